Source: an optimization exercise on an open RTL-to-GDS flow (aim: small area, a short achievable clock period and few clock cycles per item). Production flows keep margins and buffers that such runs may drop.
At most, simulation tests tie the RTL to the original design; equivalence was not proved.
Runs are listed by start time; runs that overlapped did not see each other's results, and the first one shown may already differ from the original design.
Not every run is shown, and edits may drop behaviour that the tests do not exercise.
Only the layout flow was run in runs 2 to 13; the RTL was not checked for function there.
No activity file was given, so power comes from the tool's default toggle rates.

<file path="flow/config.mk">
export PLATFORM = sky130hd
export DESIGN_NAME = muldiv
export DESIGN_NICKNAME = muldiv
export VERILOG_FILES = /design/flow/design.v
export SDC_FILE = /design/flow/constraint.sdc
export NUM_CORES = 4
export LEC_CHECK = 0
export CAP_MARGIN = 20
export CORE_MARGIN = 2
export CORE_UTILIZATION = 40
export SLEW_MARGIN = 20
</file>
<file path="flow/constraint.sdc">
create_clock -name core_clock -period 8.0 [get_ports {clk}]
set_input_delay 1.6000 -clock core_clock [delete_from_list [all_inputs] [get_ports {clk}]]
set_output_delay 1.6000 -clock core_clock [all_outputs]
set_load 0.01 [all_outputs]
</file>
<file path="flow/design.v">
module multiplicacao(A, B, MtoC, CtoM, High, Low, Clock, Reset);
  input [31:0] A;
  input [31:0] B;
  input CtoM;
  input Clock;
  input Reset;
  output reg MtoC;
  output reg [31:0] High;
  output reg [31:0] Low;
  reg [4:0] Counter;
  reg running;
  reg negate;
  reg Result_comp2;
  reg [63:0] Result, A_aux;
  reg [31:0] B_aux;
  wire [63:0] aux = A_aux << Counter;
  wire [63:0] ResultNeg = (~Result) + 64'b1;
  always @(posedge Clock) begin
    MtoC <= 1'b0;
    if (Reset) begin
      running <= 1'b0;
      negate <= 1'b0;
    end
    else if (CtoM) begin
      Counter <= 5'd0;
      Result <= 64'd0;
      running <= 1'b1;
      negate <= 1'b0;
      if (A[31]) A_aux <= {32'b0, (~A) + 32'b1};
      else A_aux <= {32'b0, A};
      if (B[31]) B_aux <= (~B) + 32'b1;
      else B_aux <= B;
      Result_comp2 <= A[31] ^ B[31];
    end
    else if (running) begin
      if (B_aux[Counter]) Result <= Result + aux;
      Counter <= Counter + 5'd1;
      if (Counter == 5'd31) begin
        running <= 1'b0;
        negate <= 1'b1;
      end
    end
    else if (negate) begin
      negate <= 1'b0;
      MtoC <= 1'b1;
      if (Result_comp2) begin
        High <= ResultNeg[63:32];
        Low <= ResultNeg[31:0];
      end
      else begin
        High <= Result[63:32];
        Low <= Result[31:0];
      end
    end
  end
endmodule
module div(A, B, DtoC, CtoD, High, Low, Clock, Reset, DivZero);
  input [31:0] A;
  input [31:0] B;
  input CtoD;
  input Clock;
  input Reset;
  output reg DtoC;
  output reg [31:0] High;
  output reg [31:0] Low;
  output reg DivZero;
  reg [4:0] Counter;
  reg running;
  reg finish;
  reg sgA;
  reg sgB;
  reg [31:0] quo;
  reg [31:0] rem;
  reg [31:0] Bb, Aa;
  wire [32:0] remS = {rem, Aa[Counter]};
  always @(posedge Clock) begin
    DtoC <= 1'b0;
    if (Reset) begin
      running <= 1'b0;
      finish <= 1'b0;
      DivZero <= 1'b0;
    end
    else if (CtoD) begin
      finish <= 1'b0;
      if (B == 32'b0) begin
        DivZero <= 1'b1;
        DtoC <= 1'b1;
        running <= 1'b0;
      end
      else begin
        DivZero <= 1'b0;
        running <= 1'b1;
        rem <= 32'b0;
        quo <= 32'b0;
        Counter <= 5'd31;
        sgA <= A[31];
        sgB <= B[31];
        if (A[31]) Aa <= (~A) + 32'b1;
        else Aa <= A;
        if (B[31]) Bb <= (~B) + 32'b1;
        else Bb <= B;
      end
    end
    else if (running) begin
      if (remS >= {1'b0, Bb}) begin
        rem <= remS[31:0] - Bb;
        quo[Counter] <= 1'b1;
      end
      else begin
        rem <= remS[31:0];
      end
      Counter <= Counter - 5'd1;
      if (Counter == 5'd0) begin
        running <= 1'b0;
        finish <= 1'b1;
      end
    end
    else if (finish) begin
      finish <= 1'b0;
      DtoC <= 1'b1;
      High <= (sgA ^ sgB) ? (~quo) + 32'b1 : quo;
      Low <= sgA ? (~rem) + 32'b1 : rem;
    end
  end
endmodule
module muldiv(clk, reset, CtoM, CtoD, A, B, High, Low, MtoC, DtoC, DivZero);
  input clk;
  input reset;
  input CtoM;
  input CtoD;
  input [31:0] A;
  input [31:0] B;
  output [31:0] High;
  output [31:0] Low;
  output MtoC;
  output DtoC;
  output DivZero;
  wire [31:0] mHigh, mLow, dHigh, dLow;
  reg divOrMul;
  always @(posedge clk) begin
    if (reset) divOrMul <= 1'b0;
    else if (CtoD) divOrMul <= 1'b1;
    else if (CtoM) divOrMul <= 1'b0;
  end
  multiplicacao MMul(.A(A), .B(B), .MtoC(MtoC), .CtoM(CtoM), .High(mHigh), .Low(mLow),
                     .Clock(clk), .Reset(reset));
  div MDiv(.A(A), .B(B), .DtoC(DtoC), .CtoD(CtoD), .High(dHigh), .Low(dLow),
           .Clock(clk), .Reset(reset), .DivZero(DivZero));
  assign High = divOrMul ? dHigh : mHigh;
  assign Low = divOrMul ? dLow : mLow;
endmodule
</file>
<file path="flow/run.sh">
#!/bin/bash
# synth_recipe.tcl (not shown) runs the flow's synth.tcl, then flattens the netlist and writes it again
# the make line also repeats each setting of config.mk as NAME=value (left out here)
make -C /OpenROAD-flow-scripts/flow DESIGN_CONFIG=/design/flow/config.mk WORK_HOME=/design/flow/orfs CLKGATE_MAP_FILE= SYNTH_SCRIPT=/design/flow/synth_recipe.tcl finish
</file>
==> impl_metrics.env, run 1 <==
export IMPL_outcome="no timing/DRC/antenna violations"
export IMPL_period_minus_slack_ns=6.04
export IMPL_grt_usage_pct=22.8
export IMPL_path_clk_slew_ns=0.06
export IMPL_fp_coreArea_um2=65500
export IMPL_path_cells="buf_4 -> mux4_2 -> a21oi_1 -> mux2i_1 -> and2_1 -> ha_1 -> nand2_1 -> or3_1 -> o21bai_1 -> o211ai_1 -> a21boi_0 -> o21ai_0 -> a31oi_1 -> o21ai_0 -> mux2_2"
export IMPL_total_power_mw=6.60
export IMPL_dpl_cell_count=3481
export IMPL_grt_pass1_vias=19960
export IMPL_ir_drop_mv=0.144
export IMPL_synth_top_cell_area_share_pct=45.3
export IMPL_synth_seq_cells=405
export IMPL_synth_edff_count=397
export IMPL_grt_max_degree=79
export IMPL_r2r_end="MMul.Result[59]"
export IMPL_seq_area_frac_synth_pct=45.9
export IMPL_firstDrtPassIters=6
export IMPL_start_util_pct=40.2
export IMPL_drc=0
export IMPL_hpwlAfterDp_mm=60.6
export IMPL_worst_path_stages=15
export IMPL_fin_nets=2844
export IMPL_cts_resized=0
export IMPL_drv_slew=0
export IMPL_syn_instance_count=2572
export IMPL_yosys_warnings=3
export IMPL_r2r_start="MMul.Counter[0]"
export IMPL_place_gp_congestion=0.986
export IMPL_cp_arrival_ns=6.38
export IMPL_syn_cell_area_um2=26300
export IMPL_worstHoldStart="MDiv.DivZero"
export IMPL_async_reset_ff_share_pct=0
export IMPL_synth_area_leaders="edfxtp_1, xnor2_1, ha_1"
export IMPL_setup_viol=0
export IMPL_ios=135
export IMPL_finClkSkew_ns=0.0214
export IMPL_r2r_cells=15
export IMPL_min_path_cells=2
export IMPL_antenna_found_initial=0
export IMPL_routed_wl_mm=78.3
export IMPL_synth_most_common_cell="edfxtp_1"
export IMPL_vias_per_cell=5.77
export IMPL_finalHoldViolCount=0
export IMPL_worstSetupEndpointType="flop"
export IMPL_min_period_over_period_pct=75.5
export IMPL_overflow=0
export IMPL_die_width_um=261
export IMPL_clock_latency_ns=0.60
export IMPL_port_buffers=134
export IMPL_vias=20578
export IMPL_drv_cap=0
export IMPL_ant_nets=0
export IMPL_required_ns=8.34
export IMPL_worstMarginPinSlew_ns=1.07
export IMPL_cellPowerDensity_nw_per_um2=219
export IMPL_utilization_pct=46.1
export IMPL_critPathSlowestCell="edfxtp_1"
export IMPL_critPathKind="reg -> reg"
export IMPL_crit_path_max_fanout=21
export IMPL_fillers=6024
export IMPL_avgSynthCellArea_um2=10.2
export IMPL_worstHoldPathType="reg -> reg"
export IMPL_root_buffer="clkbuf_16"
export IMPL_path_common_cell="o21ai_0"
export IMPL_htree_levels=2
export IMPL_drt_iter0_drc=2087
export IMPL_cp_top_family="compound AO/OA/AOI/OAI gates"
export IMPL_ys_flop_type="edfxtp_1"
export IMPL_rsz0062_at_grt="false"
export IMPL_yosysTopAreaCell="edfxtp_1"
export IMPL_r2r_slack_ns=1.96
export IMPL_synth_common_cells="edfxtp_1, nand2_1, nor2_1, xnor2_1, a21oi_1"
export IMPL_fin_tns_setup_ns=0
export IMPL_crit_path_start_kind="flop"
export IMPL_cts_buffer_depth=3
export IMPL_drive_above_1_share_pct=9.29
export IMPL_path_buf_inv=1
export IMPL_ctsHoldBuffers=0
export IMPL_die_area_um2=67900
export IMPL_ys_types=74
export IMPL_syn_num_nets=2749
export IMPL_fmax_mhz=166
export IMPL_dieHeight_um=261
export IMPL_post_cts_buffers=0
export IMPL_hold_end="MDiv.DivZero"
export IMPL_relSlewSlack_pct=27.7
export IMPL_slowest_delay_ns=0.89
export IMPL_fin_cells=3568
export IMPL_leakage_nw=10.6
export IMPL_num_rows=94
export IMPL_cts_sinks=405
export IMPL_area_delta_synth_final_pct=14.6
export IMPL_cts_tree="built"
export IMPL_cts_buffers=47
export IMPL_wl_per_cell_um=21.9
export IMPL_grt_pass1_wl_mm=119
-- sequential cells by signal (all words and copies together) (netlist names), 5 cells and up --
register and flops:
MMul.A_aux 32, MMul.High 32, MDiv.quo 32, MMul.B_aux 32
MMul.Low 32, MMul.Counter 5, MDiv.rem 32, MDiv.Aa 32
MDiv.Low 32, MDiv.Counter 5, MMul.Result 64, MDiv.High 32
MDiv.Bb 32
-- tightest hold or removal path, delay by kind of cell, from the launching register on --
| kind | cells | cell delay [ns] |
|---|---|---|
| flip-flops | 1 | 0.31 |
| AND/OR/NAND/NOR | 1 | 0.06 |
| AO/OA/AOI/OAI | 1 | 0.06 |
-- layout by cell type, fill, tap and decap left out, types with 34 or more instances in the layout --
cell type	count
a21o_1	42
a21oi_1	200
a31oi_1	34
clkbuf_16	48
clkdlybuf4s50_1	132
edfxtp_1	397
ha_1	107
inv_1	84
mux2_2	85
mux2i_1	45
nand2_1	252
nand3_1	34
nor2_1	240
nor3_1	46
o21ai_0	134
o31ai_1	45
or3_1	34
xnor2_1	210
xor2_1	60
-- how the worst max path moves through the flow --
stage                      endpoint  slack [ns]             from
floorplan              MMul.High[0]        1.89             CtoM
global placement    MMul.Result[59]        2.28  MMul.Counter[0]
detailed placement  MMul.Result[59]        2.09  MMul.Counter[0]
CTS                 MMul.Result[59]        2.06  MMul.Counter[0]
global route        MMul.Result[59]        1.55  MMul.Counter[0]
finish              MMul.Result[59]        1.96  MMul.Counter[0]
-- layout make-up --
class | count | area (um2) | area share, %
Inverter | 87 | 327 | 1.08
Sequential cell | 405 | 12100 | 40.1
Clock inverter | 30 | 320 | 1.06
Timing Repair Buffer | 163 | 1560 | 5.18
Tap cell | 864 | 1080 | 3.58
Multi-Input combinational cell | 1963 | 13500 | 44.9
Antenna cell | 1 | 2.50 | 0.00829
Clock buffer | 55 | 1250 | 4.13
-- routing by layer --
metal  wire length [um]  global-route usage (%)  vias up
met5                  0                       0        -
met4               1810                    5.75        0
li1                   -                       -     9764
met2              35700                    36.8      731
met3               5930                    4.70      114
met1              34800                    31.4     9969
-- cells by family (layout without fill, tap and decap cells) --
group	Yosys count	in the layout	share of synthesized area, %
AO/OA/AOI/OAI	617	617	14.5
XOR/XNOR	270	270	8.98
buffers and inverters	204	335	2.91
AND/OR/NAND/NOR	806	806	14.5
flip-flops	405	405	45.9
adder cells (fa/ha/maj)	109	109	5.24
other	0	1	0
multiplexers	161	161	8.00
-- through the flow --
stage | setup slack (ns) | cell area, um2 | hold slack, ns
after detailed placement | 2.09 | 28600 | 0.464
after global placement | 2.28 | 28600 | 0.462
after CTS | 2.06 | 30200 | 0.473
after floorplan | 1.89 | 26300 | 0.453
after global routing | 1.55 | 30200 | 0.496
final | 1.96 | 30200 | 0.472
-- power by group --
| group | internal [mW] | leakage (nW) | switching, mW |
|---|---|---|---|
| clock | 1.26 | 0.746 | 0.927 |
| sequential | 2.54 | 3.77 | 0.147 |
| combinational | 0.683 | 6.11 | 1.04 |
| total | 4.48 | 10.6 | 2.12 |
Testbench counts, summed over its fixed seeds: cycles 108,800, ops 3,200.
==> inputs of run 2 (changes only) <==
==> flow/design.v (replaced) <==
module muldiv(clk, reset, CtoM, CtoD, A, B, High, Low, MtoC, DtoC, DivZero);
  input clk;
  input reset;
  input CtoM;
  input CtoD;
  input [31:0] A;
  input [31:0] B;
  output [31:0] High;
  output [31:0] Low;
  output MtoC;
  output DtoC;
  output DivZero;
  localparam IDLE = 3'd0, ABS = 3'd1, SETUP = 3'd2, ITER = 3'd3, FIX = 3'd4;
  reg [2:0] st;
  reg [31:0] H, L, M;
  reg [5:0] cnt;
  reg isdiv, sA, sB;
  reg mdone, ddone, dzero;
  assign High = H;
  assign Low = L;
  assign MtoC = mdone;
  assign DtoC = ddone;
  assign DivZero = dzero;
  function [5:0] blen;
    input [31:0] x;
    integer i;
    begin
      blen = 6'd0;
      for (i = 0; i < 32; i = i + 1)
        if (x[i]) blen = i + 1;
    end
  endfunction
  wire [5:0] la = blen(L);
  wire [5:0] lb = blen(H);
  wire a_short = (la <= lb);
  wire [5:0] n = a_short ? la : lb;
  wire [5:0] ldiff = la - lb;
  wire [31:0] sh_in = (!isdiv && a_short) ? L : H;
  wire [4:0] sh_amt = isdiv ? ldiff[4:0] : (6'd32 - n);
  wire [31:0] sh_out = sh_in << sh_amt;
  wire in_abs = (st == ABS);
  wire in_iter = (st == ITER);
  wire in_fix = (st == FIX);
  wire mstep = in_iter && !isdiv;
  wire dstep = in_iter && isdiv;
  wire [31:0] ax = mstep ? {L[30:0], 1'b0} :
                   (in_abs ? (L ^ {32{sA}}) : (dstep ? L : ~L));
  wire [31:0] ay = mstep ? (H[31] ? M : 32'd0) : (dstep ? ~M : 32'd0);
  wire acin = in_abs ? sA : !mstep;
  wire [32:0] asum = {1'b0, ax} + {1'b0, ay} + {32'd0, acin};
  wire ac = asum[32];
  wire [31:0] hx = mstep ? {H[30:0], L[31]} : (in_abs ? (H ^ {32{sB}}) : ~H);
  wire hci = in_abs ? sB : ((mstep || !isdiv) ? ac : 1'b1);
  wire [31:0] hsum = hx + {31'd0, hci};
  wire negH = sA ^ sB;
  wire negL = isdiv ? sA : (sA ^ sB);
  wire last = (cnt == 6'd1);
  always @(posedge clk) begin
    mdone <= 1'b0;
    ddone <= 1'b0;
    if (reset) begin
      st <= IDLE;
      dzero <= 1'b0;
    end
    else begin
      case (st)
        IDLE: begin
          if (CtoM || CtoD) begin
            H <= B;
            L <= A;
            sA <= A[31];
            sB <= B[31];
            isdiv <= CtoD;
            st <= ABS;
          end
        end
        ABS: begin
          L <= asum[31:0];
          H <= hsum;
          st <= SETUP;
        end
        SETUP: begin
          if (!isdiv) begin
            M <= a_short ? H : L;
            H <= sh_out;
            L <= 32'd0;
            cnt <= n;
            if (n == 6'd0) begin
              H <= 32'd0;
              st <= IDLE;
              mdone <= 1'b1;
            end
            else st <= ITER;
          end
          else begin
            M <= sh_out;
            H <= 32'd0;
            cnt <= ldiff + 6'd1;
            if (lb == 6'd0) begin
              st <= IDLE;
              ddone <= 1'b1;
              dzero <= 1'b1;
            end
            else if (la < lb) begin
              dzero <= 1'b0;
              if (sA) st <= FIX;
              else begin
                st <= IDLE;
                ddone <= 1'b1;
              end
            end
            else begin
              dzero <= 1'b0;
              st <= ITER;
            end
          end
        end
        ITER: begin
          cnt <= cnt - 6'd1;
          if (isdiv) begin
            if (ac) L <= asum[31:0];
            H <= {H[30:0], ac};
            M <= {1'b0, M[31:1]};
          end
          else begin
            L <= asum[31:0];
            H <= hsum;
          end
          if (last) begin
            if (isdiv ? (sA || sB) : (sA ^ sB)) st <= FIX;
            else begin
              st <= IDLE;
              mdone <= !isdiv;
              ddone <= isdiv;
            end
          end
        end
        FIX: begin
          if (negL) L <= asum[31:0];
          if (negH) H <= hsum;
          st <= IDLE;
          mdone <= !isdiv;
          ddone <= isdiv;
        end
        default: st <= IDLE;
      endcase
    end
  end
endmodule
==> impl_metrics.env, run 2 <==
export IMPL_port_buffers=134
export IMPL_fin_tns_setup_ns=0
export IMPL_seq_area_frac_synth_pct=23.0
export IMPL_yosysTopAreaCell="edfxtp_1"
export IMPL_num_rows=69
export IMPL_relSlewSlack_pct=22.3
export IMPL_finClkSkew_ns=0.0142
export IMPL_syn_cell_area_um2=14200
export IMPL_crit_path_max_fanout=5
export IMPL_synth_common_cells="nand2_1, o21ai_0, mux2i_1, a21oi_1, clkbuf_1"
export IMPL_place_area_um2=16100
export IMPL_antenna_found_initial=0
export IMPL_ys_flop_type="edfxtp_1"
export IMPL_synth_seq_cells=111
export IMPL_worstHoldStart="dzero"
export IMPL_drt_iter0_drc=1864
export IMPL_fmax_mhz=135
export IMPL_clock_latency_ns=0.39
export IMPL_final_setup_worst_slack_ns=0.566
export IMPL_fin_nets=2023
export IMPL_grt_pass1_vias=13832
export IMPL_cts_buffers=9
export IMPL_avgSynthCellArea_um2=7.61
export IMPL_slowest_delay_ns=0.48
export IMPL_path_buf_inv=0
export IMPL_drc=0
export IMPL_diodes=0
export IMPL_yosys_warnings=1
export IMPL_grt_max_degree=92
export IMPL_firstDrtPassIters=6
export IMPL_async_reset_ff_share_pct=0
export IMPL_top_regs="H: 32 flops, L: 32 flops, M: 32 flops"
export IMPL_grt_usage_pct=30.1
export IMPL_min_period_over_period_pct=92.9
export IMPL_routed_wl_mm=56.8
export IMPL_synth_most_common_cell="nand2_1"
export IMPL_area_delta_synth_final_pct=15.3
export IMPL_ant_nets=0
export IMPL_cts_sinks=111
export IMPL_synth_edff_count=105
export IMPL_finalHoldViolCount=0
export IMPL_worstHoldPathType="reg -> reg"
export IMPL_rsz0062_at_grt="false"
export IMPL_cp_arrival_ns=7.67
export IMPL_syn_num_nets=1984
export IMPL_drive_above_1_share_pct=7.73
export IMPL_fillers=3506
export IMPL_cts_buffer_depth=2
export IMPL_most_common_layout_cells="nand2_1, o21ai_0, mux2i_1"
export IMPL_grt_pass1_wl_mm=84.8
export IMPL_place_gp_congestion=0.927
export IMPL_die_area_um2=37100
export IMPL_fp_coreArea_um2=35300
export IMPL_required_ns=8.24
export IMPL_cts_tree="built"
export IMPL_critPathSlowestCell="fa_1"
export IMPL_drv_slew=0
export IMPL_wl_per_cell_um=23.9
export IMPL_cp_top_family="compound AO/OA/AOI/OAI gates"
export IMPL_hpwlAfterDp_mm=41.9
export IMPL_r2r_end="H[28]"
export IMPL_drv_cap=0
export IMPL_syn_instance_count=1870
export IMPL_r2r_cells=34
export IMPL_design_area_um2=16400
export IMPL_post_cts_buffers=0
export IMPL_vias_per_cell=6.36
export IMPL_r2r_start="isdiv"
export IMPL_dieHeight_um=193
export IMPL_min_path_cells=2
export IMPL_setup_viol=0
export IMPL_synth_top_cell_area_share_pct=22.1
export IMPL_ys_types=81
export IMPL_vias=15103
export IMPL_synth_area_leaders="edfxtp_1, mux2i_1, o21ai_0"
export IMPL_hold_end="dzero"
export IMPL_overflow=0
export IMPL_final_common_cell="nand2_1"
export IMPL_r2r_slack_ns=0.57
export IMPL_worstMarginPinSlew_ns=1.17
export IMPL_critPathKind="reg -> reg"
export IMPL_preCtsSetupSlack_ns=0.0160
export IMPL_ios=135
export IMPL_die_width_um=193
export IMPL_worstSetupEndpointType="flop"
export IMPL_path_clk_slew_ns=0.09
export IMPL_root_buffer="clkbuf_16"
export IMPL_start_util_pct=40.3
export IMPL_outcome="no timing/DRC/antenna violations"
export IMPL_htree_levels=3
export IMPL_crit_path_start_kind="flop"
export IMPL_utilization_pct=46.5
export IMPL_period_minus_slack_ns=7.43
==> run 2: worst max path at each step <==
stage          start    end  slack (ns)  depth (start not counted)
2_1_floorplan  isdiv  H[26]        0.05                         39
3_3_place_gp   st[1]  H[26]        0.23                         33
3_5_place_dp   st[1]  H[28]        0.02                         33
4_1_cts        st[1]  H[28]        0.06                         33
5_1_grt        isdiv  H[26]      0.0009                         34
6_report       isdiv  H[28]        0.57                         34
==> run 2: logic make-up (layout without fill, tap and decap cells) <==
family,count (synthesis),count (layout),synth area share (%)
and+or+nand+nor,532,532,16.8
adders and majority gates,46,46,4.20
buffers and inverters,232,276,6.71
AOI/OAI and AO/OA,660,660,29.8
DFF,111,111,23.0
xor gates and xnor gates,118,118,7.39
muxes,171,171,12.2
==> run 2: cell type report <==
type	instances	area (um2)	area share, %
repair buffers	218	2000	12.2
clock inverters	7	47.5	0.290
flip-flops and latches	111	3270	19.9
multi-input cells	1527	10100	61.7
well taps	461	577	3.51
inverters	42	158	0.960
clock buffers	9	225	1.37
==> run 2: what timing repair did <==
action,4_1_cts,5_1_grt
gates resized for setup,1,9
endpoints found under the setup margin,1,12
pin swaps,0,0
hold endpoints to repair,0,0
hold buffers,0,0
==> run 2: per-layer routing <==
layer  track usage (%)  vias up  part of all wire, %
met3              4.62       88                  9.4
met1              44.1     7187                   45
met5                 0        -                    0
li1                  -     7047                    -
met4              9.92        0                  3.0
met2              44.8      781                   42
==> run 2: stage by stage <==
| step | hold WS, ns | instances |
|---|---|---|
| 2_1_floorplan | 0.524 | 1870 |
| 3_3_place_gp | 0.464 | 2358 |
| 3_5_place_dp | 0.473 | 2358 |
| 4_1_cts | 0.494 | 2374 |
| 5_1_grt | 0.559 | 2375 |
| 6_report | 0.492 | 2375 |
==> run 2: worst min-delay path, cell delays in order, from the launching register on <==
cell     delay, ns
dfxtp_1       0.33
a21oi_1       0.06
nor2_1        0.07
Power of run 2 is not shown: the default activity estimate is doubtful for this run.
==> inputs of run 3 (changes only) <==
--- a/flow/config.mk
+++ b/flow/config.mk
@@ -5,7 +5,9 @@
 export SDC_FILE = /design/flow/constraint.sdc
 export NUM_CORES = 4
 export LEC_CHECK = 0
+export ABC_CLOCK_PERIOD_IN_PS = 3500
 export CAP_MARGIN = 20
 export CORE_MARGIN = 2
 export CORE_UTILIZATION = 40
+export SETUP_SLACK_MARGIN = 4.5
 export SLEW_MARGIN = 20
==> impl_metrics.env, run 3 <==
export IMPL_crit_path_start_kind="flop"
export IMPL_num_rows=69
export IMPL_cp_arrival_ns=6.91
export IMPL_critPathSlowestCell="edfxtp_1"
export IMPL_vias=17358
export IMPL_die_width_um=193
export IMPL_r2r_slack_ns=1.21
export IMPL_finClkSkew_ns=0.0101
export IMPL_preCtsSetupSlack_ns=0.397
export IMPL_outcome="no timing/DRC/antenna violations"
export IMPL_r2r_start="isdiv"
export IMPL_slowest_delay_ns=0.46
export IMPL_relSlewSlack_pct=31.6
export IMPL_syn_num_nets=1984
export IMPL_fin_tns_setup_ns=0
export IMPL_fin_nets=2354
export IMPL_top_regs="H: 32 flops, L: 32 flops, M: 32 flops"
export IMPL_period_minus_slack_ns=6.79
export IMPL_synth_top_family_by_area="compound AO/OA/AOI/OAI gates"
export IMPL_dieHeight_um=193
export IMPL_grt_max_degree=99
export IMPL_design_area_um2=21600
export IMPL_endpoint="H[20]"
export IMPL_drc=0
export IMPL_drv_slew=0
export IMPL_grt_usage_pct=34.0
export IMPL_synth_common_cells="nand2_1, o21ai_0, mux2i_1, a21oi_1, clkbuf_1"
export IMPL_final_setup_worst_slack_ns=1.21
export IMPL_yosys_warnings=1
export IMPL_muxShareOfSynthArea_pct=12.2
export IMPL_die_area_um2=37100
export IMPL_synth_compound_area_share_pct=29.8
export IMPL_start_util_pct=40.3
export IMPL_path_buf_inv=3
export IMPL_place_gp_congestion=0.919
export IMPL_grtUsageMet2_pct=51.8
export IMPL_area_delta_synth_final_pct=51.9
export IMPL_grtUsageMet1_pct=47.0
export IMPL_most_common_layout_cells="buf_4, nand2_1, o21ai_0"
export IMPL_synthXorXnorAreaFrac_pct=7.39
export IMPL_ant_nets=0
export IMPL_antenna_found_initial=2
export IMPL_port_buffers=134
export IMPL_routed_wl_mm=66.6
export IMPL_finalHoldViolCount=0
export IMPL_synth_top_cell_area_share_pct=22.1
export IMPL_cts_sinks=111
export IMPL_yosysTopAreaCell="edfxtp_1"
export IMPL_synth_seq_cells=111
export IMPL_critPathKind="reg -> reg"
export IMPL_drive_above_1_share_pct=32.9
export IMPL_ios=135
export IMPL_drv_cap=0
export IMPL_htree_levels=3
export IMPL_hpwlAfterDp_mm=42.1
export IMPL_worst_path_stages=32
export IMPL_async_reset_ff_share_pct=0
export IMPL_use_met3_pct=6.46
export IMPL_worstSetupEndpointType="flop"
export IMPL_clock_latency_ns=0.40
export IMPL_root_buffer="clkbuf_16"
export IMPL_synthSimpleGateAreaFrac_pct=16.8
export IMPL_diodes=0
export IMPL_cts_buffers=9
export IMPL_synth_edff_count=105
export IMPL_holdWs_ns=0.524
export IMPL_min_period_over_period_pct=84.9
export IMPL_cp_top_family="compound AO/OA/AOI/OAI gates"
export IMPL_wl_per_cell_um=24.6
export IMPL_drt_iter0_drc=2010
export IMPL_place_area_um2=16200
export IMPL_ys_flop_type="edfxtp_1"
export IMPL_grt_pass1_wl_mm=95.2
export IMPL_syn_instance_count=1870
export IMPL_final_common_cell="buf_4"
export IMPL_required_ns=8.12
export IMPL_path_clk_slew_ns=0.08
export IMPL_synth_area_leaders="edfxtp_1, mux2i_1, o21ai_0"
export IMPL_syn_cell_area_um2=14200
export IMPL_overflow=0
export IMPL_rsz0062_at_grt="true"
export IMPL_fmax_mhz=147
export IMPL_synth_fa_ha_area_share_pct=4.20
export IMPL_cts_buffer_depth=2
export IMPL_ys_types=81
export IMPL_avgSynthCellArea_um2=7.61
export IMPL_fp_coreArea_um2=35300
export IMPL_worstHoldPathType="reg -> reg"
export IMPL_firstDrtPassIters=7
export IMPL_grt_pass1_vias=15637
export IMPL_seq_area_frac_synth_pct=23.0
export IMPL_cts_tree="built"
export IMPL_r2r_cells=32
export IMPL_vias_per_cell=6.41
export IMPL_synth_most_common_cell="nand2_1"
export IMPL_worstMarginPinSlew_ns=1.02
export IMPL_grt_busiest_layer="met2"
export IMPL_crit_path_max_fanout=8
export IMPL_worstSetupStartpoint="isdiv"
export IMPL_r2r_end="H[20]"
export IMPL_path_common_cell="o21ai_2"
export IMPL_ctsHoldBuffers=0
export IMPL_setup_viol=0
-- run 3: cell counts after synthesis --
No cell type changed its count.
-- run 3: worst min path at each step --
stage	to	from	depth (start not counted)	slack, ns
after floorplan	dzero	dzero	2	0.52
after global placement	dzero	dzero	2	0.48
after CTS	dzero	dzero	2	0.52
final	dzero	dzero	2	0.52
after global routing	dzero	dzero	2	0.58
after detailed placement	dzero	dzero	2	0.50
-- run 3: cells by family after synthesis --
logic type               count (synthesis)
adder cells (fa/ha/maj)                 46
AO/OA/AOI/OAI                          660
XOR/XNOR                               118
flip-flops                             111
buffers and inverters                  232
AND/OR/NAND/NOR                        532
multiplexers                           171
-- run 3: repair_timing --
| action | CTS | global route |
|---|---|---|
| pin swaps | 116 | 93 |
| resized for setup | 296 | 187 |
| gates cloned | 7 | 3 |
| setup endpoints to repair | 162 | 160 |
| endpoints found under the hold margin | 0 | 0 |
| setup buffers | 238 | 115 |
-- run 3: final cells by class --
type	count	area, um2
multi-input combinational	1528	12100
tap	461	577
inverter	42	165
fill	2961	13700
clock buffer	10	229
timing repair buffer	548	5180
clock inverter	6	43.8
sequential	111	3280
-- run 3: tightest hold or removal path, delay by kind of cell, from the launching register on --
kind / cells / cell delay [ns]
simple gates: 1 / 0.07
compound gates: 1 / 0.07
flops: 1 / 0.36
-- run 3: routing by layer --
metal,vias to the layer above,wire (um)
li1,7726,-
met5,-,11
met4,2,2980
met1,8364,27400
met2,1095,29200
met3,171,6940
-- run 3: metrics by stage --
stage,instances,utilization [%]
finish,2706,61.3
detailed placement,2327,45.9
global placement,2326,45.8
CTS,2588,56.1
global route,2706,61.3
floorplan,1870,-
Power of run 3 is not shown: the default activity estimate is doubtful for this run.
==> inputs of run 4 (changes only) <==
==> flow/config.mk (replaced) <==
export PLATFORM = sky130hd
export DESIGN_NAME = muldiv
export DESIGN_NICKNAME = muldiv
export VERILOG_FILES = /design/flow/design.v
export SDC_FILE = /design/flow/constraint.sdc
export NUM_CORES = 4
export LEC_CHECK = 0
export ABC_CLOCK_PERIOD_IN_PS = 4500
export CAP_MARGIN = 20
export CORE_MARGIN = 2
export CORE_UTILIZATION = 40
export SETUP_SLACK_MARGIN = 3.5
export SLEW_MARGIN = 20
==> impl_metrics.env, run 4 <==
export IMPL_outcome="no timing/DRC/antenna violations"
export IMPL_area_delta_synth_final_pct=50.8
export IMPL_synth_top_cell_area_share_pct=22.1
export IMPL_syn_instance_count=1870
export IMPL_r2r_cells=35
export IMPL_cts_sinks=111
export IMPL_cts_tree="built"
export IMPL_routed_wl_mm=68.9
export IMPL_place_gp_congestion=0.972
export IMPL_setup_viol=0
export IMPL_drv_slew=0
export IMPL_worstHoldPathType="reg -> reg"
export IMPL_crit_path_max_fanout=3
export IMPL_critPathSlowestCell="edfxtp_1"
export IMPL_overflow=0
export IMPL_fin_tns_setup_ns=0
export IMPL_final_common_cell="buf_4"
export IMPL_cts_buffer_depth=2
export IMPL_worstSetupEndpointType="flop"
export IMPL_clock_latency_ns=0.40
export IMPL_async_reset_ff_share_pct=0
export IMPL_fmax_mhz=147
export IMPL_fin_nets=2322
export IMPL_synth_seq_cells=111
export IMPL_cp_arrival_ns=6.92
export IMPL_ant_nets=0
export IMPL_ios=135
export IMPL_ctsHoldBuffers=0
export IMPL_antenna_found_initial=0
export IMPL_slowest_delay_ns=0.44
export IMPL_drt_iter0_drc=2322
export IMPL_diodes=0
export IMPL_critPathKind="reg -> reg"
export IMPL_finClkSkew_ns=0.0191
export IMPL_drc=0
export IMPL_synth_common_cells="nand2_1, o21ai_0, mux2i_1, a21oi_1, clkbuf_1"
export IMPL_wl_per_cell_um=25.8
export IMPL_seq_area_frac_synth_pct=23.0
export IMPL_rsz0062_at_grt="true"
export IMPL_worstMarginPinSlew_ns=1.23
export IMPL_ys_types=81
export IMPL_period_minus_slack_ns=6.78
export IMPL_yosysTopAreaCell="edfxtp_1"
export IMPL_die_width_um=193
export IMPL_r2r_slack_ns=1.22
export IMPL_fp_coreArea_um2=35300
export IMPL_dieHeight_um=193
export IMPL_cts_buffers=9
export IMPL_path_clk_slew_ns=0.09
export IMPL_synth_most_common_cell="nand2_1"
export IMPL_finalHoldViolCount=0
export IMPL_vias=17374
export IMPL_drive_above_1_share_pct=30.3
export IMPL_grt_usage_pct=35.4
export IMPL_syn_num_nets=1984
export IMPL_grt_pass1_vias=15893
export IMPL_grt_pass1_wl_mm=98.6
export IMPL_required_ns=8.14
export IMPL_path_common_cell="o21ai_2"
export IMPL_hpwlAfterDp_mm=42.6
export IMPL_min_period_over_period_pct=84.8
export IMPL_fin_cells=2674
export IMPL_top_regs="H: 32 flops, L: 32 flops, M: 32 flops"
export IMPL_htree_levels=3
export IMPL_most_common_layout_cells="buf_4, nand2_1, o21ai_0"
export IMPL_crit_path_start_kind="flop"
export IMPL_grt_max_degree=58
export IMPL_port_buffers=134
export IMPL_relSlewSlack_pct=17.4
export IMPL_root_buffer="clkbuf_16"
export IMPL_die_area_um2=37100
export IMPL_num_rows=69
export IMPL_avgSynthCellArea_um2=7.61
export IMPL_yosys_warnings=1
export IMPL_syn_cell_area_um2=14200
export IMPL_vias_per_cell=6.50
export IMPL_firstDrtPassIters=6
export IMPL_ys_flop_type="edfxtp_1"
export IMPL_dpl_cell_count=2334
export IMPL_synth_area_leaders="edfxtp_1, mux2i_1, o21ai_0"
export IMPL_min_path_cells=2
export IMPL_drv_cap=0
export IMPL_synth_edff_count=105
export IMPL_start_util_pct=40.3
==> run 4: cell count changes in the layout (fill, tap and decap cells not counted), sizes merged, moves of 2 or more <==
cell,before,now
buf,410,375
bufbuf,1,3
clkinvlp,0,3
inv,44,42
==> run 4: kinds of logic after synthesis <==
family / count (synthesis) / share of synthesized area [%]
mux: 171 / 12.2
xor+xnor: 118 / 7.39
simple gates: 532 / 16.8
fa+ha+maj: 46 / 4.20
buf+inv: 232 / 6.71
flops: 111 / 23.0
compound gates: 660 / 29.8
==> run 4: final cells by class <==
type / count / area, um2
Timing Repair Buffer: 515 / 5310
Tap cell: 461 / 577
Clock inverter: 7 / 46.3
Inverter: 42 / 174
Fill cell: 2981 / 13800
Clock buffer: 9 / 225
Sequential cell: 111 / 3280
Multi-Input combinational cell: 1529 / 11900
==> run 4: metal layers <==
metal | track usage, % | wire length (um)
met2 | 55.1 | 30400
met3 | 5.55 | 7430
met5 | 0 | 0
met4 | 15.6 | 3620
met1 | 48.4 | 27500
==> run 4: path summary, 6_finish.rpt <==
kind         startpoint    end
max reg2reg       isdiv  H[30]
min               dzero  dzero
min reg2reg       dzero  dzero
max               isdiv  H[30]
==> run 4: what timing repair did <==
item,CTS,global route
pin swaps,81,91
buffers inserted,233,75
gates cloned,13,3
setup endpoints to repair,116,113
gates resized for setup,307,175
==> run 4: metrics by stage <==
stage	setup slack [ns]	utilization (%)	instance area, um2	hold slack [ns]
floorplan	1.11	-	14700	0.524
global placement	0.633	45.8	16200	0.475
detailed placement	0.505	45.8	16200	0.489
CTS	1.41	56.8	20100	0.510
global route	0.954	60.8	21500	0.566
finish	1.22	60.8	21500	0.514
==> run 4: critical path, delay by kind of cell (launching register included) <==
family,cells,cell delay [ns]
compound gates,15,2.57
xor+xnor,2,0.30
fa+ha+maj,4,1.14
buf+inv,2,0.26
flops,1,0.44
simple gates,12,1.79
Power of run 4 is not shown: the default activity estimate is doubtful for this run.
==> inputs of run 5 (changes only) <==
==> flow/design.v (replaced) <==
module muldiv(clk, reset, CtoM, CtoD, A, B, High, Low, MtoC, DtoC, DivZero);
  input clk;
  input reset;
  input CtoM;
  input CtoD;
  input [31:0] A;
  input [31:0] B;
  output [31:0] High;
  output [31:0] Low;
  output MtoC;
  output DtoC;
  output DivZero;
  reg s_abs, s_setup, s_iter, s_fix;
  reg [31:0] H, L, M;
  reg [5:0] cnt;
  reg [4:0] shamt;
  reg ashort, bzero;
  reg isdiv, sA, sB;
  reg mdone, ddone, dzero;
  assign High = H;
  assign Low = L;
  assign MtoC = mdone;
  assign DtoC = ddone;
  assign DivZero = dzero;
  function [5:0] blen;
    input [31:0] x;
    reg [15:0] h;
    reg [7:0] q;
    reg [3:0] o;
    reg [1:0] t;
    reg [4:0] z;
    begin
      z[4] = (x[31:16] == 16'd0);
      h = z[4] ? x[15:0] : x[31:16];
      z[3] = (h[15:8] == 8'd0);
      q = z[3] ? h[7:0] : h[15:8];
      z[2] = (q[7:4] == 4'd0);
      o = z[2] ? q[3:0] : q[7:4];
      z[1] = (o[3:2] == 2'd0);
      t = z[1] ? o[1:0] : o[3:2];
      z[0] = !t[1];
      blen = (x == 32'd0) ? 6'd0 : (6'd32 - {1'b0, z});
    end
  endfunction
  function [5:0] alen;
    input [31:0] x;
    reg [31:0] c;
    begin
      c = x ^ {32{x[31]}};
      alen = blen(c) + {5'd0, x[31] && ((c[31:1] & ~c[30:0]) == 31'd0)};
    end
  endfunction
  wire [5:0] la = alen(L);
  wire [5:0] lb = alen(H);
  wire a_sh = (la <= lb);
  wire [5:0] n = a_sh ? la : lb;
  wire [5:0] ldiff = la - lb;
  wire [5:0] nshift = 6'd32 - n;
  wire [31:0] sh_in = (!isdiv && ashort) ? L : H;
  wire [31:0] sh_out = sh_in << shamt;
  wire mstep = s_iter && !isdiv;
  wire dstep = s_iter && isdiv;
  wire [31:0] ax = mstep ? {L[30:0], 1'b0} :
                   (s_abs ? (L ^ {32{sA}}) : (dstep ? L : ~L));
  wire [31:0] ay = mstep ? (H[31] ? M : 32'd0) : (dstep ? ~M : 32'd0);
  wire acin = s_abs ? sA : !mstep;
  wire [32:0] asum = {1'b0, ax} + {1'b0, ay} + {32'd0, acin};
  wire ac = asum[32];
  wire [31:0] hx = mstep ? {H[30:0], L[31]} : (s_abs ? (H ^ {32{sB}}) : ~H);
  wire [31:0] hx1 = hx + 32'd1;
  wire lzero = (L == 32'd0);
  wire hci = s_abs ? sB : (mstep ? ac : (isdiv || lzero));
  wire [31:0] hsum = hci ? hx1 : hx;
  wire negH = sA ^ sB;
  wire negL = isdiv ? sA : (sA ^ sB);
  wire last = (cnt == 6'd1);
  wire czero = (cnt == 6'd0);
  always @(posedge clk) begin
    mdone <= 1'b0;
    ddone <= 1'b0;
    if (reset) begin
      s_abs <= 1'b0;
      s_setup <= 1'b0;
      s_iter <= 1'b0;
      s_fix <= 1'b0;
      dzero <= 1'b0;
    end
    else begin
      if (CtoM || CtoD) begin
        H <= B;
        L <= A;
        sA <= A[31];
        sB <= B[31];
        isdiv <= CtoD;
        s_abs <= 1'b1;
      end
      if (s_abs) begin
        L <= asum[31:0];
        H <= hsum;
        ashort <= a_sh;
        bzero <= (lb == 6'd0);
        if (isdiv) begin
          shamt <= ldiff[4:0];
          cnt <= (la < lb) ? 6'd0 : ldiff + 6'd1;
        end
        else begin
          shamt <= nshift[4:0];
          cnt <= n;
        end
        s_abs <= 1'b0;
        s_setup <= 1'b1;
      end
      if (s_setup) begin
        s_setup <= 1'b0;
        if (!isdiv) begin
          M <= ashort ? H : L;
          H <= czero ? 32'd0 : sh_out;
          L <= 32'd0;
          if (czero) mdone <= 1'b1;
          else s_iter <= 1'b1;
        end
        else begin
          M <= sh_out;
          H <= 32'd0;
          dzero <= bzero;
          if (bzero) ddone <= 1'b1;
          else if (czero) begin
            if (sA) s_fix <= 1'b1;
            else ddone <= 1'b1;
          end
          else s_iter <= 1'b1;
        end
      end
      if (s_iter) begin
        cnt <= cnt - 6'd1;
        if (isdiv) begin
          if (ac) L <= asum[31:0];
          H <= {H[30:0], ac};
          M <= {1'b0, M[31:1]};
        end
        else begin
          L <= asum[31:0];
          H <= hsum;
        end
        if (last) begin
          s_iter <= 1'b0;
          if (isdiv ? (sA || sB) : (sA ^ sB)) s_fix <= 1'b1;
          else begin
            mdone <= !isdiv;
            ddone <= isdiv;
          end
        end
      end
      if (s_fix) begin
        if (negL) L <= asum[31:0];
        if (negH) H <= hsum;
        s_fix <= 1'b0;
        mdone <= !isdiv;
        ddone <= isdiv;
      end
    end
  end
endmodule
==> flow/config.mk (replaced) <==
export PLATFORM = sky130hd
export DESIGN_NAME = muldiv
export DESIGN_NICKNAME = muldiv
export VERILOG_FILES = /design/flow/design.v
export SDC_FILE = /design/flow/constraint.sdc
export NUM_CORES = 4
export LEC_CHECK = 0
export ABC_CLOCK_PERIOD_IN_PS = 3000
export CAP_MARGIN = 20
export CORE_MARGIN = 2
export CORE_UTILIZATION = 40
export SETUP_SLACK_MARGIN = 5.0
export SLEW_MARGIN = 20
==> impl_metrics.env, run 5 <==
export IMPL_outcome="no timing/DRC/antenna violations"
export IMPL_most_common_layout_cells="nand2_1, buf_4, a21oi_1"
export IMPL_routed_wl_mm=86.8
export IMPL_required_ns=8.21
export IMPL_synth_seq_cells=119
export IMPL_relSlewSlack_pct=18.1
export IMPL_period_minus_slack_ns=5.61
export IMPL_htree_levels=4
export IMPL_path_clk_slew_ns=0.06
export IMPL_fillers=3696
export IMPL_cellPowerDensity_nw_per_um2=197
export IMPL_total_power_mw=4.72
export IMPL_r2r_slack_ns=2.39
export IMPL_worstMarginPinSlew_ns=1.23
export IMPL_synth_most_common_cell="nand2_1"
export IMPL_yosys_warnings=1
export IMPL_worstHoldPathType="reg -> reg"
export IMPL_antenna_found_initial=6
export IMPL_min_period_over_period_pct=70.1
export IMPL_avgSynthCellArea_um2=7.57
export IMPL_place_gp_congestion=0.974
export IMPL_wl_per_cell_um=28.3
export IMPL_dieHeight_um=209
export IMPL_drc=0
export IMPL_finalHoldViolCount=0
export IMPL_root_buffer="clkbuf_16"
export IMPL_yosysTopAreaCell="edfxtp_1"
export IMPL_num_rows=74
export IMPL_grt_pass1_vias=18800
export IMPL_synth_edff_count=112
export IMPL_cts_buffers=17
export IMPL_cp_arrival_ns=5.82
export IMPL_grt_max_degree=62
export IMPL_ys_types=102
export IMPL_setup_viol=0
export IMPL_rsz0062_at_grt="true"
export IMPL_grt_usage_pct=38.6
export IMPL_crit_path_start_kind="flop"
export IMPL_vias=20348
export IMPL_cts_sinks=119
export IMPL_clock_latency_ns=0.47
export IMPL_fp_coreArea_um2=41100
export IMPL_syn_instance_count=2211
export IMPL_finClkSkew_ns=0.0133
export IMPL_ios=135
export IMPL_area_delta_synth_final_pct=43.0
export IMPL_fin_tns_setup_ns=0
export IMPL_ctsHoldBuffers=0
export IMPL_drv_slew=0
export IMPL_synth_area_leaders="edfxtp_1, mux2i_1, nand2_1"
export IMPL_die_width_um=209
export IMPL_firstDrtPassIters=8
export IMPL_grt_pass1_wl_mm=125
export IMPL_synth_top_cell_area_share_pct=20.1
export IMPL_design_area_um2=23900
export IMPL_fmax_mhz=178
export IMPL_place_area_um2=18900
export IMPL_drt_iter0_drc=2701
export IMPL_ant_nets=0
export IMPL_final_setup_worst_slack_ns=2.39
export IMPL_cts_buffer_depth=2
export IMPL_worstSetupEndpointType="flop"
export IMPL_vias_per_cell=6.63
export IMPL_crit_path_max_fanout=21
export IMPL_fin_nets=2639
export IMPL_hpwlAfterDp_mm=56.2
export IMPL_top_regs="H: 32 flops, L: 32 flops, M: 32 flops"
export IMPL_synth_common_cells="nand2_1, a21oi_1, nor2_1, clkbuf_1, mux2i_1"
export IMPL_seq_area_frac_synth_pct=20.9
export IMPL_overflow=0
export IMPL_ir_drop_mv=0.206
export IMPL_start_util_pct=40.7
export IMPL_die_area_um2=43500
export IMPL_cts_tree="built"
export IMPL_final_common_cell="nand2_1"
export IMPL_ys_flop_type="edfxtp_1"
export IMPL_drive_above_1_share_pct=29.7
export IMPL_drv_cap=0
export IMPL_syn_num_nets=2329
export IMPL_port_buffers=134
export IMPL_leakage_nw=9.76
export IMPL_critPathKind="reg -> reg"
export IMPL_syn_cell_area_um2=16700
export IMPL_preCtsSetupSlack_ns=1.11
export IMPL_async_reset_ff_share_pct=0
[run 5: changes by cell type in the layout (fill, tap and decap cells not counted), moves of 30 or more]
cell / change
o21ai_0: -37
clkdlybuf4s50_1: -66
mux2i_4: -30
a21oi_1: +58
nand2_1: +77
nor2_1: +32
a21o_1: +38
a32oi_1: -48
[run 5: cell type report]
| type | instances | area (um2) | area share (%) |
|---|---|---|---|
| Tap cell | 532 | 666 | 2.78 |
| Antenna cell | 5 | 12.5 | 0.0523 |
| Multi-Input combinational cell | 1814 | 13800 | 57.8 |
| Timing Repair inverter | 1 | 7.51 | 0.0314 |
| Clock buffer | 19 | 433 | 1.81 |
| Clock inverter | 13 | 155 | 0.648 |
| Sequential cell | 119 | 3510 | 14.7 |
| Timing Repair Buffer | 497 | 5050 | 21.1 |
| Inverter | 71 | 282 | 1.18 |
[run 5: critical path, stage by stage, from the launching register on]
cell and delay (ns):
edfxtp_1 0.42, buf_4 0.17, buf_12 0.15, or4_4 0.45, a21oi_4 0.24, nand3b_1 0.11
a2111o_2 0.54, a21boi_4 0.18, o21ai_4 0.10, or2_1 0.25, a21oi_2 0.19, ha_4 0.16
and3_4 0.16, o211ai_2 0.08, mux2_4 0.34, ha_4 0.29, buf_4 0.11, nand4_1 0.17
o21a_4 0.31, buf_4 0.15, mux2i_4 0.21, and2_4 0.19, o2111ai_2 0.12, xor2_1 0.17
o21ai_1 0.06
[run 5: metrics by stage]
stage	utilization (%)	cells	hold slack [ns]
6_report	58.2	3071	0.465
5_1_grt	58.2	3068	0.518
4_1_cts	56.3	3015	0.472
3_5_place_dp	45.9	2734	0.463
3_3_place_gp	45.8	2734	0.467
2_1_floorplan	-	2211	0.472
[run 5: worst paths after layout]
kind,cells past startpoint,end,start
worst max-delay path,24,shamt[4],L[31]
worst min-delay path,2,dzero,dzero
worst max register to register,24,shamt[4],L[31]
worst min register to register,2,dzero,dzero
[run 5: cell families (layout without fill, tap and decap cells)]
logic type	after synthesis	in the layout	share of synthesized area [%]
buffers and inverters	287	601	6.74
DFF	119	119	20.9
xor gates and xnor gates	147	147	7.73
adders and majority gates	51	51	3.93
and+or+nand+nor	705	709	19.3
AOI/OAI and AO/OA	722	727	28.6
other	0	5	0
muxes	180	180	12.8
[run 5: what timing repair did]
item                       4_1_cts  5_1_grt
pin swaps                       77       38
setup endpoints to repair      270      218
gates cloned                    14        0
buffers inserted               235       49
gates resized for setup        608       84
[run 5: per-layer routing]
metal  global-route usage (%)  part of all wire, %  vias up
met2                     56.0                   42     1400
met3                     11.6                   13      321
li1                         -                    -     8859
met5                        0                0.032        -
met4                     19.6                  5.6        4
met1                     51.8                   40     9764
[run 5: where the power goes]
part	total [mW]	switching (mW)	leakage (nW)	internal (mW)
Sequential	0.887	0.0886	1.16	0.799
Combinational	3.00	1.69	8.33	1.31
Clock	0.833	0.347	0.273	0.487
==> inputs of run 6 (changes only) <==
==> flow/config.mk (replaced) <==
export PLATFORM = sky130hd
export DESIGN_NAME = muldiv
export DESIGN_NICKNAME = muldiv
export VERILOG_FILES = /design/flow/design.v
export SDC_FILE = /design/flow/constraint.sdc
export NUM_CORES = 4
export LEC_CHECK = 0
export ABC_CLOCK_PERIOD_IN_PS = 5000
export CAP_MARGIN = 20
export CORE_MARGIN = 2
export CORE_UTILIZATION = 40
export SETUP_SLACK_MARGIN = 3.0
export SLEW_MARGIN = 20
==> impl_metrics.env, run 6 <==
export IMPL_async_reset_ff_share_pct=0
export IMPL_seq_area_um2=3510
export IMPL_vias_per_cell=6.64
export IMPL_yosys_warnings=1
export IMPL_worstSetupEndpointType="flop"
export IMPL_multiInputGateArea_um2=12900
export IMPL_r2r_end="shamt[4]"
export IMPL_ys_flop_type="edfxtp_1"
export IMPL_syn_cell_area_um2=16700
export IMPL_rsz0062_at_grt="true"
export IMPL_worstMarginPinSlew_ns=1.07
export IMPL_ios=135
export IMPL_holdWs_ns=0.501
export IMPL_area_delta_synth_final_pct=26.3
export IMPL_cellPowerDensity_nw_per_um2=200
export IMPL_synth_area_leaders="edfxtp_1, mux2i_1, nand2_1"
export IMPL_hold_end="dzero"
export IMPL_place_area_um2=18600
export IMPL_crit_path_start_kind="flop"
export IMPL_grt_pass1_vias=18103
export IMPL_fin_nets=2491
export IMPL_relSlewSlack_pct=28.3
export IMPL_fin_cells=2918
export IMPL_num_rows=74
export IMPL_worstHoldStart="dzero"
export IMPL_critPathKind="reg -> reg"
export IMPL_setup_viol=0
export IMPL_root_buffer="clkbuf_16"
export IMPL_dpl_cell_count=2730
export IMPL_path_clk_slew_ns=0.07
export IMPL_fp_coreArea_um2=41100
export IMPL_overflow=0
export IMPL_cts_tree="built"
export IMPL_top_regs="H: 32 flops, L: 32 flops, M: 32 flops"
export IMPL_avgSynthCellArea_um2=7.57
export IMPL_firstDrtPassIters=6
export IMPL_syn_instance_count=2211
export IMPL_final_common_cell="nand2_1"
export IMPL_r2r_slack_ns=2.23
export IMPL_port_buffers=134
export IMPL_most_common_layout_cells="nand2_1, a21oi_1, buf_4"
export IMPL_cts_buffer_depth=2
export IMPL_grt_pass1_wl_mm=115
export IMPL_grt_max_degree=57
export IMPL_hpwlAfterDp_mm=54.0
export IMPL_preCtsSetupSlack_ns=1.17
export IMPL_r2r_start="H[28]"
export IMPL_cts_buffers=17
export IMPL_seq_area_frac_synth_pct=20.9
export IMPL_routed_wl_mm=78.3
export IMPL_start_util_pct=40.7
export IMPL_ys_types=102
export IMPL_synth_top_cell_area_share_pct=20.1
export IMPL_dieHeight_um=209
export IMPL_cts_sinks=119
export IMPL_required_ns=8.21
export IMPL_synth_seq_cells=119
export IMPL_grt_usage_pct=34.7
export IMPL_r2r_cells=26
export IMPL_ant_nets=0
export IMPL_drive_above_1_share_pct=18.3
export IMPL_die_width_um=209
export IMPL_drt_iter0_drc=2496
export IMPL_ir_drop_mv=0.149
export IMPL_syn_num_nets=2329
export IMPL_yosysTopAreaCell="edfxtp_1"
export IMPL_min_period_over_period_pct=72.1
export IMPL_leakage_nw=8.54
export IMPL_fillers=3950
export IMPL_place_gp_congestion=0.979
export IMPL_drv_cap=0
export IMPL_final_setup_worst_slack_ns=2.23
export IMPL_clock_latency_ns=0.46
export IMPL_wl_per_cell_um=26.8
export IMPL_synth_most_common_cell="nand2_1"
export IMPL_synth_edff_count=112
export IMPL_worstHoldPathType="reg -> reg"
export IMPL_drv_slew=0
export IMPL_htree_levels=4
export IMPL_finClkSkew_ns=0.0133
export IMPL_diodes=0
export IMPL_min_path_cells=2
export IMPL_synth_common_cells="nand2_1, a21oi_1, nor2_1, clkbuf_1, mux2i_1"
export IMPL_period_minus_slack_ns=5.77
export IMPL_antenna_found_initial=1
export IMPL_outcome="no timing/DRC/antenna violations"
export IMPL_crit_path_max_fanout=12
export IMPL_fin_tns_setup_ns=0
export IMPL_die_area_um2=43500
export IMPL_drc=0
export IMPL_vias=19390
export IMPL_fmax_mhz=173
export IMPL_design_area_um2=21200
export IMPL_utilization_pct=51.5
export IMPL_total_power_mw=4.23
export IMPL_finalHoldViolCount=0
export IMPL_cp_arrival_ns=5.98
[run 6: kinds of logic after synthesis]
logic type	count (synthesis)	synth area share [%]
fa+ha+maj	51	3.93
xor+xnor	147	7.73
flops	119	20.9
compound gates	722	28.6
mux	180	12.8
buf+inv	287	6.74
simple gates	705	19.3
[run 6: worst max-delay path by stage]
stage / start / to / slack (ns)
after floorplan: L[31] / shamt[4] / 2.45
after global placement: L[31] / shamt[4] / 1.20
after detailed placement: L[31] / shamt[4] / 1.17
after CTS: L[19] / shamt[3] / 2.47
after global routing: L[19] / shamt[2] / 1.99
final: H[28] / shamt[4] / 2.23
[run 6: layer usage]
| layer | global-route usage, % | vias up | wire length, um |
|---|---|---|---|
| li1 | - | 8533 | - |
| met1 | 47.9 | 9248 | 31500 |
| met2 | 50.7 | 1350 | 32800 |
| met3 | 8.78 | 259 | 10100 |
| met4 | 16.2 | 0 | 3870 |
| met5 | 0 | - | 0 |
[run 6: cell type report]
cell class                 instances  share of cell area (%)
clock buffer                      17                    2.01
clock inverter                    15                   0.846
inverter                          71                    1.34
multi-input combinational       1810                    60.8
sequential                       119                    16.6
tap                              532                    3.15
timing repair buffer             354                    15.3
[run 6: report_power, final]
group / internal (mW) / switching (mW) / total [mW]
registers: 0.799 / 0.142 / 0.941
clock network: 0.490 / 0.341 / 0.831
logic: 1.03 / 1.43 / 2.46
total: 2.32 / 1.91 / 4.23
[run 6: what timing repair did]
item                       in CTS  in global routing
setup buffers                 121                 26
gates resized for setup       111                 43
setup endpoints to repair      76                 47
hold buffers                    0                  0
cloned                          8                  1
pin swaps                      50                 37
[run 6: critical path, cell delays in order, from the launching register on]
cell	delay (ns)
edfxtp_1	0.58
or4_1	0.47
mux2i_1	0.21
nand4_1	0.19
buf_4	0.17
buf_4	0.12
buf_4	0.12
buf_6	0.14
o21ai_0	0.31
a32oi_2	0.15
o21ai_1	0.19
a31oi_1	0.12
ha_2	0.38
ha_2	0.18
inv_1	0.06
fa_2	0.36
a21o_1	0.17
a21oi_2	0.16
o21bai_1	0.09
a21o_1	0.19
buf_4	0.14
o21a_2	0.14
or3_4	0.34
o2111ai_4	0.10
o2111ai_2	0.15
xor2_1	0.18
o21ai_1	0.07
==> inputs of run 7 (changes only) <==
==> flow/design.v (replaced) <==
module muldiv(clk, reset, CtoM, CtoD, A, B, High, Low, MtoC, DtoC, DivZero);
  input clk;
  input reset;
  input CtoM;
  input CtoD;
  input [31:0] A;
  input [31:0] B;
  output [31:0] High;
  output [31:0] Low;
  output MtoC;
  output DtoC;
  output DivZero;
  reg s_abs, s_setup, s_iter, s_fix;
  reg [31:0] H, L;
  reg [32:0] M;
  reg [4:0] cnt, shamt;
  reg ashort, zflag, bzero;
  reg isdiv, sA, sB;
  reg mdone, ddone, dzero;
  assign High = H;
  assign Low = L;
  assign MtoC = mdone;
  assign DtoC = ddone;
  assign DivZero = dzero;
  function [5:0] lzc;
    input [31:0] x;
    reg [15:0] h;
    reg [7:0] q;
    reg [3:0] o;
    reg [1:0] t;
    reg [4:0] z;
    begin
      z[4] = (x[31:16] == 16'd0);
      h = z[4] ? x[15:0] : x[31:16];
      z[3] = (h[15:8] == 8'd0);
      q = z[3] ? h[7:0] : h[15:8];
      z[2] = (q[7:4] == 4'd0);
      o = z[2] ? q[3:0] : q[7:4];
      z[1] = (o[3:2] == 2'd0);
      t = z[1] ? o[1:0] : o[3:2];
      z[0] = !t[1];
      lzc = (x == 32'd0) ? 6'd32 : {1'b0, z};
    end
  endfunction
  wire [31:0] uA = sA ? {L[30:0], 1'b1} : L;
  wire [31:0] wB = (sB && !isdiv) ? {H[30:0], 1'b1} : {H[31:1], H[0] | sB};
  wire [5:0] zA = lzc(uA);
  wire [5:0] zB = lzc(wB);
  wire [6:0] zd = {1'b0, zB} - {1'b0, zA};
  wire zd_neg = zd[6];
  wire [31:0] sh_in = (!isdiv && ashort) ? L : H;
  wire [32:0] sh_out = {1'b0, sh_in} << shamt;
  wire mstep = s_iter && !isdiv;
  wire dstep = s_iter && isdiv;
  wire [31:0] ax = (mstep ? {L[30:0], 1'b0} : L) ^ {32{s_fix}};
  wire [31:0] ay = (M[31:0] & {32{(mstep && H[31]) || dstep}}) ^ {32{dstep}};
  wire acin = s_abs ? sA : (dstep || s_fix);
  wire [32:0] asum = {1'b0, ax} + {1'b0, ay} + {32'd0, acin};
  wire ac = asum[32];
  wire ge = ac && !M[32];
  wire [31:0] hx = (s_iter ? {H[30:0], L[31] && !isdiv} : H) ^ {32{s_fix}};
  wire [31:0] hx1 = hx + 32'd1;
  wire hci = s_abs ? sB : (mstep ? ac : (dstep ? ge : (isdiv || (L == 32'd0))));
  wire [31:0] hsum = hci ? hx1 : hx;
  wire negH = sA ^ sB;
  wire negL = isdiv ? sA : (sA ^ sB);
  wire last = (cnt == 5'd31);
  always @(posedge clk) begin
    mdone <= 1'b0;
    ddone <= 1'b0;
    if (reset) begin
      s_abs <= 1'b0;
      s_setup <= 1'b0;
      s_iter <= 1'b0;
      s_fix <= 1'b0;
      dzero <= 1'b0;
    end
    else begin
      if (CtoM || CtoD) begin
        L <= A ^ {32{A[31]}};
        H <= B ^ {32{B[31]}};
        sA <= A[31];
        sB <= B[31];
        isdiv <= CtoD;
        s_abs <= 1'b1;
      end
      if (s_abs) begin
        L <= asum[31:0];
        H <= hsum;
        ashort <= zd_neg;
        bzero <= zB[5];
        if (isdiv) begin
          shamt <= zd[4:0];
          cnt <= ~zd[4:0];
          zflag <= zd_neg;
        end
        else begin
          shamt <= zd_neg ? zA[4:0] : zB[4:0];
          cnt <= zd_neg ? zA[4:0] : zB[4:0];
          zflag <= zd_neg ? zA[5] : zB[5];
        end
        s_abs <= 1'b0;
        s_setup <= 1'b1;
      end
      if (s_setup) begin
        s_setup <= 1'b0;
        if (!isdiv) begin
          M <= {1'b0, ashort ? H : L};
          H <= zflag ? 32'd0 : sh_out[31:0];
          L <= 32'd0;
          if (zflag) mdone <= 1'b1;
          else s_iter <= 1'b1;
        end
        else begin
          M <= sh_out;
          H <= 32'd0;
          dzero <= bzero;
          if (bzero) ddone <= 1'b1;
          else if (zflag) begin
            if (sA) s_fix <= 1'b1;
            else ddone <= 1'b1;
          end
          else s_iter <= 1'b1;
        end
      end
      if (s_iter) begin
        cnt <= cnt + 5'd1;
        if (isdiv) begin
          if (ge) L <= asum[31:0];
          H <= hsum;
          M <= {1'b0, M[32:1]};
        end
        else begin
          L <= asum[31:0];
          H <= hsum;
        end
        if (last) begin
          s_iter <= 1'b0;
          if (isdiv ? (sA || sB) : (sA ^ sB)) s_fix <= 1'b1;
          else begin
            mdone <= !isdiv;
            ddone <= isdiv;
          end
        end
      end
      if (s_fix) begin
        if (negL) L <= asum[31:0];
        if (negH) H <= hsum;
        s_fix <= 1'b0;
        mdone <= !isdiv;
        ddone <= isdiv;
      end
    end
  end
endmodule
==> flow/config.mk (replaced) <==
export PLATFORM = sky130hd
export DESIGN_NAME = muldiv
export DESIGN_NICKNAME = muldiv
export VERILOG_FILES = /design/flow/design.v
export SDC_FILE = /design/flow/constraint.sdc
export NUM_CORES = 4
export LEC_CHECK = 0
export CAP_MARGIN = 20
export CORE_MARGIN = 2
export CORE_UTILIZATION = 40
export SLEW_MARGIN = 20
==> impl_metrics.env, run 7 <==
export IMPL_outcome="no timing/DRC/antenna violations"
export IMPL_setup_viol=0
export IMPL_root_buffer="clkbuf_16"
export IMPL_critPathKind="reg -> reg"
export IMPL_endpoint="cnt[0]"
export IMPL_overflow=0
export IMPL_cellPowerDensity_nw_per_um2=181
export IMPL_async_reset_ff_share_pct=0
export IMPL_cp_arrival_ns=6.13
export IMPL_largest_reg_flops=33
export IMPL_drv_slew=0
export IMPL_cts_tree="built"
export IMPL_top_register="M"
export IMPL_rsz0062_at_grt="false"
export IMPL_worstHoldPathType="reg -> reg"
export IMPL_final_common_cell="nor2_1"
export IMPL_fillers=3801
export IMPL_antenna_found_initial=0
export IMPL_cts_buffers=17
export IMPL_ys_flop_type="edfxtp_1"
export IMPL_cts_buffer_depth=2
export IMPL_worstMarginPinSlew_ns=1.11
export IMPL_r2r_end="cnt[0]"
export IMPL_r2r_cells=17
export IMPL_most_common_layout_cells="nor2_1, a21oi_1, mux2i_1, xnor2_1, nand2_1"
export IMPL_htree_levels=4
export IMPL_fmax_mhz=168
export IMPL_dieHeight_um=200
export IMPL_num_rows=71
export IMPL_drc=0
export IMPL_grt_max_degree=66
export IMPL_synth_common_cells="nor2_1, a21oi_1, mux2i_1, xnor2_1, nand2_1"
export IMPL_final_setup_worst_slack_ns=2.05
export IMPL_hpwlAfterDp_mm=44.3
export IMPL_synth_edff_count=113
export IMPL_ys_types=98
export IMPL_fp_coreArea_um2=37800
export IMPL_period_minus_slack_ns=5.95
export IMPL_post_cts_buffers=0
export IMPL_start_util_pct=40.8
export IMPL_grt_usage_pct=29.6
export IMPL_design_area_um2=17500
export IMPL_die_area_um2=40200
export IMPL_yosysTopAreaCell="edfxtp_1"
export IMPL_fin_nets=1946
export IMPL_drv_cap=0
export IMPL_relSlewSlack_pct=25.3
export IMPL_cts_resized=0
export IMPL_fin_tns_setup_ns=0
export IMPL_ios=135
export IMPL_drt_iter0_drc=1469
export IMPL_yosys_warnings=1
export IMPL_worstSetupEndpointType="flop"
export IMPL_grt_pass1_wl_mm=91.0
export IMPL_place_gp_congestion=1.00
export IMPL_die_width_um=200
export IMPL_clock_latency_ns=0.47
export IMPL_preCtsSetupSlack_ns=2.13
export IMPL_syn_cell_area_um2=15400
export IMPL_port_buffers=134
export IMPL_r2r_start="sA"
export IMPL_synth_area_leaders="edfxtp_1, mux2i_1, xnor2_1"
export IMPL_ctsHoldBuffers=0
export IMPL_routed_wl_mm=60.7
export IMPL_worstHoldStart="dzero"
export IMPL_synth_seq_cells=120
export IMPL_finClkSkew_ns=0.0201
export IMPL_path_clk_slew_ns=0.07
export IMPL_diodes=0
export IMPL_worstSetupStartpoint="sA"
export IMPL_min_period_over_period_pct=74.3
export IMPL_top_regs="M: 33 flops, H: 32 flops, L: 32 flops"
export IMPL_seq_area_frac_synth_pct=22.9
export IMPL_finalHoldViolCount=0
export IMPL_vias_per_cell=6.37
export IMPL_vias=15022
export IMPL_cts_sinks=120
export IMPL_ir_drop_mv=0.156
export IMPL_grt_pass1_vias=14193
export IMPL_area_delta_synth_final_pct=13.4
export IMPL_leakage_nw=6.49
export IMPL_avgSynthCellArea_um2=8.40
export IMPL_syn_instance_count=1838
export IMPL_crit_path_start_kind="flop"
export IMPL_ant_nets=0
export IMPL_place_area_um2=16900
export IMPL_synth_top_cell_area_share_pct=22.0
export IMPL_required_ns=8.18
export IMPL_firstDrtPassIters=7
export IMPL_r2r_slack_ns=2.05
export IMPL_wl_per_cell_um=25.8
export IMPL_synth_most_common_cell="nor2_1"
export IMPL_crit_path_max_fanout=30
export IMPL_drive_above_1_share_pct=8.99
export IMPL_syn_num_nets=1950
## run 7: cell count changes in the layout (fill, tap and decap cells not counted), moves of 20 or more
cell	delta
buf_4	-163
inv_1	-26
a21o_1	-24
o21ai_0	-43
a21oi_1	-37
mux4_2	+25
xor2_1	-20
nand2_1	-152
nand4_1	-20
xnor2_1	+56
## run 7: worst max-delay path, stage by stage, from the launching register on
cell and delay, ns:
edfxtp_1 1.02, inv_1 0.50, a211oi_1 0.45, and4_1 0.29
o21ai_1 0.24, o32ai_1 0.48, o32a_1 0.20, o22ai_1 0.14
ha_1 0.28, fa_1 0.47, nor2b_1 0.13, o21ai_0 0.14
a21oi_1 0.22, o21ai_0 0.10, nand2b_1 0.34, inv_1 0.22
a211oi_2 0.34, o31ai_1 0.12
## run 7: worst min-delay path by stage
stage | end | slack, ns | cells after the start
after floorplan | dzero | 0.48 | 2
after global placement | dzero | 0.45 | 2
after detailed placement | dzero | 0.45 | 2
after CTS | dzero | 0.45 | 2
after global routing | dzero | 0.51 | 2
final | dzero | 0.46 | 2
## run 7: cells by family after synthesis
family                     share of synthesized area (%)
AOI/OAI and AO/OA                                   24.2
and+or+nand+nor                                     15.6
buffers and inverters                               6.01
muxes                                               17.6
xor gates and xnor gates                            9.98
DFF                                                 22.9
adders and majority gates                           3.71
## run 7: routing by layer
metal | wire (um) | global-route usage [%] | part of all wire (%) | up-vias
met4 | 2960 | 14.5 | 4.9 | 0
li1 | - | - | - | 6851
met3 | 4820 | 4.16 | 7.9 | 151
met2 | 27200 | 46.3 | 45 | 764
met5 | 0 | 0 | 0 | -
met1 | 25700 | 40.3 | 42 | 7256
## run 7: per-stage QoR
step / hold WS, ns / instances / total power, mW / utilization [%]
final: 0.457 / 2358 / 3.17 / 46.3
after global routing: 0.506 / 2358 / 3.29 / 46.3
after CTS: 0.455 / 2358 / 3.14 / 46.3
after detailed placement: 0.446 / 2326 / 2.29 / 44.6
after global placement: 0.448 / 2326 / 2.29 / 44.6
after floorplan: 0.481 / 1838 / 1.81 / -
## run 7: area by class of cell
| type | count | area, um2 | area share [%] |
|---|---|---|---|
| Sequential cell | 120 | 3540 | 20.2 |
| Tap cell | 511 | 639 | 3.65 |
| Timing Repair Buffer | 162 | 1540 | 8.80 |
| Clock inverter | 14 | 174 | 0.993 |
| Clock buffer | 18 | 439 | 2.51 |
| Inverter | 41 | 156 | 0.893 |
| Multi-Input combinational cell | 1492 | 11000 | 62.9 |
## run 7: power breakdown
group	total, mW	internal (mW)	leakage (nW)	switching [mW]
logic	1.30	0.577	5.02	0.720
clock network	0.850	0.500	0.301	0.350
registers	1.02	0.794	1.17	0.228
==> inputs of run 8 (changes only) <==
--- a/flow/config.mk
+++ b/flow/config.mk
@@ -5,7 +5,9 @@
 export SDC_FILE = /design/flow/constraint.sdc
 export NUM_CORES = 4
 export LEC_CHECK = 0
+export ABC_CLOCK_PERIOD_IN_PS = 3000
 export CAP_MARGIN = 20
 export CORE_MARGIN = 2
 export CORE_UTILIZATION = 40
+export SETUP_SLACK_MARGIN = 4.5
 export SLEW_MARGIN = 20
==> impl_metrics.env, run 8 <==
export IMPL_outcome="no timing/DRC/antenna violations"
export IMPL_synth_seq_cells=120
export IMPL_fmax_mhz=221
export IMPL_vias=16659
export IMPL_fin_tns_setup_ns=0
export IMPL_vias_per_cell=6.48
export IMPL_synth_top_cell_area_share_pct=22.0
export IMPL_crit_path_max_fanout=7
export IMPL_synth_most_common_cell="nor2_1"
export IMPL_top_regs="M: 33 flops, H: 32 flops, L: 32 flops"
export IMPL_cp_top_family="compound AO/OA/AOI/OAI gates"
export IMPL_muxShareOfSynthArea_pct=17.6
export IMPL_fillers=3522
export IMPL_worstSetupEndpointType="flop"
export IMPL_grt_pass1_vias=15631
export IMPL_period_minus_slack_ns=4.52
export IMPL_die_area_um2=40200
export IMPL_drv_slew=0
export IMPL_hpwlAfterDp_mm=45.0
export IMPL_path_cells="or4_4 -> a211oi_4 -> buf_6 -> buf_8 -> a311oi_2 -> a22o_1 -> a22oi_2 -> a211o_1 -> o211ai_1 -> ha_2 -> fa_2 -> nor2b_2 -> o21ai_2 -> a21oi_2 -> o21ai_2 -> nand2b_4 -> mux2i_4 -> a21boi_1 -> nor2_1 -> a21oi_1"
export IMPL_dieHeight_um=200
export IMPL_holdWs_ns=0.453
export IMPL_synth_common_cells="nor2_1, a21oi_1, mux2i_1, xnor2_1, nand2_1"
export IMPL_most_common_layout_cells="buf_4, nor2_1, xnor2_1"
export IMPL_grt_usage_pct=33.4
export IMPL_ios=135
export IMPL_grt_max_degree=67
export IMPL_synthXorXnorAreaFrac_pct=9.98
export IMPL_r2r_slack_ns=3.48
export IMPL_fp_coreArea_um2=37800
export IMPL_synth_compound_area_share_pct=24.2
export IMPL_worstSetupStartpoint="H[21]"
export IMPL_syn_cell_area_um2=15400
export IMPL_place_gp_congestion=0.956
export IMPL_yosysTopAreaCell="edfxtp_1"
export IMPL_cts_sinks=120
export IMPL_port_buffers=134
export IMPL_synth_top_family_by_area="compound AO/OA/AOI/OAI gates"
export IMPL_endpoint="cnt[3]"
export IMPL_slowest_delay_ns=0.55
export IMPL_worstMarginPinSlew_ns=1.09
export IMPL_drv_cap=0
export IMPL_firstDrtPassIters=6
export IMPL_routed_wl_mm=69.8
export IMPL_root_buffer="clkbuf_16"
export IMPL_ant_nets=0
export IMPL_wl_per_cell_um=27.1
export IMPL_leakage_nw=7.67
export IMPL_path_buf_inv=2
export IMPL_num_rows=71
export IMPL_ir_drop_mv=0.171
export IMPL_drc=0
export IMPL_path_clk_slew_ns=0.06
export IMPL_required_ns=8.20
export IMPL_syn_instance_count=1838
export IMPL_syn_num_nets=1950
export IMPL_area_delta_synth_final_pct=31.0
export IMPL_antenna_found_initial=0
export IMPL_drive_above_1_share_pct=23.8
export IMPL_clock_latency_ns=0.47
export IMPL_cts_buffer_depth=2
export IMPL_htree_levels=4
export IMPL_synth_fa_ha_area_share_pct=3.71
export IMPL_synth_edff_count=113
export IMPL_diodes=0
export IMPL_critPathSlowestCell="or4_4"
export IMPL_critPathKind="reg -> reg"
export IMPL_synthSimpleGateAreaFrac_pct=15.6
export IMPL_min_period_over_period_pct=56.5
export IMPL_cts_buffers=17
export IMPL_r2r_end="cnt[3]"
export IMPL_finalHoldViolCount=0
export IMPL_finClkSkew_ns=0.00868
export IMPL_worst_path_stages=20
export IMPL_final_common_cell="buf_4"
export IMPL_largest_reg_flops=33
export IMPL_start_util_pct=40.8
export IMPL_die_width_um=200
export IMPL_rsz0062_at_grt="true"
export IMPL_ys_flop_type="edfxtp_1"
export IMPL_cellPowerDensity_nw_per_um2=174
export IMPL_cp_arrival_ns=4.72
export IMPL_ys_types=98
export IMPL_avgSynthCellArea_um2=8.40
export IMPL_relSlewSlack_pct=27.1
export IMPL_r2r_cells=20
export IMPL_top_register="M"
export IMPL_r2r_start="H[21]"
export IMPL_grt_pass1_wl_mm=102
export IMPL_fin_nets=2158
export IMPL_worstHoldPathType="reg -> reg"
export IMPL_async_reset_ff_share_pct=0
export IMPL_crit_path_start_kind="flop"
export IMPL_overflow=0
export IMPL_yosys_warnings=1
export IMPL_setup_viol=0
export IMPL_path_common_cell="o21ai_2"
export IMPL_cts_tree="built"
export IMPL_seq_area_frac_synth_pct=22.9
export IMPL_drt_iter0_drc=1741
export IMPL_synth_area_leaders="edfxtp_1, mux2i_1, xnor2_1"
-- run 8: changes by cell type in the layout (fill, tap and decap cells not counted), moves of 12 or more --
cell,before,now
buf_4,28,189
o21ai_0,88,62
buf_6,0,20
o21ai_1,5,20
a21oi_1,160,146
mux2i_1,149,137
-- run 8: worst min path at each step --
stage               endpoint  slack (ns)  depth (start not counted)   from
detailed placement     dzero        0.45                          2  dzero
CTS                    dzero        0.46                          2  dzero
finish                 dzero        0.45                          2  dzero
global route           dzero        0.47                          2  dzero
global placement       dzero        0.45                          2  dzero
floorplan              dzero        0.48                          2  dzero
-- run 8: tightest hold or removal path, delay by kind of cell (launching register included) --
family / cells / cell delay, ns
flops: 1 / 0.31
simple gates: 1 / 0.05
compound gates: 1 / 0.05
-- run 8: logic make-up after synthesis --
logic type               Yosys count
flip-flops                       120
multiplexers                     208
buffers and inverters            226
adder cells (fa/ha/maj)           44
AO/OA/AOI/OAI                    564
AND/OR/NAND/NOR                  500
XOR/XNOR                         176
-- run 8: layer usage --
metal	global-route usage [%]	share of wire, %
met5	0	0
met4	17.2	6.0
met3	5.24	8.8
met2	53.9	46
met1	43.4	40
-- run 8: final cells by class --
class                      count  area [um2]  share of cell area (%)
multi-input combinational   1503       11900                    58.9
sequential                   120        3540                    17.5
tap                          511         639                    3.16
inverter                      41         205                    1.01
clock inverter                14         149                   0.736
clock buffer                  18         439                    2.17
timing repair inverter         3        21.3                   0.105
timing repair buffer         360        3320                    16.4
-- run 8: where the power goes --
group	internal, mW	switching [mW]
clock	0.467	0.352
sequential	0.793	0.124
combinational	0.801	0.981
total	2.06	1.46
-- run 8: timing repair --
item / CTS / global route
endpoints found under the setup margin: 170 / 110
pin swaps: 39 / 22
resized for setup: 113 / 71
gates cloned: 14 / 3
hold buffers: 0 / 0
buffers inserted: 121 / 69
-- run 8: through the flow --
step / cells / setup slack (ns) / total power [mW] / utilization, % / cell area (um2)
2_1_floorplan: 1838 / 3.60 / 1.84 / - / 15800
3_3_place_gp: 2329 / 2.58 / 2.31 / 45.2 / 17100
3_5_place_dp: 2329 / 2.51 / 2.32 / 45.2 / 17100
4_1_cts: 2496 / 3.70 / 3.32 / 51.1 / 19300
5_1_grt: 2570 / 3.35 / 3.64 / 53.5 / 20200
6_report: 2570 / 3.48 / 3.52 / 53.5 / 20200
==> inputs of run 9 (changes only) <==
--- a/flow/design.v
+++ b/flow/design.v
@@ -14,7 +14,7 @@
   reg [31:0] H, L;
   reg [32:0] M;
   reg [4:0] cnt, shamt;
-  reg ashort, zflag, bzero;
+  reg za5, zb5;
   reg isdiv, sA, sB;
   reg mdone, ddone, dzero;
   assign High = H;
@@ -24,42 +24,82 @@
   assign DivZero = dzero;
   function [5:0] lzc;
     input [31:0] x;
-    reg [15:0] h;
-    reg [7:0] q;
-    reg [3:0] o;
-    reg [1:0] t;
-    reg [4:0] z;
+    reg [7:0] nz;
+    reg [1:0] c [0:7];
+    reg [3:0] v;
+    integer i;
     begin
-      z[4] = (x[31:16] == 16'd0);
-      h = z[4] ? x[15:0] : x[31:16];
-      z[3] = (h[15:8] == 8'd0);
-      q = z[3] ? h[7:0] : h[15:8];
-      z[2] = (q[7:4] == 4'd0);
-      o = z[2] ? q[3:0] : q[7:4];
-      z[1] = (o[3:2] == 2'd0);
-      t = z[1] ? o[1:0] : o[3:2];
-      z[0] = !t[1];
-      lzc = (x == 32'd0) ? 6'd32 : {1'b0, z};
+      for (i = 0; i < 8; i = i + 1) begin
+        v = x[4*i +: 4];
+        nz[i] = |v;
+        c[i] = v[3] ? 2'd0 : v[2] ? 2'd1 : v[1] ? 2'd2 : 2'd3;
+      end
+      lzc = nz[7] ? {3'd0, c[7]} :
+            nz[6] ? {3'd1, c[6]} :
+            nz[5] ? {3'd2, c[5]} :
+            nz[4] ? {3'd3, c[4]} :
+            nz[3] ? {3'd4, c[3]} :
+            nz[2] ? {3'd5, c[2]} :
+            nz[1] ? {3'd6, c[1]} :
+            nz[0] ? {3'd7, c[0]} : 6'd32;
+    end
+  endfunction
+  function [32:0] add32;
+    input [31:0] a;
+    input [31:0] b;
+    input ci;
+    reg [31:0] g, p, gg, pp;
+    integer i, l;
+    begin
+      g = a & b;
+      p = a ^ b;
+      gg = g;
+      pp = p;
+      gg[0] = g[0] | (p[0] & ci);
+      for (l = 0; l < 5; l = l + 1)
+        for (i = 0; i < 32; i = i + 1)
+          if ((i >> l) & 1) begin
+            gg[i] = gg[i] | (pp[i] & gg[((i >> l) << l) - 1]);
+            pp[i] = pp[i] & pp[((i >> l) << l) - 1];
+          end
+      add32 = {gg[31], p ^ {gg[30:0], ci}};
+    end
+  endfunction
+  function [31:0] inc32;
+    input [31:0] x;
+    reg [31:0] pp;
+    integer i, l;
+    begin
+      pp = x;
+      for (l = 0; l < 5; l = l + 1)
+        for (i = 0; i < 32; i = i + 1)
+          if ((i >> l) & 1)
+            pp[i] = pp[i] & pp[((i >> l) << l) - 1];
+      inc32 = x ^ {pp[30:0], 1'b1};
     end
   endfunction
   wire [31:0] uA = sA ? {L[30:0], 1'b1} : L;
   wire [31:0] wB = (sB && !isdiv) ? {H[30:0], 1'b1} : {H[31:1], H[0] | sB};
-  wire [5:0] zA = lzc(uA);
-  wire [5:0] zB = lzc(wB);
+  wire [5:0] zA_n = lzc(uA);
+  wire [5:0] zB_n = lzc(wB);
+  wire [5:0] zA = {za5, shamt};
+  wire [5:0] zB = {zb5, cnt};
   wire [6:0] zd = {1'b0, zB} - {1'b0, zA};
-  wire zd_neg = zd[6];
-  wire [31:0] sh_in = (!isdiv && ashort) ? L : H;
-  wire [32:0] sh_out = {1'b0, sh_in} << shamt;
+  wire ash = zd[6];
+  wire [4:0] amt = isdiv ? zd[4:0] : (ash ? zA[4:0] : zB[4:0]);
+  wire zflag = isdiv ? ash : (ash ? za5 : zb5);
+  wire [31:0] sh_in = (!isdiv && ash) ? L : H;
+  wire [32:0] sh_out = {1'b0, sh_in} << amt;
   wire mstep = s_iter && !isdiv;
   wire dstep = s_iter && isdiv;
   wire [31:0] ax = (mstep ? {L[30:0], 1'b0} : L) ^ {32{s_fix}};
   wire [31:0] ay = (M[31:0] & {32{(mstep && H[31]) || dstep}}) ^ {32{dstep}};
   wire acin = s_abs ? sA : (dstep || s_fix);
-  wire [32:0] asum = {1'b0, ax} + {1'b0, ay} + {32'd0, acin};
+  wire [32:0] asum = add32(ax, ay, acin);
   wire ac = asum[32];
   wire ge = ac && !M[32];
   wire [31:0] hx = (s_iter ? {H[30:0], L[31] && !isdiv} : H) ^ {32{s_fix}};
-  wire [31:0] hx1 = hx + 32'd1;
+  wire [31:0] hx1 = inc32(hx);
   wire hci = s_abs ? sB : (mstep ? ac : (dstep ? ge : (isdiv || (L == 32'd0))));
   wire [31:0] hsum = hci ? hx1 : hx;
   wire negH = sA ^ sB;
@@ -87,25 +127,16 @@
       if (s_abs) begin
         L <= asum[31:0];
         H <= hsum;
-        ashort <= zd_neg;
-        bzero <= zB[5];
-        if (isdiv) begin
-          shamt <= zd[4:0];
-          cnt <= ~zd[4:0];
-          zflag <= zd_neg;
-        end
-        else begin
-          shamt <= zd_neg ? zA[4:0] : zB[4:0];
-          cnt <= zd_neg ? zA[4:0] : zB[4:0];
-          zflag <= zd_neg ? zA[5] : zB[5];
-        end
+        {za5, shamt} <= zA_n;
+        {zb5, cnt} <= zB_n;
         s_abs <= 1'b0;
         s_setup <= 1'b1;
       end
       if (s_setup) begin
         s_setup <= 1'b0;
+        cnt <= isdiv ? ~amt : amt;
         if (!isdiv) begin
-          M <= {1'b0, ashort ? H : L};
+          M <= {1'b0, ash ? H : L};
           H <= zflag ? 32'd0 : sh_out[31:0];
           L <= 32'd0;
           if (zflag) mdone <= 1'b1;
@@ -114,8 +145,8 @@
         else begin
           M <= sh_out;
           H <= 32'd0;
-          dzero <= bzero;
-          if (bzero) ddone <= 1'b1;
+          dzero <= zb5;
+          if (zb5) ddone <= 1'b1;
           else if (zflag) begin
             if (sA) s_fix <= 1'b1;
             else ddone <= 1'b1;
==> impl_metrics.env, run 9 <==
export IMPL_cts_tree="built"
export IMPL_routed_wl_mm=85.4
export IMPL_synth_most_common_cell="nand2_1"
export IMPL_path_cells="clkinvlp_4 -> nor2_4 -> buf_8 -> buf_16 -> nor2_1 -> a21oi_2 -> xnor2_2 -> ha_1 -> a21o_1 -> a21oi_2 -> a21boi_2 -> o31a_1 -> buf_4 -> o2111ai_4 -> a21oi_2 -> a21o_1 -> a2111o_1 -> o21ai_1 -> nor3_1"
export IMPL_antenna_found_initial=0
export IMPL_cp_top_family="compound AO/OA/AOI/OAI gates"
export IMPL_fin_cells=2918
export IMPL_ir_drop_mv=0.192
export IMPL_hold_end="dzero"
export IMPL_min_path_cells=2
export IMPL_worstSetupEndpointType="flop"
export IMPL_cts_buffer_depth=2
export IMPL_synth_area_leaders="edfxtp_1, mux2i_1, xnor2_1"
export IMPL_setup_viol=0
export IMPL_async_reset_ff_share_pct=0
export IMPL_synth_top_cell_area_share_pct=21.4
export IMPL_syn_instance_count=2064
export IMPL_diodes=0
export IMPL_place_gp_congestion=0.961
export IMPL_root_buffer="clkbuf_16"
export IMPL_yosys_warnings=3
export IMPL_wl_per_cell_um=29.3
export IMPL_cellPowerDensity_nw_per_um2=193
export IMPL_finalHoldViolCount=0
export IMPL_port_buffers=134
export IMPL_grt_pass1_wl_mm=120
export IMPL_synth_seq_cells=119
export IMPL_num_rows=72
export IMPL_slowest_delay_ns=0.41
export IMPL_grt_pass1_vias=17524
export IMPL_r2r_start="s_iter"
export IMPL_rsz0062_at_grt="true"
export IMPL_cts_sinks=119
export IMPL_hpwlAfterDp_mm=53.4
export IMPL_crit_path_start_kind="flop"
export IMPL_grt_usage_pct=40.0
export IMPL_relSlewSlack_pct=22.5
export IMPL_critPathSlowestCell="a2111o_1"
export IMPL_drv_cap=0
export IMPL_drv_slew=0
export IMPL_multiInputGateArea_um2=13400
export IMPL_period_minus_slack_ns=4.15
export IMPL_htree_levels=4
export IMPL_worstMarginPinSlew_ns=1.15
export IMPL_vias_per_cell=6.53
export IMPL_seq_area_frac_synth_pct=22.3
export IMPL_avgSynthCellArea_um2=7.61
export IMPL_seq_area_um2=3510
export IMPL_yosysTopAreaCell="edfxtp_1"
export IMPL_finClkSkew_ns=0.0197
export IMPL_vias=19060
export IMPL_overflow=0
export IMPL_fin_tns_setup_ns=0
export IMPL_r2r_slack_ns=3.85
export IMPL_grt_max_degree=65
export IMPL_r2r_cells=19
export IMPL_die_width_um=202
export IMPL_syn_num_nets=2183
export IMPL_required_ns=8.21
export IMPL_outcome="no timing/DRC/antenna violations"
export IMPL_ios=135
export IMPL_utilization_pct=61.1
export IMPL_syn_cell_area_um2=15700
export IMPL_total_power_mw=4.56
export IMPL_drt_iter0_drc=2396
export IMPL_die_area_um2=40900
export IMPL_dpl_cell_count=2574
export IMPL_drive_above_1_share_pct=31.3
export IMPL_fillers=3391
export IMPL_fp_coreArea_um2=38700
export IMPL_worstHoldPathType="reg -> reg"
export IMPL_min_period_over_period_pct=51.8
export IMPL_ant_nets=0
export IMPL_worstHoldStart="dzero"
export IMPL_most_common_layout_cells="buf_4, nand2_1, a21oi_1"
export IMPL_clock_latency_ns=0.48
export IMPL_synth_edff_count=112
export IMPL_start_util_pct=40.5
export IMPL_path_clk_slew_ns=0.07
export IMPL_area_delta_synth_final_pct=50.7
export IMPL_fin_nets=2506
export IMPL_fmax_mhz=241
export IMPL_leakage_nw=9.08
export IMPL_top_register="M"
export IMPL_top_regs="M: 33 flops, H: 32 flops, L: 32 flops"
export IMPL_cp_arrival_ns=4.36
export IMPL_r2r_end="L[31]"
export IMPL_ys_types=84
export IMPL_ctsHoldBuffers=0
export IMPL_cts_buffers=17
export IMPL_path_common_cell="a21oi_2"
export IMPL_ys_flop_type="edfxtp_1"
export IMPL_dieHeight_um=202
export IMPL_drc=0
export IMPL_largest_reg_flops=33
export IMPL_crit_path_max_fanout=6
export IMPL_synth_common_cells="nand2_1, a21oi_1, nor2_1, xnor2_1, clkbuf_1"
export IMPL_path_buf_inv=4
export IMPL_critPathKind="reg -> reg"
export IMPL_final_common_cell="buf_4"
export IMPL_firstDrtPassIters=6
[run 9: cell types whose count changed in the layout (fill, tap and decap cells not counted), moves of 19 or more]
cell      previous run  this run
mux4_2              50         1
nand2_1            134       180
buf_6               20        65
buf_4              189       228
mux2i_1            137       101
inv_1               32        66
o22ai_1             46        18
buf_12              10        37
mux2i_4              3        30
o211ai_1            14        39
o21ai_0             62        87
nor3_1              23        45
a21oi_2             13        34
a21oi_1            146       165
[run 9: area by class of cell]
| class | count | share of cell area (%) |
|---|---|---|
| well taps | 518 | 2.74 |
| clock inverters | 15 | 0.957 |
| flip-flops and latches | 119 | 14.8 |
| repair buffers | 493 | 21.9 |
| clock buffers | 17 | 1.80 |
| inverters | 74 | 1.21 |
| multi-input cells | 1682 | 56.6 |
[run 9: per-layer routing]
| layer | wire length, um | vias to the layer above | global-route usage (%) |
|---|---|---|---|
| li1 | - | 8217 | - |
| met1 | 34400 | 9329 | 54.1 |
| met2 | 37200 | 1221 | 59.8 |
| met3 | 8840 | 291 | 9.05 |
| met4 | 4930 | 2 | 20.3 |
| met5 | 62 | - | 0 |
[run 9: tightest hold or removal path: stages (launching register included)]
cell	delay, ns
dfxtp_1	0.31
nand2_1	0.05
a21oi_1	0.05
[run 9: logic make-up (layout without fill, tap and decap cells)]
| logic type | after synthesis | after routing | share of synthesized area [%] |
|---|---|---|---|
| adder cells (fa/ha/maj) | 51 | 51 | 4.40 |
| AO/OA/AOI/OAI | 657 | 657 | 27.5 |
| flip-flops | 119 | 119 | 22.3 |
| XOR/XNOR | 188 | 188 | 10.5 |
| multiplexers | 159 | 159 | 10.4 |
| buffers and inverters | 267 | 599 | 6.84 |
| AND/OR/NAND/NOR | 623 | 627 | 18.1 |
[run 9: per-stage QoR]
step / area, um2 / hold slack, ns / worst slack [ns]
after detailed placement: 17600 / 0.446 / 2.32
after global placement: 17600 / 0.447 / 2.37
after global routing: 23700 / 0.506 / 3.75
after floorplan: 16200 / 0.477 / 3.92
final: 23700 / 0.455 / 3.85
after CTS: 22100 / 0.455 / 4.01
[run 9: how the worst max path moves through the flow]
stage / cells after the start / slack [ns] / end / from
6_report: 19 / 3.85 / L[31] / s_iter
5_1_grt: 16 / 3.75 / H[26] / isdiv
4_1_cts: 19 / 4.01 / H[26] / isdiv
3_5_place_dp: 15 / 2.32 / H[26] / shamt[0]
3_3_place_gp: 15 / 2.37 / H[26] / shamt[0]
2_1_floorplan: 21 / 3.92 / L[17] / isdiv
[run 9: report_power, final]
group | internal [mW] | leakage, nW | switching [mW] | total [mW]
combinational | 1.25 | 7.61 | 1.47 | 2.71
sequential | 0.781 | 1.16 | 0.151 | 0.932
clock | 0.553 | 0.309 | 0.363 | 0.916
[run 9: repair_timing]
action / CTS / global route
cloned: 19 / 2
pin swaps: 122 / 112
endpoints found under the hold margin: 0 / 0
endpoints found under the setup margin: 179 / 105
resized for setup: 378 / 189
buffers inserted: 206 / 85
==> inputs of run 10 (changes only) <==
==> flow/config.mk (replaced) <==
export PLATFORM = sky130hd
export DESIGN_NAME = muldiv
export DESIGN_NICKNAME = muldiv
export VERILOG_FILES = /design/flow/design.v
export SDC_FILE = /design/flow/constraint.sdc
export NUM_CORES = 4
export LEC_CHECK = 0
export ABC_AREA = 1
export CAP_MARGIN = 20
export CORE_MARGIN = 2
export CORE_UTILIZATION = 40
export SETUP_SLACK_MARGIN = 4.0
export SLEW_MARGIN = 20
==> impl_metrics.env, run 10 <==
export IMPL_outcome="no timing/DRC/antenna violations"
export IMPL_grt_usage_pct=35.0
export IMPL_drv_slew=0
export IMPL_wl_per_cell_um=23.6
export IMPL_crit_path_start_kind="flop"
export IMPL_grt_pass1_vias=17731
export IMPL_ir_drop_mv=0.166
export IMPL_cts_buffer_depth=2
export IMPL_r2r_cells=27
export IMPL_overflow=0
export IMPL_ctsHoldBuffers=0
export IMPL_ys_flop_type="edfxtp_1"
export IMPL_cts_sinks=119
export IMPL_syn_num_nets=2762
export IMPL_avgSynthCellArea_um2=6.10
export IMPL_required_ns=8.21
export IMPL_fp_coreArea_um2=39700
export IMPL_die_area_um2=41900
export IMPL_drc=0
export IMPL_antenna_found_initial=2
export IMPL_drive_above_1_share_pct=10.2
export IMPL_port_buffers=134
export IMPL_ant_nets=0
export IMPL_setup_viol=0
export IMPL_yosysTopAreaCell="edfxtp_1"
export IMPL_seq_area_frac_synth_pct=21.7
export IMPL_worstMarginPinSlew_ns=1.13
export IMPL_dieHeight_um=205
export IMPL_vias_per_cell=6.02
export IMPL_worstHoldPathType="reg -> reg"
export IMPL_grt_max_degree=83
export IMPL_period_minus_slack_ns=4.00
export IMPL_top_regs="M: 33 flops, H: 32 flops, L: 32 flops"
export IMPL_leakage_nw=8.95
export IMPL_path_clk_slew_ns=0.07
export IMPL_fin_nets=2859
export IMPL_start_util_pct=40.6
export IMPL_place_gp_congestion=0.942
export IMPL_utilization_pct=50.4
export IMPL_routed_wl_mm=77.3
export IMPL_largest_reg_flops=33
export IMPL_synth_most_common_cell="nand2_1"
export IMPL_min_path_cells=2
export IMPL_ys_types=51
export IMPL_synth_seq_cells=119
export IMPL_worstSetupEndpointType="flop"
export IMPL_die_width_um=205
export IMPL_hpwlAfterDp_mm=52.1
export IMPL_root_buffer="clkbuf_16"
export IMPL_clock_latency_ns=0.48
export IMPL_cellPowerDensity_nw_per_um2=179
export IMPL_synth_area_leaders="edfxtp_1, nand2_1, nand3_1"
export IMPL_rsz0062_at_grt="true"
export IMPL_crit_path_max_fanout=6
export IMPL_yosys_warnings=3
export IMPL_fin_tns_setup_ns=0
export IMPL_grt_pass1_wl_mm=110
export IMPL_cts_buffers=17
export IMPL_ios=135
export IMPL_syn_cell_area_um2=16100
export IMPL_final_common_cell="nand2_1"
export IMPL_firstDrtPassIters=6
export IMPL_synth_common_cells="nand2_1, nand3_1, o21ai_0, inv_1, a21oi_1"
export IMPL_finalHoldViolCount=0
export IMPL_drt_iter0_drc=2389
export IMPL_synth_edff_count=112
export IMPL_most_common_layout_cells="nand2_1, nand3_1, o21ai_0"
export IMPL_fmax_mhz=250
export IMPL_cp_arrival_ns=4.21
export IMPL_drv_cap=0
export IMPL_relSlewSlack_pct=24.9
export IMPL_syn_instance_count=2643
export IMPL_top_register="M"
export IMPL_synth_top_cell_area_share_pct=20.9
export IMPL_finClkSkew_ns=0.0177
export IMPL_min_period_over_period_pct=50.0
export IMPL_cts_tree="built"
export IMPL_vias=19743
export IMPL_critPathKind="reg -> reg"
export IMPL_async_reset_ff_share_pct=0
export IMPL_htree_levels=4
export IMPL_area_delta_synth_final_pct=24.2
export IMPL_num_rows=73
==> run 10: timing repair <==
action | in CTS | in global routing
resized for setup | 81 | 101
endpoints found under the setup margin | 97 | 160
gates cloned | 13 | 11
setup buffers | 29 | 35
pin swaps | 11 | 29
==> run 10: kinds of logic after synthesis <==
group                      count (synthesis)  synth area share [%]
and+or+nand+nor                         1317                  35.3
DFF                                      119                  21.7
xor gates and xnor gates                 152                  8.30
adders and majority gates                 51                  4.28
buffers and inverters                    418                  10.4
AOI/OAI and AO/OA                        586                  19.9
==> run 10: final cells by class <==
cell class              instances  area, um2
repair buffers                243       2700
flip-flops and latches        119       3510
repair inverters                5       35.0
clock buffers                  18        439
multi-input cells            2113      11600
clock inverters                14        164
fillers                      4078      19700
diodes                          1       2.50
well taps                     525        657
inverters                     241        945
==> run 10: power by group <==
group	internal [mW]	switching (mW)
Sequential	0.784	0.125
Combinational	0.650	1.18
Clock	0.475	0.381
Total	1.91	1.68
==> run 10: per-stage QoR <==
stage	area (um2)	hold slack (ns)	cells	setup WS (ns)	power (mW)
global route	20000	0.612	3278	3.83	3.77
detailed placement	17700	0.573	3158	2.15	2.48
floorplan	16200	0.513	2643	3.94	1.92
CTS	19200	0.589	3232	3.97	3.44
global placement	17700	0.545	3158	1.97	2.47
finish	20000	0.595	3279	4.00	3.59
==> run 10: worst paths after layout <==
kind / from / slack (ns) / endpoint
worst max-delay path: isdiv / 4.00 / L[3]
worst min register to register: M[8] / 0.59 / M[7]
worst min-delay path: M[8] / 0.59 / M[7]
worst max register to register: isdiv / 4.00 / L[3]
==> run 10: metal layers <==
metal  GRT usage, %  share of wire (%)
met3           6.49                 10
met5              0              0.012
met2           53.0                 43
met4           14.6                4.0
met1           48.5                 42
==> run 10: critical path: stages, from the launching register on <==
cell        delay (ns)
edfxtp_1          0.42
buf_12            0.17
nor2_4            0.16
buf_6             0.14
buf_12            0.13
nor2_4            0.04
xor2_1            0.17
fa_2              0.36
fa_2              0.41
inv_2             0.07
nand3_2           0.06
nand3_2           0.09
nand3_2           0.07
nand2_2           0.09
nand2_2           0.07
nand2_4           0.08
nand3_4           0.07
nand2_4           0.11
nand2_4           0.05
nand2_2           0.06
nand2_2           0.06
nand2_2           0.08
nand2_4           0.08
nand2_4           0.08
buf_12            0.14
clkinvlp_4        0.24
nand3_2           0.15
o21ai_1           0.07
==> inputs of run 11 (changes only) <==
==> flow/design.v (replaced) <==
module muldiv(clk, reset, CtoM, CtoD, A, B, High, Low, MtoC, DtoC, DivZero);
  input clk;
  input reset;
  input CtoM;
  input CtoD;
  input [31:0] A;
  input [31:0] B;
  output [31:0] High;
  output [31:0] Low;
  output MtoC;
  output DtoC;
  output DivZero;
  reg s_abs, s_setup, s_mit, s_dit, s_fix;
  reg [31:0] H, L, M;
  reg [5:0] cnt;
  reg [4:0] shamt;
  reg ashort, zflag, bzero;
  reg isdiv, sA, sB;
  reg mdone, ddone, dzero;
  assign High = H;
  assign Low = L;
  assign MtoC = mdone;
  assign DtoC = ddone;
  assign DivZero = dzero;
  function [5:0] lzc;
    input [31:0] x;
    reg [7:0] nz;
    reg [1:0] c [0:7];
    reg [3:0] v;
    integer i;
    begin
      for (i = 0; i < 8; i = i + 1) begin
        v = x[4*i +: 4];
        nz[i] = |v;
        c[i] = v[3] ? 2'd0 : v[2] ? 2'd1 : v[1] ? 2'd2 : 2'd3;
      end
      lzc = nz[7] ? {3'd0, c[7]} :
            nz[6] ? {3'd1, c[6]} :
            nz[5] ? {3'd2, c[5]} :
            nz[4] ? {3'd3, c[4]} :
            nz[3] ? {3'd4, c[3]} :
            nz[2] ? {3'd5, c[2]} :
            nz[1] ? {3'd6, c[1]} :
            nz[0] ? {3'd7, c[0]} : 6'd32;
    end
  endfunction
  function [32:0] add32;
    input [31:0] a;
    input [31:0] b;
    input ci;
    reg [31:0] g, p, gg, pp;
    integer i, l;
    begin
      g = a & b;
      p = a ^ b;
      gg = g;
      pp = p;
      gg[0] = g[0] | (p[0] & ci);
      for (l = 0; l < 5; l = l + 1)
        for (i = 0; i < 32; i = i + 1)
          if ((i >> l) & 1) begin
            gg[i] = gg[i] | (pp[i] & gg[((i >> l) << l) - 1]);
            pp[i] = pp[i] & pp[((i >> l) << l) - 1];
          end
      add32 = {gg[31], p ^ {gg[30:0], ci}};
    end
  endfunction
  function [31:0] inc32;
    input [31:0] x;
    reg [31:0] pp;
    integer i, l;
    begin
      pp = x;
      for (l = 0; l < 5; l = l + 1)
        for (i = 0; i < 32; i = i + 1)
          if ((i >> l) & 1)
            pp[i] = pp[i] & pp[((i >> l) << l) - 1];
      inc32 = x ^ {pp[30:0], 1'b1};
    end
  endfunction
  function [6:0] add7;
    input [6:0] a;
    input [6:0] b;
    input ci;
    reg [6:0] g, p, gg, pp;
    integer i, l;
    begin
      g = a & b;
      p = a ^ b;
      gg = g;
      pp = p;
      gg[0] = g[0] | (p[0] & ci);
      for (l = 0; l < 3; l = l + 1)
        for (i = 0; i < 7; i = i + 1)
          if ((i >> l) & 1) begin
            gg[i] = gg[i] | (pp[i] & gg[((i >> l) << l) - 1]);
            pp[i] = pp[i] & pp[((i >> l) << l) - 1];
          end
      add7 = p ^ {gg[5:0], ci};
    end
  endfunction
  wire monoA = ((L[31:1] & ~L[30:0]) == 31'd0);
  wire monoB = ((H[31:1] & ~H[30:0]) == 31'd0);
  wire [31:0] uA = (sA && monoA) ? {L[30:0], 1'b1} : L;
  wire [31:0] uB = (sB && monoB) ? {H[30:0], 1'b1} : H;
  wire [5:0] zA = lzc(uA);
  wire [5:0] zB = lzc(uB);
  wire [6:0] zd = add7({1'b0, zB}, ~{1'b0, zA}, 1'b1);
  wire zd_neg = zd[6];
  wire [31:0] sh_in = (!isdiv && ashort) ? L : H;
  wire [31:0] sh_out = sh_in << shamt;
  wire [31:0] mval = ashort ? H : L;
  wire two = !H[31] && (cnt != 6'd31);
  wire mb = two ? H[30] : H[31];
  wire [31:0] ax = (s_mit ? (two ? {L[29:0], 2'b0} : {L[30:0], 1'b0}) : L) ^ {32{s_fix}};
  wire [31:0] ay = (M & {32{(s_mit && mb) || s_dit}}) ^ {32{s_dit}};
  wire acin = s_abs ? sA : (s_dit || s_fix);
  wire [32:0] asum = add32(ax, ay, acin);
  wire ac = asum[32];
  wire [31:0] hx = s_mit ? (two ? {H[29:0], L[31:30]} : {H[30:0], L[31]}) :
                   (s_dit ? {H[30:0], 1'b0} : (H ^ {32{s_fix}}));
  wire [31:0] hx1 = inc32(hx);
  wire hci = s_abs ? sB : ((s_mit || s_dit) ? ac : (isdiv || (L == 32'd0)));
  wire [31:0] hsum = hci ? hx1 : hx;
  wire negH = sA ^ sB;
  wire negL = isdiv ? sA : (sA ^ sB);
  wire needfix = isdiv ? (sA || sB) : (sA ^ sB);
  wire mlast = two ? (cnt == 6'd30) : (cnt == 6'd31);
  wire dlast = (cnt[4:0] == 5'd31);
  always @(posedge clk) begin
    mdone <= 1'b0;
    ddone <= 1'b0;
    if (reset) begin
      s_abs <= 1'b0;
      s_setup <= 1'b0;
      s_mit <= 1'b0;
      s_dit <= 1'b0;
      s_fix <= 1'b0;
      dzero <= 1'b0;
    end
    else begin
      if (CtoM || CtoD) begin
        L <= A ^ {32{A[31]}};
        H <= B ^ {32{B[31]}};
        sA <= A[31];
        sB <= B[31];
        isdiv <= CtoD;
        s_abs <= 1'b1;
      end
      if (s_abs) begin
        L <= asum[31:0];
        H <= hsum;
        ashort <= zd_neg;
        bzero <= zB[5];
        if (isdiv) begin
          shamt <= zd[4:0];
          zflag <= zd_neg;
        end
        else begin
          shamt <= zd_neg ? zA[4:0] : zB[4:0];
          zflag <= zd_neg ? zA[5] : zB[5];
        end
        s_abs <= 1'b0;
        s_setup <= 1'b1;
      end
      if (s_setup) begin
        s_setup <= 1'b0;
        if (!isdiv) begin
          cnt <= {1'b0, shamt} + 6'd1;
          M <= mval;
          if (zflag) begin
            H <= 32'd0;
            L <= 32'd0;
            mdone <= 1'b1;
          end
          else begin
            H <= {sh_out[30:0], 1'b0};
            L <= mval;
            if (shamt != 5'd31) s_mit <= 1'b1;
            else if (needfix) s_fix <= 1'b1;
            else mdone <= 1'b1;
          end
        end
        else begin
          cnt <= {1'b0, ~shamt};
          M <= sh_out;
          H <= 32'd0;
          dzero <= bzero;
          if (bzero) ddone <= 1'b1;
          else if (zflag) begin
            if (sA) s_fix <= 1'b1;
            else ddone <= 1'b1;
          end
          else s_dit <= 1'b1;
        end
      end
      if (s_mit) begin
        cnt <= cnt + (two ? 6'd2 : 6'd1);
        L <= asum[31:0];
        H <= hsum;
        if (mlast) begin
          s_mit <= 1'b0;
          if (needfix) s_fix <= 1'b1;
          else mdone <= 1'b1;
        end
      end
      if (s_dit) begin
        cnt <= cnt + 6'd1;
        if (ac) L <= asum[31:0];
        H <= hsum;
        M <= {1'b0, M[31:1]};
        if (dlast) begin
          s_dit <= 1'b0;
          if (needfix) s_fix <= 1'b1;
          else ddone <= 1'b1;
        end
      end
      if (s_fix) begin
        if (negL) L <= asum[31:0];
        if (negH) H <= hsum;
        s_fix <= 1'b0;
        mdone <= !isdiv;
        ddone <= isdiv;
      end
    end
  end
endmodule
==> impl_metrics.env, run 11 <==
export IMPL_root_buffer="clkbuf_16"
export IMPL_async_reset_ff_share_pct=0
export IMPL_p_int_mw=2.00
export IMPL_area_delta_synth_final_pct=36.4
export IMPL_die_area_um2=42400
export IMPL_drt_iter0_drc=3200
export IMPL_p_clk_share_pct=21.8
export IMPL_ys_flop_type="edfxtp_1"
export IMPL_seqPwrFrac_pct=22.8
export IMPL_cts_buffer_depth=2
export IMPL_antenna_found_initial=7
export IMPL_syn_cell_area_um2=16300
export IMPL_worstHoldStart="s_setup"
export IMPL_fp_coreArea_um2=40000
export IMPL_vias=21748
export IMPL_period_minus_slack_ns=4.51
export IMPL_endpoint="L[19]"
export IMPL_ctsHoldBuffers=0
export IMPL_place_gp_congestion=1.02
export IMPL_drv_slew=0
export IMPL_drc=0
export IMPL_final_common_cell="nand2_1"
export IMPL_ant_nets=0
export IMPL_crit_path_start_kind="flop"
export IMPL_rsz0062_at_grt="true"
export IMPL_finalHoldViolCount=0
export IMPL_critPathSlowestCell="edfxtp_1"
export IMPL_ios=135
export IMPL_r2r_start="cnt[1]"
export IMPL_grt_pass1_wl_mm=127
export IMPL_overflow=0
export IMPL_drive_above_1_share_pct=22.5
export IMPL_synth_edff_count=113
export IMPL_preCtsSetupSlack_ns=2.01
export IMPL_worstSetupEndpointType="flop"
export IMPL_clock_latency_ns=0.46
export IMPL_avgSynthCellArea_um2=6.10
export IMPL_required_ns=8.21
export IMPL_synth_seq_cells=121
export IMPL_relSlewSlack_pct=12.9
export IMPL_vias_per_cell=6.21
export IMPL_htree_levels=4
export IMPL_finClkSkew_ns=0.00909
export IMPL_fin_tns_setup_ns=0
export IMPL_grt_max_degree=80
export IMPL_routed_wl_mm=89.4
export IMPL_port_buffers=134
export IMPL_top_regs="H: 32 flops, L: 32 flops, M: 32 flops"
export IMPL_cts_buffers=17
export IMPL_synth_top_cell_area_share_pct=20.8
export IMPL_cts_tree="built"
export IMPL_leakage_nw=9.60
export IMPL_total_power_mw=3.74
export IMPL_worstMarginPinSlew_ns=1.31
export IMPL_ys_types=63
export IMPL_yosys_warnings=3
export IMPL_ir_drop_mv=0.170
export IMPL_final_setup_worst_slack_ns=3.49
export IMPL_critPathKind="reg -> reg"
export IMPL_syn_num_nets=2802
export IMPL_outcome="no timing/DRC/antenna violations"
export IMPL_r2r_end="L[19]"
export IMPL_synth_most_common_cell="nand2_1"
export IMPL_drv_cap=0
export IMPL_pwr_share_comb_pct=55.4
export IMPL_cp_arrival_ns=4.72
export IMPL_holdWs_ns=0.479
export IMPL_die_width_um=206
export IMPL_sw_frac_of_total_pct=46.4
export IMPL_start_util_pct=40.8
export IMPL_cellPowerDensity_nw_per_um2=168
export IMPL_seq_area_frac_synth_pct=21.8
export IMPL_worstSetupStartpoint="cnt[1]"
export IMPL_r2r_slack_ns=3.49
export IMPL_firstDrtPassIters=6
export IMPL_slowest_delay_ns=0.41
export IMPL_dieHeight_um=206
export IMPL_num_rows=73
export IMPL_r2r_cells=28
export IMPL_cts_sinks=121
export IMPL_crit_path_max_fanout=6
export IMPL_wl_per_cell_um=25.5
export IMPL_yosysTopAreaCell="edfxtp_1"
export IMPL_switchingPower_mw=1.73
export IMPL_setup_viol=0
export IMPL_fin_nets=3087
export IMPL_grt_pass1_vias=19917
export IMPL_path_clk_slew_ns=0.06
export IMPL_worstHoldPathType="reg -> reg"
export IMPL_hpwlAfterDp_mm=58.7
export IMPL_fmax_mhz=222
export IMPL_synth_area_leaders="edfxtp_1, nand2_1, o21ai_0"
export IMPL_synth_common_cells="nand2_1, o21ai_0, nor2_1, a21oi_1, inv_1"
export IMPL_grt_usage_pct=40.7
export IMPL_syn_instance_count=2677
export IMPL_min_period_over_period_pct=56.3
export IMPL_most_common_layout_cells="nand2_1, o21ai_0, buf_4"
run 11: critical path: cells and delay by family, from the launching register on:
family                   cells  cell delay (ns)
XOR/XNOR                     1             0.22
AO/OA/AOI/OAI                7             1.25
buffers and inverters        8             1.00
AND/OR/NAND/NOR             10             0.85
flip-flops                   1             0.41
adder cells (fa/ha/maj)      2             0.51
run 11: final cells by class:
class                           instances  area (um2)
Fill cell                            3943       17700
Multi-Input combinational cell       2167       12500
Timing Repair Buffer                  430        4020
Sequential cell                       121        3560
Inverter                              224         946
Tap cell                              525         657
Clock buffer                           20         447
Clock inverter                         12         125
Timing Repair inverter                  1        11.3
Antenna cell                            2        5.00
run 11: how the worst min path moves through the flow:
stage	end	slack [ns]	cells past startpoint
after detailed placement	s_setup	0.47	1
after global placement	dzero	0.46	2
after CTS	s_setup	0.48	1
after floorplan	s_setup	0.45	1
after global routing	s_setup	0.51	1
final	s_setup	0.48	1
run 11: cell families (layout without fill, tap and decap cells):
group / after synthesis / after routing / synth area share [%]
AO/OA/AOI/OAI: 842 / 844 / 28.0
AND/OR/NAND/NOR: 1107 / 1110 / 27.5
multiplexers: 6 / 6 / 0.368
flip-flops: 121 / 121 / 21.8
other: 0 / 2 / 0
buffers and inverters: 394 / 687 / 9.56
XOR/XNOR: 150 / 150 / 8.05
adder cells (fa/ha/maj): 57 / 57 / 4.78
run 11: stage by stage:
step | instances | area [um2] | utilization [%]
finish | 3502 | 22300 | 55.6
global route | 3500 | 22300 | 55.6
CTS | 3433 | 21000 | 52.5
detailed placement | 3202 | 18000 | 45.0
global placement | 3202 | 18000 | 45.0
floorplan | 2677 | 16500 | -
run 11: repair_timing:
| item | 4_1_cts | 5_1_grt |
|---|---|---|
| endpoints found under the setup margin | 92 | 78 |
| resized for setup | 253 | 211 |
| pin swaps | 91 | 116 |
| gates cloned | 9 | 3 |
| setup buffers | 190 | 64 |
run 11: layer usage:
layer	wire length (um)	vias to the layer above	part of all wire, %	global-route usage, %
met5	37	-	0.041	0
met4	6800	6	7.6	25.1
met2	36900	1652	41	59.2
met3	12100	383	14	10.6
li1	-	9644	-	-
met1	33500	10063	38	53.5
run 11: power by group through the flow:
| stage | Sequential [mW] | Clock, mW | Combinational, mW |
|---|---|---|---|
| 5_1_grt | 0.857 | 0.832 | 2.18 |
| 3_3_place_gp | 0.928 | 0 | 1.46 |
| 6_report | 0.852 | 0.815 | 2.07 |
| 2_1_floorplan | 0.889 | 0 | 0.909 |
| 4_1_cts | 0.845 | 0.810 | 1.82 |
| 3_5_place_dp | 0.931 | 0 | 1.45 |
==> inputs of run 12 (changes only) <==
--- a/flow/config.mk
+++ b/flow/config.mk
@@ -9,5 +9,5 @@
 export CAP_MARGIN = 20
 export CORE_MARGIN = 2
 export CORE_UTILIZATION = 40
-export SETUP_SLACK_MARGIN = 4.0
+export SETUP_SLACK_MARGIN = 4.5
 export SLEW_MARGIN = 20
==> impl_metrics.env, run 12 <==
export IMPL_area_delta_synth_final_pct=40.1
export IMPL_drive_above_1_share_pct=24.7
export IMPL_wl_per_cell_um=25.1
export IMPL_finClkSkew_ns=0.0119
export IMPL_synth_compound_area_share_pct=28.0
export IMPL_period_minus_slack_ns=4.40
export IMPL_finalHoldViolCount=0
export IMPL_r2r_cells=29
export IMPL_critPathKind="reg -> reg"
export IMPL_fillers=3819
export IMPL_synth_seq_cells=121
export IMPL_syn_instance_count=2677
export IMPL_cp_top_family="buffers and inverters"
export IMPL_synth_common_cells="nand2_1, o21ai_0, nor2_1, a21oi_1, inv_1"
export IMPL_syn_num_nets=2802
export IMPL_vias=22077
export IMPL_grt_pass1_vias=19685
export IMPL_port_buffers=134
export IMPL_place_gp_congestion=1.03
export IMPL_routed_wl_mm=88.7
export IMPL_yosysTopAreaCell="edfxtp_1"
export IMPL_start_util_pct=40.8
export IMPL_synth_edff_count=113
export IMPL_syn_cell_area_um2=16300
export IMPL_num_rows=73
export IMPL_worst_path_stages=29
export IMPL_synthXorXnorAreaFrac_pct=8.05
export IMPL_min_path_cells=2
export IMPL_final_common_cell="nand2_1"
export IMPL_final_setup_worst_slack_ns=3.60
export IMPL_synth_top_cell_area_share_pct=20.8
export IMPL_path_buf_inv=11
export IMPL_path_clk_slew_ns=0.07
export IMPL_cts_sinks=121
export IMPL_overflow=0
export IMPL_drc=0
export IMPL_drt_iter0_drc=3391
export IMPL_clock_latency_ns=0.46
export IMPL_muxShareOfSynthArea_pct=0.368
export IMPL_relSlewSlack_pct=21.9
export IMPL_cts_buffers=17
export IMPL_drv_cap=0
export IMPL_fin_cells=3528
export IMPL_crit_path_max_fanout=7
export IMPL_firstDrtPassIters=8
export IMPL_cts_buffer_depth=2
export IMPL_synth_top_family_by_area="compound AO/OA/AOI/OAI gates"
export IMPL_seq_area_frac_synth_pct=21.8
export IMPL_synth_area_leaders="edfxtp_1, nand2_1, o21ai_0"
export IMPL_worstSetupEndpointType="flop"
export IMPL_fmax_mhz=227
export IMPL_worstMarginPinSlew_ns=1.17
export IMPL_cellPowerDensity_nw_per_um2=170
export IMPL_ys_types=63
export IMPL_htree_levels=4
export IMPL_dpl_cell_count=3197
export IMPL_vias_per_cell=6.26
export IMPL_grt_max_degree=85
export IMPL_yosys_warnings=3
export IMPL_fp_coreArea_um2=40000
export IMPL_avgSynthCellArea_um2=6.10
export IMPL_grt_usage_pct=39.3
export IMPL_outcome="no timing/DRC/antenna violations"
export IMPL_root_buffer="clkbuf_16"
export IMPL_slowest_delay_ns=0.42
export IMPL_dieHeight_um=206
export IMPL_async_reset_ff_share_pct=0
export IMPL_setup_viol=0
export IMPL_rsz0062_at_grt="true"
export IMPL_total_power_mw=3.90
export IMPL_worstHoldPathType="reg -> reg"
export IMPL_synthSimpleGateAreaFrac_pct=27.5
export IMPL_leakage_nw=9.86
export IMPL_ant_nets=0
export IMPL_drv_slew=0
export IMPL_ctsHoldBuffers=0
export IMPL_fin_tns_setup_ns=0
export IMPL_crit_path_start_kind="flop"
export IMPL_die_area_um2=42400
export IMPL_cts_tree="built"
export IMPL_ios=135
export IMPL_most_common_layout_cells="nand2_1, o21ai_0, buf_4"
export IMPL_synth_most_common_cell="nand2_1"
export IMPL_min_period_over_period_pct=55.0
export IMPL_synth_fa_ha_area_share_pct=4.78
export IMPL_die_width_um=206
export IMPL_grt_pass1_wl_mm=124
export IMPL_required_ns=8.20
export IMPL_antenna_found_initial=7
export IMPL_ir_drop_mv=0.167
export IMPL_fin_nets=3110
export IMPL_hpwlAfterDp_mm=57.9
export IMPL_ys_flop_type="edfxtp_1"
export IMPL_top_regs="H: 32 flops, L: 32 flops, M: 32 flops"
export IMPL_cp_arrival_ns=4.60
export IMPL_critPathSlowestCell="edfxtp_1"
export IMPL_holdWs_ns=0.475
export IMPL_preCtsSetupSlack_ns=2.18
[run 12: cell counts after synthesis]
Identical to the previous run, type by type.
[run 12: path summary, 6_finish.rpt]
kind | from | end | slack (ns)
worst min register to register | dzero | dzero | 0.48
worst min-delay path | dzero | dzero | 0.48
worst max register to register | cnt[0] | L[13] | 3.60
worst max-delay path | cnt[0] | L[13] | 3.60
[run 12: layer usage]
layer	wire length (um)	vias to the layer above	GRT usage, %
met2	37200	1718	58.7
met5	25	-	0
met4	6040	4	22.0
met3	11500	345	9.29
li1	-	9703	-
met1	34000	10307	52.1
[run 12: through the flow]
stage	area, um2	util [%]
2_1_floorplan	16600	-
3_3_place_gp	18000	45.0
3_5_place_dp	18000	45.0
4_1_cts	21200	52.9
5_1_grt	22900	57.1
6_report	22900	57.2
[run 12: timing repair]
item,CTS,global route
pin swaps,75,133
setup buffers,191,88
endpoints found under the setup margin,93,93
resized for setup,243,281
cloned,11,3
[run 12: area by class of cell]
cell class / instances / area, um2 / share of cell area [%]
clock inverters: 13 / 201 / 0.881
repair buffers: 452 / 4320 / 18.9
clock buffers: 19 / 433 / 1.89
multi-input cells: 2169 / 12700 / 55.6
flip-flops and latches: 121 / 3560 / 15.6
diodes: 5 / 12.5 / 0.0547
well taps: 525 / 657 / 2.87
inverters: 224 / 955 / 4.17
[run 12: where the power goes]
part / leakage, nW / internal [mW] / switching, mW
logic: 8.40 / 0.801 / 1.34
clock network: 0.304 / 0.551 / 0.348
registers: 1.16 / 0.786 / 0.0748
[run 12: kinds of logic after synthesis]
family / after synthesis
multiplexers: 6
XOR/XNOR: 150
adder cells (fa/ha/maj): 57
AND/OR/NAND/NOR: 1107
AO/OA/AOI/OAI: 842
buffers and inverters: 394
flip-flops: 121
[run 12: worst reg2reg max path: cells and delay by family, from the launching register on]
family          cells  cell delay (ns)
compound gates      7             1.08
xor+xnor            1             0.28
simple gates        8             0.71
fa+ha+maj           2             0.40
buf+inv            11             1.27
flops               1             0.42
==> inputs of run 13 (changes only) <==
--- a/flow/config.mk
+++ b/flow/config.mk
@@ -9,5 +9,5 @@
 export CAP_MARGIN = 20
 export CORE_MARGIN = 2
 export CORE_UTILIZATION = 40
-export SETUP_SLACK_MARGIN = 4.5
+export SETUP_SLACK_MARGIN = 3.0
 export SLEW_MARGIN = 20
==> impl_metrics.env, run 13 <==
export IMPL_leakage_nw=8.93
export IMPL_yosysTopAreaCell="edfxtp_1"
export IMPL_place_gp_congestion=1.05
export IMPL_yosys_warnings=3
export IMPL_dieHeight_um=206
export IMPL_synth_area_leaders="edfxtp_1, nand2_1, o21ai_0"
export IMPL_utilization_pct=51.1
export IMPL_r2r_end="M[24]"
export IMPL_hpwlAfterDp_mm=60.1
export IMPL_setup_viol=0
export IMPL_die_width_um=206
export IMPL_top_regs="H: 32 flops, L: 32 flops, M: 32 flops"
export IMPL_grt_pass1_wl_mm=119
export IMPL_synth_seq_cells=121
export IMPL_cts_sinks=121
export IMPL_path_clk_slew_ns=0.06
export IMPL_root_buffer="clkbuf_16"
export IMPL_outcome="no timing/DRC/antenna violations"
export IMPL_grt_usage_pct=38.4
export IMPL_fp_coreArea_um2=40000
export IMPL_period_minus_slack_ns=4.87
export IMPL_wl_per_cell_um=24.9
export IMPL_htree_levels=4
export IMPL_antenna_found_initial=3
export IMPL_start_util_pct=40.8
export IMPL_critPathKind="reg -> reg"
export IMPL_relSlewSlack_pct=26.1
export IMPL_drt_iter0_drc=2911
export IMPL_vias=20934
export IMPL_ant_nets=0
export IMPL_grtUsageMet1_pct=51.9
export IMPL_routed_wl_mm=85.5
export IMPL_drive_above_1_share_pct=13.1
export IMPL_cp_arrival_ns=5.09
export IMPL_required_ns=8.22
export IMPL_finalHoldViolCount=0
export IMPL_drc=0
export IMPL_overflow=0
export IMPL_min_path_cells=1
export IMPL_fmax_mhz=206
export IMPL_crit_path_start_kind="flop"
export IMPL_cts_tree="built"
export IMPL_fin_tns_setup_ns=0
export IMPL_worstHoldStart="s_setup"
export IMPL_r2r_cells=16
export IMPL_firstDrtPassIters=8
export IMPL_worstSetupEndpointType="flop"
export IMPL_syn_cell_area_um2=16300
export IMPL_async_reset_ff_share_pct=0
export IMPL_ys_types=63
export IMPL_cellPowerDensity_nw_per_um2=175
export IMPL_syn_num_nets=2802
export IMPL_area_delta_synth_final_pct=25.2
export IMPL_drv_cap=0
export IMPL_die_area_um2=42400
export IMPL_grtUsageMet2_pct=57.7
export IMPL_r2r_start="isdiv"
export IMPL_worstHoldPathType="reg -> reg"
export IMPL_vias_per_cell=6.09
export IMPL_synth_common_cells="nand2_1, o21ai_0, nor2_1, a21oi_1, inv_1"
export IMPL_grt_busiest_layer="met2"
export IMPL_crit_path_max_fanout=47
export IMPL_final_common_cell="nand2_1"
export IMPL_most_common_layout_cells="nand2_1, o21ai_0, buf_4"
export IMPL_num_rows=73
export IMPL_ios=135
export IMPL_r2r_slack_ns=3.13
export IMPL_total_power_mw=3.57
export IMPL_preCtsSetupSlack_ns=2.46
export IMPL_holdWs_ns=0.487
export IMPL_drv_slew=0
export IMPL_fillers=4218
export IMPL_syn_instance_count=2677
export IMPL_finClkSkew_ns=0.0104
export IMPL_final_setup_worst_slack_ns=3.13
export IMPL_cts_buffer_depth=2
export IMPL_synth_most_common_cell="nand2_1"
export IMPL_seq_area_frac_synth_pct=21.8
export IMPL_grt_max_degree=90
export IMPL_avgSynthCellArea_um2=6.10
export IMPL_min_period_over_period_pct=60.8
export IMPL_ys_flop_type="edfxtp_1"
export IMPL_fin_nets=3022
export IMPL_grt_pass1_vias=17862
export IMPL_clock_latency_ns=0.47
export IMPL_use_met3_pct=7.38
export IMPL_hold_end="s_setup"
export IMPL_synth_top_cell_area_share_pct=20.8
export IMPL_synth_edff_count=113
export IMPL_ir_drop_mv=0.183
export IMPL_rsz0062_at_grt="false"
export IMPL_cts_buffers=17
export IMPL_port_buffers=134
export IMPL_worstMarginPinSlew_ns=1.09
run 13: final cells by class:
| class | instances | area, um2 | share of cell area, % |
|---|---|---|---|
| clock inverter | 12 | 180 | 0.882 |
| timing repair buffer | 370 | 3230 | 15.8 |
| sequential | 121 | 3560 | 17.5 |
| tap | 525 | 657 | 3.22 |
| multi-input combinational | 2163 | 11400 | 55.8 |
| clock buffer | 19 | 433 | 2.12 |
| antenna | 2 | 5.00 | 0.0245 |
| inverter | 224 | 950 | 4.65 |
run 13: worst max-delay path by stage:
| stage | startpoint | endpoint | slack, ns | cells past startpoint |
|---|---|---|---|---|
| 2_1_floorplan | s_dit | L[19] | 3.30 | 28 |
| 3_3_place_gp | cnt[1] | H[27] | 2.49 | 31 |
| 3_5_place_dp | cnt[1] | H[27] | 2.46 | 31 |
| 4_1_cts | H[27] | shamt[0] | 3.01 | 29 |
| 5_1_grt | L[27] | zflag | 2.93 | 29 |
| 6_report | isdiv | M[24] | 3.13 | 16 |
run 13: cells by family after synthesis:
kind of cell	synth area share, %
buffers and inverters	9.56
adder cells (fa/ha/maj)	4.78
AND/OR/NAND/NOR	27.5
flip-flops	21.8
XOR/XNOR	8.05
multiplexers	0.368
AO/OA/AOI/OAI	28.0
run 13: what timing repair did:
action | in CTS | in global routing
gates cloned | 1 | 4
setup endpoints to repair | 71 | 73
resized for setup | 20 | 71
pin swaps | 0 | 8
buffers inserted | 14 | 185
hold buffers | 0 | 0
run 13: critical path, cell delays in order (launching register included):
cell      delay, ns
edfxtp_1       0.42
inv_1          0.08
buf_4          0.49
nand2_1        0.64
buf_4          0.47
nand2_1        0.16
o21ai_0        0.11
o21ai_0        0.27
nand2_1        0.08
o21ai_0        0.11
o21ai_0        0.15
o21ai_0        0.57
nor2_1         0.14
a31oi_2        0.54
o21ai_0        0.17
nand2_1        0.10
nand2_1        0.06
run 13: metal layers:
layer	up-vias	wire length [um]
li1	9512	-
met1	9716	33400
met2	1453	37000
met3	249	10200
met4	4	4900
met5	-	26
run 13: power by group:
| part | switching (mW) | internal [mW] | leakage, nW | total (mW) |
|---|---|---|---|---|
| sequential | 0.102 | 0.786 | 1.16 | 0.888 |
| combinational | 1.16 | 0.649 | 7.47 | 1.81 |
| clock | 0.330 | 0.544 | 0.301 | 0.874 |
run 13: stage by stage:
| stage | std cells | area (um2) |
|---|---|---|
| 2_1_floorplan | 2677 | 16300 |
| 3_3_place_gp | 3199 | 17900 |
| 3_5_place_dp | 3199 | 17900 |
| 4_1_cts | 3245 | 18700 |
| 5_1_grt | 3434 | 20400 |
| 6_report | 3436 | 20400 |
==> inputs of run 14 (changes only) <==
--- a/flow/design.v
+++ b/flow/design.v
@@ -12,9 +12,11 @@
   output DivZero;
   reg s_abs, s_setup, s_mit, s_dit, s_fix;
   reg [31:0] H, L, M;
-  reg [5:0] cnt;
-  reg [4:0] shamt;
-  reg ashort, zflag, bzero;
+  reg [5:0] cnt, zar;
+  reg ashort;
+  reg c31;   
+  reg two;   
+  reg mb;    
   reg isdiv, sA, sB;
   reg mdone, ddone, dzero;
   assign High = H;
@@ -47,7 +49,6 @@
   function [32:0] add32;
     input [31:0] a;
     input [31:0] b;
-    input ci;
     reg [31:0] g, p, gg, pp;
     integer i, l;
     begin
@@ -55,14 +56,13 @@
       p = a ^ b;
       gg = g;
       pp = p;
-      gg[0] = g[0] | (p[0] & ci);
       for (l = 0; l < 5; l = l + 1)
         for (i = 0; i < 32; i = i + 1)
           if ((i >> l) & 1) begin
             gg[i] = gg[i] | (pp[i] & gg[((i >> l) << l) - 1]);
             pp[i] = pp[i] & pp[((i >> l) << l) - 1];
           end
-      add32 = {gg[31], p ^ {gg[30:0], ci}};
+      add32 = {gg[31], p ^ {gg[30:0], 1'b0}};
     end
   endfunction
   function [31:0] inc32;
@@ -105,27 +105,31 @@
   wire [31:0] uB = (sB && monoB) ? {H[30:0], 1'b1} : H;
   wire [5:0] zA = lzc(uA);
   wire [5:0] zB = lzc(uB);
-  wire [6:0] zd = add7({1'b0, zB}, ~{1'b0, zA}, 1'b1);
-  wire zd_neg = zd[6];
+  wire [6:0] zd = add7({1'b0, cnt}, ~{1'b0, zar}, 1'b1);
+  wire [5:0] mamt = ashort ? zar : cnt;
+  wire [4:0] amt = isdiv ? zd[4:0] : mamt[4:0];
   wire [31:0] sh_in = (!isdiv && ashort) ? L : H;
-  wire [31:0] sh_out = sh_in << shamt;
+  wire [31:0] sh_out = sh_in << amt;
   wire [31:0] mval = ashort ? H : L;
-  wire two = !H[31] && (cnt != 6'd31);
-  wire mb = two ? H[30] : H[31];
-  wire [31:0] ax = (s_mit ? (two ? {L[29:0], 2'b0} : {L[30:0], 1'b0}) : L) ^ {32{s_fix}};
-  wire [31:0] ay = (M & {32{(s_mit && mb) || s_dit}}) ^ {32{s_dit}};
-  wire acin = s_abs ? sA : (s_dit || s_fix);
-  wire [32:0] asum = add32(ax, ay, acin);
+  wire mc30 = (mamt == 6'd30);
+  wire [31:0] ax = s_mit ? (two ? {L[29:0], 2'b0} : {L[30:0], 1'b0}) : (L ^ {32{s_fix}});
+  wire [31:0] ay = (M & {32{(s_mit && mb) || s_dit}}) | {31'd0, (s_abs && sA) || s_fix};
+  wire [32:0] asum = add32(ax, ay);
   wire ac = asum[32];
   wire [31:0] hx = s_mit ? (two ? {H[29:0], L[31:30]} : {H[30:0], L[31]}) :
-                   (s_dit ? {H[30:0], 1'b0} : (H ^ {32{s_fix}}));
+                   (s_dit ? {H[30:0], 1'b0} : (H ^ {32{s_fix || (s_abs && isdiv)}}));
   wire [31:0] hx1 = inc32(hx);
-  wire hci = s_abs ? sB : ((s_mit || s_dit) ? ac : (isdiv || (L == 32'd0)));
+  wire hci = s_abs ? (sB ^ isdiv) : ((s_mit || s_dit) ? ac : (isdiv || (L == 32'd0)));
   wire [31:0] hsum = hci ? hx1 : hx;
+  wire c31n = two ? (cnt == 6'd29) : (cnt == 6'd30);
+  wire twon = !hx[31] && !c31n;
+  wire mbn = twon ? hx[30] : hx[31];
+  wire twos = !sh_out[30] && !mc30;
+  wire mbs = twos ? sh_out[29] : sh_out[30];
   wire negH = sA ^ sB;
   wire negL = isdiv ? sA : (sA ^ sB);
   wire needfix = isdiv ? (sA || sB) : (sA ^ sB);
-  wire mlast = two ? (cnt == 6'd30) : (cnt == 6'd31);
+  wire mlast = two ? (cnt == 6'd30) : c31;
   wire dlast = (cnt[4:0] == 5'd31);
   always @(posedge clk) begin
     mdone <= 1'b0;
@@ -150,25 +154,21 @@
       if (s_abs) begin
         L <= asum[31:0];
         H <= hsum;
-        ashort <= zd_neg;
-        bzero <= zB[5];
-        if (isdiv) begin
-          shamt <= zd[4:0];
-          zflag <= zd_neg;
-        end
-        else begin
-          shamt <= zd_neg ? zA[4:0] : zB[4:0];
-          zflag <= zd_neg ? zA[5] : zB[5];
-        end
+        zar <= zA;
+        cnt <= zB;
+        ashort <= (zA > zB);
         s_abs <= 1'b0;
         s_setup <= 1'b1;
       end
       if (s_setup) begin
         s_setup <= 1'b0;
         if (!isdiv) begin
-          cnt <= {1'b0, shamt} + 6'd1;
+          cnt <= mamt + 6'd1;
+          c31 <= mc30;
+          two <= twos;
+          mb <= mbs;
           M <= mval;
-          if (zflag) begin
+          if (mamt[5]) begin
             H <= 32'd0;
             L <= 32'd0;
             mdone <= 1'b1;
@@ -176,18 +176,18 @@
           else begin
             H <= {sh_out[30:0], 1'b0};
             L <= mval;
-            if (shamt != 5'd31) s_mit <= 1'b1;
+            if (mamt != 6'd31) s_mit <= 1'b1;
             else if (needfix) s_fix <= 1'b1;
             else mdone <= 1'b1;
           end
         end
         else begin
-          cnt <= {1'b0, ~shamt};
+          cnt <= {1'b0, ~zd[4:0]};
           M <= sh_out;
           H <= 32'd0;
-          dzero <= bzero;
-          if (bzero) ddone <= 1'b1;
-          else if (zflag) begin
+          dzero <= cnt[5];
+          if (cnt[5]) ddone <= 1'b1;
+          else if (zd[6]) begin
             if (sA) s_fix <= 1'b1;
             else ddone <= 1'b1;
           end
@@ -196,6 +196,9 @@
       end
       if (s_mit) begin
         cnt <= cnt + (two ? 6'd2 : 6'd1);
+        c31 <= c31n;
+        two <= twon;
+        mb <= mbn;
         L <= asum[31:0];
         H <= hsum;
         if (mlast) begin
@@ -208,7 +211,7 @@
         cnt <= cnt + 6'd1;
         if (ac) L <= asum[31:0];
         H <= hsum;
-        M <= {1'b0, M[31:1]};
+        M <= {1'b1, M[31:1]};
         if (dlast) begin
           s_dit <= 1'b0;
           if (needfix) s_fix <= 1'b1;
--- a/flow/config.mk
+++ b/flow/config.mk
@@ -9,5 +9,5 @@
 export CAP_MARGIN = 20
 export CORE_MARGIN = 2
 export CORE_UTILIZATION = 40
-export SETUP_SLACK_MARGIN = 3.0
+export SETUP_SLACK_MARGIN = 4.5
 export SLEW_MARGIN = 20
==> impl_metrics.env, run 14 <==
export IMPL_path_clk_slew_ns=0.08
export IMPL_grt_pass1_vias=20194
export IMPL_ys_flop_type="edfxtp_1"
export IMPL_fin_cells=3565
export IMPL_synth_edff_count=115
export IMPL_seq_area_um2=3630
export IMPL_finalHoldViolCount=0
export IMPL_dieHeight_um=208
export IMPL_rsz0062_at_grt="true"
export IMPL_fp_coreArea_um2=40900
export IMPL_grt_max_degree=112
export IMPL_wl_per_cell_um=27.1
export IMPL_drv_slew=0
export IMPL_hpwlAfterDp_mm=63.1
export IMPL_yosys_warnings=3
export IMPL_dpl_cell_count=3283
export IMPL_ant_nets=0
export IMPL_clock_latency_ns=0.48
export IMPL_synth_area_leaders="edfxtp_1, nand2_1, o21ai_0"
export IMPL_htree_levels=4
export IMPL_leakage_nw=9.84
export IMPL_synth_seq_cells=123
export IMPL_start_util_pct=40.7
export IMPL_min_period_over_period_pct=47.0
export IMPL_overflow=0
export IMPL_utilization_pct=54.9
export IMPL_vias=22531
export IMPL_drive_above_1_share_pct=19.7
export IMPL_min_path_cells=2
export IMPL_worstSetupStartpoint="s_mit"
export IMPL_cellPowerDensity_nw_per_um2=190
export IMPL_die_width_um=208
export IMPL_multiInputGateArea_um2=12300
export IMPL_antenna_found_initial=1
export IMPL_root_buffer="clkbuf_16"
export IMPL_cts_sinks=123
export IMPL_fmax_mhz=266
export IMPL_worstHoldStart="dzero"
export IMPL_grt_usage_pct=41.8
export IMPL_period_minus_slack_ns=3.76
export IMPL_drt_iter0_drc=3837
export IMPL_synth_common_cells="nand2_1, o21ai_0, nor2_1, a21oi_1, inv_1"
export IMPL_num_rows=74
export IMPL_die_area_um2=43300
export IMPL_r2r_end="L[3]"
export IMPL_port_buffers=134
export IMPL_relSlewSlack_pct=27.4
export IMPL_yosysTopAreaCell="edfxtp_1"
export IMPL_top_regs="H: 32 flops, L: 32 flops, M: 32 flops"
export IMPL_synth_most_common_cell="nand2_1"
export IMPL_syn_instance_count=2758
export IMPL_grt_pass1_wl_mm=134
export IMPL_most_common_layout_cells="nand2_1, o21ai_0, nor2_1"
export IMPL_avgSynthCellArea_um2=6.04
export IMPL_drc=0
export IMPL_place_area_um2=18200
export IMPL_r2r_slack_ns=4.24
export IMPL_ir_drop_mv=0.158
export IMPL_design_area_um2=22500
export IMPL_r2r_start="s_mit"
export IMPL_critPathKind="reg -> reg"
export IMPL_worstHoldPathType="reg -> reg"
export IMPL_ys_types=67
export IMPL_place_gp_congestion=1.02
export IMPL_ios=135
export IMPL_fin_nets=3152
export IMPL_cts_buffer_depth=2
export IMPL_diodes=0
export IMPL_cts_buffers=17
export IMPL_setup_viol=0
export IMPL_routed_wl_mm=96.6
export IMPL_crit_path_start_kind="flop"
export IMPL_fin_tns_setup_ns=0
export IMPL_outcome="no timing/DRC/antenna violations"
export IMPL_syn_cell_area_um2=16700
export IMPL_fillers=4060
export IMPL_synth_top_cell_area_share_pct=20.7
export IMPL_seq_area_frac_synth_pct=21.7
export IMPL_required_ns=8.24
export IMPL_cts_tree="built"
export IMPL_async_reset_ff_share_pct=0
export IMPL_worstSetupEndpointType="flop"
export IMPL_drv_cap=0
export IMPL_r2r_cells=20
export IMPL_crit_path_max_fanout=8
export IMPL_syn_num_nets=2890
export IMPL_cp_arrival_ns=3.99
export IMPL_area_delta_synth_final_pct=34.8
export IMPL_worstMarginPinSlew_ns=1.09
export IMPL_finClkSkew_ns=0.0194
export IMPL_firstDrtPassIters=9
export IMPL_hold_end="dzero"
export IMPL_final_common_cell="nand2_1"
export IMPL_vias_per_cell=6.32
==> run 14: cell types whose count changed after synthesis, sizes merged, moves of 22 or more <==
cell | before | now
a21oi | 212 | 260
a31oi | 18 | 40
inv | 216 | 251
nor2 | 228 | 276
o21ai | 487 | 445
o22ai | 47 | 14
xnor2 | 39 | 9
xor2 | 111 | 73
==> run 14: logic make-up (layout without fill, tap and decap cells) <==
family                   count (synthesis)  count (layout)  synth area share (%)
AND/OR/NAND/NOR                       1191            1195                  29.2
adder cells (fa/ha/maj)                 64              64                  5.17
flip-flops                             123             123                  21.7
buffers and inverters                  427             697                  10.4
AO/OA/AOI/OAI                          867             868                  29.0
multiplexers                             4               4                 0.240
XOR/XNOR                                82              82                  4.31
==> run 14: critical path, cell delays in order (launching register included) <==
cell and delay, ns:
dfxtp_4 0.42, buf_12 0.13, buf_4 0.17, a21oi_1 0.05, o21ai_1 0.10, o21ai_2 0.08
ha_1 0.35, a21o_1 0.24, a21boi_2 0.19, o21ai_1 0.09, nand2_1 0.07, nand2_2 0.07
a21oi_4 0.19, inv_2 0.08, a21oi_4 0.26, nand2_4 0.11, nand2_8 0.08, nand4_1 0.21
buf_6 0.23, clkbuf_16 0.19, a32o_1 0.21
==> run 14: worst max path at each step <==
stage               slack [ns]  endpoint  cells past startpoint
floorplan                 4.14      L[0]                     25
global placement          3.09     L[19]                     22
detailed placement        3.03     L[19]                     22
CTS                       4.35     H[15]                     25
global route              4.12     L[10]                     20
finish                    4.24      L[3]                     20
==> run 14: cell type report <==
class / count / area share (%)
timing repair inverter: 10 / 0.396
clock buffer: 17 / 1.89
tap: 532 / 2.96
clock inverter: 15 / 0.947
sequential: 123 / 16.1
timing repair buffer: 396 / 17.4
multi-input combinational: 2213 / 54.9
inverter: 259 / 5.32
==> run 14: what timing repair did <==
| item | in CTS | in global routing |
|---|---|---|
| endpoints found under the setup margin | 142 | 95 |
| buffers inserted | 164 | 56 |
| resized for setup | 237 | 165 |
| hold buffers | 0 | 0 |
| pin swaps | 55 | 61 |
| gates cloned | 17 | 12 |
==> run 14: through the flow <==
stage	setup slack [ns]	power (mW)	hold slack, ns
floorplan	4.14	2.02	0.492
global placement	3.09	2.74	0.504
detailed placement	3.03	2.74	0.508
CTS	4.35	3.95	0.528
global route	4.12	4.42	0.565
finish	4.24	4.27	0.515
==> run 14: where the power goes <==
group,internal (mW),leakage [nW],switching [mW]
Clock,0.528,0.313,0.369
Combinational,0.860,8.35,1.60
Sequential,0.808,1.17,0.107
==> run 14: per-layer routing <==
| layer | track usage, % | share of wire (%) | vias to the layer above |
|---|---|---|---|
| met4 | 24.0 | 7.5 | 2 |
| met1 | 54.5 | 37 | 10440 |
| met2 | 62.4 | 42 | 1799 |
| li1 | - | - | 9893 |
| met3 | 10.8 | 13 | 397 |
| met5 | 0 | 0.010 | - |
Testbench counts for the RTL of run 14, summed over its fixed seeds: cycles 30,928, ops 3,200.
==> inputs of run 15 (changes only) <==
--- a/flow/config.mk
+++ b/flow/config.mk
@@ -9,5 +9,5 @@
 export CAP_MARGIN = 20
 export CORE_MARGIN = 2
 export CORE_UTILIZATION = 40
-export SETUP_SLACK_MARGIN = 4.5
+export SETUP_SLACK_MARGIN = 4.0
 export SLEW_MARGIN = 20
==> impl_metrics.env, run 15 <==
export IMPL_crit_path_max_fanout=49
export IMPL_path_buf_inv=3
export IMPL_die_width_um=208
export IMPL_grt_pass1_wl_mm=127
export IMPL_holdWs_ns=0.536
export IMPL_crit_path_start_kind="flop"
export IMPL_wl_per_cell_um=25.7
export IMPL_grt_pass1_vias=19049
export IMPL_drv_slew=0
export IMPL_required_ns=8.33
export IMPL_vias_per_cell=6.21
export IMPL_fin_tns_setup_ns=0
export IMPL_most_common_layout_cells="nand2_1, o21ai_0, nor2_1"
export IMPL_avgSynthCellArea_um2=6.04
export IMPL_synthSimpleGateAreaFrac_pct=29.2
export IMPL_ios=135
export IMPL_synth_seq_cells=123
export IMPL_fmax_mhz=250
export IMPL_yosys_warnings=3
export IMPL_dpl_cell_count=3285
export IMPL_async_reset_ff_share_pct=0
export IMPL_finClkSkew_ns=0.0159
export IMPL_min_period_over_period_pct=49.9
export IMPL_muxShareOfSynthArea_pct=0.240
export IMPL_fp_coreArea_um2=40900
export IMPL_yosysTopAreaCell="edfxtp_1"
export IMPL_place_area_um2=18200
export IMPL_grt_max_degree=118
export IMPL_ys_flop_type="edfxtp_1"
export IMPL_overflow=0
export IMPL_place_gp_congestion=1.03
export IMPL_cts_tree="built"
export IMPL_ant_nets=0
export IMPL_critPathSlowestCell="edfxtp_1"
export IMPL_dieHeight_um=208
export IMPL_synth_top_family_by_area="simple AND/OR/NAND/NOR gates"
export IMPL_rsz0062_at_grt="false"
export IMPL_clock_latency_ns=0.47
export IMPL_top_regs="H: 32 flops, L: 32 flops, M: 32 flops"
export IMPL_routed_wl_mm=89.6
export IMPL_num_rows=74
export IMPL_drv_cap=0
export IMPL_outcome="no timing/DRC/antenna violations"
export IMPL_antenna_found_initial=2
export IMPL_path_common_cell="nand2_1"
export IMPL_seq_area_frac_synth_pct=21.7
export IMPL_r2r_cells=18
export IMPL_synth_area_leaders="edfxtp_1, nand2_1, o21ai_0"
export IMPL_period_minus_slack_ns=3.99
export IMPL_synth_common_cells="nand2_1, o21ai_0, nor2_1, a21oi_1, inv_1"
export IMPL_worstMarginPinSlew_ns=1.13
export IMPL_design_area_um2=20500
export IMPL_synth_most_common_cell="nand2_1"
export IMPL_grt_usage_pct=39.3
export IMPL_syn_instance_count=2758
export IMPL_start_util_pct=40.7
export IMPL_ir_drop_mv=0.123
export IMPL_min_path_cells=2
export IMPL_die_area_um2=43300
export IMPL_hpwlAfterDp_mm=62.3
export IMPL_setup_viol=0
export IMPL_diodes=0
export IMPL_drt_iter0_drc=3303
export IMPL_root_buffer="clkbuf_16"
export IMPL_cp_top_family="simple AND/OR/NAND/NOR gates"
export IMPL_drc=0
export IMPL_worstSetupEndpointType="flop"
export IMPL_ctsHoldBuffers=0
export IMPL_relSlewSlack_pct=24.6
export IMPL_cp_arrival_ns=4.32
export IMPL_fin_nets=3071
export IMPL_cellPowerDensity_nw_per_um2=187
export IMPL_final_common_cell="nand2_1"
export IMPL_finalHoldViolCount=0
export IMPL_leakage_nw=9.05
export IMPL_syn_num_nets=2890
export IMPL_synth_fa_ha_area_share_pct=5.17
export IMPL_firstDrtPassIters=7
export IMPL_slowest_delay_ns=0.59
export IMPL_synth_edff_count=115
export IMPL_synth_top_cell_area_share_pct=20.7
export IMPL_critPathKind="reg -> reg"
export IMPL_cts_buffer_depth=2
export IMPL_area_delta_synth_final_pct=23.3
export IMPL_fin_cells=3484
export IMPL_vias=21638
export IMPL_htree_levels=4
export IMPL_ys_types=67
export IMPL_cts_sinks=123
export IMPL_path_clk_slew_ns=0.06
export IMPL_cts_buffers=17
export IMPL_path_cells="nand2_1 -> o21a_1 -> nand2_1 -> nand2_1 -> buf_8 -> clkinvlp_4 -> buf_4 -> o21ai_0 -> nand2_1 -> nand2_1 -> o21ai_1 -> nor2_2 -> nand2_1 -> o21ai_1 -> nand2_1 -> nand2_1 -> nand2_1 -> nand2_1"
export IMPL_drive_above_1_share_pct=12.8
export IMPL_worst_path_stages=18
export IMPL_syn_cell_area_um2=16700
export IMPL_port_buffers=134
export IMPL_worstHoldPathType="reg -> reg"
export IMPL_synthXorXnorAreaFrac_pct=4.31
export IMPL_synth_compound_area_share_pct=29.0
==> run 15: cell types whose count changed in the layout (fill, tap and decap cells not counted), sizes merged <==
| cell | delta |
|---|---|
| buf | -57 |
| inv | -13 |
| clkbuf | -5 |
| bufinv | -4 |
| nand2 | -4 |
| clkinvlp | +3 |
| bufbuf | -2 |
| clkdlybuf4s50 | +2 |
| clkinv | +2 |
| dlymetal6s2s | -2 |
| a21oi | -1 |
==> run 15: stage by stage <==
step | utilization, % | setup WS [ns] | total power [mW]
floorplan | - | 4.00 | 2.01
global placement | 44.4 | 3.12 | 2.74
detailed placement | 44.4 | 3.07 | 2.74
CTS | 47.2 | 3.99 | 3.59
global route | 50.2 | 3.98 | 4.00
finish | 50.2 | 4.01 | 3.85
==> run 15: timing repair <==
item / 4_1_cts / 5_1_grt
pin swaps: 3 / 11
setup buffers: 47 / 114
gates cloned: 3 / 3
endpoints found under the setup margin: 92 / 87
gates resized for setup: 55 / 102
endpoints found under the hold margin: 0 / 0
==> run 15: logic make-up (layout without fill, tap and decap cells) <==
| logic type | count (synthesis) | after routing |
|---|---|---|
| mux | 4 | 4 |
| buf+inv | 427 | 621 |
| compound gates | 867 | 867 |
| xor+xnor | 82 | 82 |
| flops | 123 | 123 |
| simple gates | 1191 | 1191 |
| fa+ha+maj | 64 | 64 |
==> run 15: report_power, final <==
part           switching [mW]  internal, mW  total [mW]
clock                   0.338         0.432       0.770
sequential              0.119         0.809       0.928
combinational            1.43         0.718        2.15
==> run 15: layer usage <==
metal / GRT usage [%] / routed length [um] / part of all wire [%]
met1: 53.1 / 35200 / 39
met2: 57.3 / 37100 / 41
met5: 0 / 31 / 0.035
met4: 21.8 / 5710 / 6.4
met3: 9.34 / 11500 / 13
==> run 15: worst paths after layout <==
path	from	to	slack, ns
setup / recovery	ashort	H[22]	4.01
hold / removal	dzero	dzero	0.54
setup reg to reg	ashort	H[22]	4.01
hold reg to reg	dzero	dzero	0.54
==> run 15: worst reg2reg max path, delay by kind of cell, from the launching register on <==
| kind | cells | cell delay, ns |
|---|---|---|
| buffers and inverters | 3 | 0.64 |
| and+or+nand+nor | 11 | 1.51 |
| DFF | 1 | 0.59 |
| AOI/OAI and AO/OA | 4 | 1.13 |
==> run 15: layout make-up <==
| cell class | count | area (um2) |
|---|---|---|
| inverter | 259 | 1120 |
| timing repair inverter | 4 | 25.0 |
| multi-input combinational | 2208 | 11600 |
| sequential | 123 | 3620 |
| fill | 4265 | 20400 |
| tap | 532 | 666 |
| clock buffer | 23 | 458 |
| timing repair buffer | 326 | 2980 |
| clock inverter | 9 | 77.6 |
==> inputs of run 16 (changes only) <==
--- a/flow/design.v
+++ b/flow/design.v
@@ -10,10 +10,9 @@
   output MtoC;
   output DtoC;
   output DivZero;
-  reg s_abs, s_setup, s_mit, s_dit, s_fix;
+  reg s_setup, s_mit, s_dit, s_fix;
   reg [31:0] H, L, M;
   reg [5:0] cnt, zar;
-  reg ashort;
   reg c31;   
   reg two;   
   reg mb;    
@@ -99,12 +98,21 @@
       add7 = p ^ {gg[5:0], ci};
     end
   endfunction
-  wire monoA = ((L[31:1] & ~L[30:0]) == 31'd0);
-  wire monoB = ((H[31:1] & ~H[30:0]) == 31'd0);
-  wire [31:0] uA = (sA && monoA) ? {L[30:0], 1'b1} : L;
-  wire [31:0] uB = (sB && monoB) ? {H[30:0], 1'b1} : H;
-  wire [5:0] zA = lzc(uA);
-  wire [5:0] zB = lzc(uB);
+  function [5:0] alz;
+    input [31:0] x;
+    reg [31:0] c;
+    reg pow2;
+    begin
+      c = x ^ {32{x[31]}};
+      pow2 = x[31] && ((x[30:0] & ~x[31:1]) == 31'd0);
+      alz = pow2 ? lzc({c[30:0], 1'b1}) : lzc(c);
+    end
+  endfunction
+  wire [31:0] negA = inc32(~A);
+  wire [31:0] negB = inc32(~B);
+  wire [5:0] zA = alz(A);
+  wire [5:0] zB = alz(B);
+  wire ashort = (zar > cnt);
   wire [6:0] zd = add7({1'b0, cnt}, ~{1'b0, zar}, 1'b1);
   wire [5:0] mamt = ashort ? zar : cnt;
   wire [4:0] amt = isdiv ? zd[4:0] : mamt[4:0];
@@ -113,13 +121,13 @@
   wire [31:0] mval = ashort ? H : L;
   wire mc30 = (mamt == 6'd30);
   wire [31:0] ax = s_mit ? (two ? {L[29:0], 2'b0} : {L[30:0], 1'b0}) : (L ^ {32{s_fix}});
-  wire [31:0] ay = (M & {32{(s_mit && mb) || s_dit}}) | {31'd0, (s_abs && sA) || s_fix};
+  wire [31:0] ay = (M & {32{(s_mit && mb) || s_dit}}) | {31'd0, s_fix};
   wire [32:0] asum = add32(ax, ay);
   wire ac = asum[32];
   wire [31:0] hx = s_mit ? (two ? {H[29:0], L[31:30]} : {H[30:0], L[31]}) :
-                   (s_dit ? {H[30:0], 1'b0} : (H ^ {32{s_fix || (s_abs && isdiv)}}));
+                   (s_dit ? {H[30:0], 1'b0} : ~H);
   wire [31:0] hx1 = inc32(hx);
-  wire hci = s_abs ? (sB ^ isdiv) : ((s_mit || s_dit) ? ac : (isdiv || (L == 32'd0)));
+  wire hci = (s_mit || s_dit) ? ac : (isdiv || (L == 32'd0));
   wire [31:0] hsum = hci ? hx1 : hx;
   wire c31n = two ? (cnt == 6'd29) : (cnt == 6'd30);
   wire twon = !hx[31] && !c31n;
@@ -135,7 +143,6 @@
     mdone <= 1'b0;
     ddone <= 1'b0;
     if (reset) begin
-      s_abs <= 1'b0;
       s_setup <= 1'b0;
       s_mit <= 1'b0;
       s_dit <= 1'b0;
@@ -144,20 +151,13 @@
     end
     else begin
       if (CtoM || CtoD) begin
-        L <= A ^ {32{A[31]}};
-        H <= B ^ {32{B[31]}};
+        L <= A[31] ? negA : A;
+        H <= (B[31] ^ CtoD) ? negB : B;
+        zar <= zA;
+        cnt <= zB;
         sA <= A[31];
         sB <= B[31];
         isdiv <= CtoD;
-        s_abs <= 1'b1;
-      end
-      if (s_abs) begin
-        L <= asum[31:0];
-        H <= hsum;
-        zar <= zA;
-        cnt <= zB;
-        ashort <= (zA > zB);
-        s_abs <= 1'b0;
         s_setup <= 1'b1;
       end
       if (s_setup) begin
--- a/flow/config.mk
+++ b/flow/config.mk
@@ -8,6 +8,6 @@
 export ABC_AREA = 1
 export CAP_MARGIN = 20
 export CORE_MARGIN = 2
-export CORE_UTILIZATION = 40
-export SETUP_SLACK_MARGIN = 4.0
+export CORE_UTILIZATION = 70
+export SETUP_SLACK_MARGIN = 4.5
 export SLEW_MARGIN = 20
==> impl_metrics.env, run 16 <==
export IMPL_error_line="[ERROR GRT-0232] Routing congestion too high. Check the congestion heatmap in the GUI."
export IMPL_preCtsSetupSlack_ns=2.95
export IMPL_synth_most_common_cell="nand2_1"
export IMPL_port_buffers=134
export IMPL_synth_edff_count=114
export IMPL_grt_max_degree=59
export IMPL_avgSynthCellArea_um2=6.08
export IMPL_overflow=394
export IMPL_muxShareOfSynthArea_pct=0.0627
export IMPL_syn_num_nets=3097
export IMPL_root_buffer="clkbuf_16"
export IMPL_synth_fa_ha_area_share_pct=5.63
export IMPL_yosys_warnings=5
export IMPL_syn_instance_count=2953
export IMPL_synth_common_cells="nand2_1, nand3_1, inv_1, a21oi_1, o21ai_0"
export IMPL_die_width_um=164
export IMPL_cts_buffers=17
export IMPL_num_rows=58
export IMPL_hpwlAfterDp_mm=54.8
export IMPL_synth_area_leaders="edfxtp_1, nand2_1, nand3_1"
export IMPL_dieHeight_um=164
export IMPL_ys_types=61
export IMPL_ios=135
export IMPL_ctsHoldBuffers=0
export IMPL_synth_seq_cells=121
export IMPL_place_gp_congestion=1.16
export IMPL_synth_top_family_by_area="simple AND/OR/NAND/NOR gates"
export IMPL_syn_cell_area_um2=18000
export IMPL_cts_buffer_depth=2
export IMPL_synth_top_cell_area_share_pct=19.1
export IMPL_cts_sinks=121
export IMPL_outcome="stopped before the end"
export IMPL_synthSimpleGateAreaFrac_pct=33.6
export IMPL_async_reset_ff_share_pct=0
export IMPL_seq_area_frac_synth_pct=19.8
export IMPL_synth_compound_area_share_pct=23.0
export IMPL_htree_levels=4
export IMPL_start_util_pct=71.3
export IMPL_yosysTopAreaCell="edfxtp_1"
export IMPL_ys_flop_type="edfxtp_1"
export IMPL_lastStage="global routing"
export IMPL_synthXorXnorAreaFrac_pct=6.34
export IMPL_grt_usage_pct=89.1
==> run 16: changes by cell type after synthesis, moves of 17 or more <==
cell | before | now
nand4_1 | 11 | 60
o21ai_0 | 414 | 273
buf_2 | 34 | 51
nand3_1 | 116 | 315
clkbuf_1 | 104 | 81
a22oi_1 | 2 | 32
nand2_1 | 730 | 653
inv_2 | 25 | 7
a21oi_1 | 252 | 294
a31oi_1 | 40 | 23
inv_1 | 225 | 312
xnor2_1 | 9 | 45
==> run 16: layer usage <==
layer,GRT overflow,GRT usage [%]
met1,32,87.9
met2,170,99.0
met3,45,80.0
met4,141,89.6
met5,6,69.3
==> run 16: how the worst max path moves through the flow <==
stage | slack, ns | depth (start not counted) | start | to
4_1_cts | 4.44 | 18 | A[0] | L[16]
2_1_floorplan | 4.32 | 17 | A[1] | L[16]
3_5_place_dp | 2.95 | 10 | A[31] | zar[5]
3_3_place_gp | 3.05 | 10 | A[31] | zar[5]
==> run 16: cell families after synthesis <==
kind of cell               after synthesis
buffers and inverters                  496
muxes                                    1
AOI/OAI and AO/OA                      743
xor gates and xnor gates               130
and+or+nand+nor                       1386
adders and majority gates               76
DFF                                    121
==> run 16: per-stage QoR <==
step                      utilization, %  instance area (um2)  hold WS [ns]  instances
after CTS                           84.4                21300         0.543       3384
after detailed placement            76.1                19200         0.507       3268
after global placement              76.1                19200         0.504       3268
after floorplan                        -                18100         0.529       2953
==> run 16: timing repair <==
| action | in CTS |
|---|---|
| pin swaps | 27 |
| setup buffers | 63 |
| resized for setup | 207 |
| setup endpoints to repair | 119 |
| cloned | 21 |
Testbench counts for the RTL of run 16, summed over its fixed seeds: cycles 27,728, ops 3,200.
==> inputs of run 17 (changes only) <==
--- a/flow/design.v
+++ b/flow/design.v
@@ -25,24 +25,31 @@
   assign DivZero = dzero;
   function [5:0] lzc;
     input [31:0] x;
-    reg [7:0] nz;
-    reg [1:0] c [0:7];
-    reg [3:0] v;
+    reg [15:0] v1; reg [15:0] z1;
+    reg [7:0] v2;  reg [1:0] z2 [0:7];
+    reg [3:0] v3;  reg [2:0] z3 [0:3];
+    reg [1:0] v4;  reg [3:0] z4 [0:1];
+    reg [4:0] z5;
     integer i;
     begin
+      for (i = 0; i < 16; i = i + 1) begin
+        v1[i] = x[2*i+1] | x[2*i];
+        z1[i] = !x[2*i+1];
+      end
       for (i = 0; i < 8; i = i + 1) begin
-        v = x[4*i +: 4];
-        nz[i] = |v;
-        c[i] = v[3] ? 2'd0 : v[2] ? 2'd1 : v[1] ? 2'd2 : 2'd3;
-      end
-      lzc = nz[7] ? {3'd0, c[7]} :
-            nz[6] ? {3'd1, c[6]} :
-            nz[5] ? {3'd2, c[5]} :
-            nz[4] ? {3'd3, c[4]} :
-            nz[3] ? {3'd4, c[3]} :
-            nz[2] ? {3'd5, c[2]} :
-            nz[1] ? {3'd6, c[1]} :
-            nz[0] ? {3'd7, c[0]} : 6'd32;
+        v2[i] = v1[2*i+1] | v1[2*i];
+        z2[i] = {!v1[2*i+1], v1[2*i+1] ? z1[2*i+1] : z1[2*i]};
+      end
+      for (i = 0; i < 4; i = i + 1) begin
+        v3[i] = v2[2*i+1] | v2[2*i];
+        z3[i] = {!v2[2*i+1], v2[2*i+1] ? z2[2*i+1] : z2[2*i]};
+      end
+      for (i = 0; i < 2; i = i + 1) begin
+        v4[i] = v3[2*i+1] | v3[2*i];
+        z4[i] = {!v3[2*i+1], v3[2*i+1] ? z3[2*i+1] : z3[2*i]};
+      end
+      z5 = {!v4[1], v4[1] ? z4[1] : z4[0]};
+      lzc = (v4[1] | v4[0]) ? {1'b0, z5} : 6'd32;
     end
   endfunction
   function [32:0] add32;
@@ -98,20 +105,12 @@
       add7 = p ^ {gg[5:0], ci};
     end
   endfunction
-  function [5:0] alz;
-    input [31:0] x;
-    reg [31:0] c;
-    reg pow2;
-    begin
-      c = x ^ {32{x[31]}};
-      pow2 = x[31] && ((x[30:0] & ~x[31:1]) == 31'd0);
-      alz = pow2 ? lzc({c[30:0], 1'b1}) : lzc(c);
-    end
-  endfunction
   wire [31:0] negA = inc32(~A);
   wire [31:0] negB = inc32(~B);
-  wire [5:0] zA = alz(A);
-  wire [5:0] zB = alz(B);
+  wire [31:0] absA = A[31] ? negA : A;
+  wire [31:0] absB = B[31] ? negB : B;
+  wire [5:0] zA = lzc(absA);
+  wire [5:0] zB = lzc(absB);
   wire ashort = (zar > cnt);
   wire [6:0] zd = add7({1'b0, cnt}, ~{1'b0, zar}, 1'b1);
   wire [5:0] mamt = ashort ? zar : cnt;
@@ -151,7 +150,7 @@
     end
     else begin
       if (CtoM || CtoD) begin
-        L <= A[31] ? negA : A;
+        L <= absA;
         H <= (B[31] ^ CtoD) ? negB : B;
         zar <= zA;
         cnt <= zB;
--- a/flow/config.mk
+++ b/flow/config.mk
@@ -8,6 +8,6 @@
 export ABC_AREA = 1
 export CAP_MARGIN = 20
 export CORE_MARGIN = 2
-export CORE_UTILIZATION = 70
-export SETUP_SLACK_MARGIN = 4.5
+export CORE_UTILIZATION = 40
+export SETUP_SLACK_MARGIN = 4.0
 export SLEW_MARGIN = 20
==> impl_metrics.env, run 17 <==
export IMPL_seq_area_frac_synth_pct=20.4
export IMPL_drv_cap=0
export IMPL_path_clk_slew_ns=0.06
export IMPL_fin_tns_setup_ns=0
export IMPL_synth_edff_count=114
export IMPL_die_width_um=213
export IMPL_worstMarginPinSlew_ns=1.06
export IMPL_avgSynthCellArea_um2=5.94
export IMPL_setup_viol=0
export IMPL_firstDrtPassIters=8
export IMPL_critPathKind="in -> reg"
export IMPL_vias_per_cell=6.04
export IMPL_synth_fa_ha_area_share_pct=5.70
export IMPL_synthSimpleGateAreaFrac_pct=36.5
export IMPL_leakage_nw=9.50
export IMPL_root_buffer="clkbuf_16"
export IMPL_place_gp_congestion=0.997
export IMPL_yosys_warnings=7
export IMPL_min_period_over_period_pct=49.2
export IMPL_slowest_delay_ns=0.59
export IMPL_muxShareOfSynthArea_pct=0
export IMPL_grtUsageMet1_pct=48.9
export IMPL_crit_path_start_kind="input port"
export IMPL_finalHoldViolCount=0
export IMPL_outcome="no timing/DRC/antenna violations"
export IMPL_grt_usage_pct=36.7
export IMPL_synth_common_cells="nand2_1, nand3_1, inv_1, a21oi_1, o21ai_0"
export IMPL_fmax_mhz=254
export IMPL_syn_cell_area_um2=17500
export IMPL_ant_nets=0
export IMPL_ys_flop_type="edfxtp_1"
export IMPL_vias=21987
export IMPL_grt_pass1_vias=19635
export IMPL_antenna_found_initial=8
export IMPL_fin_nets=3183
export IMPL_drive_above_1_share_pct=10.9
export IMPL_worstSetupEndpointType="flop"
export IMPL_most_common_layout_cells="nand2_1, nand3_1, a21oi_1"
export IMPL_ys_types=59
export IMPL_overflow=0
export IMPL_yosysTopAreaCell="edfxtp_1"
export IMPL_synth_top_family_by_area="simple AND/OR/NAND/NOR gates"
export IMPL_relSlewSlack_pct=29.4
export IMPL_final_common_cell="nand2_1"
export IMPL_cp_arrival_ns=4.16
export IMPL_synth_most_common_cell="nand2_1"
export IMPL_async_reset_ff_share_pct=0
export IMPL_fp_coreArea_um2=43200
export IMPL_dieHeight_um=213
export IMPL_grtUsageMet2_pct=55.4
export IMPL_routed_wl_mm=85.6
export IMPL_hpwlAfterDp_mm=62.2
export IMPL_synth_area_leaders="edfxtp_1, nand2_1, nand3_1"
export IMPL_synth_compound_area_share_pct=23.1
export IMPL_cts_sinks=121
export IMPL_drt_iter0_drc=2913
export IMPL_ios=135
export IMPL_utilization_pct=48.6
export IMPL_drc=0
export IMPL_total_power_mw=4.15
export IMPL_wl_per_cell_um=23.5
export IMPL_worstHoldPathType="reg -> reg"
export IMPL_path_cells="clkdlybuf4s50_1 -> inv_1 -> nand3_4 -> clkinv_4 -> buf_4 -> nand4_2 -> nand2_1 -> xnor2_1 -> nor2_1 -> nand3_1 -> nor2_4 -> nand3_2 -> nor2_4 -> buf_4 -> buf_4"
export IMPL_drv_slew=0
export IMPL_use_met3_pct=9.65
export IMPL_critPathSlowestCell="xnor2_1"
export IMPL_start_util_pct=40.6
export IMPL_syn_instance_count=2946
export IMPL_cellPowerDensity_nw_per_um2=198
export IMPL_area_delta_synth_final_pct=19.9
export IMPL_grt_pass1_wl_mm=123
export IMPL_finClkSkew_ns=0.0143
export IMPL_required_ns=8.23
export IMPL_grt_max_degree=79
export IMPL_period_minus_slack_ns=3.93
export IMPL_synthXorXnorAreaFrac_pct=2.70
export IMPL_cts_buffers=17
export IMPL_grt_busiest_layer="met2"
export IMPL_synth_top_cell_area_share_pct=19.6
export IMPL_htree_levels=4
export IMPL_syn_num_nets=3089
export IMPL_cts_buffer_depth=2
export IMPL_rsz0062_at_grt="true"
export IMPL_top_regs="H: 32 flops, L: 32 flops, M: 32 flops"
export IMPL_port_buffers=134
export IMPL_die_area_um2=45500
export IMPL_cts_tree="built"
export IMPL_clock_latency_ns=0.47
export IMPL_crit_path_max_fanout=5
export IMPL_synth_seq_cells=121
export IMPL_path_common_cell="buf_4"
export IMPL_ir_drop_mv=0.148
export IMPL_r2r_slack_ns=4.07
export IMPL_num_rows=76
run 17: cell type report:
type / instances / area (um2)
repair buffers: 244 / 2360
fillers: 4589 / 22200
flip-flops and latches: 121 / 3570
clock inverters: 13 / 153
inverters: 326 / 1290
diodes: 2 / 5.00
well taps: 585 / 732
repair inverters: 2 / 15.0
multi-input cells: 2328 / 12400
clock buffers: 19 / 433
run 17: through the flow:
step | cells | setup WS (ns) | hold WS, ns | cell area, um2
6_report | 3640 | 4.07 | 0.575 | 21000
5_1_grt | 3638 | 3.99 | 0.601 | 21000
4_1_cts | 3589 | 4.00 | 0.574 | 20200
3_5_place_dp | 3519 | 2.76 | 0.549 | 19000
3_3_place_gp | 3519 | 2.60 | 0.551 | 19000
2_1_floorplan | 2946 | 4.07 | 0.520 | 17500
run 17: path summary, 6_finish.rpt:
check | start | end | cells after the start
max | A[6] | zar[5] | 15
min | M[6] | M[5] | 2
max reg2reg | cnt[0] | M[23] | 14
min reg2reg | M[6] | M[5] | 2
run 17: power breakdown:
| part | total [mW] | switching (mW) | leakage, nW | internal, mW |
|---|---|---|---|---|
| Sequential | 0.964 | 0.147 | 1.16 | 0.817 |
| Combinational | 2.36 | 1.62 | 8.06 | 0.746 |
| Clock | 0.827 | 0.341 | 0.278 | 0.486 |
run 17: kinds of logic after synthesis:
logic type	after synthesis
compound gates	734
buf+inv	502
flops	121
simple gates	1460
fa+ha+maj	75
xor+xnor	54
run 17: what timing repair did:
item,in CTS,in global routing
setup endpoints to repair,110,88
gates resized for setup,88,135
setup buffers,33,45
cloned,5,4
pin swaps,25,38
hold buffers,0,0
run 17: critical path, delay by kind of cell:
kind / cells / cell delay (ns)
and+or+nand+nor: 8 / 0.85
buffers and inverters: 6 / 1.12
xor gates and xnor gates: 1 / 0.59
run 17: routing by layer:
metal	vias up	part of all wire, %
met1	10291	41
li1	10142	-
met3	229	11
met4	8	4.9
met5	-	0.30
met2	1317	43
Testbench counts for the RTL of run 17, summed over its fixed seeds: cycles 27,728, ops 3,200.
==> inputs of run 18 (changes only) <==
--- a/flow/design.v
+++ b/flow/design.v
@@ -16,6 +16,7 @@
   reg c31;   
   reg two;   
   reg mb;    
+  reg m2;    
   reg isdiv, sA, sB;
   reg mdone, ddone, dzero;
   assign High = H;
@@ -120,7 +121,8 @@
   wire [31:0] mval = ashort ? H : L;
   wire mc30 = (mamt == 6'd30);
   wire [31:0] ax = s_mit ? (two ? {L[29:0], 2'b0} : {L[30:0], 1'b0}) : (L ^ {32{s_fix}});
-  wire [31:0] ay = (M & {32{(s_mit && mb) || s_dit}}) | {31'd0, s_fix};
+  wire [31:0] ay = (M & {32{(s_mit && mb) || s_dit}}) | ({M[30:0], 1'b0} & {32{s_mit && m2}}) |
+                   {31'd0, s_fix};
   wire [32:0] asum = add32(ax, ay);
   wire ac = asum[32];
   wire [31:0] hx = s_mit ? (two ? {H[29:0], L[31:30]} : {H[30:0], L[31]}) :
@@ -129,10 +131,12 @@
   wire hci = (s_mit || s_dit) ? ac : (isdiv || (L == 32'd0));
   wire [31:0] hsum = hci ? hx1 : hx;
   wire c31n = two ? (cnt == 6'd29) : (cnt == 6'd30);
-  wire twon = !hx[31] && !c31n;
-  wire mbn = twon ? hx[30] : hx[31];
-  wire twos = !sh_out[30] && !mc30;
-  wire mbs = twos ? sh_out[29] : sh_out[30];
+  wire twon = !c31n && (!hx[31] || (!hx[30] && !M[31]));
+  wire mbn = twon ? (!hx[31] && hx[30]) : hx[31];
+  wire m2n = twon && hx[31];
+  wire twos = !mc30 && (!sh_out[30] || (!sh_out[29] && !mval[31]));
+  wire mbs = twos ? (!sh_out[30] && sh_out[29]) : sh_out[30];
+  wire m2s = twos && sh_out[30];
   wire negH = sA ^ sB;
   wire negL = isdiv ? sA : (sA ^ sB);
   wire needfix = isdiv ? (sA || sB) : (sA ^ sB);
@@ -166,6 +170,7 @@
           c31 <= mc30;
           two <= twos;
           mb <= mbs;
+          m2 <= m2s;
           M <= mval;
           if (mamt[5]) begin
             H <= 32'd0;
@@ -198,6 +203,7 @@
         c31 <= c31n;
         two <= twon;
         mb <= mbn;
+        m2 <= m2n;
         L <= asum[31:0];
         H <= hsum;
         if (mlast) begin
==> impl_metrics.env, run 18 <==
export IMPL_cellPowerDensity_nw_per_um2=201
export IMPL_drv_cap=0
export IMPL_crit_path_start_kind="flop"
export IMPL_drv_slew=0
export IMPL_port_buffers=134
export IMPL_seq_area_frac_synth_pct=20.3
export IMPL_clock_latency_ns=0.49
export IMPL_worstSetupEndpointType="flop"
export IMPL_design_area_um2=21300
export IMPL_sw_frac_of_total_pct=51.0
export IMPL_ir_drop_mv=0.178
export IMPL_pwr_share_comb_pct=57.3
export IMPL_synth_most_common_cell="nand2_1"
export IMPL_root_buffer="clkbuf_16"
export IMPL_cp_arrival_ns=4.14
export IMPL_required_ns=8.23
export IMPL_total_power_mw=4.27
export IMPL_syn_instance_count=2938
export IMPL_most_common_layout_cells="nand2_1, nand3_1, inv_1"
export IMPL_relSlewSlack_pct=14.1
export IMPL_ys_types=59
export IMPL_cts_tree="built"
export IMPL_die_area_um2=45900
export IMPL_p_clk_share_pct=19.4
export IMPL_antenna_found_initial=4
export IMPL_fmax_mhz=255
export IMPL_path_clk_slew_ns=0.07
export IMPL_start_util_pct=40.2
export IMPL_critPathKind="reg -> reg"
export IMPL_final_common_cell="nand2_1"
export IMPL_synth_top_cell_area_share_pct=19.5
export IMPL_fillers=4640
export IMPL_place_area_um2=19300
export IMPL_worstHoldPathType="reg -> reg"
export IMPL_yosys_warnings=7
export IMPL_drc=0
export IMPL_cts_sinks=122
export IMPL_utilization_pct=48.5
export IMPL_finClkSkew_ns=0.0194
export IMPL_period_minus_slack_ns=3.91
export IMPL_fin_tns_setup_ns=0
export IMPL_min_period_over_period_pct=48.9
export IMPL_place_gp_congestion=1.02
export IMPL_grt_max_degree=62
export IMPL_fin_nets=3183
export IMPL_worstMarginPinSlew_ns=1.27
export IMPL_area_delta_synth_final_pct=20.5
export IMPL_htree_levels=4
export IMPL_vias_per_cell=6.09
export IMPL_avgSynthCellArea_um2=6.02
export IMPL_outcome="no timing/DRC/antenna violations"
export IMPL_finalHoldViolCount=0
export IMPL_overflow=0
export IMPL_vias=22191
export IMPL_cts_buffer_depth=2
export IMPL_fp_coreArea_um2=43900
export IMPL_switchingPower_mw=2.18
export IMPL_dpl_cell_count=3526
export IMPL_grt_pass1_wl_mm=124
export IMPL_grt_pass1_vias=19964
export IMPL_synth_area_leaders="edfxtp_1, nand2_1, nand3_1"
export IMPL_yosysTopAreaCell="edfxtp_1"
export IMPL_ys_flop_type="edfxtp_1"
export IMPL_rsz0062_at_grt="true"
export IMPL_hpwlAfterDp_mm=61.2
export IMPL_drt_iter0_drc=2811
export IMPL_synth_seq_cells=122
export IMPL_fin_cells=3646
export IMPL_seqPwrFrac_pct=23.3
export IMPL_p_int_mw=2.09
export IMPL_synth_edff_count=115
export IMPL_cts_buffers=17
export IMPL_wl_per_cell_um=23.5
export IMPL_ios=135
export IMPL_routed_wl_mm=85.8
export IMPL_crit_path_max_fanout=40
export IMPL_top_regs="H: 32 flops, L: 32 flops, M: 32 flops"
export IMPL_die_width_um=214
export IMPL_leakage_nw=9.37
export IMPL_ant_nets=0
export IMPL_dieHeight_um=214
export IMPL_syn_num_nets=3081
export IMPL_num_rows=77
export IMPL_multiInputGateArea_um2=12700
export IMPL_firstDrtPassIters=6
export IMPL_drive_above_1_share_pct=11.6
export IMPL_seq_area_um2=3600
export IMPL_grt_usage_pct=35.6
export IMPL_async_reset_ff_share_pct=0
export IMPL_setup_viol=0
export IMPL_syn_cell_area_um2=17700
export IMPL_synth_common_cells="nand2_1, nand3_1, inv_1, a21oi_1, o21ai_0"
==> run 18: cells by family after synthesis <==
group | after synthesis | share of synthesized area (%)
buf+inv | 502 | 11.5
xor+xnor | 46 | 2.28
simple gates | 1426 | 35.7
compound gates | 767 | 24.6
fa+ha+maj | 75 | 5.65
flops | 122 | 20.3
==> run 18: metal layers <==
metal  global-route usage, %  share of wire (%)
met5                       0                  0
met2                    54.9                 44
met1                    46.5                 39
met4                    19.5                6.1
met3                    7.45                 11
==> run 18: what timing repair did <==
item | in CTS | in global routing
gates cloned | 8 | 6
setup endpoints to repair | 114 | 107
resized for setup | 95 | 140
setup buffers | 28 | 45
hold buffers | 0 | 0
pin swaps | 25 | 37
==> run 18: final timing paths <==
kind | slack, ns | cells after the start | endpoint | from
worst max-delay path | 4.09 | 17 | H[25] | two
worst min-delay path | 0.56 | 2 | M[6] | M[7]
worst max register to register | 4.09 | 17 | H[25] | two
worst min register to register | 0.56 | 2 | M[6] | M[7]
==> run 18: worst max-delay path, cell delays in order (launching register included) <==
cell and delay (ns):
edfxtp_1 0.47, inv_4 0.23, buf_8 0.27, buf_8 0.26
nor2_1 0.10, o22ai_2 0.25, ha_1 0.26, nand2_1 0.08
nor2_2 0.18, nand4_2 0.18, nor2_2 0.20, nand4_1 0.22
nor2_4 0.18, nand2_1 0.12, nor2_2 0.22, nand3_1 0.15
nand3_1 0.14, nand3_1 0.08
==> run 18: layout make-up <==
cell class | count | share of cell area, %
Clock buffer | 19 | 2.03
Tap cell | 592 | 3.48
Antenna cell | 1 | 0.0117
Timing Repair inverter | 3 | 0.0881
Multi-Input combinational cell | 2323 | 59.6
Timing Repair Buffer | 241 | 10.8
Clock inverter | 13 | 0.716
Sequential cell | 122 | 16.9
Inverter | 332 | 6.33
==> run 18: stage by stage <==
stage	hold WS (ns)	worst slack [ns]
floorplan	0.520	3.99
global placement	0.532	2.60
detailed placement	0.546	2.61
CTS	0.561	4.00
global route	0.594	3.96
finish	0.561	4.09
==> run 18: power groups by stage <==
stage          registers, mW  logic (mW)  clock network, mW
2_1_floorplan          0.932        1.51                  0
3_3_place_gp           0.998        2.19                  0
3_5_place_dp           0.997        2.20                  0
4_1_cts                0.986        2.28              0.831
5_1_grt                0.996        2.64              0.852
6_report               0.996        2.45              0.830
Testbench counts for the RTL of run 18, summed over its fixed seeds: cycles 26,682, ops 3,200.
==> inputs of run 19 (changes only) <==
--- a/flow/config.mk
+++ b/flow/config.mk
@@ -8,6 +8,6 @@
 export ABC_AREA = 1
 export CAP_MARGIN = 20
 export CORE_MARGIN = 2
-export CORE_UTILIZATION = 40
+export CORE_UTILIZATION = 50
 export SETUP_SLACK_MARGIN = 4.0
 export SLEW_MARGIN = 20
==> impl_metrics.env, run 19 <==
export IMPL_outcome="no timing/DRC/antenna violations"
export IMPL_grt_usage_pct=44.6
export IMPL_start_util_pct=50.9
export IMPL_num_rows=68
export IMPL_drt_iter0_drc=3665
export IMPL_multiInputGateArea_um2=12600
export IMPL_seq_area_frac_synth_pct=20.3
export IMPL_holdWs_ns=0.568
export IMPL_yosysTopAreaCell="edfxtp_1"
export IMPL_clock_latency_ns=0.45
export IMPL_vias=22945
export IMPL_synth_area_leaders="edfxtp_1, nand2_1, nand3_1"
export IMPL_worstSetupEndpointType="flop"
export IMPL_final_common_cell="nand2_1"
export IMPL_final_setup_worst_slack_ns=4.01
export IMPL_ys_flop_type="edfxtp_1"
export IMPL_dpl_cell_count=3386
export IMPL_die_area_um2=36900
export IMPL_ys_types=59
export IMPL_place_gp_congestion=1.02
export IMPL_path_clk_slew_ns=0.06
export IMPL_total_power_mw=4.23
export IMPL_setup_viol=0
export IMPL_cts_tree="built"
export IMPL_hpwlAfterDp_mm=60.9
export IMPL_crit_path_max_fanout=19
export IMPL_finalHoldViolCount=0
export IMPL_cts_sinks=122
export IMPL_drv_cap=0
export IMPL_vias_per_cell=6.56
export IMPL_ios=135
export IMPL_rsz0062_at_grt="true"
export IMPL_syn_cell_area_um2=17700
export IMPL_worstHoldPathType="reg -> reg"
export IMPL_dieHeight_um=192
export IMPL_place_area_um2=19100
export IMPL_leakage_nw=9.31
export IMPL_antenna_found_initial=3
export IMPL_ctsHoldBuffers=0
export IMPL_cp_top_family="simple AND/OR/NAND/NOR gates"
export IMPL_min_period_over_period_pct=49.9
export IMPL_fin_tns_setup_ns=0
export IMPL_path_common_cell="nand3_1"
export IMPL_preCtsSetupSlack_ns=2.61
export IMPL_fmax_mhz=250
export IMPL_cts_buffers=17
export IMPL_overflow=0
export IMPL_crit_path_start_kind="flop"
export IMPL_drive_above_1_share_pct=11.5
export IMPL_synth_seq_cells=122
export IMPL_critPathSlowestCell="edfxtp_1"
export IMPL_slowest_delay_ns=0.60
export IMPL_yosys_warnings=7
export IMPL_path_cells="ha_1 -> nand2_2 -> nor2_4 -> nand2_2 -> nand3_4 -> nand3_2 -> nand2_1 -> nand4_1 -> nand3_1 -> nand3_1 -> nand3_1 -> nand3_1 -> nand3_1 -> nand2_1 -> nand2_1 -> nand2_1"
export IMPL_drc=0
export IMPL_fillers=3425
export IMPL_drv_slew=0
export IMPL_htree_levels=4
export IMPL_ant_nets=0
export IMPL_ir_drop_mv=0.106
export IMPL_required_ns=8.20
export IMPL_die_width_um=192
export IMPL_synth_top_cell_area_share_pct=19.5
export IMPL_finClkSkew_ns=0.0115
export IMPL_period_minus_slack_ns=3.99
export IMPL_critPathKind="reg -> reg"
export IMPL_fp_coreArea_um2=34700
export IMPL_routed_wl_mm=85.4
export IMPL_async_reset_ff_share_pct=0
export IMPL_port_buffers=134
export IMPL_root_buffer="clkbuf_16"
export IMPL_synth_most_common_cell="nand2_1"
export IMPL_worstMarginPinSlew_ns=1.15
export IMPL_path_buf_inv=0
export IMPL_cp_arrival_ns=4.19
export IMPL_grt_pass1_wl_mm=123
export IMPL_cellPowerDensity_nw_per_um2=201
export IMPL_avgSynthCellArea_um2=6.02
export IMPL_fin_nets=3174
export IMPL_synth_edff_count=115
export IMPL_grt_pass1_vias=20267
export IMPL_design_area_um2=21000
export IMPL_cts_buffer_depth=2
export IMPL_grt_max_degree=63
export IMPL_seq_area_um2=3600
export IMPL_synth_common_cells="nand2_1, nand3_1, inv_1, a21oi_1, o21ai_0"
export IMPL_area_delta_synth_final_pct=18.9
export IMPL_wl_per_cell_um=24.4
export IMPL_top_regs="H: 32 flops, L: 32 flops, M: 32 flops"
export IMPL_syn_num_nets=3081
export IMPL_syn_instance_count=2938
export IMPL_most_common_layout_cells="nand2_1, nand3_1, inv_1"
export IMPL_utilization_pct=60.6
export IMPL_relSlewSlack_pct=23.1
export IMPL_firstDrtPassIters=10
export IMPL_fin_cells=3499
-- run 19: cell counts after synthesis --
Identical to the previous run, type by type.
-- run 19: kinds of logic (layout without fill, tap and decap cells) --
logic type / after synthesis / after routing / share of synthesized area (%)
and+or+nand+nor: 1426 / 1433 / 35.7
DFF: 122 / 122 / 20.3
xor gates and xnor gates: 46 / 46 / 2.28
other: 0 / 1 / 0
adders and majority gates: 75 / 75 / 5.65
AOI/OAI and AO/OA: 767 / 767 / 24.6
buffers and inverters: 502 / 600 / 11.5
-- run 19: worst paths after layout --
kind / startpoint / to / slack [ns] / cells past startpoint
worst max register to register: zar[3] / mb / 4.01 / 16
worst min-delay path: M[7] / M[6] / 0.57 / 2
worst max-delay path: zar[3] / mb / 4.01 / 16
worst min register to register: M[7] / M[6] / 0.57 / 2
-- run 19: repair_timing --
action                     4_1_cts  5_1_grt
resized for setup              100      128
pin swaps                       23       42
setup buffers                   30       39
hold endpoints to repair         0        0
cloned                           5        7
setup endpoints to repair      107      107
-- run 19: area by class of cell --
type / instances / area share (%)
Antenna cell: 1 / 0.0119
Sequential cell: 122 / 17.1
Inverter: 332 / 6.28
Tap cell: 455 / 2.71
Clock buffer: 21 / 2.09
Timing Repair inverter: 1 / 0.0357
Multi-Input combinational cell: 2321 / 60.0
Timing Repair Buffer: 236 / 11.3
Clock inverter: 10 / 0.488
-- run 19: power breakdown --
part	internal (mW)	total (mW)	leakage [nW]	switching (mW)
combinational	0.784	2.47	7.88	1.68
sequential	0.830	0.993	1.17	0.162
clock	0.451	0.775	0.262	0.324
-- run 19: metal layers --
metal  GRT usage [%]  wire length (um)
met5               0                23
met4            26.1              6100
met3            13.8             12900
met2            65.0             34700
met1            57.9             31600
-- run 19: tightest hold or removal path, stage by stage, from the launching register on --
cell and delay (ns):
edfxtp_1 0.35, nand2_1 0.06, nand2_1 0.05
==> inputs of run 20 (changes only) <==
--- a/flow/design.v
+++ b/flow/design.v
@@ -12,7 +12,7 @@
   output DivZero;
   reg s_setup, s_mit, s_dit, s_fix;
   reg [31:0] H, L, M;
-  reg [5:0] cnt, zar;
+  reg [5:0] cnt;
   reg c31;   
   reg two;   
   reg mb;    
@@ -112,6 +112,7 @@
   wire [31:0] absB = B[31] ? negB : B;
   wire [5:0] zA = lzc(absA);
   wire [5:0] zB = lzc(absB);
+  wire [5:0] zar = M[5:0];
   wire ashort = (zar > cnt);
   wire [6:0] zd = add7({1'b0, cnt}, ~{1'b0, zar}, 1'b1);
   wire [5:0] mamt = ashort ? zar : cnt;
@@ -128,7 +129,7 @@
   wire [31:0] hx = s_mit ? (two ? {H[29:0], L[31:30]} : {H[30:0], L[31]}) :
                    (s_dit ? {H[30:0], 1'b0} : ~H);
   wire [31:0] hx1 = inc32(hx);
-  wire hci = (s_mit || s_dit) ? ac : (isdiv || (L == 32'd0));
+  wire hci = ac || (s_fix && isdiv);
   wire [31:0] hsum = hci ? hx1 : hx;
   wire c31n = two ? (cnt == 6'd29) : (cnt == 6'd30);
   wire twon = !c31n && (!hx[31] || (!hx[30] && !M[31]));
@@ -156,7 +157,7 @@
       if (CtoM || CtoD) begin
         L <= absA;
         H <= (B[31] ^ CtoD) ? negB : B;
-        zar <= zA;
+        M[5:0] <= zA;
         cnt <= zB;
         sA <= A[31];
         sB <= B[31];
--- a/flow/config.mk
+++ b/flow/config.mk
@@ -8,6 +8,6 @@
 export ABC_AREA = 1
 export CAP_MARGIN = 20
 export CORE_MARGIN = 2
-export CORE_UTILIZATION = 50
+export CORE_UTILIZATION = 40
 export SETUP_SLACK_MARGIN = 4.0
 export SLEW_MARGIN = 20
==> impl_metrics.env, run 20 <==
export IMPL_outcome="no timing/DRC/antenna violations"
export IMPL_die_width_um=216
export IMPL_worst_path_stages=15
export IMPL_seqPwrFrac_pct=21.3
export IMPL_cts_tree="built"
export IMPL_avgSynthCellArea_um2=5.93
export IMPL_r2r_cells=19
export IMPL_num_rows=77
export IMPL_yosysTopAreaCell="edfxtp_1"
export IMPL_cp_arrival_ns=4.20
export IMPL_drive_above_1_share_pct=12.4
export IMPL_worstMarginPinSlew_ns=1.15
export IMPL_dieHeight_um=216
export IMPL_final_common_cell="nand2_1"
export IMPL_ys_types=61
export IMPL_hpwlAfterDp_mm=66.7
export IMPL_cp_top_family="simple AND/OR/NAND/NOR gates"
export IMPL_fmax_mhz=254
export IMPL_top_regs="H: 32 flops, L: 32 flops, M: 32 flops"
export IMPL_syn_num_nets=3169
export IMPL_cellPowerDensity_nw_per_um2=212
export IMPL_cts_buffers=17
export IMPL_leakage_nw=9.74
export IMPL_finalHoldViolCount=0
export IMPL_path_clk_slew_ns=0.07
export IMPL_sw_frac_of_total_pct=52.8
export IMPL_slowest_delay_ns=0.42
export IMPL_setup_viol=0
export IMPL_grt_usage_pct=37.4
export IMPL_ant_nets=0
export IMPL_required_ns=8.27
export IMPL_ys_flop_type="edfxtp_1"
export IMPL_yosys_warnings=7
export IMPL_worstSetupEndpointType="flop"
export IMPL_area_delta_synth_final_pct=20.0
export IMPL_ctsHoldBuffers=0
export IMPL_ir_drop_mv=0.158
export IMPL_die_area_um2=46500
export IMPL_preCtsSetupSlack_ns=2.12
export IMPL_place_gp_congestion=1.03
export IMPL_path_buf_inv=5
export IMPL_rsz0062_at_grt="true"
export IMPL_crit_path_start_kind="input port"
export IMPL_seq_area_frac_synth_pct=19.0
export IMPL_grt_pass1_vias=20179
export IMPL_ios=135
export IMPL_relSlewSlack_pct=23.1
export IMPL_most_common_layout_cells="nand2_1, nand3_1, a21oi_1"
export IMPL_min_path_cells=2
export IMPL_port_buffers=134
export IMPL_htree_levels=4
export IMPL_vias_per_cell=6.11
export IMPL_diodes=0
export IMPL_async_reset_ff_share_pct=0
export IMPL_worstHoldStart="dzero"
export IMPL_worstHoldPathType="reg -> reg"
export IMPL_synth_common_cells="nand2_1, nand3_1, a21oi_1, inv_1, o21ai_0"
export IMPL_fin_nets=3250
export IMPL_drc=0
export IMPL_drv_cap=0
export IMPL_final_setup_worst_slack_ns=4.07
export IMPL_fin_tns_setup_ns=0
export IMPL_crit_path_max_fanout=23
export IMPL_cts_sinks=116
export IMPL_synth_most_common_cell="nand2_1"
export IMPL_cts_buffer_depth=2
export IMPL_synth_top_cell_area_share_pct=18.3
export IMPL_period_minus_slack_ns=3.93
export IMPL_synth_edff_count=109
export IMPL_start_util_pct=40.5
export IMPL_worstSetupStartpoint="A[31]"
export IMPL_wl_per_cell_um=24.6
export IMPL_p_clk_share_pct=18.3
export IMPL_fillers=4671
export IMPL_grt_max_degree=68
export IMPL_synth_area_leaders="edfxtp_1, nand2_1, nand3_1"
export IMPL_syn_instance_count=3024
export IMPL_grt_pass1_wl_mm=130
export IMPL_switchingPower_mw=2.41
export IMPL_drv_slew=0
export IMPL_finClkSkew_ns=0.0128
export IMPL_routed_wl_mm=91.1
export IMPL_path_cells="dlymetal6s2s_1 -> buf_12 -> clkinvlp_4 -> or2_2 -> xor2_2 -> inv_2 -> nor2_2 -> and2_1 -> nand3_1 -> nor2_4 -> nor2_1 -> nand2_2 -> nand4_1 -> nand2_1 -> inv_1"
export IMPL_critPathSlowestCell="dlymetal6s2s_1"
export IMPL_clock_latency_ns=0.51
export IMPL_root_buffer="clkbuf_16"
export IMPL_firstDrtPassIters=8
export IMPL_critPathKind="in -> reg"
export IMPL_fp_coreArea_um2=44200
export IMPL_drt_iter0_drc=3278
export IMPL_syn_cell_area_um2=17900
export IMPL_vias=22683
export IMPL_pwr_share_comb_pct=60.4
export IMPL_antenna_found_initial=6
export IMPL_min_period_over_period_pct=49.1
export IMPL_synth_seq_cells=116
export IMPL_overflow=0
export IMPL_r2r_start="M[5]"
export IMPL_p_int_mw=2.15
## run 20: power by group through the flow
stage | combinational (mW) | clock [mW] | sequential (mW)
6_report | 2.76 | 0.834 | 0.970
5_1_grt | 2.96 | 0.859 | 0.968
4_1_cts | 2.57 | 0.837 | 0.963
3_5_place_dp | 2.49 | 0 | 0.976
3_3_place_gp | 2.49 | 0 | 0.978
2_1_floorplan | 1.72 | 0 | 0.896
## run 20: path summary, 6_finish.rpt
path | end | slack, ns
setup / recovery | M[4] | 4.07
hold / removal | dzero | 0.54
setup reg to reg | M[5] | 4.09
hold reg to reg | dzero | 0.54
## run 20: area by class of cell
class | count | area, um2 | share of cell area, %
tap | 592 | 741 | 3.45
timing repair buffer | 237 | 2320 | 10.8
clock buffer | 18 | 429 | 2.00
inverter | 317 | 1280 | 5.94
multi-input combinational | 2414 | 13100 | 61.1
sequential | 116 | 3420 | 15.9
timing repair inverter | 2 | 15.0 | 0.0698
clock inverter | 14 | 160 | 0.745
## run 20: per-stage QoR
stage	power (mW)	cells	hold WS (ns)	util [%]	cell area, um2
floorplan	2.61	3024	0.512	-	17900
global placement	3.47	3601	0.533	43.9	19400
detailed placement	3.46	3601	0.532	43.9	19400
CTS	4.37	3672	0.559	46.8	20700
global route	4.79	3710	0.584	48.6	21500
finish	4.56	3710	0.543	48.6	21500
## run 20: kinds of logic after synthesis
logic type / share of synthesized area, %
AOI/OAI and AO/OA: 24.3
xor gates and xnor gates: 2.00
adders and majority gates: 5.71
buffers and inverters: 11.5
DFF: 19.0
and+or+nand+nor: 37.4
## run 20: what timing repair did
action | in CTS | in global routing
buffers inserted | 33 | 32
resized for setup | 120 | 193
endpoints found under the setup margin | 106 | 97
gates cloned | 6 | 6
pin swaps | 35 | 63
endpoints found under the hold margin | 0 | 0
## run 20: routing by layer
layer / global-route usage [%] / wire [um]
met3: 8.03 / 10300
met5: 0 / 27
met1: 50.1 / 36400
met4: 18.5 / 4970
met2: 56.9 / 39400
## run 20: tightest hold or removal path, cell delays in order, from the launching register on
cell,delay (ns)
dfxtp_1,0.34
o21ai_0,0.09
nor2_1,0.08
Testbench counts for the RTL of run 20, summed over its fixed seeds: cycles 26,682, ops 3,200.
==> inputs of run 21 (changes only) <==
--- a/flow/design.v
+++ b/flow/design.v
@@ -12,7 +12,7 @@
   output DivZero;
   reg s_setup, s_mit, s_dit, s_fix;
   reg [31:0] H, L, M;
-  reg [5:0] cnt;
+  reg [5:0] cnt, zar;
   reg c31;   
   reg two;   
   reg mb;    
@@ -112,7 +112,6 @@
   wire [31:0] absB = B[31] ? negB : B;
   wire [5:0] zA = lzc(absA);
   wire [5:0] zB = lzc(absB);
-  wire [5:0] zar = M[5:0];
   wire ashort = (zar > cnt);
   wire [6:0] zd = add7({1'b0, cnt}, ~{1'b0, zar}, 1'b1);
   wire [5:0] mamt = ashort ? zar : cnt;
@@ -129,7 +128,7 @@
   wire [31:0] hx = s_mit ? (two ? {H[29:0], L[31:30]} : {H[30:0], L[31]}) :
                    (s_dit ? {H[30:0], 1'b0} : ~H);
   wire [31:0] hx1 = inc32(hx);
-  wire hci = ac || (s_fix && isdiv);
+  wire hci = (s_mit || s_dit) ? ac : (isdiv || (L == 32'd0));
   wire [31:0] hsum = hci ? hx1 : hx;
   wire c31n = two ? (cnt == 6'd29) : (cnt == 6'd30);
   wire twon = !c31n && (!hx[31] || (!hx[30] && !M[31]));
@@ -157,7 +156,7 @@
       if (CtoM || CtoD) begin
         L <= absA;
         H <= (B[31] ^ CtoD) ? negB : B;
-        M[5:0] <= zA;
+        zar <= zA;
         cnt <= zB;
         sA <= A[31];
         sB <= B[31];
==> flow/flow/run.sh (new file) <==
#!/bin/bash
# The standard layout (standard.sh, unchanged), with plain buf_1
# cells as the port buffers in place of the delay cells that buffer_ports
# picks by default. Every port is still buffered.
set -euo pipefail
export BUFFER_PORTS_ARGS="-buffer_cell sky130_fd_sc_hd__buf_1"
bash standard.sh > standard.log 2>&1
==> flow/standard.sh (new file) <==
#!/bin/bash
# synth_recipe.tcl (not shown) runs the flow's synth.tcl, then flattens the netlist and writes it again
# the make line also repeats each setting of config.mk as NAME=value (left out here)
make -C /OpenROAD-flow-scripts/flow DESIGN_CONFIG=/design/flow/config.mk WORK_HOME=/design/flow/orfs CLKGATE_MAP_FILE= SYNTH_SCRIPT=/design/flow/synth_recipe.tcl "${@:-finish}"
removed: flow/run.sh
==> impl_metrics.env, run 21 <==
export IMPL_path_cells="ha_1 -> nand2_1 -> nor2_4 -> nand2_2 -> nand3_4 -> nand2_8 -> o21ai_2 -> inv_2 -> nor2_4 -> inv_1 -> nor2_4 -> nand2_1 -> clkinvlp_4 -> nand3_1 -> nand3_1"
export IMPL_min_path_cells=2
export IMPL_outcome="no timing/DRC/antenna violations"
export IMPL_num_rows=77
export IMPL_hpwlAfterDp_mm=61.4
export IMPL_r2r_slack_ns=4.04
export IMPL_cp_arrival_ns=4.28
export IMPL_critPathSlowestCell="edfxtp_1"
export IMPL_fin_tns_setup_ns=0
export IMPL_avgSynthCellArea_um2=6.02
export IMPL_holdWs_ns=0.516
export IMPL_clock_latency_ns=0.48
export IMPL_async_reset_ff_share_pct=0
export IMPL_rsz0062_at_grt="false"
export IMPL_met2_length_mm=36.1
export IMPL_cts_tree="built"
export IMPL_wl_per_cell_um=23.5
export IMPL_diodes=0
export IMPL_synth_area_leaders="edfxtp_1, nand2_1, nand3_1"
export IMPL_design_area_um2=19900
export IMPL_setup_viol=0
export IMPL_cts_buffer_depth=2
export IMPL_grt_pass1_wl_mm=125
export IMPL_relSlewSlack_pct=24.0
export IMPL_yosys_warnings=7
export IMPL_most_common_layout_cells="nand2_1, nand3_1, inv_1"
export IMPL_routed_top_layer="met5"
export IMPL_grt_pass1_vias=19920
export IMPL_synth_seq_cells=122
export IMPL_synth_edff_count=115
export IMPL_worstSetupEndpointType="flop"
export IMPL_path_common_cell="nor2_4"
export IMPL_grt_usage_pct=35.5
export IMPL_ir_drop_mv=0.152
export IMPL_synth_most_common_cell="nand2_1"
export IMPL_cts_sinks=122
export IMPL_grt_max_degree=69
export IMPL_slowest_delay_ns=0.61
export IMPL_drt_iter0_drc=2995
export IMPL_drv_cap=0
export IMPL_vias=22161
export IMPL_cp_top_family="simple AND/OR/NAND/NOR gates"
export IMPL_syn_num_nets=3081
export IMPL_dpl_cell_count=3528
export IMPL_htree_levels=4
export IMPL_synth_common_cells="nand2_1, nand3_1, inv_1, a21oi_1, o21ai_0"
export IMPL_port_buffers=134
export IMPL_root_buffer="clkbuf_16"
export IMPL_ant_nets=0
export IMPL_r2r_cells=15
export IMPL_synth_top_cell_area_share_pct=19.5
export IMPL_fin_cells=3609
export IMPL_path_buf_inv=3
export IMPL_overflow=0
export IMPL_fin_nets=3147
export IMPL_start_util_pct=40.2
export IMPL_yosysTopAreaCell="edfxtp_1"
export IMPL_area_delta_synth_final_pct=12.3
export IMPL_vias_per_cell=6.14
export IMPL_worstHoldStart="dzero"
export IMPL_fmax_mhz=253
export IMPL_drive_above_1_share_pct=8.85
export IMPL_die_width_um=214
export IMPL_cellPowerDensity_nw_per_um2=208
export IMPL_firstDrtPassIters=7
export IMPL_ys_types=59
export IMPL_place_area_um2=18500
export IMPL_r2r_start="zar[5]"
export IMPL_drv_slew=0
export IMPL_worstHoldPathType="reg -> reg"
export IMPL_fp_coreArea_um2=43900
export IMPL_die_area_um2=45900
export IMPL_final_common_cell="nand2_1"
export IMPL_period_minus_slack_ns=3.96
export IMPL_ctsHoldBuffers=0
export IMPL_r2r_end="H[21]"
export IMPL_dieHeight_um=214
export IMPL_ios=135
export IMPL_crit_path_start_kind="flop"
export IMPL_path_clk_slew_ns=0.07
export IMPL_route_met3_wl_mm=10.1
export IMPL_required_ns=8.32
export IMPL_finClkSkew_ns=0.0150
export IMPL_top_regs="H: 32 flops, L: 32 flops, M: 32 flops"
export IMPL_seq_area_frac_synth_pct=20.3
export IMPL_critPathKind="reg -> reg"
export IMPL_crit_path_max_fanout=17
export IMPL_min_period_over_period_pct=49.5
export IMPL_ys_flop_type="edfxtp_1"
export IMPL_syn_cell_area_um2=17700
export IMPL_place_gp_congestion=1.00
export IMPL_drc=0
export IMPL_total_power_mw=4.13
export IMPL_routed_wl_mm=84.8
export IMPL_leakage_nw=8.66
export IMPL_hold_end="dzero"
export IMPL_worstMarginPinSlew_ns=1.14
export IMPL_finalHoldViolCount=0
export IMPL_antenna_found_initial=4
export IMPL_syn_instance_count=2938
export IMPL_wl_met1_mm=32.9
export IMPL_cts_buffers=17
[run 21: changes by cell type after synthesis, moves of 12 or more]
| cell | before | now |
|---|---|---|
| nand2_1 | 788 | 743 |
| nand3_1 | 362 | 332 |
| o21ai_0 | 259 | 275 |
| o21ai_1 | 40 | 24 |
| a21oi_1 | 304 | 290 |
| inv_1 | 301 | 313 |
[run 21: metal layers]
layer,vias up,track usage (%)
met1,10308,45.5
li1,10168,-
met5,-,0
met3,279,9.72
met2,1400,53.0
met4,6,21.5
[run 21: worst register-to-register path: stages, from the launching register on]
cell        delay (ns)
edfxtp_1          0.61
ha_1              0.43
nand2_1           0.14
nor2_4            0.18
nand2_2           0.08
nand3_4           0.22
nand2_8           0.14
o21ai_2           0.38
inv_2             0.19
nor2_4            0.19
inv_1             0.12
nor2_4            0.19
nand2_1           0.12
clkinvlp_4        0.33
nand3_1           0.32
nand3_1           0.17
[run 21: worst max path at each step]
stage                     startpoint  endpoint  slack, ns  cells past startpoint
after floorplan                 B[1]    cnt[0]       3.99                     21
after global placement         s_mit     H[22]       2.88                     21
after detailed placement       s_mit     H[22]       2.84                     21
after CTS                       A[0]     L[16]       3.95                     16
after global routing            A[0]    zar[0]       3.96                     18
final                         zar[5]     H[21]       4.04                     15
[run 21: cells by family after synthesis]
group                    share of synthesized area [%]
buffers and inverters                             11.5
AND/OR/NAND/NOR                                   35.7
adder cells (fa/ha/maj)                           5.65
XOR/XNOR                                          2.28
flip-flops                                        20.3
AO/OA/AOI/OAI                                     24.6
[run 21: stage by stage]
step | worst slack (ns) | util (%)
2_1_floorplan | 3.99 | -
4_1_cts | 3.95 | 43.9
5_1_grt | 3.96 | 45.2
3_3_place_gp | 2.88 | 42.1
6_report | 4.04 | 45.2
3_5_place_dp | 2.84 | 42.1
[run 21: where the power goes]
group	internal, mW	switching, mW
Combinational	0.682	1.64
Clock	0.456	0.353
Sequential	0.830	0.164
Total	1.97	2.16
[run 21: what timing repair did]
action                     4_1_cts  5_1_grt
setup buffers                   12       30
hold endpoints to repair         0        0
cloned                           3        4
pin swaps                        6       18
setup endpoints to repair       95      109
resized for setup               30       82
[run 21: area by class of cell]
type	count	area (um2)
clock buffer	17	425
clock inverter	15	146
fill	4749	24100
inverter	332	1310
multi-input combinational	2319	12400
sequential	122	3600
tap	592	741
timing repair buffer	211	1220
timing repair inverter	1	7.51
Testbench counts for the RTL of run 21, summed over its fixed seeds: cycles 26,682, ops 3,200.
==> inputs of run 22 (changes only) <==
--- a/flow/design.v
+++ b/flow/design.v
@@ -12,7 +12,7 @@
   output DivZero;
   reg s_setup, s_mit, s_dit, s_fix;
   reg [31:0] H, L, M;
-  reg [5:0] cnt, zar;
+  reg [5:0] cnt;
   reg c31;   
   reg two;   
   reg mb;    
@@ -112,6 +112,7 @@
   wire [31:0] absB = B[31] ? negB : B;
   wire [5:0] zA = lzc(absA);
   wire [5:0] zB = lzc(absB);
+  wire [5:0] zar = M[5:0];
   wire ashort = (zar > cnt);
   wire [6:0] zd = add7({1'b0, cnt}, ~{1'b0, zar}, 1'b1);
   wire [5:0] mamt = ashort ? zar : cnt;
@@ -128,7 +129,7 @@
   wire [31:0] hx = s_mit ? (two ? {H[29:0], L[31:30]} : {H[30:0], L[31]}) :
                    (s_dit ? {H[30:0], 1'b0} : ~H);
   wire [31:0] hx1 = inc32(hx);
-  wire hci = (s_mit || s_dit) ? ac : (isdiv || (L == 32'd0));
+  wire hci = ac || (s_fix && isdiv);
   wire [31:0] hsum = hci ? hx1 : hx;
   wire c31n = two ? (cnt == 6'd29) : (cnt == 6'd30);
   wire twon = !c31n && (!hx[31] || (!hx[30] && !M[31]));
@@ -156,7 +157,7 @@
       if (CtoM || CtoD) begin
         L <= absA;
         H <= (B[31] ^ CtoD) ? negB : B;
-        zar <= zA;
+        M[5:0] <= zA;
         cnt <= zB;
         sA <= A[31];
         sB <= B[31];
==> impl_metrics.env, run 22 <==
export IMPL_outcome="no timing/DRC/antenna violations"
export IMPL_wl_per_cell_um=24.5
export IMPL_finalHoldViolCount=0
export IMPL_grtUsageMet1_pct=49.7
export IMPL_leakage_nw=9.11
export IMPL_die_area_um2=46500
export IMPL_worstHoldPathType="reg -> reg"
export IMPL_p_int_mw=2.10
export IMPL_place_area_um2=18600
export IMPL_cts_tree="built"
export IMPL_yosys_warnings=7
export IMPL_most_common_layout_cells="nand2_1, nand3_1, a21oi_1"
export IMPL_ys_flop_type="edfxtp_1"
export IMPL_hpwlAfterDp_mm=65.4
export IMPL_grt_busiest_layer="met2"
export IMPL_fin_tns_setup_ns=0
export IMPL_drt_iter0_drc=3315
export IMPL_worstSetupEndpointType="flop"
export IMPL_avgSynthCellArea_um2=5.93
export IMPL_vias=22988
export IMPL_preCtsSetupSlack_ns=2.48
export IMPL_drive_above_1_share_pct=9.86
export IMPL_path_cells="buf_6 -> inv_4 -> ha_4 -> nand3_4 -> nor2_4 -> nand2_2 -> nor3_2 -> nand3_1 -> nor3_2 -> ha_2 -> xnor2_2 -> nand2_1 -> o211ai_1 -> nor2_1 -> nand2_1 -> nor2_4 -> buf_12 -> nand4_1 -> nand3_1 -> nand2_1 -> nand2_1"
export IMPL_antenna_found_initial=1
export IMPL_synth_seq_cells=116
export IMPL_slowest_delay_ns=0.22
export IMPL_ios=135
export IMPL_path_common_cell="nand2_1"
export IMPL_final_setup_worst_slack_ns=4.07
export IMPL_cellPowerDensity_nw_per_um2=222
export IMPL_critPathKind="in -> reg"
export IMPL_required_ns=8.36
export IMPL_dieHeight_um=216
export IMPL_critPathSlowestCell="ha_2"
export IMPL_rsz0062_at_grt="true"
export IMPL_ant_nets=0
export IMPL_drv_slew=0
export IMPL_grt_pass1_vias=20576
export IMPL_grt_pass1_wl_mm=131
export IMPL_place_gp_congestion=1.04
export IMPL_routed_wl_mm=90.5
export IMPL_ir_drop_mv=0.146
export IMPL_ys_types=61
export IMPL_synth_area_leaders="edfxtp_1, nand2_1, nand3_1"
export IMPL_port_buffers=134
export IMPL_num_rows=77
export IMPL_path_buf_inv=3
export IMPL_setup_viol=0
export IMPL_crit_path_start_kind="input port"
export IMPL_pwr_share_comb_pct=59.8
export IMPL_min_period_over_period_pct=49.1
export IMPL_worstMarginPinSlew_ns=1.14
export IMPL_clock_latency_ns=0.50
export IMPL_final_common_cell="nand2_1"
export IMPL_cp_top_family="simple AND/OR/NAND/NOR gates"
export IMPL_use_met3_pct=7.96
export IMPL_switchingPower_mw=2.43
export IMPL_finClkSkew_ns=0.0131
export IMPL_total_power_mw=4.53
export IMPL_drv_cap=0
export IMPL_syn_cell_area_um2=17900
export IMPL_synth_top_cell_area_share_pct=18.3
export IMPL_cts_buffers=17
export IMPL_seq_area_frac_synth_pct=19.0
export IMPL_crit_path_max_fanout=5
export IMPL_syn_instance_count=3024
export IMPL_drc=0
export IMPL_overflow=0
export IMPL_ctsHoldBuffers=0
export IMPL_grtUsageMet2_pct=57.0
export IMPL_cts_sinks=116
export IMPL_p_clk_share_pct=18.7
export IMPL_die_width_um=216
export IMPL_fin_nets=3235
export IMPL_design_area_um2=20400
export IMPL_grt_max_degree=75
export IMPL_sw_frac_of_total_pct=53.6
export IMPL_syn_num_nets=3169
export IMPL_start_util_pct=40.5
export IMPL_synth_edff_count=109
export IMPL_fmax_mhz=254
export IMPL_firstDrtPassIters=6
export IMPL_root_buffer="clkbuf_16"
export IMPL_top_regs="H: 32 flops, L: 32 flops, M: 32 flops"
export IMPL_path_clk_slew_ns=0.06
export IMPL_async_reset_ff_share_pct=0
export IMPL_fp_coreArea_um2=44200
export IMPL_yosysTopAreaCell="edfxtp_1"
export IMPL_synth_most_common_cell="nand2_1"
export IMPL_utilization_pct=46.1
export IMPL_seqPwrFrac_pct=21.6
export IMPL_grt_usage_pct=37.4
export IMPL_period_minus_slack_ns=3.93
export IMPL_relSlewSlack_pct=24.0
export IMPL_htree_levels=4
export IMPL_cts_buffer_depth=2
export IMPL_area_delta_synth_final_pct=13.8
export IMPL_synth_common_cells="nand2_1, nand3_1, a21oi_1, inv_1, o21ai_0"
export IMPL_cp_arrival_ns=4.29
export IMPL_vias_per_cell=6.22
run 22: cell count changes after synthesis, sizes merged, moves of 7 or more:
cell and change:
a21oi +11, a31oi +8, a32o -8, a32oi +8, buf +21, clkbuf -7
inv -11, nand2 +49, nand3 +32, nand4 +7, nor4 -10, xor2 -9
run 22: layout make-up:
| cell class | instances | area (um2) |
|---|---|---|
| repair buffers | 220 | 1400 |
| fillers | 4700 | 23800 |
| clock buffers | 24 | 482 |
| repair inverters | 3 | 22.5 |
| multi-input cells | 2415 | 12900 |
| diodes | 1 | 2.50 |
| inverters | 317 | 1270 |
| clock inverters | 8 | 128 |
| flip-flops and latches | 116 | 3420 |
| well taps | 592 | 741 |
run 22: metal layers:
layer | vias up | routed length [um]
li1 | 10467 | -
met1 | 10723 | 35800
met2 | 1518 | 38900
met3 | 278 | 10700
met4 | 2 | 5060
met5 | - | 13
run 22: power groups by stage:
stage | Combinational (mW) | Sequential (mW) | Clock, mW
detailed placement | 2.42 | 0.981 | 0
floorplan | 1.72 | 0.896 | 0
finish | 2.71 | 0.976 | 0.846
global placement | 2.41 | 0.979 | 0
global route | 2.91 | 0.972 | 0.869
CTS | 2.51 | 0.968 | 0.851
run 22: through the flow:
stage | hold WS (ns) | instances
3_3_place_gp | 0.576 | 3596
2_1_floorplan | 0.512 | 3024
6_report | 0.589 | 3696
4_1_cts | 0.597 | 3657
5_1_grt | 0.615 | 3695
3_5_place_dp | 0.572 | 3596
run 22: final timing paths:
path	startpoint	to	slack (ns)	cells after the start
worst min register to register	dzero	dzero	0.59	2
worst min-delay path	dzero	dzero	0.59	2
worst max register to register	M[5]	M[2]	4.11	18
worst max-delay path	B[1]	cnt[5]	4.07	21
run 22: logic make-up (layout without fill, tap and decap cells):
logic type               count (synthesis)  after routing  synth area share, %
AO/OA/AOI/OAI                          779            779                 24.3
XOR/XNOR                                41             41                 2.00
adder cells (fa/ha/maj)                 77             77                 5.71
buffers and inverters                  501            572                 11.5
flip-flops                             116            116                 19.0
other                                    0              1                    0
AND/OR/NAND/NOR                       1510           1518                 37.4
run 22: tightest hold or removal path, stage by stage (launching register included):
cell	delay, ns
dfxtp_1	0.37
o21ai_0	0.10
nor2_1	0.08
run 22: repair_timing:
item / CTS / global route
cloned: 8 / 5
setup buffers: 21 / 33
resized for setup: 61 / 107
pin swaps: 11 / 38
endpoints found under the setup margin: 107 / 97
Testbench counts for the RTL of run 22, summed over its fixed seeds: cycles 26,682, ops 3,200.

==> afterwards: timing with drivers on the ports <==
The results above use ideal ports. As a check the final layouts listed here were re-extracted and re-timed, cells and wires unchanged. Step 1: set_driving_cell puts a clkbuf_16 on clk and a buf_2 on each other input, an assumption about the parent block. Step 2, shift: input delay + t, output delay - t, t = (earliest + latest rising clock arrival at the registers) / 2. This alone moves slack from input paths to output paths. Three values: ideal, step 1, step 2; two values: the first two.
run	t (ns)	slack for setup (ns)	hold slack, ns
run 1	0.657	1.959 / 1.959 / 1.959	0.472 / 0.472 / 0.472
run 2	0.433	0.566 / 0.566 / 0.566	0.492 / 0.492 / 0.492
run 3	0.444	1.212 / 1.212 / 1.212	0.524 / 0.524 / 0.524
run 4	0.449	1.218 / 1.218 / 1.218	0.514 / 0.514 / 0.514
run 5	0.519	2.393 / 2.393 / 2.393	0.465 / 0.465 / 0.465
run 6	0.512	2.234 / 2.234 / 2.234	0.501 / 0.501 / 0.501
run 7	0.511	2.052 / 2.052 / 2.052	0.457 / 0.457 / 0.457
run 8	0.516	3.481 / 3.481 / 3.481	0.453 / 0.453 / 0.453
run 9	0.528	3.854 / 3.854 / 3.745	0.455 / 0.455 / 0.455
run 10	0.526	4.000 / 4.000 / 3.605	0.595 / 0.595 / 0.595
run 11	0.512	3.493 / 3.493 / 3.293	0.479 / 0.479 / 0.479
run 12	0.511	3.600 / 3.600 / 3.343	0.475 / 0.475 / 0.475
run 13	0.524	3.134 / 3.134 / 3.134	0.487 / 0.487 / 0.487
run 14	0.526	4.244 / 4.244 / 3.997	0.515 / 0.515 / 0.515
run 15	0.527	4.008 / 4.008 / 3.999	0.536 / 0.536 / 0.536
run 17	0.524	4.066 / 4.066 / 3.566	0.575 / 0.575 / 0.575
run 18	0.530	4.086 / 4.086 / 3.612	0.561 / 0.561 / 0.561
run 19	0.497	4.007 / 4.007 / 3.665	0.568 / 0.568 / 0.568
run 20	0.556	4.070 / 4.092 / 3.548	0.543 / 0.543 / 0.543
run 21	0.526	4.041 / 4.041 / 3.636	0.516 / 0.516 / 0.516
run 22	0.550	4.069 / 4.091 / 3.542	0.589 / 0.589 / 0.589
After both steps setup and hold are still met in every run listed. The setup slack of run 22, which loses most, moves by +0.022 ns with the drivers and by -0.527 ns with both steps.
